Source: an optimization exercise on an open RTL-to-GDS flow (aim: small area). Production flows keep margins and buffers that such runs may drop.
The RTL was checked by simulation tests, not by an equivalence proof against the original design.
Order is by start time. A run may have started before the one above it ended, and the first run may already hold edits.
Some runs may be left out. An edit can pass the tests and still lose a function that they never use.

<file path="flow/config.mk">
export PLATFORM = sky130hd
export DESIGN_NAME = jtcps2_decrypt
export DESIGN_NICKNAME = jtcps2_decrypt
export VERILOG_FILES = /design/flow/design.v
export SDC_FILE = /design/flow/constraint.sdc
export NUM_CORES = 4
export LEC_CHECK = 0
export CAP_MARGIN = 20
export CORE_MARGIN = 2
export CORE_UTILIZATION = 40
export SLEW_MARGIN = 20
</file>
<file path="flow/constraint.sdc">
create_clock -name core_clock -period 8.0 [get_ports {clk}]
set_input_delay 1.6000 -clock core_clock [delete_from_list [all_inputs] [get_ports {clk}]]
set_output_delay 1.6000 -clock core_clock [all_outputs]
set_load 0.01 [all_outputs]
</file>
<file path="flow/design.v">
module jtcps2_sbox(
    input  [ 7:0] din,
    input  [ 5:0] key,
    output [ 1:0] dout
);
parameter [127:0] LUT=128'd0;
parameter [ 17:0] LOC=24'd0;
parameter [  5:0] OK=6'd0;
wire [5:0] dex;
wire [5:0] addr;
generate
    genvar aux;
    for( aux=0; aux<6; aux=aux+1 ) begin : mux
        if( OK[aux] )
            assign dex[aux] = din[ LOC[ 3*(aux+1)-1:3*aux ] ];
        else
            assign dex[aux] = 0;
    end
endgenerate
assign addr = dex ^ key;
assign dout = { LUT[{addr,1'b1}], LUT[{addr,1'b0}] };
endmodule
module jtcps2_sbox_fn1_r1(
    input  [ 7:0] din,
    input  [23:0] key,
    output [ 7:0] dout
);
    jtcps2_sbox #(
        .LUT( {
        2'd3, 2'd1, 2'd0, 2'd2, 2'd3, 2'd1, 2'd3, 2'd2, 
        2'd2, 2'd2, 2'd3, 2'd2, 2'd1, 2'd2, 2'd2, 2'd1, 
        2'd0, 2'd0, 2'd1, 2'd0, 2'd0, 2'd3, 2'd1, 2'd1, 
        2'd1, 2'd3, 2'd1, 2'd3, 2'd0, 2'd0, 2'd2, 2'd2, 
        2'd2, 2'd1, 2'd1, 2'd1, 2'd2, 2'd3, 2'd3, 2'd2, 
        2'd2, 2'd2, 2'd3, 2'd1, 2'd2, 2'd1, 2'd1, 2'd1, 
        2'd2, 2'd1, 2'd3, 2'd0, 2'd3, 2'd0, 2'd2, 2'd3, 
        2'd1, 2'd1, 2'd0, 2'd1, 2'd0, 2'd2, 2'd2, 2'd0
        } ),
        .LOC( { 3'd0, 3'd0, 3'd6, 3'd5, 3'd4, 3'd3 } ),
        .OK ( 6'b00_1111 ))
    u_sbox_fn1_r1_0(
        .din ( din                  ),
        .key ( key[ 5:0 ]           ),
        .dout( { dout[6], dout[3] } )
    );
    jtcps2_sbox #(
        .LUT( {
        2'd0, 2'd0, 2'd3, 2'd2, 2'd3, 2'd1, 2'd3, 2'd2, 
        2'd2, 2'd2, 2'd3, 2'd1, 2'd1, 2'd3, 2'd2, 2'd3, 
        2'd1, 2'd2, 2'd1, 2'd0, 2'd2, 2'd1, 2'd1, 2'd1, 
        2'd1, 2'd3, 2'd3, 2'd3, 2'd2, 2'd3, 2'd1, 2'd0, 
        2'd3, 2'd3, 2'd3, 2'd0, 2'd3, 2'd2, 2'd2, 2'd1, 
        2'd2, 2'd0, 2'd0, 2'd0, 2'd3, 2'd1, 2'd3, 2'd2, 
        2'd3, 2'd2, 2'd0, 2'd0, 2'd0, 2'd1, 2'd2, 2'd1, 
        2'd1, 2'd1, 2'd1, 2'd2, 2'd2, 2'd2, 2'd0, 2'd3
        } ),
        .LOC( { 3'd0, 3'd7, 3'd4, 3'd2, 3'd1, 3'd0 } ),
        .OK ( 6'b01_1111 ))
    u_sbox_fn1_r1_1(
        .din ( din                  ),
        .key ( key[11:6 ]           ),
        .dout( { dout[7], dout[2] } )
    );
    jtcps2_sbox #(
        .LUT( {
        2'd0, 2'd0, 2'd0, 2'd2, 2'd2, 2'd0, 2'd2, 2'd1, 
        2'd1, 2'd1, 2'd3, 2'd1, 2'd3, 2'd2, 2'd1, 2'd3, 
        2'd0, 2'd1, 2'd2, 2'd0, 2'd1, 2'd0, 2'd1, 2'd2, 
        2'd0, 2'd2, 2'd0, 2'd1, 2'd2, 2'd1, 2'd3, 2'd2, 
        2'd0, 2'd1, 2'd0, 2'd0, 2'd1, 2'd0, 2'd2, 2'd0, 
        2'd2, 2'd0, 2'd3, 2'd2, 2'd1, 2'd0, 2'd1, 2'd0, 
        2'd3, 2'd2, 2'd3, 2'd3, 2'd0, 2'd2, 2'd1, 2'd3, 
        2'd2, 2'd2, 2'd0, 2'd1, 2'd1, 2'd3, 2'd0, 2'd3
        } ),
        .LOC( { 3'd7, 3'd6, 3'd3, 3'd2, 3'd1, 3'd0 } ),
        .OK ( 6'b11_1111 ))
    u_sbox_fn1_r1_2(
        .din ( din                  ),
        .key ( key[17:12]           ),
        .dout( { dout[1], dout[0] } )
    );
    jtcps2_sbox #(
        .LUT( {
        2'd3, 2'd3, 2'd1, 2'd1, 2'd0, 2'd3, 2'd0, 2'd0, 
        2'd3, 2'd3, 2'd1, 2'd2, 2'd0, 2'd2, 2'd3, 2'd3, 
        2'd0, 2'd2, 2'd3, 2'd2, 2'd2, 2'd1, 2'd1, 2'd3, 
        2'd1, 2'd0, 2'd1, 2'd0, 2'd1, 2'd0, 2'd1, 2'd2, 
        2'd2, 2'd0, 2'd0, 2'd0, 2'd3, 2'd1, 2'd0, 2'd1, 
        2'd0, 2'd1, 2'd2, 2'd3, 2'd3, 2'd1, 2'd2, 2'd2, 
        2'd1, 2'd2, 2'd3, 2'd1, 2'd2, 2'd3, 2'd2, 2'd1, 
        2'd1, 2'd2, 2'd2, 2'd0, 2'd3, 2'd0, 2'd2, 2'd3
        } ),
        .LOC( { 3'd7, 3'd6, 3'd5, 3'd3, 3'd1, 3'd0 } ),
        .OK ( 6'b11_1111 ))
    u_sbox_fn1_r1_3(
        .din ( din                  ),
        .key ( key[23:18]           ),
        .dout( { dout[5], dout[4] } )
    );
endmodule
module jtcps2_sbox_fn1_r2(
    input  [ 7:0] din,
    input  [23:0] key,
    output [ 7:0] dout
);
    jtcps2_sbox #(
        .LUT( {
        2'd0, 2'd3, 2'd1, 2'd0, 2'd2, 2'd1, 2'd2, 2'd1, 
        2'd2, 2'd2, 2'd1, 2'd0, 2'd3, 2'd1, 2'd0, 2'd3, 
        2'd2, 2'd1, 2'd2, 2'd3, 2'd1, 2'd0, 2'd3, 2'd3, 
        2'd0, 2'd2, 2'd1, 2'd0, 2'd1, 2'd2, 2'd2, 2'd0, 
        2'd2, 2'd1, 2'd3, 2'd2, 2'd2, 2'd3, 2'd2, 2'd3, 
        2'd3, 2'd3, 2'd1, 2'd3, 2'd3, 2'd0, 2'd3, 2'd1, 
        2'd3, 2'd1, 2'd2, 2'd0, 2'd1, 2'd0, 2'd3, 2'd0, 
        2'd1, 2'd3, 2'd0, 2'd3, 2'd0, 2'd2, 2'd3, 2'd3
        } ),
        .LOC( { 3'd0, 3'd6, 3'd3, 3'd2, 3'd1, 3'd0 } ),
        .OK ( 6'b01_1111 ))
    u_sbox_fn1_r2_0(
        .din ( din                  ),
        .key ( key[ 5:0 ]           ),
        .dout( { dout[6], dout[1] } )
    );
    jtcps2_sbox #(
        .LUT( {
        2'd0, 2'd2, 2'd0, 2'd3, 2'd2, 2'd3, 2'd0, 2'd2, 
        2'd3, 2'd1, 2'd2, 2'd1, 2'd3, 2'd2, 2'd1, 2'd0, 
        2'd3, 2'd0, 2'd1, 2'd2, 2'd1, 2'd2, 2'd1, 2'd2, 
        2'd3, 2'd2, 2'd0, 2'd1, 2'd0, 2'd2, 2'd2, 2'd2, 
        2'd3, 2'd1, 2'd2, 2'd3, 2'd2, 2'd1, 2'd0, 2'd1, 
        2'd0, 2'd1, 2'd2, 2'd2, 2'd1, 2'd0, 2'd3, 2'd3, 
        2'd2, 2'd3, 2'd2, 2'd0, 2'd0, 2'd2, 2'd0, 2'd1, 
        2'd1, 2'd0, 2'd3, 2'd1, 2'd2, 2'd3, 2'd2, 2'd1
        } ),
        .LOC( { 3'd0, 3'd7, 3'd6, 3'd5, 3'd4, 3'd2 } ),
        .OK ( 6'b01_1111 ))
    u_sbox_fn1_r2_1(
        .din ( din                  ),
        .key ( key[11:6 ]           ),
        .dout( { dout[7], dout[5] } )
    );
    jtcps2_sbox #(
        .LUT( {
        2'd3, 2'd1, 2'd3, 2'd2, 2'd3, 2'd0, 2'd0, 2'd2, 
        2'd2, 2'd1, 2'd1, 2'd1, 2'd2, 2'd2, 2'd2, 2'd1, 
        2'd0, 2'd0, 2'd1, 2'd1, 2'd2, 2'd3, 2'd3, 2'd1, 
        2'd0, 2'd3, 2'd1, 2'd3, 2'd0, 2'd3, 2'd1, 2'd1, 
        2'd2, 2'd2, 2'd2, 2'd3, 2'd3, 2'd3, 2'd0, 2'd1, 
        2'd3, 2'd2, 2'd2, 2'd2, 2'd1, 2'd3, 2'd1, 2'd1, 
        2'd0, 2'd0, 2'd3, 2'd1, 2'd2, 2'd2, 2'd2, 2'd0, 
        2'd1, 2'd0, 2'd1, 2'd1, 2'd2, 2'd0, 2'd1, 2'd0
        } ),
        .LOC( { 3'd7, 3'd5, 3'd4, 3'd3, 3'd2, 3'd1 } ),
        .OK ( 6'b11_1111 ))
    u_sbox_fn1_r2_2(
        .din ( din                  ),
        .key ( key[17:12]           ),
        .dout( { dout[3], dout[0] } )
    );
    jtcps2_sbox #(
        .LUT( {
        2'd3, 2'd3, 2'd2, 2'd1, 2'd0, 2'd1, 2'd3, 2'd1, 
        2'd1, 2'd1, 2'd1, 2'd0, 2'd1, 2'd0, 2'd1, 2'd0, 
        2'd3, 2'd1, 2'd1, 2'd2, 2'd2, 2'd2, 2'd1, 2'd2, 
        2'd0, 2'd2, 2'd3, 2'd0, 2'd3, 2'd3, 2'd3, 2'd1, 
        2'd0, 2'd3, 2'd0, 2'd3, 2'd0, 2'd3, 2'd0, 2'd0, 
        2'd0, 2'd1, 2'd2, 2'd1, 2'd0, 2'd3, 2'd3, 2'd1, 
        2'd1, 2'd3, 2'd0, 2'd1, 2'd1, 2'd1, 2'd2, 2'd1, 
        2'd0, 2'd2, 2'd3, 2'd3, 2'd3, 2'd0, 2'd1, 2'd2
        } ),
        .LOC( { 3'd7, 3'd6, 3'd4, 3'd3, 3'd1, 3'd0 } ),
        .OK ( 6'b11_1111 ))
    u_sbox_fn1_r2_3(
        .din ( din                  ),
        .key ( key[23:18]           ),
        .dout( { dout[4], dout[2] } )
    );
endmodule
module jtcps2_sbox_fn1_r3(
    input  [ 7:0] din,
    input  [23:0] key,
    output [ 7:0] dout
);
    jtcps2_sbox #(
        .LUT( {
        2'd3, 2'd3, 2'd3, 2'd3, 2'd3, 2'd1, 2'd3, 2'd0, 
        2'd0, 2'd0, 2'd2, 2'd0, 2'd1, 2'd0, 2'd0, 2'd2, 
        2'd3, 2'd3, 2'd1, 2'd0, 2'd2, 2'd3, 2'd1, 2'd0, 
        2'd3, 2'd3, 2'd2, 2'd1, 2'd1, 2'd0, 2'd0, 2'd3, 
        2'd3, 2'd2, 2'd0, 2'd0, 2'd0, 2'd0, 2'd0, 2'd3, 
        2'd0, 2'd1, 2'd2, 2'd2, 2'd3, 2'd2, 2'd1, 2'd0, 
        2'd2, 2'd3, 2'd0, 2'd0, 2'd0, 2'd2, 2'd0, 2'd2, 
        2'd0, 2'd1, 2'd1, 2'd3, 2'd3, 2'd0, 2'd0, 2'd0
        } ),
        .LOC( { 3'd0, 3'd7, 3'd6, 3'd5, 3'd1, 3'd0 } ),
        .OK ( 6'b01_1111 ))
    u_sbox_fn1_r3_0(
        .din ( din                  ),
        .key ( key[ 5:0 ]           ),
        .dout( { dout[5], dout[0] } )
    );
    jtcps2_sbox #(
        .LUT( {
        2'd3, 2'd1, 2'd1, 2'd1, 2'd2, 2'd0, 2'd3, 2'd1, 
        2'd3, 2'd1, 2'd2, 2'd0, 2'd3, 2'd2, 2'd2, 2'd1, 
        2'd0, 2'd1, 2'd2, 2'd0, 2'd1, 2'd3, 2'd2, 2'd3, 
        2'd0, 2'd3, 2'd3, 2'd2, 2'd1, 2'd2, 2'd0, 2'd3, 
        2'd1, 2'd2, 2'd2, 2'd1, 2'd2, 2'd0, 2'd1, 2'd0, 
        2'd0, 2'd1, 2'd1, 2'd1, 2'd3, 2'd2, 2'd0, 2'd1, 
        2'd2, 2'd0, 2'd2, 2'd3, 2'd0, 2'd3, 2'd2, 2'd2, 
        2'd0, 2'd3, 2'd2, 2'd0, 2'd3, 2'd2, 2'd3, 2'd2
        } ),
        .LOC( { 3'd0, 3'd7, 3'd6, 3'd4, 3'd3, 3'd2 } ),
        .OK ( 6'b01_1111 ))
    u_sbox_fn1_r3_1(
        .din ( din                  ),
        .key ( key[11:6 ]           ),
        .dout( { dout[7], dout[6] } )
    );
    jtcps2_sbox #(
        .LUT( {
        2'd0, 2'd0, 2'd0, 2'd2, 2'd3, 2'd0, 2'd0, 2'd0, 
        2'd0, 2'd3, 2'd2, 2'd0, 2'd0, 2'd1, 2'd1, 2'd3, 
        2'd0, 2'd3, 2'd1, 2'd0, 2'd2, 2'd1, 2'd1, 2'd3, 
        2'd2, 2'd1, 2'd0, 2'd0, 2'd2, 2'd1, 2'd1, 2'd2, 
        2'd0, 2'd3, 2'd0, 2'd0, 2'd0, 2'd2, 2'd1, 2'd3, 
        2'd2, 2'd0, 2'd0, 2'd2, 2'd0, 2'd1, 2'd3, 2'd2, 
        2'd1, 2'd0, 2'd0, 2'd2, 2'd2, 2'd2, 2'd1, 2'd2, 
        2'd2, 2'd1, 2'd3, 2'd1, 2'd1, 2'd2, 2'd0, 2'd3
        } ),
        .LOC( { 3'd6, 3'd5, 3'd4, 3'd3, 3'd2, 3'd0 } ),
        .OK ( 6'b11_1111 ))
    u_sbox_fn1_r3_2(
        .din ( din                  ),
        .key ( key[17:12]           ),
        .dout( { dout[4], dout[1] } )
    );
    jtcps2_sbox #(
        .LUT( {
        2'd0, 2'd1, 2'd1, 2'd3, 2'd0, 2'd3, 2'd2, 2'd0, 
        2'd1, 2'd3, 2'd2, 2'd2, 2'd3, 2'd3, 2'd3, 2'd0, 
        2'd0, 2'd1, 2'd2, 2'd2, 2'd2, 2'd3, 2'd2, 2'd1, 
        2'd1, 2'd2, 2'd0, 2'd3, 2'd0, 2'd3, 2'd3, 2'd1, 
        2'd2, 2'd3, 2'd3, 2'd0, 2'd1, 2'd2, 2'd2, 2'd0, 
        2'd0, 2'd1, 2'd1, 2'd3, 2'd3, 2'd0, 2'd1, 2'd1, 
        2'd1, 2'd1, 2'd1, 2'd0, 2'd1, 2'd2, 2'd3, 2'd3, 
        2'd2, 2'd3, 2'd1, 2'd2, 2'd0, 2'd0, 2'd1, 2'd0
        } ),
        .LOC( { 3'd7, 3'd5, 3'd3, 3'd2, 3'd1, 3'd0 } ),
        .OK ( 6'b11_1111 ))
    u_sbox_fn1_r3_3(
        .din ( din                  ),
        .key ( key[23:18]           ),
        .dout( { dout[3], dout[2] } )
    );
endmodule
module jtcps2_sbox_fn1_r4(
    input  [ 7:0] din,
    input  [23:0] key,
    output [ 7:0] dout
);
    jtcps2_sbox #(
        .LUT( {
        2'd0, 2'd3, 2'd3, 2'd1, 2'd0, 2'd3, 2'd1, 2'd3, 
        2'd0, 2'd3, 2'd1, 2'd2, 2'd0, 2'd0, 2'd0, 2'd2, 
        2'd2, 2'd1, 2'd0, 2'd2, 2'd3, 2'd2, 2'd1, 2'd3, 
        2'd2, 2'd3, 2'd1, 2'd2, 2'd3, 2'd0, 2'd1, 2'd0, 
        2'd2, 2'd1, 2'd0, 2'd2, 2'd3, 2'd2, 2'd3, 2'd0, 
        2'd3, 2'd2, 2'd1, 2'd2, 2'd1, 2'd0, 2'd3, 2'd3, 
        2'd2, 2'd0, 2'd2, 2'd1, 2'd0, 2'd3, 2'd2, 2'd3, 
        2'd3, 2'd1, 2'd0, 2'd1, 2'd1, 2'd1, 2'd1, 2'd1
        } ),
        .LOC( { 3'd7, 3'd5, 3'd4, 3'd3, 3'd2, 3'd1 } ),
        .OK ( 6'b11_1111 ))
    u_sbox_fn1_r4_0(
        .din ( din                  ),
        .key ( key[ 5:0 ]           ),
        .dout( { dout[4], dout[0] } )
    );
    jtcps2_sbox #(
        .LUT( {
        2'd0, 2'd1, 2'd2, 2'd2, 2'd3, 2'd3, 2'd1, 2'd0, 
        2'd0, 2'd1, 2'd1, 2'd3, 2'd1, 2'd0, 2'd3, 2'd0, 
        2'd1, 2'd0, 2'd2, 2'd0, 2'd2, 2'd0, 2'd3, 2'd0, 
        2'd3, 2'd0, 2'd3, 2'd2, 2'd0, 2'd3, 2'd1, 2'd1, 
        2'd0, 2'd0, 2'd3, 2'd3, 2'd2, 2'd2, 2'd0, 2'd1, 
        2'd0, 2'd2, 2'd0, 2'd0, 2'd1, 2'd3, 2'd2, 2'd2, 
        2'd2, 2'd1, 2'd3, 2'd0, 2'd3, 2'd1, 2'd3, 2'd3, 
        2'd2, 2'd0, 2'd1, 2'd0, 2'd0, 2'd0, 2'd0, 2'd3
        } ),
        .LOC( { 3'd6, 3'd5, 3'd3, 3'd2, 3'd1, 3'd0 } ),
        .OK ( 6'b11_1111 ))
    u_sbox_fn1_r4_1(
        .din ( din                  ),
        .key ( key[11:6 ]           ),
        .dout( { dout[3], dout[1] } )
    );
    jtcps2_sbox #(
        .LUT( {
        2'd0, 2'd3, 2'd1, 2'd1, 2'd3, 2'd3, 2'd2, 2'd1, 
        2'd3, 2'd0, 2'd3, 2'd2, 2'd1, 2'd1, 2'd1, 2'd2, 
        2'd1, 2'd0, 2'd0, 2'd2, 2'd2, 2'd0, 2'd1, 2'd1, 
        2'd2, 2'd2, 2'd2, 2'd0, 2'd3, 2'd2, 2'd0, 2'd3, 
        2'd0, 2'd1, 2'd0, 2'd0, 2'd1, 2'd0, 2'd2, 2'd3, 
        2'd2, 2'd3, 2'd3, 2'd2, 2'd2, 2'd1, 2'd0, 2'd3, 
        2'd0, 2'd3, 2'd0, 2'd0, 2'd2, 2'd3, 2'd0, 2'd2, 
        2'd1, 2'd3, 2'd1, 2'd0, 2'd2, 2'd1, 2'd1, 2'd0
        } ),
        .LOC( { 3'd7, 3'd6, 3'd5, 3'd4, 3'd2, 3'd0 } ),
        .OK ( 6'b11_1111 ))
    u_sbox_fn1_r4_2(
        .din ( din                  ),
        .key ( key[17:12]           ),
        .dout( { dout[6], dout[2] } )
    );
    jtcps2_sbox #(
        .LUT( {
        2'd0, 2'd0, 2'd3, 2'd2, 2'd1, 2'd2, 2'd2, 2'd2, 
        2'd0, 2'd0, 2'd0, 2'd3, 2'd0, 2'd0, 2'd1, 2'd3, 
        2'd0, 2'd3, 2'd2, 2'd3, 2'd2, 2'd3, 2'd3, 2'd0, 
        2'd1, 2'd1, 2'd2, 2'd1, 2'd3, 2'd1, 2'd1, 2'd1, 
        2'd3, 2'd3, 2'd1, 2'd2, 2'd0, 2'd0, 2'd2, 2'd3, 
        2'd3, 2'd2, 2'd2, 2'd0, 2'd3, 2'd3, 2'd1, 2'd0, 
        2'd2, 2'd0, 2'd2, 2'd3, 2'd1, 2'd1, 2'd2, 2'd2, 
        2'd3, 2'd0, 2'd1, 2'd0, 2'd2, 2'd2, 2'd1, 2'd0
        } ),
        .LOC( { 3'd7, 3'd6, 3'd4, 3'd3, 3'd1, 3'd0 } ),
        .OK ( 6'b11_1111 ))
    u_sbox_fn1_r4_3(
        .din ( din                  ),
        .key ( key[23:18]           ),
        .dout( { dout[7], dout[5] } )
    );
endmodule
module jtcps2_sbox_fn2_r1(
    input  [ 7:0] din,
    input  [23:0] key,
    output [ 7:0] dout
);
    jtcps2_sbox #(
        .LUT( {
        2'd1, 2'd3, 2'd1, 2'd1, 2'd3, 2'd1, 2'd2, 2'd2, 
        2'd1, 2'd1, 2'd3, 2'd0, 2'd2, 2'd0, 2'd1, 2'd1, 
        2'd2, 2'd1, 2'd0, 2'd3, 2'd2, 2'd0, 2'd3, 2'd0, 
        2'd3, 2'd3, 2'd2, 2'd2, 2'd1, 2'd0, 2'd1, 2'd0, 
        2'd0, 2'd3, 2'd1, 2'd2, 2'd0, 2'd3, 2'd2, 2'd2, 
        2'd2, 2'd0, 2'd2, 2'd0, 2'd2, 2'd1, 2'd0, 2'd2, 
        2'd1, 2'd0, 2'd2, 2'd3, 2'd1, 2'd0, 2'd1, 2'd1, 
        2'd3, 2'd0, 2'd0, 2'd3, 2'd0, 2'd2, 2'd0, 2'd2
        } ),
        .LOC( { 3'd0, 3'd7, 3'd5, 3'd4, 3'd3, 3'd0 } ),
        .OK ( 6'b01_1111 ))
    u_sbox_fn2_r1_0(
        .din ( din                  ),
        .key ( key[ 5:0 ]           ),
        .dout( { dout[7], dout[6] } )
    );
    jtcps2_sbox #(
        .LUT( {
        2'd0, 2'd3, 2'd1, 2'd1, 2'd1, 2'd3, 2'd2, 2'd2, 
        2'd3, 2'd3, 2'd3, 2'd0, 2'd2, 2'd1, 2'd1, 2'd3, 
        2'd2, 2'd1, 2'd1, 2'd0, 2'd1, 2'd0, 2'd2, 2'd2, 
        2'd2, 2'd2, 2'd2, 2'd2, 2'd3, 2'd1, 2'd3, 2'd1, 
        2'd1, 2'd1, 2'd3, 2'd3, 2'd3, 2'd1, 2'd0, 2'd2, 
        2'd2, 2'd2, 2'd2, 2'd0, 2'd2, 2'd2, 2'd3, 2'd1, 
        2'd0, 2'd0, 2'd1, 2'd1, 2'd0, 2'd2, 2'd0, 2'd3, 
        2'd1, 2'd0, 2'd2, 2'd0, 2'd3, 2'd0, 2'd1, 2'd1
        } ),
        .LOC( { 3'd0, 3'd6, 3'd4, 3'd3, 3'd2, 3'd1 } ),
        .OK ( 6'b01_1111 ))
    u_sbox_fn2_r1_1(
        .din ( din                  ),
        .key ( key[11:6 ]           ),
        .dout( { dout[5], dout[3] } )
    );
    jtcps2_sbox #(
        .LUT( {
        2'd3, 2'd1, 2'd1, 2'd3, 2'd1, 2'd2, 2'd3, 2'd1, 
        2'd0, 2'd2, 2'd3, 2'd2, 2'd0, 2'd0, 2'd0, 2'd3, 
        2'd1, 2'd0, 2'd3, 2'd2, 2'd3, 2'd2, 2'd0, 2'd0, 
        2'd0, 2'd2, 2'd0, 2'd0, 2'd1, 2'd1, 2'd0, 2'd2, 
        2'd2, 2'd0, 2'd0, 2'd0, 2'd2, 2'd1, 2'd3, 2'd2, 
        2'd1, 2'd0, 2'd0, 2'd2, 2'd1, 2'd3, 2'd2, 2'd1, 
        2'd1, 2'd2, 2'd1, 2'd0, 2'd1, 2'd2, 2'd2, 2'd1, 
        2'd3, 2'd3, 2'd3, 2'd3, 2'd2, 2'd2, 2'd0, 2'd1
        } ),
        .LOC( { 3'd7, 3'd6, 3'd5, 3'd4, 3'd2, 3'd1 } ),
        .OK ( 6'b11_1111 ))
    u_sbox_fn2_r1_2(
        .din ( din                  ),
        .key ( key[17:12]           ),
        .dout( { dout[4], dout[1] } )
    );
    jtcps2_sbox #(
        .LUT( {
        2'd0, 2'd2, 2'd2, 2'd3, 2'd1, 2'd0, 2'd3, 2'd0, 
        2'd0, 2'd0, 2'd3, 2'd1, 2'd2, 2'd1, 2'd3, 2'd3, 
        2'd2, 2'd2, 2'd2, 2'd0, 2'd1, 2'd0, 2'd0, 2'd3, 
        2'd1, 2'd2, 2'd1, 2'd0, 2'd0, 2'd0, 2'd3, 2'd2, 
        2'd1, 2'd0, 2'd3, 2'd3, 2'd0, 2'd0, 2'd0, 2'd3, 
        2'd2, 2'd0, 2'd0, 2'd1, 2'd3, 2'd0, 2'd3, 2'd2, 
        2'd1, 2'd2, 2'd3, 2'd3, 2'd1, 2'd1, 2'd2, 2'd3, 
        2'd1, 2'd3, 2'd2, 2'd3, 2'd0, 2'd3, 2'd3, 2'd1
        } ),
        .LOC( { 3'd7, 3'd6, 3'd5, 3'd3, 3'd2, 3'd0 } ),
        .OK ( 6'b11_1111 ))
    u_sbox_fn2_r1_3(
        .din ( din                  ),
        .key ( key[23:18]           ),
        .dout( { dout[2], dout[0] } )
    );
endmodule
module jtcps2_sbox_fn2_r2(
    input  [ 7:0] din,
    input  [23:0] key,
    output [ 7:0] dout
);
    jtcps2_sbox #(
        .LUT( {
        2'd0, 2'd1, 2'd1, 2'd2, 2'd1, 2'd2, 2'd1, 2'd1, 
        2'd0, 2'd0, 2'd2, 2'd0, 2'd0, 2'd3, 2'd3, 2'd0, 
        2'd2, 2'd0, 2'd1, 2'd1, 2'd1, 2'd2, 2'd1, 2'd3, 
        2'd0, 2'd3, 2'd3, 2'd1, 2'd1, 2'd2, 2'd2, 2'd2, 
        2'd3, 2'd2, 2'd0, 2'd2, 2'd2, 2'd2, 2'd1, 2'd3, 
        2'd3, 2'd2, 2'd3, 2'd2, 2'd1, 2'd0, 2'd1, 2'd1, 
        2'd3, 2'd0, 2'd3, 2'd1, 2'd1, 2'd0, 2'd0, 2'd3, 
        2'd1, 2'd3, 2'd0, 2'd3, 2'd0, 2'd3, 2'd1, 2'd3
        } ),
        .LOC( { 3'd0, 3'd0, 3'd6, 3'd4, 3'd2, 3'd0 } ),
        .OK ( 6'b00_1111 ))
    u_sbox_fn2_r2_0(
        .din ( din                  ),
        .key ( key[ 5:0 ]           ),
        .dout( { dout[6], dout[4] } )
    );
    jtcps2_sbox #(
        .LUT( {
        2'd0, 2'd2, 2'd1, 2'd0, 2'd0, 2'd3, 2'd1, 2'd1, 
        2'd3, 2'd0, 2'd3, 2'd3, 2'd2, 2'd0, 2'd1, 2'd3, 
        2'd3, 2'd2, 2'd0, 2'd2, 2'd1, 2'd2, 2'd0, 2'd2, 
        2'd1, 2'd1, 2'd0, 2'd2, 2'd1, 2'd0, 2'd3, 2'd2, 
        2'd0, 2'd1, 2'd0, 2'd2, 2'd2, 2'd1, 2'd2, 2'd3, 
        2'd3, 2'd3, 2'd1, 2'd2, 2'd2, 2'd1, 2'd3, 2'd0, 
        2'd3, 2'd2, 2'd0, 2'd2, 2'd1, 2'd1, 2'd1, 2'd3, 
        2'd2, 2'd1, 2'd2, 2'd3, 2'd3, 2'd0, 2'd3, 2'd0
        } ),
        .LOC( { 3'd7, 3'd6, 3'd5, 3'd4, 3'd3, 3'd1 } ),
        .OK ( 6'b11_1111 ))
    u_sbox_fn2_r2_1(
        .din ( din                  ),
        .key ( key[11:6 ]           ),
        .dout( { dout[3], dout[0] } )
    );
    jtcps2_sbox #(
        .LUT( {
        2'd1, 2'd2, 2'd0, 2'd1, 2'd2, 2'd3, 2'd2, 2'd1, 
        2'd2, 2'd2, 2'd0, 2'd2, 2'd2, 2'd3, 2'd0, 2'd3, 
        2'd3, 2'd0, 2'd3, 2'd2, 2'd1, 2'd0, 2'd2, 2'd1, 
        2'd1, 2'd1, 2'd0, 2'd1, 2'd2, 2'd2, 2'd3, 2'd3, 
        2'd1, 2'd3, 2'd2, 2'd1, 2'd1, 2'd0, 2'd0, 2'd3, 
        2'd0, 2'd1, 2'd1, 2'd2, 2'd3, 2'd2, 2'd2, 2'd1, 
        2'd3, 2'd0, 2'd1, 2'd1, 2'd2, 2'd2, 2'd2, 2'd1, 
        2'd0, 2'd1, 2'd2, 2'd3, 2'd1, 2'd2, 2'd0, 2'd0
        } ),
        .LOC( { 3'd7, 3'd5, 3'd4, 3'd3, 3'd1, 3'd0 } ),
        .OK ( 6'b11_1111 ))
    u_sbox_fn2_r2_2(
        .din ( din                  ),
        .key ( key[17:12]           ),
        .dout( { dout[7], dout[1] } )
    );
    jtcps2_sbox #(
        .LUT( {
        2'd0, 2'd2, 2'd3, 2'd2, 2'd2, 2'd1, 2'd0, 2'd0, 
        2'd3, 2'd1, 2'd0, 2'd1, 2'd0, 2'd1, 2'd1, 2'd1, 
        2'd1, 2'd3, 2'd2, 2'd3, 2'd0, 2'd2, 2'd3, 2'd0, 
        2'd0, 2'd0, 2'd1, 2'd1, 2'd3, 2'd3, 2'd3, 2'd2, 
        2'd2, 2'd1, 2'd2, 2'd2, 2'd0, 2'd0, 2'd2, 2'd2, 
        2'd1, 2'd3, 2'd2, 2'd1, 2'd3, 2'd2, 2'd3, 2'd3, 
        2'd0, 2'd3, 2'd2, 2'd3, 2'd0, 2'd2, 2'd3, 2'd1, 
        2'd0, 2'd2, 2'd2, 2'd0, 2'd2, 2'd1, 2'd2, 2'd0
        } ),
        .LOC( { 3'd7, 3'd6, 3'd5, 3'd3, 3'd2, 3'd1 } ),
        .OK ( 6'b11_1111 ))
    u_sbox_fn2_r2_3(
        .din ( din                  ),
        .key ( key[23:18]           ),
        .dout( { dout[5], dout[2] } )
    );
endmodule
module jtcps2_sbox_fn2_r3(
    input  [ 7:0] din,
    input  [23:0] key,
    output [ 7:0] dout
);
    jtcps2_sbox #(
        .LUT( {
        2'd1, 2'd3, 2'd3, 2'd2, 2'd0, 2'd1, 2'd2, 2'd1, 
        2'd0, 2'd3, 2'd3, 2'd3, 2'd0, 2'd0, 2'd0, 2'd0, 
        2'd0, 2'd2, 2'd3, 2'd3, 2'd3, 2'd2, 2'd2, 2'd0, 
        2'd2, 2'd2, 2'd3, 2'd1, 2'd1, 2'd2, 2'd1, 2'd1, 
        2'd2, 2'd1, 2'd2, 2'd3, 2'd2, 2'd0, 2'd1, 2'd1, 
        2'd0, 2'd0, 2'd1, 2'd3, 2'd3, 2'd0, 2'd2, 2'd0, 
        2'd1, 2'd0, 2'd0, 2'd3, 2'd3, 2'd1, 2'd2, 2'd2, 
        2'd3, 2'd1, 2'd3, 2'd2, 2'd1, 2'd2, 2'd1, 2'd2
        } ),
        .LOC( { 3'd0, 3'd0, 3'd6, 3'd4, 3'd3, 3'd2 } ),
        .OK ( 6'b00_1111 ))
    u_sbox_fn2_r3_0(
        .din ( din                  ),
        .key ( key[ 5:0 ]           ),
        .dout( { dout[5], dout[3] } )
    );
    jtcps2_sbox #(
        .LUT( {
        2'd0, 2'd0, 2'd3, 2'd2, 2'd2, 2'd2, 2'd0, 2'd1, 
        2'd3, 2'd3, 2'd0, 2'd2, 2'd3, 2'd1, 2'd3, 2'd1, 
        2'd0, 2'd0, 2'd2, 2'd0, 2'd0, 2'd1, 2'd0, 2'd2, 
        2'd2, 2'd0, 2'd0, 2'd1, 2'd2, 2'd0, 2'd0, 2'd3, 
        2'd2, 2'd1, 2'd1, 2'd0, 2'd2, 2'd3, 2'd2, 2'd2, 
        2'd3, 2'd2, 2'd1, 2'd0, 2'd1, 2'd3, 2'd1, 2'd3, 
        2'd0, 2'd3, 2'd0, 2'd1, 2'd1, 2'd1, 2'd0, 2'd2, 
        2'd0, 2'd3, 2'd0, 2'd1, 2'd3, 2'd3, 2'd2, 2'd3
        } ),
        .LOC( { 3'd0, 3'd7, 3'd5, 3'd3, 3'd1, 3'd0 } ),
        .OK ( 6'b01_1111 ))
    u_sbox_fn2_r3_1(
        .din ( din                  ),
        .key ( key[11:6 ]           ),
        .dout( { dout[2], dout[0] } )
    );
    jtcps2_sbox #(
        .LUT( {
        2'd1, 2'd3, 2'd3, 2'd0, 2'd1, 2'd2, 2'd0, 2'd2, 
        2'd0, 2'd3, 2'd1, 2'd3, 2'd2, 2'd2, 2'd2, 2'd3, 
        2'd1, 2'd2, 2'd3, 2'd2, 2'd0, 2'd3, 2'd1, 2'd0, 
        2'd2, 2'd1, 2'd0, 2'd0, 2'd2, 2'd2, 2'd2, 2'd1, 
        2'd2, 2'd0, 2'd0, 2'd0, 2'd1, 2'd2, 2'd2, 2'd3, 
        2'd3, 2'd0, 2'd3, 2'd0, 2'd3, 2'd1, 2'd3, 2'd2, 
        2'd2, 2'd3, 2'd2, 2'd1, 2'd3, 2'd1, 2'd0, 2'd0, 
        2'd0, 2'd3, 2'd3, 2'd2, 2'd0, 2'd1, 2'd2, 2'd2
        } ),
        .LOC( { 3'd7, 3'd5, 3'd3, 3'd2, 3'd1, 3'd0 } ),
        .OK ( 6'b11_1111 ))
    u_sbox_fn2_r3_2(
        .din ( din                  ),
        .key ( key[17:12]           ),
        .dout( { dout[6], dout[1] } )
    );
    jtcps2_sbox #(
        .LUT( {
        2'd1, 2'd1, 2'd2, 2'd2, 2'd0, 2'd3, 2'd2, 2'd0, 
        2'd3, 2'd3, 2'd2, 2'd2, 2'd0, 2'd2, 2'd2, 2'd3, 
        2'd2, 2'd3, 2'd2, 2'd2, 2'd0, 2'd0, 2'd1, 2'd2, 
        2'd1, 2'd1, 2'd1, 2'd2, 2'd0, 2'd1, 2'd3, 2'd3, 
        2'd2, 2'd1, 2'd1, 2'd1, 2'd3, 2'd3, 2'd1, 2'd0, 
        2'd2, 2'd1, 2'd1, 2'd2, 2'd1, 2'd1, 2'd1, 2'd0, 
        2'd0, 2'd2, 2'd2, 2'd1, 2'd1, 2'd0, 2'd1, 2'd3, 
        2'd3, 2'd1, 2'd2, 2'd0, 2'd2, 2'd3, 2'd2, 2'd1
        } ),
        .LOC( { 3'd7, 3'd6, 3'd5, 3'd4, 3'd2, 3'd0 } ),
        .OK ( 6'b11_1111 ))
    u_sbox_fn2_r3_3(
        .din ( din                  ),
        .key ( key[23:18]           ),
        .dout( { dout[7], dout[4] } )
    );
endmodule
module jtcps2_sbox_fn2_r4(
    input  [ 7:0] din,
    input  [23:0] key,
    output [ 7:0] dout
);
    jtcps2_sbox #(
        .LUT( {
        2'd0, 2'd1, 2'd1, 2'd3, 2'd3, 2'd1, 2'd1, 2'd1, 
        2'd3, 2'd3, 2'd0, 2'd2, 2'd1, 2'd0, 2'd1, 2'd1, 
        2'd1, 2'd3, 2'd2, 2'd1, 2'd1, 2'd0, 2'd0, 2'd2, 
        2'd3, 2'd1, 2'd3, 2'd2, 2'd0, 2'd2, 2'd0, 2'd3, 
        2'd1, 2'd0, 2'd2, 2'd3, 2'd2, 2'd2, 2'd3, 2'd3, 
        2'd2, 2'd0, 2'd3, 2'd2, 2'd0, 2'd2, 2'd1, 2'd0, 
        2'd2, 2'd0, 2'd1, 2'd0, 2'd2, 2'd1, 2'd1, 2'd1, 
        2'd3, 2'd3, 2'd1, 2'd2, 2'd1, 2'd1, 2'd0, 2'd2
        } ),
        .LOC( { 3'd0, 3'd7, 3'd6, 3'd3, 3'd1, 3'd0 } ),
        .OK ( 6'b01_1111 ))
    u_sbox_fn2_r4_0(
        .din ( din                  ),
        .key ( key[ 5:0 ]           ),
        .dout( { dout[3], dout[0] } )
    );
    jtcps2_sbox #(
        .LUT( {
        2'd2, 2'd0, 2'd1, 2'd2, 2'd3, 2'd1, 2'd2, 2'd3, 
        2'd2, 2'd3, 2'd3, 2'd0, 2'd2, 2'd1, 2'd0, 2'd0, 
        2'd0, 2'd3, 2'd1, 2'd0, 2'd1, 2'd0, 2'd3, 2'd3, 
        2'd3, 2'd1, 2'd3, 2'd2, 2'd2, 2'd1, 2'd2, 2'd2, 
        2'd3, 2'd3, 2'd2, 2'd3, 2'd2, 2'd0, 2'd1, 2'd2, 
        2'd0, 2'd1, 2'd2, 2'd0, 2'd1, 2'd0, 2'd1, 2'd1, 
        2'd0, 2'd1, 2'd0, 2'd1, 2'd2, 2'd2, 2'd2, 2'd0, 
        2'd1, 2'd3, 2'd3, 2'd0, 2'd1, 2'd2, 2'd2, 2'd1
        } ),
        .LOC( { 3'd6, 3'd5, 3'd4, 3'd2, 3'd1, 3'd0 } ),
        .OK ( 6'b11_1111 ))
    u_sbox_fn2_r4_1(
        .din ( din                  ),
        .key ( key[11:6 ]           ),
        .dout( { dout[7], dout[4] } )
    );
    jtcps2_sbox #(
        .LUT( {
        2'd3, 2'd1, 2'd1, 2'd2, 2'd3, 2'd0, 2'd0, 2'd1, 
        2'd2, 2'd3, 2'd2, 2'd1, 2'd2, 2'd1, 2'd0, 2'd0, 
        2'd3, 2'd1, 2'd0, 2'd1, 2'd0, 2'd2, 2'd3, 2'd3, 
        2'd1, 2'd1, 2'd3, 2'd0, 2'd0, 2'd1, 2'd3, 2'd0, 
        2'd2, 2'd1, 2'd2, 2'd0, 2'd1, 2'd2, 2'd2, 2'd3, 
        2'd1, 2'd2, 2'd2, 2'd2, 2'd1, 2'd0, 2'd1, 2'd3, 
        2'd2, 2'd3, 2'd0, 2'd0, 2'd1, 2'd1, 2'd2, 2'd0, 
        2'd0, 2'd3, 2'd2, 2'd3, 2'd1, 2'd2, 2'd3, 2'd2
        } ),
        .LOC( { 3'd7, 3'd5, 3'd4, 3'd3, 3'd2, 3'd0 } ),
        .OK ( 6'b11_1111 ))
    u_sbox_fn2_r4_2(
        .din ( din                  ),
        .key ( key[17:12]           ),
        .dout( { dout[2], dout[1] } )
    );
    jtcps2_sbox #(
        .LUT( {
        2'd1, 2'd2, 2'd3, 2'd1, 2'd0, 2'd0, 2'd3, 2'd2, 
        2'd3, 2'd1, 2'd2, 2'd3, 2'd2, 2'd0, 2'd3, 2'd0, 
        2'd2, 2'd3, 2'd1, 2'd1, 2'd3, 2'd0, 2'd1, 2'd0, 
        2'd3, 2'd3, 2'd1, 2'd2, 2'd2, 2'd0, 2'd3, 2'd1, 
        2'd0, 2'd3, 2'd0, 2'd2, 2'd3, 2'd2, 2'd2, 2'd3, 
        2'd0, 2'd2, 2'd0, 2'd1, 2'd2, 2'd3, 2'd0, 2'd1, 
        2'd3, 2'd0, 2'd0, 2'd2, 2'd1, 2'd1, 2'd3, 2'd3, 
        2'd1, 2'd2, 2'd2, 2'd2, 2'd3, 2'd0, 2'd0, 2'd2
        } ),
        .LOC( { 3'd7, 3'd6, 3'd5, 3'd4, 3'd3, 3'd2 } ),
        .OK ( 6'b11_1111 ))
    u_sbox_fn2_r4_3(
        .din ( din                  ),
        .key ( key[23:18]           ),
        .dout( { dout[6], dout[5] } )
    );
endmodule
module jtcps2_fn1(
    input             clk,
    input      [15:0] din,
    input      [63:0] key,
    output reg [15:0] dout
);
reg  [95:0] full_keys;
reg  [23:0] key1, key2, key3, key4;
wire [ 7:0] pre_r1, pre_r2, pre_r3, pre_r4;
wire [ 7:0] r0, r1, r2, r3, r4,
            l0, l1, l2, l3, l4;
wire [15:0] pre_out;
reg  [ 7:0] latch_r3;
assign r1 = pre_r1 ^ l0;
assign r2 = pre_r2 ^ l1;
assign r3 = latch_r3 ^ l2;
assign r4 = pre_r4 ^ l3;
assign pre_out = { l4, r4 };
assign l0 = { din[12], din[11], din[ 9], din[8], din[5], din[3], din[1], din[ 0] };
assign r0 = { din[14], din[15], din[13], din[2], din[7], din[6], din[4], din[10] };
assign l1 = r0;
assign l2 = r1;
assign l3 = r2;
assign l4 = r3;
always @(posedge clk) begin
    {
    dout[14], dout[15], dout[13], dout[ 2],
    dout[ 7], dout[ 6], dout[ 4], dout[10],
    dout[12], dout[11], dout[ 9], dout[ 8],
    dout[ 5], dout[ 3], dout[ 1], dout[ 0]
    } <= pre_out;
    latch_r3 <= pre_r3;
end
always @(*) begin
    full_keys = {
        key[17], key[44], key[28], key[52], key[31], key[ 2], key[14], key[23],
        key[40], key[45], key[42], key[26], key[ 7], key[22], key[63], key[24],
        key[ 9], key[54], key[57], key[51], key[56], key[62], key[61], key[59],
        key[ 2], key[48], key[29], key[62], key[11], key[13], key[25], key[38],
        key[51], key[45], key[ 4], key[ 5], key[46], key[16], key[44], key[50],
        key[ 1], key[63], key[15], key[ 8], key[18], key[35], key[33], key[27],
        key[60], key[59], key[54], key[55], key[ 8], key[20], key[53], key[57],
        key[37], key[46], key[47], key[18], key[25], key[52], key[41], key[21],
        key[14], key[43], key[42], key[ 6], key[35], key[32], key[13], key[48],
        key[21], key[61], key[12], key[34], key[ 6], key[43], key[39], key[27],
        key[19], key[23], key[41], key[10], key[53], key[ 5], key[16], key[ 3],
        key[30], key[22], key[31], key[ 0], key[36], key[49], key[58], key[33]
    };
    full_keys[5:4  ] = full_keys[5:4  ] ^ full_keys[2:1 ];
    full_keys[ 11  ] = full_keys[11   ] ^ full_keys[8   ];
    full_keys[24+5 ] = full_keys[24+5 ] ^ full_keys[24  ];
    full_keys[24+11] = full_keys[24+11] ^ full_keys[24+8];
    full_keys[48+5 ] = full_keys[48+5 ] ^ full_keys[48+1];
    full_keys[48+11] = full_keys[48+11] ^ full_keys[48+8];
    {key4, key3, key2, key1 } = full_keys;
end
jtcps2_sbox_fn1_r1 u_r1(
    .din    (   r0      ),
    .key    ( key1      ),
    .dout   ( pre_r1    )
);
jtcps2_sbox_fn1_r2 u_r2(
    .din    (   r1      ),
    .key    ( key2      ),
    .dout   ( pre_r2    )
);
jtcps2_sbox_fn1_r3 u_r3(
    .din    (   r2      ),
    .key    ( key3      ),
    .dout   ( pre_r3    )
);
jtcps2_sbox_fn1_r4 u_r4(
    .din    (   r3      ),
    .key    ( key4      ),
    .dout   ( pre_r4    )
);
endmodule
module jtcps2_fn2(
    input          clk,
    input   [15:0] din,
    input   [15:0] key,
    input   [63:0] master_key,
    output  [15:0] dout
);
reg  [63:0] kext, kpre;
reg  [95:0] full_keys;
reg  [23:0] key1, key2, key3, key4;
wire [ 7:0] pre_r1, pre_r2, pre_r3, pre_r4;
wire [ 7:0] r0, r1, r2, r3, r4,
            l0, l1, l2, l3, l4;
wire [15:0] pre_out;
reg  [ 7:0] latch_r3;
assign r1 = pre_r1 ^ l0;
assign r2 = pre_r2 ^ l1;
assign r3 = latch_r3 ^ l2;
assign r4 = pre_r4 ^ l3;
assign pre_out = { l4, r4 };
assign l0 = { din[11], din[12], din[15], din[8], din[10], din[9], din[5], din[3] };
assign r0 = { din[ 7], din[14], din[ 4], din[1], din[13], din[2], din[0], din[6] };
assign l1 = r0;
assign l2 = r1;
assign l3 = r2;
assign l4 = r3;
assign {
    dout[ 7], dout[14], dout[ 4], dout[ 1],
    dout[13], dout[ 2], dout[ 0], dout[ 6],
    dout[11], dout[12], dout[15], dout[ 8],
    dout[10], dout[ 9], dout[ 5], dout[ 3]
} = pre_out;
always @(posedge clk) begin
    latch_r3 <= pre_r3;
end
always @(*) begin
    kpre = {
        key[ 3], key[13], key[ 6], key[ 8], key[ 9], key[ 0], key[15], key[ 1],
        key[10], key[ 2], key[ 5], key[ 4], key[ 7], key[12], key[11], key[14],
        key[ 3], key[14], key[ 5], key[13], key[ 8], key[15], key[ 7], key[11],
        key[ 1], key[12], key[ 9], key[ 6], key[ 0], key[ 2], key[10], key[ 4],
        key[ 3], key[15], key[ 0], key[ 8], key[10], key[ 6], key[ 1], key[ 4],
        key[14], key[ 9], key[11], key[13], key[ 2], key[ 7], key[12], key[ 5],
        key[11], key[13], key[ 7], key[12], key[ 2], key[ 3], key[ 8], key[ 1],
        key[ 6], key[15], key[ 0], key[ 4], key[ 9], key[14], key[10], key[ 5]
    };
    kext = kpre ^ master_key;
    full_keys = {
        kext[26], kext[ 8], kext[28], kext[23], kext[52], kext[55], kext[33], kext[21],
        kext[ 2], kext[44], kext[45], kext[51], kext[49], kext[14], kext[59], kext[ 3],
        kext[35], kext[50], kext[ 0], kext[10], kext[48], kext[53], kext[30], kext[12],
        kext[32], kext[59], kext[60], kext[48], kext[62], kext[56], kext[16], kext[33],
        kext[63], kext[11], kext[36], kext[24], kext[27], kext[26], kext[41], kext[31],
        kext[57], kext[49], kext[30], kext[12], kext[39], kext[29], kext[37], kext[46],
        kext[19], kext[ 2], kext[ 7], kext[22], kext[42], kext[15], kext[ 4], kext[ 5],
        kext[57], kext[55], kext[38], kext[47], kext[25], kext[17], kext[61], kext[56],
        kext[ 3], kext[31], kext[40], kext[54], kext[62], kext[16], kext[23], kext[63],
        kext[19], kext[39], kext[43], kext[11], kext[ 6], kext[15], kext[60], kext[20],
        kext[ 1], kext[18], kext[58], kext[29], kext[ 7], kext[28], kext[13], kext[47],
        kext[61], kext[38], kext[54], kext[44], kext[24], kext[32], kext[ 9], kext[34]
    };
    full_keys[  5  ] = full_keys[5    ] ^ full_keys[0   ];
    full_keys[ 11  ] = full_keys[11   ] ^ full_keys[6   ];
    full_keys[24+5 ] = full_keys[24+5 ] ^ full_keys[24  ];
    full_keys[24+4 ] = full_keys[24+4 ] ^ full_keys[24+1];
    full_keys[48+5 ] = full_keys[48+5 ] ^ full_keys[48+2];
    full_keys[48+4 ] = full_keys[48+4 ] ^ full_keys[48+3];
    full_keys[48+11] = full_keys[48+11] ^ full_keys[48+7];
    full_keys[72+5 ] = full_keys[72+5 ] ^ full_keys[72+1];
    {key4, key3, key2, key1 } = full_keys;
end
jtcps2_sbox_fn2_r1 u_r1(
    .din    (   r0      ),
    .key    ( key1      ),
    .dout   ( pre_r1    )
);
jtcps2_sbox_fn2_r2 u_r2(
    .din    (   r1      ),
    .key    ( key2      ),
    .dout   ( pre_r2    )
);
jtcps2_sbox_fn2_r3 u_r3(
    .din    (   r2      ),
    .key    ( key3      ),
    .dout   ( pre_r3    )
);
jtcps2_sbox_fn2_r4 u_r4(
    .din    (   r3      ),
    .key    ( key4      ),
    .dout   ( pre_r4    )
);
endmodule
module jtcps2_keyload(
    input             clk,
    input             rst,
    input      [ 7:0] din,
    input             din_we,
    output     [15:0] addr_rng,
    output     [63:0] key,
    output            dec_en
);
reg          last_din_we;
wire [159:0] cfg;
reg  [159:0] raw;
reg          dec_en_reg;
always @(posedge clk, posedge rst) begin
    if( rst ) begin
        last_din_we <= 0;
        raw <= 160'd0;
        dec_en_reg <= 0;
    end else begin
        last_din_we <= din_we;
        if( din_we && !last_din_we ) begin
            raw <= { din, raw[159:8] };
        end
        dec_en_reg <= (addr_rng[15:0] != ~16'h0);
    end
end
assign dec_en   = dec_en_reg;
assign key      = cfg[63:0];
assign addr_rng = cfg[159:144];
assign cfg={
raw[ 10], raw[ 11], raw[ 12], raw[ 13], raw[ 14], raw[ 15], raw[  0], raw[  1],
raw[  2], raw[  3], raw[  4], raw[  5], raw[  6], raw[  7], raw[152], raw[153],
raw[ 26], raw[ 27], raw[ 28], raw[ 29], raw[ 30], raw[ 31], raw[ 16], raw[ 17],
raw[ 18], raw[ 19], raw[ 20], raw[ 21], raw[ 22], raw[ 23], raw[  8], raw[  9],
raw[ 42], raw[ 43], raw[ 44], raw[ 45], raw[ 46], raw[ 47], raw[ 32], raw[ 33],
raw[ 34], raw[ 35], raw[ 36], raw[ 37], raw[ 38], raw[ 39], raw[ 24], raw[ 25],
raw[ 58], raw[ 59], raw[ 60], raw[ 61], raw[ 62], raw[ 63], raw[ 48], raw[ 49],
raw[ 50], raw[ 51], raw[ 52], raw[ 53], raw[ 54], raw[ 55], raw[ 40], raw[ 41],
raw[ 74], raw[ 75], raw[ 76], raw[ 77], raw[ 78], raw[ 79], raw[ 64], raw[ 65],
raw[ 66], raw[ 67], raw[ 68], raw[ 69], raw[ 70], raw[ 71], raw[ 56], raw[ 57],
raw[ 90], raw[ 91], raw[ 92], raw[ 93], raw[ 94], raw[ 95], raw[ 80], raw[ 81],
raw[ 82], raw[ 83], raw[ 84], raw[ 85], raw[ 86], raw[ 87], raw[ 72], raw[ 73],
raw[122], raw[123], raw[124], raw[125], raw[126], raw[127], raw[112], raw[113],
raw[114], raw[115], raw[116], raw[117], raw[118], raw[119], raw[104], raw[105],
raw[106], raw[107], raw[108], raw[109], raw[110], raw[111], raw[ 96], raw[ 97],
raw[ 98], raw[ 99], raw[100], raw[101], raw[102], raw[103], raw[ 88], raw[ 89],
raw[154], raw[155], raw[156], raw[157], raw[158], raw[159], raw[144], raw[145],
raw[146], raw[147], raw[148], raw[149], raw[150], raw[151], raw[136], raw[137],
raw[138], raw[139], raw[140], raw[141], raw[142], raw[143], raw[128], raw[129],
raw[130], raw[131], raw[132], raw[133], raw[134], raw[135], raw[120], raw[121]
};
endmodule
module jtcps2_dec_ctrl(
    input             clk,
    input             rom_ok,
    output            rom_ok_out,
    input      [15:0] range,
    input      [23:1] addr,
    input      [ 2:0] fc,
    input             en,
    input      [15:0] din,
    input      [15:0] dec,
    output reg [15:0] dout
);
reg en_latch;
reg [1:0] ok_sh;
assign rom_ok_out = ok_sh[0];
wire op_fetch = fc[1:0]==2'b10;
always @(posedge clk) begin
    en_latch <= op_fetch && en && (addr[14+:10] <= range[9:0]);
    ok_sh    <= { ok_sh[0], rom_ok };
    dout     <= en_latch ? dec : din;
end
endmodule
module jtcps2_decrypt(
    input             rst,
    input             clk,
    input      [ 7:0] prog_din,
    input             prog_we,
    input      [ 2:0] fc,
    output            dec_en,
    input             rom_ok,
    output            rom_ok_out,
    input      [23:1] addr,
    input      [15:0] din,
    output     [15:0] dout
);
wire [63:0] master_key;
wire [15:0] addr_rng, dec_data, addr_key;
jtcps2_keyload u_keyload(
    .rst       ( rst           ),
    .clk       ( clk           ),
    .din       ( prog_din      ),
    .din_we    ( prog_we       ),
    .addr_rng  ( addr_rng      ),
    .key       ( master_key    ),
    .dec_en    ( dec_en        )
);
jtcps2_fn1 u_fn1(
    .clk       ( clk           ),
    .din       ( addr[16:1]    ),
    .key       ( master_key    ),
    .dout      ( addr_key      )
);
jtcps2_fn2 u_fn2(
    .clk       ( clk           ),
    .din       ( din           ),
    .master_key( master_key    ),
    .key       ( addr_key      ),
    .dout      ( dec_data      )
);
jtcps2_dec_ctrl u_ctrl(
    .clk       ( clk           ),
    .rom_ok    ( rom_ok        ),
    .rom_ok_out( rom_ok_out    ),
    .fc        ( fc            ),
    .en        ( dec_en        ),
    .addr      ( addr          ),
    .range     ( addr_rng      ),
    .din       ( din           ),
    .dec       ( dec_data      ),
    .dout      ( dout          )
);
endmodule
</file>
<file path="flow/run.sh">
#!/bin/bash
# synth_recipe.tcl (not shown) runs the flow's synth.tcl, then flattens the netlist and writes it again
# the make line also repeats each setting of config.mk as NAME=value (left out here)
make -C /OpenROAD-flow-scripts/flow DESIGN_CONFIG=/design/flow/config.mk WORK_HOME=/design/flow/orfs CLKGATE_MAP_FILE= SYNTH_SCRIPT=/design/flow/synth_recipe.tcl finish
</file>
==> impl_metrics.yaml, run 1 <==
run_status:
  status: "finished clean"
clock_network:
  clk_pin_slew_ps: 60
  clockRootBuffer: "clkbuf_16"
  cts_buffers: 26
  clock_latency_ps: 570
  clockBufferDepth: 3
  cts.sinks: 212
  ctsResizeCount: 0
  cts_setup_buffers: 0
  cts_tree: "done"
  cts_hold_buf: 0
  h-tree-depth: 1
synthesis:
  ys_warn_count: 4
  synth_cell_types: 103
  syn-mean-instance-area_um2: 9.38
  synth_top_family_by_area: "XOR/XNOR gates"
  synth-edff-count: 0
  synth_fa_ha_area_share_pct: 10.9
  synth-compound-area-share_pct: 17.0
  syn_area_um2: 22900
  yosysMostFrequentCell: "xnor2_1"
  synth_area_leaders: "dfrtp_1 (18%), ha_1 (11%), xnor2_1 (9.1%)"
  ys_dominant_reg_cell: "dfrtp_1"
  synth-simple-area-share_pct: 10.2
  ys_seq_elements: 212
  synth_top_area_cell: "dfrtp_1"
  syn-instance-count: 2436
  synth_seq_area_share_pct: 22.1
  synth_nets: 2690
  synth_top_area_share_pct: 17.7
  synth-async-reset-ratio_pct: 76.4
  synth_commonest_cells: "xnor2_1 (237), ha_1 (200), mux2_2 (181)"
  synthMuxAreaShare_pct: 15.1
  synth-xor-area-share_pct: 19.8
min_path:
  hold_depth: 2
  min_path_type: "reg2reg"
sta:
  tns_ps: 0
  max_slew.worst_pin.slew_ps: 988
  fmax_ghz: 0.138
  timing.final.crit_share_pct: 90.7
  hold_violations: 0
  rsz0062_at_grt: "false"
  skew_ps: 21.9
  slew_violations: 0
  slew_headroom_pct: 33.9
  setup-violations-final: 0
  min_period_ps: 7250
routing:
  antenna_left: 0
  first_pass_iters: 8
  drt_wl_total_um: 67900
  drt_iter0_drc: 1710
  vias: 18800
  vias_per_cell: 5.67
  drc: 0
  wl_per_cell_um: 20.5
cells_and_area:
  insertedDiodeCount: 0
  largest_reg_flops: 160
  nets: 2797
  reg.largest.list: "u_keyload.raw: 160 flops, u_ctrl.dout: 16 flops, u_fn1.dout: 16 flops"
  finalInstanceArea_um2: 25900
  top_register: "u_keyload.raw"
  seqCellArea_um2: 5050
  nFillCells: 5441
  drive_gt1_share_pct: 17.7
  syn_to_final_growth_pct: 13.3
  multi_input_area_um2: 16700
setup_path:
  crit_chain: "clkdlybuf4s50_1, xnor2_1, xnor2_1, inv_1, ha_1, or3_1, a31oi_1, a21oi_2, xnor2_1, xnor2_1, buf_4, ha_1, or2_2, mux2_2, a221oi_1, a32o_2, xnor2_4, xor2_2, inv_2, ha_1, o21ai_0, o21ai_0, mux2_2, mux4_2"
  cp_max_fo: 5
  cp_num_cells: 24
  endpoint_kind: "flop"
  critPathSlowestCell: "clkdlybuf4s50_1"
  crit_family: "XOR/XNOR gates"
  cp_common_cell: "xnor2_1"
  regToRegSetupSlack_ps: 1720
  cp_num_buf_inv: 4
  reg2reg_depth: 23
  cp.required_ps: 8440
  max_stage_delay_ps: 690
  path_class: "in2reg"
  cp.arrival_ps: 7690
  startpoint_type: "primary input"
global_route:
  track_usage_pct: 22.5
  grt_max_degree: 173
  antenna_found_initial: 1
  grt_pass1_wl_um: 106000
  grt_pass1_vias: 18500
  grt_overflow: 0
floorplan:
  rows: 87
  initial_core_util_pct: 40.5
  ios: 72
  die_h_um: 243
  core_area_um2: 56400
  die_w_um: 243
  dieArea_um2: 59100
placed_design:
  place.gp.congestion: 0.923
  hpwlAfterDp_um: 52800
  dpl-instance-area_um2: 25000
  io_buffers: 70
job:
  drv_cap: 0
-- layer usage --
layer	GRT usage, %	part of all wire (%)	routed length, µm	vias to the layer above
li1	-	-	-	8953
met1	30.0	44	29800	9197
met2	37.7	47	31900	567
met3	3.01	5.7	3850	109
met4	7.13	3.4	2320	0
met5	0	0	0	-
-- cell usage in the layout (no fill, tap or decap), types with 12 or more instances in the layout --
cell               n
nand2_1          143
or2_2             14
mux2i_1           85
ha_1             200
xor3_1            14
xnor2_1          237
a211o_1           14
o22ai_1           15
a31oi_1           29
clkbuf_16         26
mux2_2           181
a2111oi_0         13
and3_1            18
mux4_2            24
a21oi_1           96
xor2_1           118
nand2b_1          19
nor2b_1           12
nor2_1           106
clkdlybuf4s50_1   70
o211ai_1          40
nand3_1           44
or3_1             16
a211oi_1          49
xnor3_1           31
buf_4            139
dfrtp_1          162
a311oi_1          13
dfxtp_1           50
and2_1            18
inv_1            137
nor3_1            51
o21ai_0          125
-- logic make-up after synthesis --
logic type / after synthesis
adder cells (fa/ha/maj): 200
flip-flops: 212
XOR/XNOR: 419
buffers and inverters: 274
multiplexers: 292
AND/OR/NAND/NOR: 481
AO/OA/AOI/OAI: 558
-- final timing paths --
| kind | start | endpoint |
|---|---|---|
| setup / recovery | din[2] | u_fn2.latch_r3[0] |
| hold / removal | u_keyload.raw[8] | u_keyload.raw[0] |
| setup reg to reg | u_keyload.raw[96] | u_fn1.latch_r3[3] |
| hold reg to reg | u_keyload.raw[8] | u_keyload.raw[0] |
| max in group asynchronous | rst | u_keyload.raw[133] |
| min in group asynchronous | rst | u_keyload.raw[155] |
-- area by class of cell --
class	instances	share of cell area [%]
Multi-Input combinational cell	1950	64.5
Sequential cell	212	19.5
Timing Repair Buffer	211	6.92
Tap cell	756	3.65
Clock buffer	36	2.77
Inverter	142	2.08
Clock inverter	12	0.517
-- worst reg2reg max path: stages, from the launching register on --
cell and delay, ps:
dfrtp_1 660, xor2_1 410, inv_1 200, ha_1 300
or3_1 350, a311oi_1 260, o21ai_0 160, and2_1 220
xnor3_1 310, inv_1 150, ha_1 260, nor2_1 250
o21ai_0 150, a211oi_1 240, a2111oi_0 120, or2_2 300
o211a_1 270, buf_4 180, xor2_1 260, inv_1 180
ha_1 360, mux2i_1 80, mux2_2 270, a22o_1 220
-- through the flow --
step	worst slack (ps)	hold WS, ps	util, %	std cells
6_report	746	485	45.9	3319
5_1_grt	302	515	45.9	3319
4_1_cts	814	493	45.9	3318
3_5_place_dp	237	479	44.3	3270
3_3_place_gp	343	469	44.3	3270
2_1_floorplan	849	446	-	2436
Power of run 1 is not shown: default switching activity piles up to over one toggle a cycle in this logic, so the estimate is an artifact.
==> inputs of run 2 (changes only) <==
==> flow/flow/run.sh (new file) <==
#!/bin/bash
# Standard ORFS layout, but without yosys's half/full-adder extraction and with the ABC area script.
bash standard.sh ADDER_MAP_FILE= ABC_AREA=1 finish > standard.log 2>&1
==> flow/standard.sh (new file) <==
#!/bin/bash
# synth_recipe.tcl (not shown) runs the flow's synth.tcl, then flattens the netlist and writes it again
# the make line also repeats each setting of config.mk as NAME=value (left out here)
make -C /OpenROAD-flow-scripts/flow DESIGN_CONFIG=/design/flow/config.mk WORK_HOME=/design/flow/orfs CLKGATE_MAP_FILE= SYNTH_SCRIPT=/design/flow/synth_recipe.tcl "${@:-finish}"
removed: flow/run.sh
==> impl_metrics.yaml, run 2 <==
floorplan:
  initial_core_util_pct: 40.5
  dieArea_um2: 53800
  die_h_um: 232
  rows: 83
  ios: 72
  die_w_um: 232
  core_area_um2: 51300
run_status:
  status: "finished clean"
setup_path:
  startpoint_type: "primary input"
  max_stage_delay_ps: 780
  cp.arrival_ps: 6320
  reg2reg_depth: 27
  regToRegSetupSlack_ps: 3270
  cp_max_fo: 11
  r2r-start: "u_keyload.raw[101]"
  cp.required_ps: 8510
  cp_common_cell: "nand2_1"
  path_class: "in2reg"
  rr_endpoint: "u_fn1.latch_r3[1]"
  endpoint_kind: "flop"
  critPathSlowestCell: "clkdlybuf4s50_1"
synthesis:
  ys_dominant_reg_cell: "dfrtp_1"
  synth_top_area_share_pct: 19.5
  ys_seq_elements: 212
  synth_seq_area_share_pct: 24.3
  syn_area_um2: 20800
  synth-edff-count: 0
  synth_commonest_cells: "nand2_1 (1013), nand3_1 (440), inv_1 (244)"
  yosysMostFrequentCell: "nand2_1"
  synth_cell_types: 60
  ys_warn_count: 4
  syn-instance-count: 3144
  synth_top_area_cell: "dfrtp_1"
  synth-async-reset-ratio_pct: 76.4
  synth_nets: 3198
  synth_area_leaders: "dfrtp_1 (19%), nand2_1 (18%), nand3_1 (11%)"
  syn-mean-instance-area_um2: 6.61
placed_design:
  hpwlAfterDp_um: 58800
  place.gp.congestion: 0.997
  io_buffers: 70
sta:
  rsz0062_at_grt: "false"
  slew_violations: 0
  tns_ps: 0
  slew_headroom_pct: 29.8
  min_period_ps: 5810
  fmax_ghz: 0.172
  skew_ps: 47.9
  setup-violations-final: 0
  hold_violations: 0
  max_slew.worst_pin.slew_ps: 1050
  timing.final.crit_share_pct: 72.6
cells_and_area:
  nets: 3231
  reg.largest.list: "u_keyload.raw: 160 flops, u_ctrl.dout: 16 flops, u_fn1.dout: 16 flops"
  final_cell_mix: "nand2_1 (1012), nand3_1 (440), inv_1 (243)"
  drive_gt1_share_pct: 16.0
  final_common_cell: "nand2_1"
  insertedDiodeCount: 0
  syn_to_final_growth_pct: 10.7
  top_register: "u_keyload.raw"
  largest_reg_flops: 160
min_path:
  hold_depth: 2
  min_path_type: "reg2reg"
  hold_end: "u_keyload.raw[91]"
  hp-start: "u_keyload.raw[91]"
global_route:
  grt_overflow: 0
  grt_pass1_wl_um: 111000
  antenna_found_initial: 2
  track_usage_pct: 26.9
  grt_pass1_vias: 19300
  grt_max_degree: 109
clock_network:
  cts_tree: "done"
  cts_setup_buffers: 0
  cts.sinks: 212
  clockRootBuffer: "clkbuf_16"
  cts_hold_buf: 0
  ctsResizeCount: 0
  clockBufferDepth: 3
  clock_latency_ps: 620
  cts_buffers: 28
  h-tree-depth: 1
  clk_pin_slew_ps: 60
job:
  drv_cap: 0
routing:
  drc: 0
  first_pass_iters: 8
  antenna_left: 0
  wl_per_cell_um: 18.9
  drt_iter0_drc: 1994
  vias_per_cell: 5.45
  drt_wl_total_um: 73300
  vias: 21200
## run 2: worst max path at each step
stage          startpoint  slack [ps]  depth (start not counted)                   end
2_1_floorplan         rst        2020                          1  u_keyload.dec_en_reg
3_3_place_gp     addr[16]        1630                         26     u_fn1.latch_r3[1]
3_5_place_dp     addr[16]        1680                         28     u_fn1.latch_r3[1]
4_1_cts          addr[16]        2310                         28     u_fn1.latch_r3[1]
5_1_grt          addr[16]        1670                         28     u_fn1.latch_r3[1]
6_report         addr[16]        2190                         28     u_fn1.latch_r3[1]
## run 2: area by class of cell
cell class | count | area, µm²
multi-input cells | 2541 | 14200
clock inverters | 16 | 184
flip-flops and latches | 212 | 5050
clock buffers | 36 | 781
well taps | 680 | 851
repair buffers | 76 | 746
inverters | 318 | 1210
fillers | 5229 | 28300
## run 2: critical path, delay by kind of cell
kind | cells | cell delay, ps
simple gates | 20 | 1930
buf+inv | 4 | 1270
compound gates | 2 | 280
xor+xnor | 2 | 1220
## run 2: cells by family after synthesis
family	count (synthesis)	synth area share, %
mux	80	4.33
flops	212	24.3
simple gates	1870	41.8
xor+xnor	208	11.7
compound gates	383	10.2
buf+inv	391	7.55
## run 2: routing by layer
metal  routed length [µm]  part of all wire [%]  global-route usage (%)  up-vias
met2                31300                    43                    41.2      817
met3                 6200                   8.5                    6.61      154
li1                     -                     -                       -    10300
met1                32500                    44                    36.4     9900
met5                    0                     0                       0        -
met4                 3290                   4.5                    10.6        0
## run 2: per-stage QoR
stage                     instance area (µm²)  hold slack, ps  std cells  util, %  setup slack, ps
after detailed placement                22000             474       3827     42.9             1680
after global routing                    23000             511       3879     44.8             1670
after CTS                               23000             494       3879     44.8             2310
after global placement                  22000             465       3827     42.9             1630
after floorplan                         20800             449       3144        -             2020
final                                   23000             491       3879     44.8             2190
Power of run 2 is left out for the same reason.
==> inputs of run 3 (changes only) <==
==> flow/design.v (replaced) <==
module cps2_box0(input [5:0] x, output [1:0] y);
wire n00, n01, n02, n03, n04, n05, n06, n07, n08, n09, n10, n11, n12, n13, n14, n15, n16, n17, n18, n19, n20, n21, n22, n23, n24, n25, n26, n27, n28, n29, n30, n31, n32, n33, n34, n35, n36, n37, n38, n39, n40;
assign n40 = ~x[0];
assign n00 = ~(x[1] | n40);
assign n01 = ~x[3];
assign n02 = ~(x[1] & x[0]);
assign n03 = ~x[2];
assign n04 = ~x[1];
assign n05 = ~(x[0] | n04);
assign n06 = ~(n00 | n05);
assign n07 = ~(n03 | n06);
assign n08 = ~n07;
assign n09 = ~(n08 & n01 & n02);
assign n10 = ~(n02 & x[2] & x[3]);
assign n11 = ~(n09 & x[4] & n10);
assign n12 = ~(n05 | n07);
assign n13 = ~(n01 | n12);
assign n14 = ~(n00 | n13 | n11);
assign n15 = ~x[5];
assign n16 = ~(n06 & n03);
assign n17 = ~n16;
assign n18 = ~(n07 | n17);
assign n19 = ~(n01 & x[2]);
assign n20 = ~((n00 | n19) & (n01 | n18));
assign n21 = ~((x[4] | n20) & (n15));
assign n22 = ~(x[0] | n03);
assign n23 = ~n22;
assign n24 = ~(n23 & n01);
assign n25 = ~((n03 & x[0]) | (x[1]));
assign n26 = ~((n01 | n25) & (n24 | n18) & (x[4]));
assign n27 = ~x[4];
assign n28 = ~(n23 & x[3] & n02);
assign n29 = ~(n28 & n27 & n19);
assign n30 = ~(n26 & x[5] & n29);
assign y[0] = ~((n14 | n21) & (n30));
assign n31 = ~(n01 | n05 | n22);
assign n32 = ~(x[2] | x[3] | n06);
assign n33 = ~((n31 | n32) & (n27));
assign n34 = ~(n01 | n05);
assign n35 = ~((n03 & n04) | (n24));
assign n36 = ~(n10 & n27);
assign n37 = ~(n34 | n36 | n35);
assign n38 = ~((n01 & n17) | (n27) | (n13));
assign n39 = ~(n15 | n37 | n38);
assign y[1] = ~((n15 & n11 & n33) | (n39));
endmodule
module cps2_box1(input [5:0] x, output [1:0] y);
wire n00, n01, n02, n03, n04, n05, n06, n07, n08, n09, n10, n11, n12, n13, n14, n15, n16, n17, n18, n19, n20, n21, n22, n23, n24, n25, n26, n27, n28, n29, n30, n31, n32, n33, n34, n35, n36, n37, n38, n39;
assign n39 = ~x[5];
assign n00 = ~x[0];
assign n01 = ~(x[2] | n00);
assign n02 = ~x[2];
assign n03 = ~(x[0] | n02);
assign n04 = ~(n01 | n03);
assign n05 = ~n04;
assign n06 = ~(n05 & x[1]);
assign n07 = ~x[1];
assign n08 = ~(x[2] | n07);
assign n09 = ~((n05 | n08) & (n06));
assign n10 = ~(x[1] | x[0]);
assign n11 = ~(x[1] | n02);
assign n12 = ~(n10 | n08 | n11);
assign n13 = ~(n04 | n12);
assign n14 = ~(x[3] | n13);
assign n15 = ~n14;
assign n16 = (n09 | n15);
assign n17 = ~((n05 | n11) & (n15));
assign n18 = ~((n16 & n17) | (x[4]));
assign n19 = ~x[4];
assign n20 = ~((n15 & n09) | (n19));
assign n21 = ~(n16 & n20);
assign n22 = ~(n21 & n39);
assign n23 = ~(x[0] | n07);
assign n24 = ~((n11 | n23) & (~x[3]));
assign n25 = ~(n24 & n19);
assign n26 = ~n12;
assign n27 = ~(x[3] | n10 | n08);
assign n28 = ~((n26 & x[3]) | (n27));
assign n29 = ~((n28 & n00) | (n13));
assign n30 = ~(n25 | n29);
assign n31 = ~((n07 | n01) & (x[3]));
assign n32 = ~(n31 & x[4]);
assign n33 = ~(n10 & x[3]);
assign n34 = ~((n19 | n33) & (n32 | n26));
assign y[0] = ~((n39 | n34 | n30) & (n18 | n22));
assign n35 = ~((n05 & x[1]) | (n25));
assign n36 = ~((n32 | n14) & (x[5]));
assign n37 = ~((n24 & n33) | (n19));
assign n38 = ~((x[4] | n28) & (n39));
assign y[1] = ~((n35 | n36) & (n37 | n38));
endmodule
module cps2_box2(input [5:0] x, output [1:0] y);
wire n00, n01, n02, n03, n04, n05, n06, n07, n08, n09, n10, n11, n12, n13, n14, n15, n16, n17, n18, n19, n20, n21, n22, n23, n24, n25, n26, n27, n28, n29, n30, n31, n32, n33, n34, n35, n36, n37, n38, n39, n40, n41;
assign n41 = ~x[5];
assign n00 = ~x[0];
assign n01 = ~(x[3] | n00);
assign n02 = ~x[2];
assign n03 = ~x[1];
assign n04 = ~(x[3] | n03);
assign n05 = ~(x[2] | n04);
assign n06 = ~n05;
assign n07 = ~x[3];
assign n08 = ~(n00 | n07);
assign n09 = ~((n02 | n08) & (n06));
assign n10 = ((x[1] | n01) & (n09));
assign n11 = ~n10;
assign n12 = ~n04;
assign n13 = ~(x[1] | n07);
assign n14 = ~n13;
assign n15 = ~((n12 & n14) | (n02));
assign n16 = ~(x[0] | n05 | n15);
assign n17 = ~(x[2] | n00);
assign n18 = ~((n12 & n17) | (n16));
assign n19 = ~x[4];
assign n20 = ~n17;
assign n21 = ~((n02 | x[1] | x[3]) & (n20));
assign n22 = ~((n21 & n01) | (n19));
assign n23 = ~((n18 | n11) & (n22));
assign n24 = ~(n10 & n19);
assign n25 = ~((n00 & x[1]) | (n08));
assign n26 = ~(n25 | n15);
assign n27 = ~((x[2] & n25) | (n26));
assign n28 = ~((n00 | n07) & (n27));
assign n29 = ~(n00 & x[1]);
assign n30 = ~((n29 & x[2] & n07) | (n19));
assign n31 = ~((n28 & n30) | (n18 & n19) | (n41));
assign y[0] = ((n41 & n23 & n24) | (n31));
assign n32 = ~(x[4] | n27);
assign n33 = ~(x[0] | x[3]);
assign n34 = ~(n33 | n08);
assign n35 = ~((n34 & n03) | (n02));
assign n36 = ~((n05 & n34) | (n35));
assign n37 = ~((n19 | n36) & (x[5]));
assign n38 = ~((n14 | n20) & (n30));
assign n39 = ~(n21 & n19);
assign n40 = ~(n39 & n41 & n38);
assign y[1] = ~((n37 | n32) & (n40));
endmodule
module cps2_box3(input [5:0] x, output [1:0] y);
wire n00, n01, n02, n03, n04, n05, n06, n07, n08, n09, n10, n11, n12, n13, n14, n15, n16, n17, n18, n19, n20, n21, n22, n23, n24, n25, n26, n27, n28, n29, n30, n31, n32, n33;
assign n33 = ~x[1];
assign n00 = ~(x[4] | n33);
assign n01 = (n00 & x[0]);
assign n02 = ~x[4];
assign n03 = ~(x[1] | n02);
assign n04 = ~((x[0] & x[5] & n03) | (n01));
assign n05 = ~(n04 & x[0] & x[5]);
assign n06 = ~(x[2] | x[5]);
assign n07 = ~(x[0] | x[1]);
assign n08 = ~(x[4] | x[5] | n07);
assign n09 = ~(n03 | n08);
assign n10 = ~x[2];
assign n11 = ~x[3];
assign n12 = ~((n10 | n07) & (n11));
assign n13 = ~x[5];
assign n14 = ~(n02 | n13);
assign n15 = ~(x[0] | n33);
assign n16 = ~n15;
assign n17 = ~(n16 & n10);
assign n18 = ~((n17 & n12 & n14) | (n06 & n09));
assign n19 = ~(x[0] | x[2] | n14);
assign n20 = ~(n11 | n19);
assign n21 = ~((n10 | x[4] | x[5] | n15) & (n20));
assign n22 = ~(x[0] | x[5]);
assign n23 = ~((n33 & n10) | (n22));
assign n24 = ~(n02 | n06 | n23);
assign n25 = ~((x[3] | n01 | n24) & (n21));
assign y[0] = ~((x[4] | n05) & (n18) & (n25));
assign n26 = ~(x[3] | n14);
assign n27 = ~(n09 & n26);
assign n28 = ~(n04 & x[2] & n27);
assign n29 = ~((x[3] | x[5] | n16) & (n10) & (n05));
assign n30 = ~(n00 & x[5]);
assign n31 = ~((n22 | n03) & (x[3]));
assign n32 = ~((n00 | n31) & (n30 | n20));
assign y[1] = ~((n29 & n28) | (n32));
endmodule
module cps2_box4(input [5:0] x, output [1:0] y);
wire n00, n01, n02, n03, n04, n05, n06, n07, n08, n09, n10, n11, n12, n13, n14, n15, n16, n17, n18, n19, n20, n21, n22, n23, n24, n25, n26, n27, n28, n29, n30, n31, n32;
assign n32 = ~x[0];
assign n00 = ~x[3];
assign n01 = ~x[1];
assign n02 = ~((x[2] | n01) & (x[5]));
assign n03 = ~x[2];
assign n04 = ~(n32 | n03);
assign n05 = ~((n02 & n32) | (n00) | (n04));
assign n06 = ~x[4];
assign n07 = ~(x[1] & x[2]);
assign n08 = ~((x[5] | n07) & (n06));
assign n09 = ~(n08 | n05);
assign n10 = ~(x[3] | x[5]);
assign n11 = ~n10;
assign n12 = ~(n11 & x[0]);
assign n13 = ~((x[1] & x[3]) | (x[0]));
assign n14 = ~((x[2] | n10) & (n13));
assign n15 = ~(n04 & n01);
assign n16 = ~(n15 & x[4]);
assign n17 = ~((n12 & n14) | (n16));
assign n18 = ~((n01 | x[2]) & (n15));
assign n19 = ~(n18 & x[0] & n00 & x[5]);
assign y[0] = ~((n11 | n18) & (n17 | n09) & (n19));
assign n20 = ~x[5];
assign n21 = ~(x[1] | x[3]);
assign n22 = ~((n20 | n21) & (n11));
assign n23 = ~((x[2] | n06) & (n22));
assign n24 = ~(~n22 & x[4] & n07);
assign n25 = ~((n04 & x[3]) | (n01));
assign n26 = ~(x[4] | n13);
assign n27 = ~(n25 & n26);
assign n28 = ~(x[2] & x[4] & x[5]);
assign n29 = ~((x[4] & x[5]) | (x[2]));
assign n30 = ~(n21 & x[0]);
assign n31 = ~((n28 | n25) & (n29 | n30) & (n27));
assign y[1] = ~((n24 & n32 & n23) | (n31));
endmodule
module cps2_box5(input [5:0] x, output [1:0] y);
wire n00, n01, n02, n03, n04, n05, n06, n07, n08, n09, n10, n11, n12, n13, n14, n15, n16, n17, n18, n19, n20, n21, n22, n23, n24, n25, n26, n27, n28, n29, n30, n31, n32, n33, n34, n35;
assign n35 = ~x[0];
assign n00 = ~x[2];
assign n01 = ~(n35 | n00);
assign n02 = ~n01;
assign n03 = ~x[1];
assign n04 = ~(n00 | n03);
assign n05 = ~((x[0] | n04) & (n02));
assign n06 = ~n05;
assign n07 = ~(x[3] | n06);
assign n08 = ~(x[2] | x[1]);
assign n09 = ~(n08 | n04);
assign n10 = ~(x[0] | n09);
assign n11 = ~((n10 & x[3]) | (n07));
assign n12 = ~(n11 & x[4]);
assign n13 = ~(x[0] | n03);
assign n14 = ~x[3];
assign n15 = ~(n35 | n14);
assign n16 = ~n15;
assign n17 = ~((x[1] | n35) & (n14));
assign n18 = ~((n00 | n13 | n17) & (n16));
assign n19 = ~(n12 & n18);
assign n20 = ((n18 | n12) & (x[5]));
assign n21 = ~((x[0] | n09) & (n07));
assign n22 = ~((n04 | n16) & (x[4]) & (n21));
assign n23 = ~((x[4] | n11) & (n22));
assign y[0] = ~((~x[5] & ~n23) | (n19 & n20));
assign n24 = ~((n02 & n14) | (n15));
assign n25 = ~((x[2] | n03) & (x[4]));
assign n26 = ~n13;
assign n27 = ~((n09 & n26) | (x[3]));
assign n28 = ~((x[0] & n03) | (n14) | (n06));
assign n29 = ~((x[4] | n27 | n28) & (n24 | n25));
assign n30 = ~((n00 & x[1]) | (n17));
assign n31 = ~((n02 & n26 & x[3]) | (x[4]) | (n30));
assign n32 = ~((n03 | n15) & (x[4]));
assign n33 = ~((x[3] & n08) | (n32));
assign n34 = ~(x[5] | n33 | n31);
assign y[1] = ~((n29 & x[5]) | (n34));
endmodule
module cps2_box6(input [5:0] x, output [1:0] y);
wire n00, n01, n02, n03, n04, n05, n06, n07, n08, n09, n10, n11, n12, n13, n14, n15, n16, n17, n18, n19, n20, n21, n22, n23, n24, n25, n26, n27, n28, n29;
assign n29 = ~x[3];
assign n00 = ~((x[1] | x[2]) & (n29));
assign n01 = ~(x[0] | x[1]);
assign n02 = ~n01;
assign n03 = ~(n02 & x[3]);
assign n04 = ~((n03 & n00) | (x[1]));
assign n05 = ~((x[5] | n04) & (x[4]));
assign n06 = ~x[1];
assign n07 = ~x[0];
assign n08 = ~(x[3] | n07);
assign n09 = ~x[2];
assign n10 = ~x[5];
assign n11 = ~(n09 & n10);
assign n12 = ~((n08 & n06) | (x[4]) | (n11));
assign n13 = ~(n06 | n09 | n08);
assign n14 = ~((x[0] & x[1] & x[5]) | (n13) | (n12));
assign n15 = ~(n14 & n05);
assign n16 = ~((x[0] & x[1]) | (n09));
assign n17 = ~((x[3] | n01 | n16) & (x[5]));
assign n18 = ~((x[1] | x[2]) & (x[0]));
assign n19 = ~((n06 | n09) & (n18));
assign n20 = ~((n19 & x[4]) | (n29));
assign y[0] = ~((n17 | n20) & (n15));
assign n21 = ~((n02 & n18) | (n29));
assign n22 = ~(n06 | n08);
assign n23 = ~((n11 | n22) & (n21 | n17));
assign n24 = ~(x[0] | x[5]);
assign n25 = ~((n11 & x[0]) | (n00) | (n24));
assign n26 = ~((n06 & n10) | (n09));
assign n27 = ~(n26 | n03);
assign n28 = ~(x[4] | n25 | n27);
assign y[1] = ~((n23 & x[4]) | (n28));
endmodule
module cps2_box7(input [5:0] x, output [1:0] y);
wire n00, n01, n02, n03, n04, n05, n06, n07, n08, n09, n10, n11, n12, n13, n14, n15, n16, n17, n18, n19, n20, n21, n22, n23, n24, n25, n26, n27, n28, n29, n30, n31, n32;
assign n32 = ~x[0];
assign n00 = ~x[5];
assign n01 = ~x[4];
assign n02 = ~(x[2] | x[1]);
assign n03 = ~((n01 & x[2]) | (n02));
assign n04 = ~(~n03 & x[3] & n00);
assign n05 = ~((n03 & x[3] & x[5]) | (n32));
assign n06 = ~x[2];
assign n07 = ~x[1];
assign n08 = ~(n06 | n07);
assign n09 = ~(x[3] | x[4]);
assign n10 = ~x[3];
assign n11 = ~(n10 | n01);
assign n12 = ~(n00 | n09 | n11);
assign n13 = ~n12;
assign n14 = ~((n04 & n05) | (n13 & n32) | (n08));
assign n15 = ~(x[0] | x[5]);
assign n16 = ~((n06 | n32) & (~n15));
assign n17 = ~((x[2] | n15) & (n09));
assign n18 = ~((n16 & x[2] & n07) | (n17));
assign n19 = ~(n01 | n02);
assign n20 = ~(n08 | n19);
assign n21 = ~(x[0] | n20);
assign n22 = ~((n11 | n19) & (n00));
assign n23 = ~(n22 | n21);
assign y[0] = ~(n18 | n23 | n14);
assign n24 = ~(x[1] | n32);
assign n25 = ~((n24 | n21) & (n01));
assign n26 = ~((n01 | n08) & (x[3]) & (x[5]) & (n25));
assign n27 = ~((n09 | n11) & (n00));
assign n28 = ~((n06 | x[4]) & (n24) & (n27) & (n13));
assign n29 = x[1] ^ n16;
assign n30 = ~(n29 & n09);
assign n31 = ~((x[3] | n06 | n01) & (n15));
assign y[1] = ~((n20 | n31) & (n28) & (n30) & (n26));
endmodule
module cps2_box8(input [5:0] x, output [1:0] y);
wire n00, n01, n02, n03, n04, n05, n06, n07, n08, n09, n10, n11, n12, n13, n14, n15, n16, n17, n18, n19, n20, n21, n22, n23, n24, n25, n26, n27, n28, n29, n30, n31, n32, n33, n34, n35, n36, n37, n38;
assign n38 = ~x[3];
assign n00 = ~x[4];
assign n01 = ~(n38 | n00);
assign n02 = ~(x[1] | x[5]);
assign n03 = ~((x[0] & x[5]) | (x[2]) | (n02));
assign n04 = ~x[2];
assign n05 = ~x[1];
assign n06 = ~x[0];
assign n07 = ~((n05 & n06 & x[5]) | (n04));
assign n08 = ~(x[5] | n04);
assign n09 = ~(x[4] | n04);
assign n10 = ~(x[0] | x[4]);
assign n11 = ~(x[5] | n10);
assign n12 = ~(n09 | n11);
assign n13 = ~((n08 | n12) & (x[1]));
assign n14 = ~((n03 | n07) & (n13));
assign n15 = ~(n04 | n38);
assign n16 = ~x[5];
assign n17 = ~(n06 & x[1]);
assign n18 = ~(n05 & x[0]);
assign n19 = ~(n17 & n18);
assign n20 = ~n19;
assign n21 = ~((x[4] & n16) | (n20));
assign n22 = ~((n15 | n21) & (n02));
assign n23 = ~(x[2] | n06);
assign n24 = ~(x[1] | x[4] | n16);
assign n25 = ~((n23 & n16) | (n24));
assign n26 = ~(n03 & n01);
assign n27 = ~((n38 | n25) & (n26) & (n22));
assign y[1] = ~((n38 & n14) | (n27));
assign n28 = ~(y[1] & x[0] & n01);
assign n29 = ~((n00 & x[5]) | (n23));
assign n30 = ~((n04 | x[5] | n17) & (n29 | n21));
assign n31 = ~((n04 | n10) & (n20));
assign n32 = ~(n31 & x[3] & x[5]);
assign n33 = ~(n09 | n01);
assign n34 = ~((n04 | n38) & (n02));
assign n35 = ~(n09 & x[1] & n06);
assign n36 = ~((n23 | n33 | n34) & (n35) & (n32));
assign n37 = ~((n30 & n38) | (n36));
assign y[0] = ~(n28 & n37);
endmodule
module cps2_box9(input [5:0] x, output [1:0] y);
wire n00, n01, n02, n03, n04, n05, n06, n07, n08, n09, n10, n11, n12, n13, n14, n15, n16, n17, n18, n19, n20, n21, n22, n23, n24, n25, n26, n27, n28, n29, n30, n31, n32, n33, n34;
assign n34 = ~x[3];
assign n00 = ~x[1];
assign n01 = ~x[0];
assign n02 = ~((x[2] | n01) & (n00));
assign n03 = ~(x[3] | x[5]);
assign n04 = ~n03;
assign n05 = ~(x[2] & x[5]);
assign n06 = ~(n34 & n05);
assign n07 = ~x[2];
assign n08 = ~((n07 | n01) & (x[1]));
assign n09 = ~(n08 & n02 & n06);
assign n10 = ~((n34 | n05) & (n02 | n04) & (n09));
assign n11 = ~(n10 & x[4]);
assign n12 = ~(x[2] | x[0]);
assign n13 = ~(n12 | n08);
assign n14 = ~x[5];
assign n15 = ~(x[1] | n05);
assign n16 = ~((n07 & n14) | (n15));
assign n17 = ~(n01 | x[4] | n16);
assign n18 = ~((n13 | n17) & (n34));
assign n19 = ~x[4];
assign n20 = ~(n13 & x[3] & n19 & n14);
assign n21 = ~(n34 | x[4] | n08);
assign n22 = ~(x[3] | n07);
assign n23 = ~n22;
assign n24 = ~((n07 & n14) | (n01));
assign n25 = ~((n24 & n04) | (n23 & x[1]));
assign n26 = ~((n25 & n16 & n23) | (n20 & n21));
assign y[0] = ~(n26 & n11 & n18);
assign n27 = ~n25;
assign n28 = ~((n12 | n15) & (x[3]));
assign n29 = ~((n27 & n28) | (n19));
assign n30 = ~(n19 & n14 & x[3]);
assign n31 = ~((x[2] | x[3]) & (n00));
assign n32 = ~((n19 | n14) & (n30) & (n31) & (n24));
assign n33 = ~(n20 & n32);
assign y[1] = ~((x[2] & n01 & n10) | (n33) | (n29));
endmodule
module cps2_box10(input [5:0] x, output [1:0] y);
wire n00, n01, n02, n03, n04, n05, n06, n07, n08, n09, n10, n11, n12, n13, n14, n15, n16, n17, n18, n19, n20, n21, n22, n23, n24, n25, n26, n27, n28, n29, n30, n31, n32, n33, n34, n35, n36;
assign n36 = ~x[3];
assign n00 = ~(x[0] | n36);
assign n01 = ~n00;
assign n02 = x[4] ^ x[5];
assign n03 = ~(n02 | n01);
assign n04 = ~x[1];
assign n05 = ~(x[3] | x[4]);
assign n06 = ~((n04 | n36) & (~n05));
assign n07 = ~x[5];
assign n08 = ~(n07 & x[2]);
assign n09 = ~x[4];
assign n10 = ~(n36 | n09);
assign n11 = ~((n05 | n10) & (x[5]));
assign n12 = ~((n11 & n08) | (n06));
assign n13 = ~x[2];
assign n14 = ~(n13 | n07);
assign n15 = ~((n01 & n02) | (n14));
assign n16 = ~(x[1] | x[0]);
assign n17 = ~x[0];
assign n18 = ~(n04 | n17);
assign n19 = ~(n16 | n18);
assign n20 = ~(x[3] | n17);
assign n21 = ~(x[2] | x[5]);
assign n22 = ~((n04 | n21) & (~n14));
assign n23 = ~((n16 | n18) & (n36));
assign n24 = ~((n23 & n06 & n21) | (n22 & n20));
assign n25 = ~((n15 | n19) & (n24));
assign y[0] = ~(n03 | n12 | n25);
assign n26 = ~((n10 | n14) & (n11));
assign n27 = ~((x[0] | n26) & (x[4] | n24));
assign n28 = ~(n27 & x[1]);
assign n29 = ~(x[1] | x[0] | n10);
assign n30 = ~(n04 | n17 | n36 | n07);
assign n31 = ~((n29 | n30) & (n13 | n12));
assign n32 = ~(x[1] | n09);
assign n33 = ~((n21 | n14) & (n32));
assign n34 = ~((x[3] | n08 | n32) & (n33));
assign n35 = ~((n00 | n20) & (n34));
assign y[1] = ~(n28 & n31 & n35);
endmodule
module cps2_box11(input [5:0] x, output [1:0] y);
wire n00, n01, n02, n03, n04, n05, n06, n07, n08, n09, n10, n11, n12, n13, n14, n15, n16, n17, n18, n19, n20, n21, n22, n23, n24, n25, n26, n27, n28, n29, n30, n31, n32, n33, n34, n35;
assign n35 = ~x[0];
assign n00 = ~(x[1] | x[3]);
assign n01 = ~n00;
assign n02 = ~x[4];
assign n03 = ~x[1];
assign n04 = ~(n35 | n03);
assign n05 = ~(n00 | n04);
assign n06 = ~((x[2] & n01) | (n02) | (n05));
assign n07 = ~x[2];
assign n08 = ~(x[0] | x[1]);
assign n09 = ~(n07 | n08 | n04);
assign n10 = ~x[5];
assign n11 = ~(x[2] | x[1]);
assign n12 = ~x[3];
assign n13 = ~(x[4] | n12);
assign n14 = ~((x[0] | n11) & (n13));
assign n15 = ~(n14 & n10);
assign n16 = ~(n03 | n12);
assign n17 = ~n16;
assign n18 = ~((n07 | n00) & (n02));
assign n19 = ~((n17 & n18) | (x[0]));
assign n20 = ~(n00 | n16);
assign n21 = ~(n20 & x[4]);
assign n22 = ~(n04 & x[2]);
assign n23 = ~((x[3] | n22) & (n11 | n21) & (x[5]));
assign n24 = ~((n09 | n15 | n06) & (n19 | n23));
assign y[0] = ~((x[2] | n35 | n01) & (n24));
assign n25 = ~(n22 & x[0]);
assign n26 = ~(n25 & x[4] & n20);
assign n27 = ~(n07 | n12);
assign n28 = ~(x[2] | x[3]);
assign n29 = ~((n02 | n00) & (n28 | n27));
assign n30 = ~((n20 | n25) & (n10) & (n29) & (n26));
assign n31 = ~(x[3] | n02);
assign n32 = ~(n35 | n11 | n13 | n31);
assign n33 = ~((n07 & n08) | (n27 & x[1]));
assign n34 = ~(n33 & x[5] & n22);
assign y[1] = ~((n32 | n34) & (n30));
endmodule
module cps2_box12(input [5:0] x, output [1:0] y);
wire n00, n01, n02, n03, n04, n05, n06, n07, n08, n09, n10, n11, n12, n13, n14, n15, n16, n17, n18, n19, n20, n21, n22, n23, n24, n25, n26, n27, n28, n29, n30, n31, n32, n33, n34;
assign n34 = ~x[3];
assign n00 = ~x[1];
assign n01 = ~x[0];
assign n02 = ~(n00 | n01);
assign n03 = ~x[2];
assign n04 = ~((n00 & n03) | (x[4]));
assign n05 = ~((x[1] & x[2]) | (x[0]));
assign n06 = ~x[4];
assign n07 = ~(x[1] | n03);
assign n08 = ~((n03 & n06) | (n07 & n34) | (n01));
assign n09 = ~((n34 | n02 | n04) & (n05 | n08));
assign n10 = ~(x[0] | x[3]);
assign n11 = ~((x[1] | x[2]) & (n10));
assign n12 = ~((n00 | n03) & (n34 | n02));
assign n13 = ~((n05 | n02) & (x[3]));
assign n14 = ~((x[1] | n03) & (n13));
assign n15 = ~(n14 & n12);
assign n16 = ~(n15 & n11);
assign n17 = ~(n16 & x[4]);
assign n18 = ~n05;
assign n19 = ~((n01 & x[2]) | (n02));
assign n20 = ((x[3] | n19) & (n06));
assign n21 = ~(n07 & x[0]);
assign n22 = ~(x[2] | n00);
assign n23 = ~n22;
assign n24 = ~(n23 & n21 & n34);
assign n25 = ~((n20 & n18 & n24) | (x[5]));
assign y[0] = ((x[5] & n09) | (n17 & n25));
assign n26 = x[0] ^ n07;
assign n27 = ~((n22 | n26) & (x[3]));
assign n28 = ~(n27 & x[4] & n24);
assign n29 = ~((x[0] | n03) & (n12));
assign n30 = ~((n29 & n06) | (x[5]));
assign n31 = ~(n20 & n13);
assign n32 = ~((n23 & n10) | (n06));
assign n33 = ~((n34 | n26) & (n32));
assign y[1] = ((n31 & x[5] & n33) | (n28 & n30));
endmodule
module cps2_box13(input [5:0] x, output [1:0] y);
wire n00, n01, n02, n03, n04, n05, n06, n07, n08, n09, n10, n11, n12, n13, n14, n15, n16, n17, n18, n19, n20, n21, n22, n23, n24, n25, n26, n27, n28, n29, n30, n31, n32, n33, n34, n35, n36, n37, n38;
assign n38 = ~(x[4] | x[5]);
assign n00 = ~n38;
assign n01 = ~(x[0] | n00);
assign n02 = ~x[1];
assign n03 = ~x[3];
assign n04 = ~(n02 | n03);
assign n05 = ~x[2];
assign n06 = ~(x[4] | n05);
assign n07 = ~x[4];
assign n08 = ~(x[2] | n07);
assign n09 = ~(n06 | n08);
assign n10 = ~(x[5] | n03);
assign n11 = ~(n09 & n10);
assign n12 = ~((x[2] & x[1]) | (n11));
assign n13 = ~n01;
assign n14 = ~(x[2] | x[1]);
assign n15 = ~n14;
assign n16 = ~(n15 | n13);
assign n17 = ~((n01 & n04) | (n12) | (n16));
assign n18 = ~x[0];
assign n19 = ~(n18 | n06);
assign n20 = ~(n03 | n07);
assign n21 = ~(x[1] | x[5]);
assign n22 = ~x[5];
assign n23 = ~(n02 | n22);
assign n24 = ~((x[0] | n20) & (n21 | n23));
assign n25 = ~(x[0] | n22);
assign n26 = ~(n21 | n10 | n25);
assign n27 = ~((n08 | n14) & (n26));
assign n28 = ~((x[0] & x[1]) | (x[3]) | (n22));
assign n29 = ~((x[0] | n09) & (n28));
assign y[0] = ~((n19 | n24) & (n27) & (n29) & (n17));
assign n30 = ~n16;
assign n31 = ~(x[3] | n08);
assign n32 = ~(n20 | n31);
assign n33 = ~((n04 & n00 & x[2]) | (n01));
assign n34 = ~((n15 | n32) & (n33));
assign n35 = ~((x[2] & x[1]) | (n32));
assign n36 = ~((n21 | n19) & (n15));
assign n37 = ~((x[0] | n22 | n35) & (x[3] | n36));
assign y[1] = ~((n30 & n34) | (n37));
endmodule
module cps2_box14(input [5:0] x, output [1:0] y);
wire n00, n01, n02, n03, n04, n05, n06, n07, n08, n09, n10, n11, n12, n13, n14, n15, n16, n17, n18, n19, n20, n21, n22, n23, n24, n25, n26, n27, n28, n29, n30, n31, n32, n33, n34, n35, n36, n37, n38, n39, n40;
assign n40 = ~x[4];
assign n00 = ~x[2];
assign n01 = ~(x[1] | n00);
assign n02 = ~x[3];
assign n03 = ~x[1];
assign n04 = ~x[0];
assign n05 = ~(n04 | n00);
assign n06 = ~((n03 & n04) | (n05));
assign n07 = ~(n02 | n06);
assign n08 = ~(x[0] | n01);
assign n09 = ~(n00 & x[1] & x[0]);
assign n10 = ~(n09 & x[3]);
assign n11 = ~(n10 | n08);
assign n12 = ~(n11 | n07);
assign n13 = ~(n01 | n12);
assign n14 = ~(x[0] | x[2]);
assign n15 = ~n14;
assign n16 = ~(x[1] | n15);
assign n17 = ~n16;
assign n18 = ~((n17 & n09) | (x[3]));
assign n19 = ~((n18 | n13) & (n40) & (x[5]));
assign n20 = ~x[5];
assign n21 = ~(n03 | n14 | n05);
assign n22 = ~(x[3] | n21);
assign n23 = ~(n04 | n22);
assign n24 = ~((x[1] | x[0]) & (n40));
assign n25 = ~(n02 | n16 | n21);
assign n26 = ~((n03 & n05) | (x[3]) | (n08));
assign n27 = ~((n40 | n26 | n25) & (n24 | n23));
assign n28 = ~(n27 & n20);
assign n29 = ~((x[2] | n03) & (n04));
assign n30 = ~(n13 & n29);
assign n31 = ~((x[3] | n29) & (x[4]) & (x[5]) & (n30));
assign y[0] = ~(n31 & n19 & n28);
assign n32 = ~(x[5] | n11 | n22);
assign n33 = ~(n06 & n02);
assign n34 = ~(n40 | n07);
assign n35 = ~(n34 & n33);
assign n36 = ~(n14 | n05);
assign n37 = ~((n04 & n01) | (n10));
assign n38 = ~((n22 & n36) | (x[4]) | (n20) | (n37));
assign n39 = ~((n32 & n35) | (n38));
assign y[1] = ~((n32 | n35) & (n39));
endmodule
module cps2_box15(input [5:0] x, output [1:0] y);
wire n00, n01, n02, n03, n04, n05, n06, n07, n08, n09, n10, n11, n12, n13, n14, n15, n16, n17, n18, n19, n20, n21, n22, n23, n24, n25, n26, n27, n28, n29, n30, n31, n32, n33, n34, n35, n36, n37, n38, n39, n40, n41;
assign n41 = ~x[4];
assign n00 = ~x[0];
assign n01 = ~x[2];
assign n02 = ~(n00 | n01);
assign n03 = ~(x[1] | n02);
assign n04 = ~(x[3] | n03);
assign n05 = ~(x[1] | n01);
assign n06 = ~n05;
assign n07 = ~x[1];
assign n08 = ~(x[2] | n07);
assign n09 = ~n08;
assign n10 = ~(n09 & n00);
assign n11 = ~(n10 & n06);
assign n12 = ~((n07 | n02) & (x[3]));
assign n13 = ~((x[3] | n03 | n11) & (n41) & (n12));
assign n14 = ~(n00 | n06);
assign n15 = ~(n09 & x[3]);
assign n16 = ~((n15 | n14) & (x[4]));
assign n17 = ~((n04 | n16) & (n13));
assign n18 = ~(x[0] | x[1]);
assign n19 = ~(n18 & n01);
assign n20 = ~n19;
assign n21 = ~x[3];
assign n22 = ~(n21 | n02);
assign n23 = ~n22;
assign n24 = ~(n00 | n09);
assign n25 = ~(n20 | n24 | n23);
assign n26 = ~n25;
assign n27 = ~(n17 & x[5] & n26);
assign n28 = ~((n05 | n10) & (n22));
assign n29 = ~((n11 & n21) | (x[5]));
assign n30 = ~((n29 & n28) | (n41));
assign n31 = ~(x[3] | n14);
assign n32 = ~((n31 | n25) & (x[5]));
assign n33 = ~x[5];
assign n34 = ~((n00 | n08) & (n28));
assign n35 = ~((n00 | n15) & (n33) & (n34));
assign y[0] = ~((n41 & n32 & n35) | (n27 & n30));
assign n36 = ~((x[0] | x[2]) & (x[1]) & (x[3]));
assign n37 = ~((x[3] | n18) & (x[4]) & (n36));
assign n38 = ~(n14 | n24);
assign n39 = ~(n26 & n38);
assign n40 = ~((n39 & n41) | (n33));
assign y[1] = ~((n33 & n17) | (n40 & n37));
endmodule
module cps2_box16(input [5:0] x, output [1:0] y);
wire n00, n01, n02, n03, n04, n05, n06, n07, n08, n09, n10, n11, n12, n13, n14, n15, n16, n17, n18, n19, n20, n21, n22, n23, n24, n25, n26, n27, n28, n29, n30, n31, n32, n33, n34, n35, n36, n37;
assign n37 = ~(x[1] | x[2]);
assign n00 = ~x[1];
assign n01 = ~x[2];
assign n02 = ~(n00 | n01);
assign n03 = ~(n37 | n02);
assign n04 = ~x[0];
assign n05 = ~(x[3] | n04);
assign n06 = ~(n03 & n05);
assign n07 = ~(n06 & x[4]);
assign n08 = ~(n04 | n01);
assign n09 = ~((x[2] | x[3]) & (x[0] | n00));
assign n10 = ~((n08 & n00) | (n09));
assign n11 = ~x[5];
assign n12 = ~n08;
assign n13 = ~((n03 & n12) | (x[3]));
assign n14 = ~(n10 | n13);
assign n15 = ~n14;
assign n16 = ~((n07 | n15) & (n11));
assign n17 = ~((n07 & n10) | (n16));
assign n18 = ~n37;
assign n19 = ((x[3] & n18) | (n13));
assign n20 = (x[0] | x[3]);
assign n21 = ~((n12 & n20) | (x[1]));
assign n22 = ~(x[0] & x[3]);
assign n23 = ~((x[0] | x[2]) & (n22 | n00));
assign n24 = ~(x[4] | n23 | n21);
assign n25 = ~((n19 & x[4]) | (n11) | (n24));
assign y[0] = ~(n25 | n17);
assign n26 = ~(x[2] | x[3]);
assign n27 = ~((n04 & n01) | (n26));
assign n28 = ~((n15 & n27) | (x[4]));
assign n29 = ~((n03 & n04) | (n08));
assign n30 = ~((n29 & x[3]) | (n07));
assign n31 = ~(n23 | n29);
assign n32 = ~((n04 & n26) | (n31 & n06) | (x[4]));
assign n33 = ~((n05 | n18) & (x[4]));
assign n34 = ~((n18 & n20 & n22) | (n33));
assign n35 = ~(n34 | n32);
assign n36 = ~(n35 & n11);
assign y[1] = ~((n11 | n30 | n28) & (n36));
endmodule
module cps2_box17(input [5:0] x, output [1:0] y);
wire n00, n01, n02, n03, n04, n05, n06, n07, n08, n09, n10, n11, n12, n13, n14, n15, n16, n17, n18, n19, n20, n21, n22, n23, n24, n25, n26, n27, n28, n29, n30, n31, n32, n33, n34, n35, n36;
assign n36 = ~x[3];
assign n00 = ~x[1];
assign n01 = ~x[0];
assign n02 = ~(x[5] | n00);
assign n03 = ~n02;
assign n04 = ~(x[4] | n03);
assign n05 = ~(x[1] | x[0] | x[4]);
assign n06 = ~((x[5] & n05) | (n04));
assign n07 = ~(n06 & n00 & n01);
assign n08 = ~(n03 & x[2]);
assign n09 = ~x[5];
assign n10 = ~(n09 & x[4]);
assign n11 = ~(n08 & n10);
assign n12 = ~(n07 & n36 & n11);
assign n13 = ~(x[4] & x[5]);
assign n14 = ~((x[2] | n05) & (n06));
assign n15 = ~(n14 & x[3]);
assign n16 = ~((n01 | x[4]) & (n02));
assign n17 = ~(n08 & n16);
assign n18 = ~((x[1] & x[0] & x[5]) | (n17 & n36));
assign n19 = ~(n18 & n15);
assign n20 = ~(x[4] | n01 | n09);
assign n21 = ~((x[3] & x[4]) | (n20));
assign n22 = ~(x[2] | n00);
assign n23 = ~n22;
assign y[0] = ~((n21 | n23) & (n13 | n12) & (n19));
assign n24 = ~x[2];
assign n25 = ~(n07 & n36);
assign n26 = ~(n25 & n00 & n24 & x[5]);
assign n27 = ~((x[1] & x[4]) | (n24 & n09));
assign n28 = ~(x[1] | n24);
assign n29 = ~n28;
assign n30 = ~((x[0] | n27) & (n10 | n29));
assign n31 = ~((n00 | n10) & (x[3]));
assign n32 = ~n31;
assign n33 = ~(n30 & n32);
assign n34 = ~(n01 | n23 | n32);
assign n35 = ~((n20 & n23 & n29) | (n34));
assign y[1] = ~(n26 & n12 & n33 & n35);
endmodule
module cps2_box18(input [5:0] x, output [1:0] y);
wire n00, n01, n02, n03, n04, n05, n06, n07, n08, n09, n10, n11, n12, n13, n14, n15, n16, n17, n18, n19, n20, n21, n22, n23, n24, n25, n26, n27, n28, n29, n30, n31, n32, n33, n34;
assign n34 = ~x[1];
assign n00 = ~x[5];
assign n01 = ~((n34 & x[4]) | (n00));
assign n02 = ~(x[0] & x[3]);
assign n03 = ~x[3];
assign n04 = ~(n03 & n00 & x[2]);
assign n05 = ~(x[4] | n34);
assign n06 = ~((x[2] & x[5]) | (n05));
assign n07 = ~((x[4] | n04) & (n01 | n06));
assign n08 = ~(n07 & n02);
assign n09 = ~x[4];
assign n10 = ~(x[0] | x[3]);
assign n11 = ~((n03 & x[1] & x[5]) | (n09) | (n10));
assign n12 = ~(x[0] | x[2]);
assign n13 = ~(n11 & n01 & n12);
assign n14 = ~x[2];
assign n15 = ~(n34 & x[4]);
assign n16 = ~((n10 | n15) & (n02 | n05));
assign n17 = ~(n16 & n14 & n00);
assign n18 = ~(n08 & n13 & n17);
assign n19 = ~((x[2] & x[5]) | (n03 & x[1]));
assign n20 = ~(x[4] | n00);
assign n21 = ~((n14 & n20) | (n11));
assign n22 = ~(n19 | n21);
assign n23 = ~(n04 & n02);
assign n24 = ~(x[1] | x[2]);
assign n25 = ~(x[5] | n09 | n24);
assign n26 = ~((n09 & n24) | (n25));
assign n27 = ~((n23 & n26) | (n22));
assign y[0] = ~((x[0] | x[2] | n01 | n18) & (n27));
assign n28 = ~(n10 | n20);
assign n29 = ~((n03 & x[5]) | (n28));
assign n30 = ~(n34 | n14);
assign n31 = ~(x[0] | x[3] | n00);
assign n32 = ~((n09 | n02) & (n24 | n30));
assign n33 = ~((n24 | n30 | n29) & (n31 | n32));
assign y[1] = ~(n33 & n08 & n13 & n17);
endmodule
module cps2_box19(input [5:0] x, output [1:0] y);
wire n00, n01, n02, n03, n04, n05, n06, n07, n08, n09, n10, n11, n12, n13, n14, n15, n16, n17, n18, n19, n20, n21, n22, n23, n24, n25, n26, n27, n28, n29, n30, n31, n32, n33;
assign n33 = ~x[3];
assign n00 = ~(x[1] | n33);
assign n01 = ~x[2];
assign n02 = ~(x[0] | x[4]);
assign n03 = ~n02;
assign n04 = ~x[1];
assign n05 = ~((n04 & x[5]) | (n03));
assign n06 = ~(x[0] & x[4]);
assign n07 = ~x[5];
assign n08 = ~(n33 | n07);
assign n09 = ~((n03 & n06 & n08) | (n05));
assign n10 = ~(n01 | n09);
assign n11 = ~((n33 | n02) & (n01));
assign n12 = ~((n11 & n06) | (x[1]) | (n07));
assign n13 = ~((x[0] | n04) & (n01) & (n33) & (x[4]));
assign n14 = ~(n01 & x[0]);
assign n15 = ~(n00 & n07 & n14);
assign n16 = ~(n03 & n06);
assign n17 = ~(x[3] | x[5]);
assign n18 = ~(n16 & x[1] & n17);
assign n19 = ~(n18 & n13 & n15);
assign n20 = ~(n12 | n19 | n10);
assign n21 = ~x[4];
assign n22 = ~(x[2] | x[5] | n21);
assign n23 = ~(x[2] & x[4]);
assign n24 = ~((n14 & n23) | (n22));
assign n25 = ~((x[0] | n01) & (x[3]));
assign n26 = ~((n22 | n25) & (x[3] | n24) & (x[1]));
assign n27 = ~(x[0] | x[2] | n21);
assign n28 = ~(n04 & x[0]);
assign n29 = ~(x[1] & x[3]);
assign n30 = ~((n28 & n29) | (n01));
assign n31 = ~((n08 | n17) & (n27 | n30));
assign n32 = ~((n07 | n00 | n03) & (n31) & (n26));
assign y[0] = ~((n20 & n00) | (n32));
assign y[1] = ~((x[4] | x[5] | n28) & (n20));
endmodule
module cps2_box20(input [5:0] x, output [1:0] y);
wire n00, n01, n02, n03, n04, n05, n06, n07, n08, n09, n10, n11, n12, n13, n14, n15, n16, n17, n18, n19, n20, n21, n22, n23, n24, n25, n26, n27, n28, n29, n30, n31, n32, n33, n34, n35, n36, n37, n38, n39;
assign n39 = ~x[5];
assign n00 = ~x[0];
assign n01 = ~(x[3] | x[4] | n00);
assign n02 = ~x[3];
assign n03 = ~x[4];
assign n04 = ~(n02 | n03);
assign n05 = ~x[1];
assign n06 = ~(x[2] | n05);
assign n07 = ~x[2];
assign n08 = ~(x[1] | n07);
assign n09 = ~((n06 | n08) & (n04 | n01));
assign n10 = ~(x[3] | x[4]);
assign n11 = ~(x[1] | n39);
assign n12 = ~n11;
assign n13 = ~((n12 & n10) | (x[0]));
assign n14 = ~(n13 & x[1]);
assign n15 = ~(x[1] | n00);
assign n16 = ~(n15 & n07 & x[3] & n03);
assign n17 = ~(n14 & n39 & n09 & n16);
assign n18 = ~(n03 & x[2] & x[3]);
assign n19 = ~((n02 & x[4]) | (x[2]));
assign n20 = ~((n00 | n19) & (n18));
assign n21 = ~(x[3] | n07 | n03);
assign n22 = ((n20 & x[1]) | (n39) | (n21));
assign n23 = ~(n00 | n19);
assign n24 = ~((x[1] | n07) & (x[3] | n12));
assign n25 = ~(n24 & x[4]);
assign n26 = ~(n06 & x[3]);
assign n27 = ~(n10 & n07 & x[5]);
assign n28 = ~((n11 & n02) | (n00));
assign n29 = ~((n25 & n26 & n27) | (n23) | (n28));
assign y[0] = ~((n22 & n17) | (n29));
assign n30 = ~(n05 & x[0]);
assign n31 = ~((n04 & n30) | (n21));
assign n32 = ~n21;
assign n33 = ~((n24 & n32) | (n39));
assign n34 = ~((n11 | n18) & (n28));
assign n35 = ~(x[1] | n03);
assign n36 = ~((x[5] | n05) & (n07));
assign n37 = ~((n35 | n36) & (n13));
assign n38 = ~(n37 & n34);
assign y[1] = ~((n31 | n33) & (n38));
endmodule
module cps2_box21(input [5:0] x, output [1:0] y);
wire n00, n01, n02, n03, n04, n05, n06, n07, n08, n09, n10, n11, n12, n13, n14, n15, n16, n17, n18, n19, n20, n21, n22, n23, n24, n25, n26, n27;
assign n27 = ~x[0];
assign n00 = ~x[1];
assign n01 = ~x[4];
assign n02 = ~(n01 & x[2]);
assign n03 = ~x[3];
assign n04 = ~(n03 & x[2]);
assign n05 = ~x[2];
assign n06 = ~(n05 & x[3]);
assign n07 = ~(n06 & n01);
assign n08 = ~(n07 & n04);
assign n09 = ~((n00 & x[4] & x[5]) | (n08 & n02));
assign n10 = ~(x[0] & x[4]);
assign n11 = ~x[5];
assign n12 = ~((x[0] & x[3]) | (n11 & x[4]));
assign n13 = ~(x[4] | n11);
assign n14 = ~((n06 | n13) & (n00 | n12));
assign n15 = ~((x[1] | n11) & (n03));
assign n16 = ~((n27 | x[5]) & (~n15));
assign n17 = ~(n16 & n00 & n03 & x[4]);
assign n18 = ~((n02 | n16) & (n17));
assign n19 = ~((n10 & n14) | (n18));
assign y[0] = ~((n27 | n09) & (n19));
assign n20 = ~((n00 & x[2]) | (n07));
assign n21 = ~((x[0] & x[4] & n11) | (n04));
assign n22 = ~(n21 & n11);
assign n23 = ~((x[1] & n03) | (n05 & n11) | (n21));
assign n24 = ~(n00 & x[3] & x[4] & x[5]);
assign n25 = ~((n11 & x[1]) | (x[0]));
assign n26 = ~((n15 & n24 & n25) | (n16 & n20));
assign y[1] = ~((n20 | n22) & (n10 | n23) & (n26));
endmodule
module cps2_box22(input [5:0] x, output [1:0] y);
wire n00, n01, n02, n03, n04, n05, n06, n07, n08, n09, n10, n11, n12, n13, n14, n15, n16, n17, n18, n19, n20, n21, n22, n23, n24, n25, n26, n27, n28, n29, n30, n31, n32, n33, n34, n35, n36, n37, n38, n39, n40;
assign n40 = ~x[1];
assign n00 = ~x[3];
assign n01 = ~x[5];
assign n02 = ~(x[4] | n01);
assign n03 = ~((x[2] | n01) & (n00 | n02));
assign n04 = ~((x[5] | n40) & (x[2]));
assign n05 = ~x[2];
assign n06 = ~(n05 & n01 & x[1]);
assign n07 = ~((x[4] & n04 & n06) | (n03 & n40));
assign n08 = ~(n07 & x[0] & x[4] & n01);
assign n09 = ~(x[2] | n40 | n01);
assign n10 = ~(n09 & n00);
assign n11 = ~n02;
assign n12 = x[2] ^ x[3];
assign n13 = ~(n11 & n12);
assign n14 = ~x[0];
assign n15 = ~(n05 & n00);
assign n16 = ~((n40 | n14) & (n15 | n11));
assign n17 = ~(n16 & n10 & n13);
assign n18 = ~x[4];
assign n19 = ~(x[0] | x[3]);
assign n20 = ~(n14 | n00);
assign n21 = ~(n19 | n20);
assign n22 = ~(n05 | n21);
assign n23 = ~(n22 & n18);
assign y[0] = ~((x[0] | n07) & (n17) & (n23) & (n08));
assign n24 = ~((n12 & n01) | (n40) | (n20));
assign n25 = ~((n05 | n00) & (x[5]));
assign n26 = ~(x[1] | x[5]);
assign n27 = ~(n26 & n14 & n05 & x[3]);
assign n28 = ~((n25 | n21) & (n27));
assign n29 = ~((n28 | n24) & (x[4]));
assign n30 = ~(x[1] | n05);
assign n31 = ~n30;
assign n32 = ~(n31 & n20);
assign n33 = ~((x[0] | n06) & (n09 | n32));
assign n34 = ~(n33 & n18);
assign n35 = ~(x[0] & x[4]);
assign n36 = ~(x[3] | n05);
assign n37 = ~((x[5] | n35) & (n11));
assign n38 = ~((n00 | n31) & (n15));
assign n39 = ~((n35 & n36 & n26) | (n38 & n37));
assign y[1] = ~(n29 & n34 & n39);
endmodule
module cps2_box23(input [5:0] x, output [1:0] y);
wire n00, n01, n02, n03, n04, n05, n06, n07, n08, n09, n10, n11, n12, n13, n14, n15, n16, n17, n18, n19, n20, n21, n22, n23, n24, n25, n26, n27, n28, n29, n30, n31, n32, n33;
assign n33 = ~x[2];
assign n00 = x[0] ^ x[1];
assign n01 = ~(n00 & x[5]);
assign n02 = ~(n01 & n33);
assign n03 = ~x[3];
assign n04 = ~(x[5] | n03);
assign n05 = ~x[5];
assign n06 = ~(x[3] | n05);
assign n07 = ~(x[1] | x[4]);
assign n08 = ~((n33 | n06) & (n04 | n02) & (n07));
assign n09 = ~(n33 | n03);
assign n10 = ~(n01 & x[1]);
assign n11 = ~(n10 & n09);
assign n12 = ~x[1];
assign n13 = ~x[4];
assign n14 = ~((n12 & x[0]) | (n13));
assign n15 = ~(n09 & x[0]);
assign n16 = ~(n11 & n02 & n14 & n15);
assign n17 = ~((n05 | n07) & (x[0]));
assign n18 = ~(~n14 & n09 & n17);
assign n19 = ~x[0];
assign n20 = ~(x[5] | n19);
assign n21 = ~(n12 | n13 | n20);
assign n22 = ~((n12 | n20) & (n13));
assign n23 = ~(x[2] | x[3]);
assign n24 = ~(n22 & n23);
assign y[0] = ~((n21 | n24) & (n18) & (n08) & (n16));
assign n25 = ~((n15 & x[1]) | (n04));
assign n26 = ~((n19 | n05 | n23) & (x[1]) & (n15));
assign n27 = ~(n26 & x[4]);
assign n28 = ~((x[3] & x[4]) | (n06));
assign n29 = ~(n28 & n19);
assign n30 = ~(n29 & n13 & n23);
assign n31 = ~(n23 & n13);
assign n32 = ~((n23 | n00) & (n31) & (n28));
assign y[1] = ~((n25 | n27) & (n11) & (n30) & (n32));
endmodule
module cps2_box24(input [5:0] x, output [1:0] y);
wire n00, n01, n02, n03, n04, n05, n06, n07, n08, n09, n10, n11, n12, n13, n14, n15, n16, n17, n18, n19, n20, n21, n22, n23, n24, n25, n26, n27, n28, n29, n30, n31, n32, n33;
assign n33 = ~x[2];
assign n00 = ~x[3];
assign n01 = ~(n33 | n00);
assign n02 = ~x[5];
assign n03 = (x[1] | n02);
assign n04 = ~((n03 & x[4]) | (x[0]));
assign n05 = ~x[4];
assign n06 = ~((n05 & x[1]) | (x[5]));
assign n07 = ~(n04 & n06);
assign n08 = ~(n33 & n02);
assign n09 = ~(x[0] | n02);
assign n10 = ~(n05 | n09);
assign n11 = ~((n33 | x[1]) & (n08) & (n10));
assign n12 = ~(x[1] | x[4]);
assign n13 = ~n12;
assign n14 = ~(x[5] | n05);
assign n15 = ~(n14 & x[1]);
assign n16 = ~(n15 & n13);
assign n17 = ~(n16 & x[3]);
assign n18 = ~((n07 & n11 & n17) | (n01));
assign n19 = ~n01;
assign n20 = ~((x[0] & n06) | (n04 & n13));
assign n21 = ~(n19 | n20);
assign n22 = ~(x[2] | x[3]);
assign n23 = ~((n05 & x[5]) | (n22));
assign n24 = ~((n33 & x[0] & x[1]) | (n12) | (n23));
assign y[0] = ~(n24 | n18 | n21);
assign n25 = ~n22;
assign n26 = ~(n19 & n25);
assign n27 = ~((n16 & x[3]) | (n05));
assign n28 = ~(n26 & n14);
assign n29 = ~((n03 | n22) & (n26 | n27) & (n28));
assign n30 = ~(n19 & x[5] & n12);
assign n31 = ~(n25 & x[1] & n02);
assign n32 = ~((n33 & x[4]) | (x[0]));
assign y[1] = ((n30 & n31 & n32) | (n29 & x[0]));
endmodule
module cps2_box25(input [5:0] x, output [1:0] y);
wire n00, n01, n02, n03, n04, n05, n06, n07, n08, n09, n10, n11, n12, n13, n14, n15, n16, n17, n18, n19, n20, n21, n22, n23, n24, n25, n26, n27, n28, n29, n30, n31;
assign n31 = ~x[0];
assign n00 = ~x[5];
assign n01 = ~(x[1] | x[2] | n00);
assign n02 = ~(n01 & n31);
assign n03 = ~(x[0] | x[5]);
assign n04 = ~x[3];
assign n05 = ~((x[1] | n00) & (n04));
assign n06 = ~x[1];
assign n07 = ~x[2];
assign n08 = ~(n07 | n04);
assign n09 = ~(n08 & n06 & x[0]);
assign n10 = ~x[4];
assign n11 = ~(x[2] | x[3]);
assign n12 = ~(n10 | n11);
assign n13 = ~((n03 | n05) & (n09) & (n12) & (n02));
assign n14 = ~n03;
assign n15 = ~(n07 | n14);
assign n16 = ~(x[1] | x[0]);
assign n17 = ~((n04 & n16) | (n15));
assign n18 = ~(n17 & n10);
assign n19 = ~(n07 & n10);
assign n20 = ~((x[5] | n19) & (n04));
assign n21 = ~(n14 & n19);
assign n22 = ~((x[0] & x[5]) | (n06));
assign y[0] = ((n20 & n21 & n22) | (n18 & n13));
assign n23 = ~((n01 | n15) & (x[4]));
assign n24 = ~((n16 | n19) & (n23));
assign n25 = ~((n04 & x[0]) | (n00));
assign n26 = ~((n11 | n08) & (x[1]) & (n25));
assign n27 = ~((n10 & x[5]) | (x[2]));
assign n28 = ~(n12 | n21);
assign n29 = ~((n31 | n00) & (n28));
assign n30 = ~((x[1] | n25 | n27) & (n26) & (n29));
assign y[1] = ~((n24 & x[3]) | (n30));
endmodule
module cps2_box26(input [5:0] x, output [1:0] y);
wire n00, n01, n02, n03, n04, n05, n06, n07, n08, n09, n10, n11, n12, n13, n14, n15, n16, n17, n18, n19, n20, n21, n22, n23, n24, n25, n26, n27, n28, n29, n30, n31, n32, n33, n34, n35, n36, n37, n38;
assign n38 = ~x[0];
assign n00 = ~(n38 & x[2]);
assign n01 = ~x[3];
assign n02 = ~(x[1] | x[0]);
assign n03 = ~n02;
assign n04 = ~(n03 & n00);
assign n05 = ~x[2];
assign n06 = ~x[1];
assign n07 = ~(n06 | n38);
assign n08 = ~((n07 & n05) | (n01));
assign n09 = ~n08;
assign n10 = ~(n04 | n09);
assign n11 = ~n07;
assign n12 = ~((x[2] | x[1]) & (n11));
assign n13 = ~((x[2] | x[0]) & (n02 | n12));
assign n14 = ~((n13 & n01 & n04) | (n10));
assign n15 = ~((x[2] | x[1]) & (n38));
assign n16 = ~x[4];
assign n17 = ~((n02 | n12) & (n01));
assign n18 = ~(n17 & n16);
assign n19 = ~((n08 & n15) | (n18));
assign n20 = ~((n14 & x[4] & n00) | (n19));
assign n21 = ~(n14 & n16);
assign n22 = ~x[5];
assign n23 = ~(n05 | n07);
assign n24 = ~((n02 | n23) & (n01));
assign n25 = ~n24;
assign n26 = ~((n11 & n05) | (n01));
assign n27 = ~((n03 & n26) | (n25));
assign n28 = ~((n27 & x[4]) | (n22));
assign n29 = ~(n28 & n21);
assign y[0] = ~((x[5] | n20) & (n29));
assign n30 = ~((n06 & n01) | (x[4]));
assign n31 = ~((n05 | n07) & (n08));
assign n32 = ~(n15 & n01);
assign n33 = ((n31 & x[4] & n32) | (n27 & n30));
assign n34 = ~((n01 & x[2] & x[0]) | (n16));
assign n35 = ~((n01 | n13) & (n34));
assign n36 = ~((n12 & x[3]) | (x[4]));
assign n37 = ~((n36 & n24) | (n22));
assign y[1] = ~((n35 & n37) | (n33 & n22));
endmodule
module cps2_box27(input [5:0] x, output [1:0] y);
wire n00, n01, n02, n03, n04, n05, n06, n07, n08, n09, n10, n11, n12, n13, n14, n15, n16, n17, n18, n19, n20, n21, n22, n23, n24, n25, n26, n27, n28, n29;
assign n29 = ~x[1];
assign n00 = ~x[2];
assign n01 = ~x[3];
assign n02 = ~(x[4] | n00);
assign n03 = ~x[4];
assign n04 = ~(x[0] | n03);
assign n05 = ~((n00 | n01) & (n02 | n04) & (n29));
assign n06 = ~x[0];
assign n07 = ~(n06 & n03 & x[3]);
assign n08 = ~(n03 & x[0]);
assign n09 = ~(n00 & n01);
assign n10 = ~(n08 | n09);
assign n11 = ~(x[5] | n10);
assign n12 = ~((n29 | n07) & (n05) & (n11));
assign n13 = x[3] ^ x[4];
assign n14 = ~((x[0] | n13) & (n00) & (x[1]));
assign n15 = ~(n09 & n29 & n06);
assign n16 = ~(n14 & x[5] & n15);
assign n17 = (x[5] | n29);
assign n18 = ~(n29 & x[5]);
assign n19 = ~((n00 & x[1]) | (n03));
assign n20 = ~(n19 & x[0]);
assign n21 = ~((n17 & n18) | (n20));
assign n22 = ~(n00 | n01 | n08);
assign y[0] = ~((n16 & n12) | (n21) | (n22));
assign n23 = ~(n12 & x[2] & n13);
assign n24 = ~((x[4] | n29) & (x[5]));
assign n25 = ~((x[1] | n07) & (n17 | n13));
assign n26 = ~((x[5] | n08) & (n18 | n02));
assign n27 = ~((x[1] | n00) & (x[3]));
assign n28 = ~((n26 & n27) | (n25 & n00) | (n21));
assign y[1] = ~((x[0] | n19 | n24) & (n23) & (n28));
endmodule
module cps2_box28(input [5:0] x, output [1:0] y);
wire n00, n01, n02, n03, n04, n05, n06, n07, n08, n09, n10, n11, n12, n13, n14, n15, n16, n17, n18, n19, n20, n21, n22, n23, n24, n25, n26, n27, n28, n29, n30, n31, n32, n33, n34;
assign n34 = ~x[2];
assign n00 = ~(x[0] & x[1] & x[3]);
assign n01 = ~x[0];
assign n02 = ~(x[1] | n01);
assign n03 = ~((n34 | n02) & (n00));
assign n04 = ~((n03 & x[3]) | (x[4]));
assign n05 = ~x[1];
assign n06 = ~x[3];
assign n07 = ~((n01 | n34) & (n05) & (n06));
assign n08 = ~(n01 | n34);
assign n09 = ~((x[0] | x[1]) & (n34));
assign n10 = ~(n01 & n05 & x[2]);
assign n11 = ~(n10 & n09);
assign n12 = ~((n11 & n01) | (n08));
assign n13 = ~((n01 | n05) & (n06));
assign n14 = ~((n00 & n13) | (n12));
assign n15 = ~(n06 | n14);
assign n16 = ~((x[1] | n08) & (n15));
assign n17 = ~x[4];
assign n18 = ~n02;
assign n19 = ~((n18 & n06) | (n17));
assign n20 = ~((n04 & n07) | (n16 & n19));
assign n21 = ~x[5];
assign n22 = ~n11;
assign n23 = ~(n22 & n06);
assign n24 = ((n04 & n23) | (n14 & x[4]) | (n21));
assign y[0] = ~((x[5] | n20) & (n24));
assign n25 = ~(x[1] & x[2] & x[3]);
assign n26 = ~(n12 & n06);
assign n27 = ~((n26 & n25) | (n17));
assign n28 = ~(n18 & n06 & n09);
assign n29 = ~(n28 & n17 & n00);
assign n30 = ~(n29 & n21);
assign n31 = ~((x[0] | x[1]) & (n12));
assign n32 = ~((n06 & n31) | (n15 & n22) | (x[4]));
assign n33 = ~((n03 & n25) | (n17));
assign y[1] = ~((n21 | n33 | n32) & (n27 | n30));
endmodule
module cps2_box29(input [5:0] x, output [1:0] y);
wire n00, n01, n02, n03, n04, n05, n06, n07, n08, n09, n10, n11, n12, n13, n14, n15, n16, n17, n18, n19, n20, n21, n22, n23, n24, n25, n26, n27, n28, n29, n30, n31, n32, n33;
assign n33 = ~x[2];
assign n00 = ~x[5];
assign n01 = ~x[0];
assign n02 = ~x[1];
assign n03 = ~(n02 & x[5]);
assign n04 = ~((n03 & x[4]) | (n01));
assign n05 = ~((x[4] | n00) & (n04));
assign n06 = ~((n00 & x[0]) | (~x[3]));
assign n07 = ~(x[3] | x[5] | n01);
assign n08 = ~(x[5] | n07);
assign n09 = ((x[1] | n06) & (n08));
assign n10 = ~(n01 & x[1]);
assign n11 = ~(x[4] | n10);
assign n12 = ~((n09 & n05) | (n11));
assign n13 = ~(x[3] | n00);
assign n14 = ~n13;
assign n15 = ~(n10 | n14);
assign n16 = ~(n00 & x[1]);
assign n17 = ~((n16 & n33) | (n01));
assign n18 = ~((x[3] | x[4]) & (n03));
assign n19 = ~((n17 & n18) | (n15));
assign n20 = ~(n12 & n33 & n05 & n14);
assign y[0] = ~((n33 | n12) & (n19) & (n20));
assign n21 = ~(n02 | n00);
assign n22 = ~n21;
assign n23 = ~x[4];
assign n24 = ~((n22 & n23) | (n04));
assign n25 = ~(x[2] | x[4]);
assign n26 = ~((n01 & x[4]) | (n25));
assign n27 = ~((n22 | n26) & (n33 | n24));
assign n28 = ~(n23 | n06 | n21 | n17);
assign n29 = ~((n02 | n13) & (n01) & (n23) & (n03));
assign n30 = ~(x[2] | x[0] | n23);
assign n31 = ~((n07 | n30) & (x[1]));
assign n32 = ~(n29 & n31);
assign y[1] = ~((n27 & x[3]) | (n28) | (n32));
endmodule
module cps2_box30(input [5:0] x, output [1:0] y);
wire n00, n01, n02, n03, n04, n05, n06, n07, n08, n09, n10, n11, n12, n13, n14, n15, n16, n17, n18, n19, n20, n21, n22, n23, n24, n25, n26, n27, n28, n29, n30, n31, n32, n33, n34, n35, n36, n37;
assign n37 = ~x[0];
assign n00 = ~(n37 & x[2]);
assign n01 = ~(x[0] | x[3]);
assign n02 = ~((x[2] | n01) & (n00));
assign n03 = ~x[1];
assign n04 = ~((n03 & x[3]) | (x[4]));
assign n05 = ~(x[2] | x[1]);
assign n06 = ~n05;
assign n07 = ((x[1] | x[0]) & (x[3]));
assign n08 = ~x[2];
assign n09 = ~(n08 | n03);
assign n10 = ~((n05 | n09) & (n07));
assign n11 = ~(n03 | n37);
assign n12 = ~n11;
assign n13 = ~(n10 & n06 & n12);
assign n14 = ~x[4];
assign n15 = ~((n06 & n12) | (n10));
assign n16 = ~(n14 | n15);
assign n17 = ~((n02 & n04) | (n16 & n13));
assign n18 = ~(x[2] | n11);
assign n19 = ~((x[1] | x[0]) & (n18));
assign n20 = ~(n12 & n07);
assign n21 = ~(n00 & x[3]);
assign n22 = ~(n20 & n21);
assign n23 = ~((n01 & n06) | (n22 & n19) | (n14));
assign n24 = ~(x[2] | n12);
assign n25 = ~n01;
assign n26 = ~((x[1] | n25) & (n20));
assign n27 = ~(n24 | n26);
assign n28 = ~(n10 & n14);
assign n29 = ~((n28 | n27) & (x[5]));
assign y[0] = ~((x[5] | n17) & (n23 | n29));
assign n30 = ~(x[3] | n11);
assign n31 = ~((n18 | n30 | n15) & (n14) & (n25));
assign n32 = ~(n18 | n26);
assign n33 = ~(n32 & x[4]);
assign n34 = ~((n21 | n24) & (x[4]));
assign n35 = ~((n28 | n30) & (n34));
assign n36 = ~((n19 & n30) | (x[5]));
assign y[1] = ~((n31 & x[5] & n33) | (n35 & n36));
endmodule
module cps2_box31(input [5:0] x, output [1:0] y);
wire n00, n01, n02, n03, n04, n05, n06, n07, n08, n09, n10, n11, n12, n13, n14, n15, n16, n17, n18, n19, n20, n21, n22, n23, n24, n25, n26, n27, n28, n29, n30, n31, n32, n33, n34, n35, n36, n37, n38, n39;
assign n39 = ~x[2];
assign n00 = ~x[4];
assign n01 = ~(x[0] | x[5] | n00);
assign n02 = ~n01;
assign n03 = ~x[1];
assign n04 = ~x[3];
assign n05 = ~(n03 | n04);
assign n06 = ~(x[1] | x[3]);
assign n07 = ~(n06 | n05);
assign n08 = ~(n07 | n02);
assign n09 = ~(x[0] | n00);
assign n10 = ~x[0];
assign n11 = ~(x[4] | n10);
assign n12 = ~((n09 | n11) & (n05));
assign n13 = ~x[5];
assign n14 = ~(n09 | n11);
assign n15 = ~((n14 & n06) | (n13));
assign n16 = ~((n15 & n12) | (n08));
assign n17 = ~(n13 & x[0]);
assign n18 = ~(x[0] | n13);
assign n19 = ~((x[2] | n04 | n18) & (n03 | n17));
assign n20 = ~(n19 & n00);
assign n21 = ~(x[1] | n13);
assign n22 = ~((n05 & n13) | (n21));
assign n23 = ~((n04 & n00) | (x[0]) | (n22));
assign n24 = ~(n22 & n02);
assign n25 = ~(n24 & n39);
assign y[0] = ~((n23 | n25) & (n39 | n16) & (n20));
assign n26 = ~(x[5] | n00);
assign n27 = ~n18;
assign n28 = ~((n27 & n17) | (x[2]));
assign n29 = ~(n10 | x[4] | n28);
assign n30 = ~((n39 | n27) & (n05));
assign n31 = ~((x[2] | x[3]) & (n00));
assign n32 = ~(x[0] | x[3]);
assign n33 = ~(n31 & x[1] & n32);
assign n34 = ((n30 | n29) & (n33));
assign n35 = ~(n39 | n17);
assign n36 = ~((n26 | n07 | n28) & (n06 | n35));
assign n37 = ~((x[0] | n39) & (n31));
assign n38 = ~((x[0] | x[3]) & (n21) & (n37));
assign y[1] = ((n26 | n34) & (n38) & (n36));
endmodule
module jtcps2_sbox_fn1_r1(input [7:0] din, input [23:0] key, output [7:0] dout);
wire [1:0] y0;
cps2_box0 u_box0(.x({ key[5], key[4], din[6] ^ key[3], din[5] ^ key[2], din[4] ^ key[1], din[3] ^ key[0] }), .y(y0));
assign dout[6] = y0[1];
assign dout[3] = y0[0];
wire [1:0] y1;
cps2_box1 u_box1(.x({ key[11], din[7] ^ key[10], din[4] ^ key[9], din[2] ^ key[8], din[1] ^ key[7], din[0] ^ key[6] }), .y(y1));
assign dout[7] = y1[1];
assign dout[2] = y1[0];
wire [1:0] y2;
cps2_box2 u_box2(.x({ din[7] ^ key[17], din[6] ^ key[16], din[3] ^ key[15], din[2] ^ key[14], din[1] ^ key[13], din[0] ^ key[12] }), .y(y2));
assign dout[1] = y2[1];
assign dout[0] = y2[0];
wire [1:0] y3;
cps2_box3 u_box3(.x({ din[7] ^ key[23], din[6] ^ key[22], din[5] ^ key[21], din[3] ^ key[20], din[1] ^ key[19], din[0] ^ key[18] }), .y(y3));
assign dout[5] = y3[1];
assign dout[4] = y3[0];
endmodule
module jtcps2_sbox_fn1_r2(input [7:0] din, input [23:0] key, output [7:0] dout);
wire [1:0] y4;
cps2_box4 u_box4(.x({ key[5], din[6] ^ key[4], din[3] ^ key[3], din[2] ^ key[2], din[1] ^ key[1], din[0] ^ key[0] }), .y(y4));
assign dout[6] = y4[1];
assign dout[1] = y4[0];
wire [1:0] y5;
cps2_box5 u_box5(.x({ key[11], din[7] ^ key[10], din[6] ^ key[9], din[5] ^ key[8], din[4] ^ key[7], din[2] ^ key[6] }), .y(y5));
assign dout[7] = y5[1];
assign dout[5] = y5[0];
wire [1:0] y6;
cps2_box6 u_box6(.x({ din[7] ^ key[17], din[5] ^ key[16], din[4] ^ key[15], din[3] ^ key[14], din[2] ^ key[13], din[1] ^ key[12] }), .y(y6));
assign dout[3] = y6[1];
assign dout[0] = y6[0];
wire [1:0] y7;
cps2_box7 u_box7(.x({ din[7] ^ key[23], din[6] ^ key[22], din[4] ^ key[21], din[3] ^ key[20], din[1] ^ key[19], din[0] ^ key[18] }), .y(y7));
assign dout[4] = y7[1];
assign dout[2] = y7[0];
endmodule
module jtcps2_sbox_fn1_r3(input [7:0] din, input [23:0] key, output [7:0] dout);
wire [1:0] y8;
cps2_box8 u_box8(.x({ key[5], din[7] ^ key[4], din[6] ^ key[3], din[5] ^ key[2], din[1] ^ key[1], din[0] ^ key[0] }), .y(y8));
assign dout[5] = y8[1];
assign dout[0] = y8[0];
wire [1:0] y9;
cps2_box9 u_box9(.x({ key[11], din[7] ^ key[10], din[6] ^ key[9], din[4] ^ key[8], din[3] ^ key[7], din[2] ^ key[6] }), .y(y9));
assign dout[7] = y9[1];
assign dout[6] = y9[0];
wire [1:0] y10;
cps2_box10 u_box10(.x({ din[6] ^ key[17], din[5] ^ key[16], din[4] ^ key[15], din[3] ^ key[14], din[2] ^ key[13], din[0] ^ key[12] }), .y(y10));
assign dout[4] = y10[1];
assign dout[1] = y10[0];
wire [1:0] y11;
cps2_box11 u_box11(.x({ din[7] ^ key[23], din[5] ^ key[22], din[3] ^ key[21], din[2] ^ key[20], din[1] ^ key[19], din[0] ^ key[18] }), .y(y11));
assign dout[3] = y11[1];
assign dout[2] = y11[0];
endmodule
module jtcps2_sbox_fn1_r4(input [7:0] din, input [23:0] key, output [7:0] dout);
wire [1:0] y12;
cps2_box12 u_box12(.x({ din[7] ^ key[5], din[5] ^ key[4], din[4] ^ key[3], din[3] ^ key[2], din[2] ^ key[1], din[1] ^ key[0] }), .y(y12));
assign dout[4] = y12[1];
assign dout[0] = y12[0];
wire [1:0] y13;
cps2_box13 u_box13(.x({ din[6] ^ key[11], din[5] ^ key[10], din[3] ^ key[9], din[2] ^ key[8], din[1] ^ key[7], din[0] ^ key[6] }), .y(y13));
assign dout[3] = y13[1];
assign dout[1] = y13[0];
wire [1:0] y14;
cps2_box14 u_box14(.x({ din[7] ^ key[17], din[6] ^ key[16], din[5] ^ key[15], din[4] ^ key[14], din[2] ^ key[13], din[0] ^ key[12] }), .y(y14));
assign dout[6] = y14[1];
assign dout[2] = y14[0];
wire [1:0] y15;
cps2_box15 u_box15(.x({ din[7] ^ key[23], din[6] ^ key[22], din[4] ^ key[21], din[3] ^ key[20], din[1] ^ key[19], din[0] ^ key[18] }), .y(y15));
assign dout[7] = y15[1];
assign dout[5] = y15[0];
endmodule
module jtcps2_sbox_fn2_r1(input [7:0] din, input [23:0] key, output [7:0] dout);
wire [1:0] y16;
cps2_box16 u_box16(.x({ key[5], din[7] ^ key[4], din[5] ^ key[3], din[4] ^ key[2], din[3] ^ key[1], din[0] ^ key[0] }), .y(y16));
assign dout[7] = y16[1];
assign dout[6] = y16[0];
wire [1:0] y17;
cps2_box17 u_box17(.x({ key[11], din[6] ^ key[10], din[4] ^ key[9], din[3] ^ key[8], din[2] ^ key[7], din[1] ^ key[6] }), .y(y17));
assign dout[5] = y17[1];
assign dout[3] = y17[0];
wire [1:0] y18;
cps2_box18 u_box18(.x({ din[7] ^ key[17], din[6] ^ key[16], din[5] ^ key[15], din[4] ^ key[14], din[2] ^ key[13], din[1] ^ key[12] }), .y(y18));
assign dout[4] = y18[1];
assign dout[1] = y18[0];
wire [1:0] y19;
cps2_box19 u_box19(.x({ din[7] ^ key[23], din[6] ^ key[22], din[5] ^ key[21], din[3] ^ key[20], din[2] ^ key[19], din[0] ^ key[18] }), .y(y19));
assign dout[2] = y19[1];
assign dout[0] = y19[0];
endmodule
module jtcps2_sbox_fn2_r2(input [7:0] din, input [23:0] key, output [7:0] dout);
wire [1:0] y20;
cps2_box20 u_box20(.x({ key[5], key[4], din[6] ^ key[3], din[4] ^ key[2], din[2] ^ key[1], din[0] ^ key[0] }), .y(y20));
assign dout[6] = y20[1];
assign dout[4] = y20[0];
wire [1:0] y21;
cps2_box21 u_box21(.x({ din[7] ^ key[11], din[6] ^ key[10], din[5] ^ key[9], din[4] ^ key[8], din[3] ^ key[7], din[1] ^ key[6] }), .y(y21));
assign dout[3] = y21[1];
assign dout[0] = y21[0];
wire [1:0] y22;
cps2_box22 u_box22(.x({ din[7] ^ key[17], din[5] ^ key[16], din[4] ^ key[15], din[3] ^ key[14], din[1] ^ key[13], din[0] ^ key[12] }), .y(y22));
assign dout[7] = y22[1];
assign dout[1] = y22[0];
wire [1:0] y23;
cps2_box23 u_box23(.x({ din[7] ^ key[23], din[6] ^ key[22], din[5] ^ key[21], din[3] ^ key[20], din[2] ^ key[19], din[1] ^ key[18] }), .y(y23));
assign dout[5] = y23[1];
assign dout[2] = y23[0];
endmodule
module jtcps2_sbox_fn2_r3(input [7:0] din, input [23:0] key, output [7:0] dout);
wire [1:0] y24;
cps2_box24 u_box24(.x({ key[5], key[4], din[6] ^ key[3], din[4] ^ key[2], din[3] ^ key[1], din[2] ^ key[0] }), .y(y24));
assign dout[5] = y24[1];
assign dout[3] = y24[0];
wire [1:0] y25;
cps2_box25 u_box25(.x({ key[11], din[7] ^ key[10], din[5] ^ key[9], din[3] ^ key[8], din[1] ^ key[7], din[0] ^ key[6] }), .y(y25));
assign dout[2] = y25[1];
assign dout[0] = y25[0];
wire [1:0] y26;
cps2_box26 u_box26(.x({ din[7] ^ key[17], din[5] ^ key[16], din[3] ^ key[15], din[2] ^ key[14], din[1] ^ key[13], din[0] ^ key[12] }), .y(y26));
assign dout[6] = y26[1];
assign dout[1] = y26[0];
wire [1:0] y27;
cps2_box27 u_box27(.x({ din[7] ^ key[23], din[6] ^ key[22], din[5] ^ key[21], din[4] ^ key[20], din[2] ^ key[19], din[0] ^ key[18] }), .y(y27));
assign dout[7] = y27[1];
assign dout[4] = y27[0];
endmodule
module jtcps2_sbox_fn2_r4(input [7:0] din, input [23:0] key, output [7:0] dout);
wire [1:0] y28;
cps2_box28 u_box28(.x({ key[5], din[7] ^ key[4], din[6] ^ key[3], din[3] ^ key[2], din[1] ^ key[1], din[0] ^ key[0] }), .y(y28));
assign dout[3] = y28[1];
assign dout[0] = y28[0];
wire [1:0] y29;
cps2_box29 u_box29(.x({ din[6] ^ key[11], din[5] ^ key[10], din[4] ^ key[9], din[2] ^ key[8], din[1] ^ key[7], din[0] ^ key[6] }), .y(y29));
assign dout[7] = y29[1];
assign dout[4] = y29[0];
wire [1:0] y30;
cps2_box30 u_box30(.x({ din[7] ^ key[17], din[5] ^ key[16], din[4] ^ key[15], din[3] ^ key[14], din[2] ^ key[13], din[0] ^ key[12] }), .y(y30));
assign dout[2] = y30[1];
assign dout[1] = y30[0];
wire [1:0] y31;
cps2_box31 u_box31(.x({ din[7] ^ key[23], din[6] ^ key[22], din[5] ^ key[21], din[4] ^ key[20], din[3] ^ key[19], din[2] ^ key[18] }), .y(y31));
assign dout[6] = y31[1];
assign dout[5] = y31[0];
endmodule
module jtcps2_fn1(
    input             clk,
    input      [15:0] din,
    input      [63:0] key,
    output reg [15:0] dout
);
reg  [95:0] full_keys;
reg  [23:0] key1, key2, key3, key4;
wire [ 7:0] pre_r1, pre_r2, pre_r3, pre_r4;
wire [ 7:0] r0, r1, r2, r3, r4,
            l0, l1, l2, l3, l4;
wire [15:0] pre_out;
reg  [ 7:0] latch_r3;
assign r1 = pre_r1 ^ l0;
assign r2 = pre_r2 ^ l1;
assign r3 = latch_r3 ^ l2;
assign r4 = pre_r4 ^ l3;
assign pre_out = { l4, r4 };
assign l0 = { din[12], din[11], din[ 9], din[8], din[5], din[3], din[1], din[ 0] };
assign r0 = { din[14], din[15], din[13], din[2], din[7], din[6], din[4], din[10] };
assign l1 = r0;
assign l2 = r1;
assign l3 = r2;
assign l4 = r3;
always @(posedge clk) begin
    {
    dout[14], dout[15], dout[13], dout[ 2],
    dout[ 7], dout[ 6], dout[ 4], dout[10],
    dout[12], dout[11], dout[ 9], dout[ 8],
    dout[ 5], dout[ 3], dout[ 1], dout[ 0]
    } <= pre_out;
    latch_r3 <= pre_r3;
end
always @(*) begin
    full_keys = {
        key[17], key[44], key[28], key[52], key[31], key[ 2], key[14], key[23],
        key[40], key[45], key[42], key[26], key[ 7], key[22], key[63], key[24],
        key[ 9], key[54], key[57], key[51], key[56], key[62], key[61], key[59],
        key[ 2], key[48], key[29], key[62], key[11], key[13], key[25], key[38],
        key[51], key[45], key[ 4], key[ 5], key[46], key[16], key[44], key[50],
        key[ 1], key[63], key[15], key[ 8], key[18], key[35], key[33], key[27],
        key[60], key[59], key[54], key[55], key[ 8], key[20], key[53], key[57],
        key[37], key[46], key[47], key[18], key[25], key[52], key[41], key[21],
        key[14], key[43], key[42], key[ 6], key[35], key[32], key[13], key[48],
        key[21], key[61], key[12], key[34], key[ 6], key[43], key[39], key[27],
        key[19], key[23], key[41], key[10], key[53], key[ 5], key[16], key[ 3],
        key[30], key[22], key[31], key[ 0], key[36], key[49], key[58], key[33]
    };
    full_keys[5:4  ] = full_keys[5:4  ] ^ full_keys[2:1 ];
    full_keys[ 11  ] = full_keys[11   ] ^ full_keys[8   ];
    full_keys[24+5 ] = full_keys[24+5 ] ^ full_keys[24  ];
    full_keys[24+11] = full_keys[24+11] ^ full_keys[24+8];
    full_keys[48+5 ] = full_keys[48+5 ] ^ full_keys[48+1];
    full_keys[48+11] = full_keys[48+11] ^ full_keys[48+8];
    {key4, key3, key2, key1 } = full_keys;
end
jtcps2_sbox_fn1_r1 u_r1(
    .din    (   r0      ),
    .key    ( key1      ),
    .dout   ( pre_r1    )
);
jtcps2_sbox_fn1_r2 u_r2(
    .din    (   r1      ),
    .key    ( key2      ),
    .dout   ( pre_r2    )
);
jtcps2_sbox_fn1_r3 u_r3(
    .din    (   r2      ),
    .key    ( key3      ),
    .dout   ( pre_r3    )
);
jtcps2_sbox_fn1_r4 u_r4(
    .din    (   r3      ),
    .key    ( key4      ),
    .dout   ( pre_r4    )
);
endmodule
module jtcps2_fn2(
    input          clk,
    input   [15:0] din,
    input   [15:0] key,
    input   [63:0] master_key,
    output  [15:0] dout
);
reg  [63:0] kext, kpre;
reg  [95:0] full_keys;
reg  [23:0] key1, key2, key3, key4;
wire [ 7:0] pre_r1, pre_r2, pre_r3, pre_r4;
wire [ 7:0] r0, r1, r2, r3, r4,
            l0, l1, l2, l3, l4;
wire [15:0] pre_out;
reg  [ 7:0] latch_r3;
assign r1 = pre_r1 ^ l0;
assign r2 = pre_r2 ^ l1;
assign r3 = latch_r3 ^ l2;
assign r4 = pre_r4 ^ l3;
assign pre_out = { l4, r4 };
assign l0 = { din[11], din[12], din[15], din[8], din[10], din[9], din[5], din[3] };
assign r0 = { din[ 7], din[14], din[ 4], din[1], din[13], din[2], din[0], din[6] };
assign l1 = r0;
assign l2 = r1;
assign l3 = r2;
assign l4 = r3;
assign {
    dout[ 7], dout[14], dout[ 4], dout[ 1],
    dout[13], dout[ 2], dout[ 0], dout[ 6],
    dout[11], dout[12], dout[15], dout[ 8],
    dout[10], dout[ 9], dout[ 5], dout[ 3]
} = pre_out;
always @(posedge clk) begin
    latch_r3 <= pre_r3;
end
always @(*) begin
    kpre = {
        key[ 3], key[13], key[ 6], key[ 8], key[ 9], key[ 0], key[15], key[ 1],
        key[10], key[ 2], key[ 5], key[ 4], key[ 7], key[12], key[11], key[14],
        key[ 3], key[14], key[ 5], key[13], key[ 8], key[15], key[ 7], key[11],
        key[ 1], key[12], key[ 9], key[ 6], key[ 0], key[ 2], key[10], key[ 4],
        key[ 3], key[15], key[ 0], key[ 8], key[10], key[ 6], key[ 1], key[ 4],
        key[14], key[ 9], key[11], key[13], key[ 2], key[ 7], key[12], key[ 5],
        key[11], key[13], key[ 7], key[12], key[ 2], key[ 3], key[ 8], key[ 1],
        key[ 6], key[15], key[ 0], key[ 4], key[ 9], key[14], key[10], key[ 5]
    };
    kext = kpre ^ master_key;
    full_keys = {
        kext[26], kext[ 8], kext[28], kext[23], kext[52], kext[55], kext[33], kext[21],
        kext[ 2], kext[44], kext[45], kext[51], kext[49], kext[14], kext[59], kext[ 3],
        kext[35], kext[50], kext[ 0], kext[10], kext[48], kext[53], kext[30], kext[12],
        kext[32], kext[59], kext[60], kext[48], kext[62], kext[56], kext[16], kext[33],
        kext[63], kext[11], kext[36], kext[24], kext[27], kext[26], kext[41], kext[31],
        kext[57], kext[49], kext[30], kext[12], kext[39], kext[29], kext[37], kext[46],
        kext[19], kext[ 2], kext[ 7], kext[22], kext[42], kext[15], kext[ 4], kext[ 5],
        kext[57], kext[55], kext[38], kext[47], kext[25], kext[17], kext[61], kext[56],
        kext[ 3], kext[31], kext[40], kext[54], kext[62], kext[16], kext[23], kext[63],
        kext[19], kext[39], kext[43], kext[11], kext[ 6], kext[15], kext[60], kext[20],
        kext[ 1], kext[18], kext[58], kext[29], kext[ 7], kext[28], kext[13], kext[47],
        kext[61], kext[38], kext[54], kext[44], kext[24], kext[32], kext[ 9], kext[34]
    };
    full_keys[  5  ] = full_keys[5    ] ^ full_keys[0   ];
    full_keys[ 11  ] = full_keys[11   ] ^ full_keys[6   ];
    full_keys[24+5 ] = full_keys[24+5 ] ^ full_keys[24  ];
    full_keys[24+4 ] = full_keys[24+4 ] ^ full_keys[24+1];
    full_keys[48+5 ] = full_keys[48+5 ] ^ full_keys[48+2];
    full_keys[48+4 ] = full_keys[48+4 ] ^ full_keys[48+3];
    full_keys[48+11] = full_keys[48+11] ^ full_keys[48+7];
    full_keys[72+5 ] = full_keys[72+5 ] ^ full_keys[72+1];
    {key4, key3, key2, key1 } = full_keys;
end
jtcps2_sbox_fn2_r1 u_r1(
    .din    (   r0      ),
    .key    ( key1      ),
    .dout   ( pre_r1    )
);
jtcps2_sbox_fn2_r2 u_r2(
    .din    (   r1      ),
    .key    ( key2      ),
    .dout   ( pre_r2    )
);
jtcps2_sbox_fn2_r3 u_r3(
    .din    (   r2      ),
    .key    ( key3      ),
    .dout   ( pre_r3    )
);
jtcps2_sbox_fn2_r4 u_r4(
    .din    (   r3      ),
    .key    ( key4      ),
    .dout   ( pre_r4    )
);
endmodule
module jtcps2_keyload(
    input             clk,
    input             rst,
    input      [ 7:0] din,
    input             din_we,
    output     [15:0] addr_rng,
    output     [63:0] key,
    output            dec_en
);
reg          last_din_we;
wire [159:0] cfg;
reg  [159:0] raw;
reg          dec_en_reg;
always @(posedge clk, posedge rst) begin
    if( rst ) begin
        last_din_we <= 0;
        raw <= 160'd0;
        dec_en_reg <= 0;
    end else begin
        last_din_we <= din_we;
        if( din_we && !last_din_we ) begin
            raw <= { din, raw[159:8] };
        end
        dec_en_reg <= (addr_rng[15:0] != ~16'h0);
    end
end
assign dec_en   = dec_en_reg;
assign key      = cfg[63:0];
assign addr_rng = cfg[159:144];
assign cfg={
raw[ 10], raw[ 11], raw[ 12], raw[ 13], raw[ 14], raw[ 15], raw[  0], raw[  1],
raw[  2], raw[  3], raw[  4], raw[  5], raw[  6], raw[  7], raw[152], raw[153],
raw[ 26], raw[ 27], raw[ 28], raw[ 29], raw[ 30], raw[ 31], raw[ 16], raw[ 17],
raw[ 18], raw[ 19], raw[ 20], raw[ 21], raw[ 22], raw[ 23], raw[  8], raw[  9],
raw[ 42], raw[ 43], raw[ 44], raw[ 45], raw[ 46], raw[ 47], raw[ 32], raw[ 33],
raw[ 34], raw[ 35], raw[ 36], raw[ 37], raw[ 38], raw[ 39], raw[ 24], raw[ 25],
raw[ 58], raw[ 59], raw[ 60], raw[ 61], raw[ 62], raw[ 63], raw[ 48], raw[ 49],
raw[ 50], raw[ 51], raw[ 52], raw[ 53], raw[ 54], raw[ 55], raw[ 40], raw[ 41],
raw[ 74], raw[ 75], raw[ 76], raw[ 77], raw[ 78], raw[ 79], raw[ 64], raw[ 65],
raw[ 66], raw[ 67], raw[ 68], raw[ 69], raw[ 70], raw[ 71], raw[ 56], raw[ 57],
raw[ 90], raw[ 91], raw[ 92], raw[ 93], raw[ 94], raw[ 95], raw[ 80], raw[ 81],
raw[ 82], raw[ 83], raw[ 84], raw[ 85], raw[ 86], raw[ 87], raw[ 72], raw[ 73],
raw[122], raw[123], raw[124], raw[125], raw[126], raw[127], raw[112], raw[113],
raw[114], raw[115], raw[116], raw[117], raw[118], raw[119], raw[104], raw[105],
raw[106], raw[107], raw[108], raw[109], raw[110], raw[111], raw[ 96], raw[ 97],
raw[ 98], raw[ 99], raw[100], raw[101], raw[102], raw[103], raw[ 88], raw[ 89],
raw[154], raw[155], raw[156], raw[157], raw[158], raw[159], raw[144], raw[145],
raw[146], raw[147], raw[148], raw[149], raw[150], raw[151], raw[136], raw[137],
raw[138], raw[139], raw[140], raw[141], raw[142], raw[143], raw[128], raw[129],
raw[130], raw[131], raw[132], raw[133], raw[134], raw[135], raw[120], raw[121]
};
endmodule
module jtcps2_dec_ctrl(
    input             clk,
    input             rom_ok,
    output            rom_ok_out,
    input      [15:0] range,
    input      [23:1] addr,
    input      [ 2:0] fc,
    input             en,
    input      [15:0] din,
    input      [15:0] dec,
    output reg [15:0] dout
);
reg en_latch;
reg [1:0] ok_sh;
assign rom_ok_out = ok_sh[0];
wire op_fetch = fc[1:0]==2'b10;
always @(posedge clk) begin
    en_latch <= op_fetch && en && (addr[14+:10] <= range[9:0]);
    ok_sh    <= { ok_sh[0], rom_ok };
    dout     <= en_latch ? dec : din;
end
endmodule
module jtcps2_decrypt(
    input             rst,
    input             clk,
    input      [ 7:0] prog_din,
    input             prog_we,
    input      [ 2:0] fc,
    output            dec_en,
    input             rom_ok,
    output            rom_ok_out,
    input      [23:1] addr,
    input      [15:0] din,
    output     [15:0] dout
);
wire [63:0] master_key;
wire [15:0] addr_rng, dec_data, addr_key;
jtcps2_keyload u_keyload(
    .rst       ( rst           ),
    .clk       ( clk           ),
    .din       ( prog_din      ),
    .din_we    ( prog_we       ),
    .addr_rng  ( addr_rng      ),
    .key       ( master_key    ),
    .dec_en    ( dec_en        )
);
jtcps2_fn1 u_fn1(
    .clk       ( clk           ),
    .din       ( addr[16:1]    ),
    .key       ( master_key    ),
    .dout      ( addr_key      )
);
jtcps2_fn2 u_fn2(
    .clk       ( clk           ),
    .din       ( din           ),
    .master_key( master_key    ),
    .key       ( addr_key      ),
    .dout      ( dec_data      )
);
jtcps2_dec_ctrl u_ctrl(
    .clk       ( clk           ),
    .rom_ok    ( rom_ok        ),
    .rom_ok_out( rom_ok_out    ),
    .fc        ( fc            ),
    .en        ( dec_en        ),
    .addr      ( addr          ),
    .range     ( addr_rng      ),
    .din       ( din           ),
    .dec       ( dec_data      ),
    .dout      ( dout          )
);
endmodule
==> impl_metrics.yaml, run 3 <==
synthesis:
  ys_seq_elements: 212
  synth_top_area_cell: "dfrtp_1"
  syn-mean-instance-area_um2: 6.49
  syn_area_um2: 19700
  synth_area_leaders: "dfrtp_1 (21%), nand2_1 (19%), nand3_1 (8.3%)"
  synth_seq_area_share_pct: 25.6
  synth_commonest_cells: "nand2_1 (1021), nand3_1 (329), inv_1 (282)"
  synth-async-reset-ratio_pct: 76.4
  syn-instance-count: 3042
  synth-edff-count: 0
  ys_warn_count: 4
  synth_cell_types: 70
  synth_top_area_share_pct: 20.5
  ys_dominant_reg_cell: "dfrtp_1"
  yosysMostFrequentCell: "nand2_1"
  synth_nets: 3096
clock_network:
  h-tree-depth: 1
  clk_pin_slew_ps: 60
  cts_hold_buf: 0
  clockBufferDepth: 3
  clockRootBuffer: "clkbuf_16"
  cts_tree: "done"
  cts_setup_buffers: 0
  cts.sinks: 212
  clock_latency_ps: 560
  ctsResizeCount: 0
  cts_buffers: 26
setup_path:
  startpoint_type: "primary input"
  reg2reg_depth: 25
  cp.required_ps: 8370
  max_stage_delay_ps: 860
  rr_endpoint: "u_ctrl.dout[10]"
  path_class: "in2reg"
  cp_common_cell: "nand2_1"
  r2r-start: "u_keyload.raw[151]"
  cp.arrival_ps: 6010
  cp_max_fo: 7
  critPathSlowestCell: "clkdlybuf4s50_1"
  regToRegSetupSlack_ps: 3620
  endpoint_kind: "flop"
global_route:
  grt_overflow: 0
  track_usage_pct: 25.8
  grt_pass1_vias: 18500
  grt_pass1_wl_um: 103000
  grt_max_degree: 105
  antenna_found_initial: 0
sta:
  setup-violations-final: 0
  rsz0062_at_grt: "false"
  setup_slack_ps: 2360
  fmax_ghz: 0.177
  tns_ps: 0
  timing.final.crit_share_pct: 70.5
  timing.hold.ws_ps: 493
  skew_ps: 16.8
  slew_headroom_pct: 25.0
  hold_violations: 0
  slew_violations: 0
  max_slew.worst_pin.slew_ps: 1120
  min_period_ps: 5640
routing:
  drt_iter0_drc: 2259
  wl_per_cell_um: 17.7
  drt_wl_total_um: 66700
  vias_per_cell: 5.37
  antenna_left: 0
  vias: 20200
  first_pass_iters: 12
  drc: 0
cells_and_area:
  nFillCells: 5003
  final-instance-count-excl-fill: 3757
  syn_to_final_growth_pct: 10.9
  nets: 3127
  insertedDiodeCount: 0
  drive_gt1_share_pct: 14.4
  final_common_cell: "nand2_1"
  largest_reg_flops: 160
  top_register: "u_keyload.raw"
  final_cell_mix: "nand2_1 (1020), nand3_1 (329), inv_1 (281)"
  reg.largest.list: "u_keyload.raw: 160 flops, u_ctrl.dout: 16 flops, u_fn1.dout: 16 flops"
floorplan:
  die_w_um: 226
  initial_core_util_pct: 40.4
  ios: 72
  rows: 81
  die_h_um: 226
  core_area_um2: 48800
  dieArea_um2: 51200
placed_design:
  io_buffers: 70
  dp_slack_ps: 1890
  place.gp.congestion: 1.00
  place_inst: 3709
  hpwlAfterDp_um: 53200
run_status:
  status: "finished clean"
job:
  drv_cap: 0
min_path:
  hold_depth: 2
  hold_end: "u_keyload.raw[80]"
  min_path_type: "reg2reg"
  hp-start: "u_keyload.raw[80]"
[run 3: cell types whose count changed in the layout (fill, tap and decap cells not counted), sizes merged, moves of 8 or more]
cell / previous run / this run
nand4: 15 / 48
a21oi: 127 / 110
nand3: 483 / 349
nand2: 1186 / 1143
o211ai: 30 / 22
xnor2: 93 / 80
xor2: 115 / 104
nor2: 151 / 198
o21ai: 183 / 171
inv: 318 / 370
[run 3: final cells by class]
type / instances / area, µm² / share of cell area, %
Sequential cell: 212 / 5050 / 23.1
Inverter: 368 / 1400 / 6.38
Multi-Input combinational cell: 2392 / 12900 / 59.1
Tap cell: 664 / 831 / 3.80
Clock buffer: 33 / 728 / 3.33
Clock inverter: 15 / 228 / 1.04
Timing Repair Buffer: 73 / 723 / 3.30
[run 3: worst max-delay path by stage]
stage                       from  cells after the start                    to
final                     din[2]                     27       u_ctrl.dout[10]
after CTS                 din[4]                     27       u_ctrl.dout[10]
after detailed placement  din[4]                     27       u_ctrl.dout[10]
after global routing      din[4]                     34     u_fn2.latch_r3[7]
after global placement    din[4]                     27       u_ctrl.dout[10]
after floorplan              rst                      1  u_keyload.dec_en_reg
[run 3: critical path: cells and delay by family]
| kind | cells | cell delay (ps) |
|---|---|---|
| AND/OR/NAND/NOR | 19 | 1860 |
| buffers and inverters | 3 | 1170 |
| XOR/XNOR | 3 | 1000 |
| AO/OA/AOI/OAI | 2 | 360 |
[run 3: cells by family after synthesis]
logic type / Yosys count / share of synthesized area [%]
flops: 212 / 25.6
buf+inv: 438 / 8.95
compound gates: 355 / 10.1
simple gates: 1772 / 40.2
mux: 80 / 4.56
xor+xnor: 185 / 10.6
[run 3: per-stage QoR]
stage / area (µm²) / utilization [%]
2_1_floorplan: 19700 / -
3_5_place_dp: 20900 / 42.9
4_1_cts: 21900 / 44.8
6_report: 21900 / 44.8
5_1_grt: 21900 / 44.8
3_3_place_gp: 20900 / 42.9
[run 3: layer usage]
layer / part of all wire (%) / track usage, % / wire (µm) / vias to the layer above
met1: 43 / 33.8 / 28400 / 9340
met4: 4.8 / 11.0 / 3220 / 0
met3: 7.6 / 3.62 / 5050 / 150
li1: - / - / - / 9844
met2: 45 / 42.5 / 30000 / 838
met5: 0 / 0 / 0 / -
Power of run 3 is left out for the same reason.

port drivers added, routing unchanged:
Ports are ideal in the flow. The routed layouts listed here were re-timed in OpenROAD. Step 1 assumes that a clkbuf_16 drives the clock port and a buf_2 every other input. Step 2 moves the port delays by t, midway between the first and last clock arrival at a register: inputs arrive t later, outputs are due t later. That takes back most of the time a late clock gives input paths. Three values: ideal ports, drivers, drivers and shift; two values: the first two.
| run | shift t [ns] | setup WS [ns] | worst hold slack (ns) | latest minus earliest clock arrival (ns) | pins driven straight from the clock port |
|---|---|---|---|---|---|
| run 1 | 0.615 | 0.746 / 0.776 / 0.161 | 0.485 / 0.485 / 0.485 | 0.023 / 0.022 | 1 |
| run 2 | 0.649 | 2.195 / 2.227 / 1.578 | 0.491 / 0.491 / 0.491 | 0.048 / 0.048 | 1 |
| run 3 | 0.603 | 2.360 / 2.372 / 1.770 | 0.493 / 0.493 / 0.493 | 0.018 / 0.019 | 1 |
After both steps every run listed still meets setup and hold. The setup slack of run 2, which loses most, moves by +0.032 ns with the drivers and by -0.617 ns with both steps.
